From an optimization exercise on the open Yosys and OpenROAD flow, aimed at small area; shortcuts taken in it are not production practice. Where RTL was checked, it was by simulation tests only, not by an equivalence proof against the original. Runs are listed by start time; runs that overlapped did not see each other's results, and the first one shown may already differ from the original design. The series may have gaps, and a smaller design here may also do less where the tests do not look. The RTL of runs 2 to 6 was laid out without a check of its function. The flow treats the clock pin as an ideal source, which a real chip does not have. Power figures rest on the tool's default switching activity, not on a simulated workload.

==> flow/design.v <==
`timescale 1ns / 1ps
module bin_to_seg(
    input [3:0] bin,  
    output reg [6:0] disp  
);
    always @(*) begin
        case(bin)
            4'b0000: begin disp = 7'b1000000; end  
            4'b0001: begin disp = 7'b1111001; end  
            4'b0010: begin disp = 7'b0100100; end  
            4'b0011: begin disp = 7'b0110000; end  
            4'b0100: begin disp = 7'b0011001; end  
				4'b0101: begin disp = 7'b0010010; end  
				4'b0110: begin disp = 7'b0000010; end  
				4'b0111: begin disp = 7'b1111000; end  
				4'b1000: begin disp = 7'b0000000; end  
				4'b1001: begin disp = 7'b0011000; end  
            default: begin disp = 7'b0000110; end  
        endcase
    end
endmodule
`timescale 1ns / 1ps
module vga_controller (clk,chip_rst,rst,pixel_en,HS,VS,hcounter,vcounter,blank);
	input clk, chip_rst;	 
	input rst, pixel_en;	 
	output reg HS, VS, blank;	 
	output reg [10:0] hcounter, vcounter;	 
	parameter HMAX = 800; 	 
	parameter VMAX = 525; 	 
	parameter HLINES = 640;	 
	parameter HFP = 648; 	 
	parameter HSP = 744; 	 
	parameter VLINES = 480;	 
	parameter VFP = 482; 	 
	parameter VSP = 484; 	 
	parameter SPP = 0;		 
	wire video_enable;	 
	always@(posedge clk)begin
		if(chip_rst) blank <= 0;
		else if(pixel_en) blank <= ~video_enable; 
	end
	always@(posedge clk)begin
		if(chip_rst == 1) hcounter <= 0;
		else if(!pixel_en) hcounter <= hcounter;
		else if(rst == 1) hcounter <= 0;
		else if (hcounter == HMAX) hcounter <= 0;
		else hcounter <= hcounter + 1'b1;
	end
	always@(posedge clk)begin
		if(chip_rst == 1) vcounter <= 0;
		else if(!pixel_en) vcounter <= vcounter;
		else if(rst == 1) vcounter <=0;
		else if(hcounter == HMAX) begin
			if(vcounter == VMAX) vcounter <= 0;
			else vcounter <= vcounter + 1'b1; 
		end
	end
	always@(posedge clk)begin
		if(chip_rst == 1) HS <= 0;
		else if(!pixel_en) HS <= HS;
		else if(hcounter >= HFP && hcounter < HSP) HS <= SPP;
		else HS <= ~SPP; 
	end
	always@(posedge clk)begin
		if(chip_rst == 1) VS <= 0;
		else if(!pixel_en) VS <= VS;
		else if(vcounter >= VFP && vcounter < VSP) VS <= SPP;
		else VS <= ~SPP; 
	end
	assign video_enable = (hcounter < HLINES && vcounter < VLINES) ? 1'b1 : 1'b0;
endmodule
`timescale 1ns / 1ps
module VGA_display(chip_rst, rst, clk, R, G, B, HS, VS, big_bin);
	input chip_rst;	 
	input rst;	 
	input clk;	 
	input [15:0] big_bin;
	output reg [2:0] R, G;
	output reg [1:0] B;
	output HS;
	output VS;
	wire [10:0] hcount, vcount;	 
	wire blank;	 
	wire [13:0] min_1, min_0, sec_1, sec_0;	 
	wire [1:0] dot; 
	wire [6:0] num_0, num_1, num_2, num_3;
	bin_to_seg bts0 (big_bin[3:0], num_0);
	bin_to_seg bts1 (big_bin[7:4], num_1);
	bin_to_seg bts2 (big_bin[11:8], num_2);
	bin_to_seg bts3 (big_bin[15:12], num_3);
	parameter N = 2;	 
	reg clk_25Mhz;
	reg clk_25Mhz_q;	 
	reg [N-1:0] count;
	always @ (posedge clk) begin
		if (chip_rst) begin
			count <= 0;
			clk_25Mhz <= 0;
			clk_25Mhz_q <= 0;
		end
		else begin
			count <= count + 1'b1;
			clk_25Mhz <= count[N-1];
			clk_25Mhz_q <= clk_25Mhz;
		end
	end
	wire pixel_en = clk_25Mhz & ~clk_25Mhz_q;	 
	vga_controller vc(
		.clk(clk),
		.chip_rst(chip_rst),
		.rst(rst), 
		.pixel_en(pixel_en), 
		.HS(HS), 
		.VS(VS), 
		.hcounter(hcount), 
		.vcounter(vcount), 
		.blank(blank));
	assign min_1[0] = ~blank & (hcount >= 200 & hcount <= 250 & vcount >= 100 & vcount <= 110);
	assign min_1[1] = ~blank & (hcount >= 240 & hcount <= 250 & vcount >= 115 & vcount <= 155);
	assign min_1[2] = ~blank & (hcount >= 240 & hcount <= 250 & vcount >= 160 & vcount <= 200);
	assign min_1[3] = ~blank & (hcount >= 200 & hcount <= 250 & vcount >= 205 & vcount <= 215);
	assign min_1[4] = ~blank & (hcount >= 200 & hcount <= 210 & vcount >= 160 & vcount <= 200);
	assign min_1[5] = ~blank & (hcount >= 200 & hcount <= 210 & vcount >= 115 & vcount <= 155);
	assign min_1[6] = ~blank & (hcount >= 215 & hcount <= 235 & vcount >= 153 & vcount <= 163);
	assign min_0[0] = ~blank & (hcount >= 260 & hcount <= 310 & vcount >= 100 & vcount <= 110);
	assign min_0[1] = ~blank & (hcount >= 300 & hcount <= 310 & vcount >= 115 & vcount <= 155);
	assign min_0[2] = ~blank & (hcount >= 300 & hcount <= 310 & vcount >= 160 & vcount <= 200);
	assign min_0[3] = ~blank & (hcount >= 260 & hcount <= 310 & vcount >= 205 & vcount <= 215);
	assign min_0[4] = ~blank & (hcount >= 260 & hcount <= 270 & vcount >= 160 & vcount <= 200);
	assign min_0[5] = ~blank & (hcount >= 260 & hcount <= 270 & vcount >= 115 & vcount <= 155);
	assign min_0[6] = ~blank & (hcount >= 275 & hcount <= 295 & vcount >= 153 & vcount <= 163);
	assign sec_1[0] = ~blank & (hcount >= 340 & hcount <= 390 & vcount >= 100 & vcount <= 110);
	assign sec_1[1] = ~blank & (hcount >= 380 & hcount <= 390 & vcount >= 115 & vcount <= 155);
	assign sec_1[2] = ~blank & (hcount >= 380 & hcount <= 390 & vcount >= 160 & vcount <= 200);
	assign sec_1[3] = ~blank & (hcount >= 340 & hcount <= 390 & vcount >= 205 & vcount <= 215);
	assign sec_1[4] = ~blank & (hcount >= 340 & hcount <= 350 & vcount >= 160 & vcount <= 200);
	assign sec_1[5] = ~blank & (hcount >= 340 & hcount <= 350 & vcount >= 115 & vcount <= 155);
	assign sec_1[6] = ~blank & (hcount >= 355 & hcount <= 375 & vcount >= 153 & vcount <= 163);
	assign sec_0[0] = ~blank & (hcount >= 400 & hcount <= 450 & vcount >= 100 & vcount <= 110);
	assign sec_0[1] = ~blank & (hcount >= 440 & hcount <= 450 & vcount >= 115 & vcount <= 155);
	assign sec_0[2] = ~blank & (hcount >= 440 & hcount <= 450 & vcount >= 160 & vcount <= 200);
	assign sec_0[3] = ~blank & (hcount >= 400 & hcount <= 450 & vcount >= 205 & vcount <= 215);
	assign sec_0[4] = ~blank & (hcount >= 400 & hcount <= 410 & vcount >= 160 & vcount <= 200);
	assign sec_0[5] = ~blank & (hcount >= 400 & hcount <= 410 & vcount >= 115 & vcount <= 155);
	assign sec_0[6] = ~blank & (hcount >= 415 & hcount <= 435 & vcount >= 153 & vcount <= 163);
	assign dot[0] = ~blank & (hcount >= 320 & hcount <= 330 & vcount >= 125 & vcount <= 145);
	assign dot[1] = ~blank & (hcount >= 320 & hcount <= 330 & vcount >= 170 & vcount <= 190);
	always @ (posedge clk) begin
		if (chip_rst) begin
			R <= 0;
			G <= 0;
			B <= 0;
		end
		else if ( (min_1[0] && !num_3[0]) || (min_1[1] && !num_3[1]) || (min_1[2] && !num_3[2]) || (min_1[3] && !num_3[3]) || (min_1[4] && !num_3[4]) || (min_1[5] && !num_3[5]) || (min_1[6] && !num_3[6]) ||
			  (min_0[0] && !num_2[0]) || (min_0[1] && !num_2[1]) || (min_0[2] && !num_2[2]) || (min_0[3] && !num_2[3]) || (min_0[4] && !num_2[4]) || (min_0[5] && !num_2[5]) || (min_0[6] && !num_2[6]) ||
			  (sec_1[0] && !num_1[0]) || (sec_1[1] && !num_1[1]) || (sec_1[2] && !num_1[2]) || (sec_1[3] && !num_1[3]) || (sec_1[4] && !num_1[4]) || (sec_1[5] && !num_1[5]) || (sec_1[6] && !num_1[6]) ||
			  (sec_0[0] && !num_0[0]) || (sec_0[1] && !num_0[1]) || (sec_0[2] && !num_0[2]) || (sec_0[3] && !num_0[3]) || (sec_0[4] && !num_0[4]) || (sec_0[5] && !num_0[5]) || (sec_0[6] && !num_0[6]) ||
			  (|dot)
			 ) begin	 
			R <= 1;
			G <= 0;
			B <= 0;
		end
		else begin
			R <= 0;
			G <= 0;
			B <= 0;
		end
	end
endmodule
`timescale 1ns / 1ps
module k_clock_delay(
    input clk, rst,
    output reg k_clk
);
reg [6:0] count;
always @(posedge clk) begin
	if (rst) begin
		count <= 0;
		k_clk <= 0;
	end
	else begin
    count <= count + 1;
    if (count == 100) begin
        k_clk <= ~k_clk;
        count <= 1;
    end 
	end
end
endmodule
`timescale 1ns / 1ps
module fakecounter(
	input clk, rst,  
	input clock,  
	input [3:0] min_1, min_0, sec_1, sec_0,  
	output reg [15:0] big_bin  
    );
reg clock_q;  
always @(posedge clk) begin
	if (rst) begin
		clock_q <= 0;
		big_bin <= 0;
	end
	else begin
		clock_q <= clock;
		if (clock && !clock_q)
			big_bin <= {min_1, min_0, sec_1, sec_0};
	end
end
endmodule
`timescale 1ns / 1ps
module debugger(
	input clk, rst, clock, up, reset, pause, start, get_min, get_sec,  
	input [5:0] num,  
	output reg led,  
	output reg [3:0] min_1, min_0, sec_1, sec_0  
);
reg move, strt, tick;
reg [5:0] min, sec;
always @(posedge clk) begin
	if (rst) begin  
		min_1 <= 0;
		min_0 <= 0;
		sec_1 <= 0;
		sec_0 <= 0;
		move <= 1;
		led <= 0;
		tick <= 1;
		strt <= 0;
		min <= 0;
		sec <= 0;
	end
	else begin
	if (reset) begin  
		min <= 0;
		sec <= 0;
		move <= 1;
		strt <= 0;
		led <= 0;
	end
	else if (start) begin  
		strt <= 1;
	end
	else if (pause) begin  
		move <= ~move;
	end
	else if (clock && up && tick && move && strt) begin  
		tick <= 0;
		led <= 0;
		if (sec < 59) begin
			sec <= sec + 1;
		end
		else if (sec == 59 && min < 59) begin
			sec <= 0;
			min <= min + 1;
		end
		else if (sec == 59 && min == 59) begin
			sec <= 0;
			min <= 0;
		end
	end
	else if (clock && !up && tick && move && strt) begin  
		tick <= 0;
		led <= 0;
		if (sec > 0) begin
			sec <= sec - 1;
		end
		else if (sec == 0 && min > 0) begin
			sec <= 59;
			min <= min - 1;
		end
		else if (min == 0 && sec == 0) begin
			led <= 1;
		end
	end
	else if (get_min && !strt) begin  
		if (num <= 59) begin
			min <= num;
		end
		else begin
			min <= 59;
		end
	end
	else if (get_sec && !strt) begin  
		if (num <= 59) begin
			sec <= num;
		end
		else begin
			sec <= 59;
		end
	end
	sec_0 <= sec%10;
	sec_1 <= sec/10;
	min_0 <= min%10;
	min_1 <= min/10;
	if (!clock) begin
		tick <= 1;
	end
	end
end
endmodule
`timescale 1ns / 1ps
module debouncer(
    input clk,
    input rst,
    input PB,   
    output PB_up
);
reg PB_state;   
reg PB_sync_0;  always @(posedge clk) if (rst) PB_sync_0 <= 0; else PB_sync_0 <= ~PB;   
reg PB_sync_1;  always @(posedge clk) if (rst) PB_sync_1 <= 0; else PB_sync_1 <= PB_sync_0;
reg [7:0] PB_cnt;
wire PB_idle = (PB_state==PB_sync_1);
wire PB_cnt_max = &PB_cnt;   
always @(posedge clk)
if (rst) begin
    PB_state <= 0;
    PB_cnt <= 0;
end
else if(PB_idle)
    PB_cnt <= 0;   
else
begin
    PB_cnt <= PB_cnt + 1;   
    if(PB_cnt_max) PB_state <= ~PB_state;   
end
assign PB_up = ~PB_idle & PB_cnt_max & PB_state;
endmodule
`timescale 1ns / 1ps
module clock_delay(
    input clk, rst, fast,  
    output reg clock  
);
reg [9:0] count;
always @(posedge clk) begin
	if (rst) begin
		count <= 0;
		clock <= 0;
	end
	else if(fast) begin
		count <= count +1;
		if(count == 200)begin
			clock <= ~clock;
			count <= 1;
		end
	end
	else begin
    count <= count + 1;
    if (count == 1000) begin
        clock <= ~clock;
        count <= 1;
    end 
	end
end
endmodule
`timescale 1ns / 1ps
module alternate(
    input clk, rst,  
    input k_clk,  
    input [15:0] big_bin,  
    output reg[3:0] small_bin, AN  
);
    reg [1:0] count;
    reg k_clk_q;  
    always @(posedge clk) begin
        if (rst) begin
            count <= 0;
            AN <= 0;
            small_bin <= 0;
            k_clk_q <= 0;
        end
        else begin
            k_clk_q <= k_clk;
            if (k_clk && !k_clk_q) begin
            count <= count + 1;
            case(count)
                2'b00: begin
                    AN <= 4'b1110;
                    small_bin <= big_bin[3:0];
                end
                2'b01: begin
                    AN <= 4'b1101;
                    small_bin <= big_bin[7:4];
                end
                2'b10: begin
                    AN <= 4'b1011;
                    small_bin <= big_bin[11:8];
                end
                2'b11: begin
                    AN <= 4'b0111;
                    small_bin <= big_bin[15:12];
                    count <= 0;
                end
            endcase
            end
        end
    end
endmodule
`timescale 1ns / 1ps
module Kitchen_Timer(
	input [5:0] num,  
	input un_start, un_pause, un_reset, un_get_min, un_get_sec,  
	input fast, up, clk,  
	input rst,  
	output led,  
	output [3:0] AN,  
	output [6:0] disp,  
	output HS, VS,
	output [2:0] R, G,
	output [1:0] B
);
wire clock, k_clk; 
wire reset, start, pause, get_min, get_sec;  
wire [3:0] small_bin, min_1, min_0, sec_1, sec_0;  
wire [15:0] big_bin;  
clock_delay cd0 (clk, rst, fast, clock);  
k_clock_delay cd1 (clk, rst, k_clk);  
debouncer s (clk, rst, un_start, start); 
debouncer p (clk, rst, un_pause, pause); 
debouncer r (clk, rst, un_reset, reset); 
debouncer gm (clk, rst, un_get_min, get_min); 
debouncer gs (clk, rst, un_get_sec, get_sec); 
debugger d (clk, rst, clock, up, reset, pause, start, get_min, get_sec, num, led, min_1, min_0, sec_1, sec_0); 
fakecounter fc (clk, rst, clock, min_1, min_0, sec_1, sec_0, big_bin); 
alternate alt (clk, rst, k_clk, big_bin, small_bin, AN); 
bin_to_seg bts (small_bin, disp); 
VGA_display vdisplay (rst, reset, clk, R, G, B, HS, VS, big_bin);
endmodule
==> flow/run.sh <==
#!/bin/bash
# synth_recipe.tcl (not shown) runs the flow's synth.tcl, then flattens the netlist and writes it again
# the make line also repeats each setting of config.mk as NAME=value (left out here)
make -C /OpenROAD-flow-scripts/flow DESIGN_CONFIG=/design/flow/config.mk WORK_HOME=/design/flow/orfs CLKGATE_MAP_FILE= SYNTH_SCRIPT=/design/flow/synth_recipe.tcl finish
==> flow/config.mk <==
export PLATFORM = sky130hd
export DESIGN_NAME = Kitchen_Timer
export DESIGN_NICKNAME = Kitchen_Timer
export VERILOG_FILES = /design/flow/design.v
export SDC_FILE = /design/flow/constraint.sdc
export NUM_CORES = 4
export LEC_CHECK = 0
export CAP_MARGIN = 20
export CORE_MARGIN = 2
export CORE_UTILIZATION = 40
export PLACE_DENSITY = 0.6
export SLEW_MARGIN = 20
==> flow/constraint.sdc <==
create_clock -name core_clock -period 10.0 [get_ports {clk}]
set_input_delay 2.0000 -clock core_clock [delete_from_list [all_inputs] [get_ports {clk}]]
set_output_delay 2.0000 -clock core_clock [all_outputs]
set_load 0.01 [all_outputs]
==> impl_metrics.csv, run 1 <==
group,metric,value,unit
power_and_ir_drop,cellLeakagePower,4.12,nW
cts,cts_hold_buffers,0,
detailed_routing,vias_per_cell,5.31,
sta,hold_viol,0,
cells_and_area,final_layout_size_suffix_gt1_share,6.70,%
yosys,syn_inst,1208,
die,placementRows,58,
yosys,synth_top_family_by_area,"simple AND/OR/NAND/NOR gates",
cts,clock_sinks,195,
die,io_pins,37,
yosys,synth_top_area_share,38.4,%
die,die_h,163,um
sta,slew_viol_final,0,
yosys,ys_ff_latch,195,
detailed_routing,wirelength,22500,um
power_and_ir_drop,powerDensity,138,mW/mm^2
setup_path,crit_start,"up",
sta,fin_crit_sh,39.3,%
setup_path,cp_data_required_time,10.32,ns
setup_path,reg2reg_setup_slack,6.55,ns
setup_path,path_class,"in -> reg",
die,die_area,0.0267,sq mm
setup_path,worstSetupEndpointType,"register",
setup_path,start_kind,"input pin",
power_and_ir_drop,vdd_drop_max,119,uV
power_and_ir_drop,pwr-share-clk,46.3,%
yosys,async_reset_ff_share,0,%
die,die_x,163,um
setup_path,cp.arrival,4.25,ns
yosys,synth.cell_area,0.0102,sq mm
detailed_routing,num_vias,8165,
setup_path,reg2reg_from,"d.sec[4]",
cells_and_area,multi_input_area,0.00573,sq mm
setup_path,reg2reg_to,"d.sec_0[2]",
die,start_util,40.6,%
hold_path,holdPathEnd,"vdisplay.count[0]",
place,portBuffers,29,
cts,clk_pin_slew,0.08,ns
yosys,ys_warn_count,9,
yosys,synth_edf_count,0,
flow_run,drv_cap,0,
place,globalplace.congestion,0.848,
yosys,synth_top_cells_by_area,"dfxtp_1 38%, ha_1 7.3%, nor2_1 6.5%",
sta,setup_violations,0,
setup_path,max_stage_delay,0.81,ns
place,dp_hpwl,15800,um
detailed_routing,drc,0,
power_and_ir_drop,p_int,0.00117,W
power_and_ir_drop,seqPwrFrac,51.1,%
cts,clock-root-buffer,"clkbuf_16",
grt,grt_usage,17.3,%
cts,clk_latency,0.43,ns
yosys,synth_top_area_cell,"dfxtp_1",
setup_path,cpMostUsedCell,"nor2_1",
yosys,synth_adder_area_share,7.38,%
yosys,synth-seq-area-share,38.4,%
cells_and_area,fin_nets,1270,
grt,grt-ovfl-total,0,
cts,cts_tree,"built",
yosys,synth_mux_area_share,3.15,%
setup_path,crit_chain,"clkdlybuf4s50_1, nor2_1, nand2b_1, nor2_1, nor4_4, o21ai_0, a22oi_1, nor2_1",
sta,skew,0.0188,ns
yosys,synth-xor-area-share,6.55,%
power_and_ir_drop,power_switching,0.000369,W
cells_and_area,fillers,2486,
yosys,avgSynthCellArea,8.41,sq um
sta,worst_slew_pin_slew,0.934,ns
cells_and_area,seqCellArea,0.00390,sq mm
grt,antenna_found_initial,0,
sta,relSlewSlack,37.6,%
detailed_routing,drt_iter0_drc,610,
detailed_routing,post_drt_wl_per_cell,14.6,um
yosys,synth-compound-area-share,14.8,%
detailed_routing,ant_nets,0,
cells_and_area,syn_to_final_growth,9.87,%
yosys,synth-simple-area-share,24.2,%
yosys,synth_ff_type,"dfxtp_1",
hold_path,hp-class,"reg -> reg",
yosys,synth_cell_types,90,
power_and_ir_drop,p_sw_share,23.9,%
power_and_ir_drop,fin_total_pwr,0.00154,W
cts,cts_buffers,17,
sta,fin_setup_tns,0,ns
cts,cts_buffer_depth,2,
setup_path,slowest_stage,"clkdlybuf4s50_1",
grt,grt_max_degree,81,
hold_path,hold_start,"vdisplay.count[0]",
detailed_routing,firstDrtPassIters,9,
die,core_area,0.0250,sq mm
sta,fmax,254,MHz
cts,cts_resized,0,
sta,period_needed,3.93,ns
cts,cts_setup_buffers,0,
hold_path,whs_path_depth,1,
sta,grt_setup_unrepaired,"no",
cts,htree_num_levels,4,
grt,grt_pass1_vias,7622,
run_status,outcome,"timing/DRC/antenna clean",
setup_path,reg2regPathDepth,12,
cells_and_area,insertedDiodeCount,0,
setup_path,path_max_fanout,17,
power_and_ir_drop,combPwrFrac,2.6,%
grt,grt_pass1_wl,38000,um
## power by group through the flow
stage / registers (W) / logic [W] / clock network (W)
after global routing: 0.000790 / 0.0000462 / 0.000766
after global placement: 0.000807 / 0.0000406 / 0
after detailed placement: 0.000807 / 0.0000411 / 0
after CTS: 0.000789 / 0.0000413 / 0.000732
after floorplan: 0.000805 / 0.0000299 / 0
final: 0.000789 / 0.0000404 / 0.000714
## layer usage
layer | share of wire [%] | up-vias | global-route usage (%)
li1 | - | 4165 | -
met1 | 51 | 3818 | 25.1
met2 | 44 | 164 | 26.4
met3 | 4.1 | 18 | 3.02
met4 | 1.3 | 0 | 4.83
met5 | 0 | - | 0
## kinds of logic (layout without fill, tap and decap cells)
kind of cell             Yosys count  in the layout
AND/OR/NAND/NOR                  498            498
AO/OA/AOI/OAI                    230            230
flip-flops                       195            195
buffers and inverters            117            112
XOR/XNOR                          76             76
adder cells (fa/ha/maj)           60             60
multiplexers                      31             31
other                              1              7
## layout by cell type, fill, tap and decap left out, types with 5 or more instances in the layout
cell type        count
o31ai_1              5
nor3_1              23
a21oi_1             59
nand4_1             14
or2_2               13
nand2_1             97
mux2_2               8
mux2i_1             23
clkbuf_16           17
a211oi_1            13
and2_1               8
a22oi_1              6
o211ai_1            11
ha_1                59
xnor2_1             40
nand3_1             58
nand2b_1            10
conb_1               7
nand4b_1             6
and3_1              15
nor2_1             175
a31oi_1             15
inv_1               46
o21a_1               7
nor2b_1             21
o21ai_0             61
xor2_1              36
dfxtp_1            195
nor3b_1              6
nor4_1              11
o21bai_1             5
or3_1               12
clkdlybuf4s50_1     28
## how the worst max path moves through the flow
stage | end | slack (ns)
after global placement | d.sec[3] | 5.64
after CTS | d.sec[3] | 6.13
after floorplan | d.sec[2] | 6.53
after detailed placement | d.sec[2] | 5.67
final | d.sec[3] | 6.07
after global routing | d.sec[2] | 5.88
## sequential cells by signal, indices dropped and copies added (netlist names), 6 cells and up
name,cells
vdisplay.num_0,7
cd0.count,10
gs.PB_cnt,8
r.PB_cnt,8
vdisplay.num_2,7
fc.big_bin,14
cd1.count,7
vdisplay.vc.hcounter,11
vdisplay.num_3,7
gm.PB_cnt,8
vdisplay.vc.vcounter,11
vdisplay.num_1,7
s.PB_cnt,8
d.min,6
d.sec,6
p.PB_cnt,8
disp,7
## cells in the mapped netlist, drive strengths merged, types with 14 or more instances
| cell | number |
|---|---|
| a31oi | 15 |
| dfxtp | 195 |
| xnor2 | 40 |
| or2 | 14 |
| nand2 | 97 |
| o21ai | 62 |
| a21oi | 61 |
| nor3 | 25 |
| nand4 | 14 |
| clkbuf | 37 |
| buf | 32 |
| nor2b | 21 |
| inv | 48 |
| and3 | 16 |
| xor2 | 36 |
| mux2i | 23 |
| ha | 59 |
| nor2 | 175 |
| nand3 | 59 |
## stage by stage
stage / cell area (sq um) / instances / util [%] / hold WS (ns) / worst slack (ns)
floorplan: 10200 / 1214 / - / 0.413 / 6.53
global route: 11200 / 1539 / 44.6 / 0.462 / 5.88
finish: 11200 / 1539 / 44.6 / 0.436 / 6.07
CTS: 11200 / 1539 / 44.6 / 0.440 / 6.13
global placement: 10500 / 1507 / 42.1 / 0.417 / 5.64
detailed placement: 10500 / 1507 / 42.1 / 0.422 / 5.67
## critical path: cells and delay by family
kind	cells	cell delay (ns)
compound gates	2	0.40
buf+inv	1	0.81
simple gates	5	1.03
## final cells by class
cell class	count	area share [%]
Tap cell	330	3.70
Clock inverter	13	1.54
Timing Repair Buffer	32	2.76
Sequential cell	195	35.0
Inverter	48	1.61
Clock buffer	19	4.06
Multi-Input combinational cell	902	51.4
==> run 2: changes to the inputs <==
==> flow/design.v (replaced) <==
`timescale 1ns / 1ps
module bin_to_seg(
    input [3:0] bin,
    output [6:0] disp
);
    wire x3 = bin[3], x2 = bin[2], x1 = bin[1], x0 = bin[0];
    assign disp[0] = (~x3 & ~x2 & ~x1 & x0) | (x2 & ~x1 & ~x0);
    assign disp[1] = x2 & (x1 ^ x0);
    assign disp[2] = ~x2 & x1 & ~x0;
    assign disp[3] = (~x2 & ~x1 & x0) | (x2 & ~(x1 ^ x0));
    assign disp[4] = x0 | (x2 & ~x1);
    assign disp[5] = (x1 & x0) | (~x2 & x1) | (~x3 & ~x2 & x0);
    assign disp[6] = (~x3 & ~x2 & ~x1) | (x2 & x1 & x0);
endmodule
`timescale 1ns / 1ps
module vga_controller (clk, chip_rst, rst, pixel_en, HS, VS, hcounter, vcounter);
	input clk, chip_rst;
	input rst, pixel_en;
	output reg HS, VS;
	output reg [9:0] hcounter, vcounter;
	wire hmax = hcounter[9] & hcounter[8] & hcounter[5];                
	wire vmax = vcounter[9] & vcounter[3] & vcounter[2] & vcounter[0];  
	always @(posedge clk) begin
		if (chip_rst) begin
			hcounter <= 0;
			vcounter <= 0;
			HS <= 0;
			VS <= 0;
		end else if (pixel_en) begin
			if (rst || hmax) hcounter <= 0;
			else hcounter <= hcounter + 1'b1;
			if (rst) vcounter <= 0;
			else if (hmax) vcounter <= vmax ? 10'd0 : vcounter + 1'b1;
			HS <= ~(hcounter >= 648 && hcounter < 744);
			VS <= ~(vcounter >= 482 && vcounter < 484);
		end
	end
endmodule
`timescale 1ns / 1ps
module VGA_display(chip_rst, rst, clk, ph, R, HS, VS, big_bin);
	input chip_rst, rst, clk;
	input [1:0] ph;
	input [13:0] big_bin;
	output reg R;
	output HS, VS;
	wire [9:0] h, v;
	vga_controller vc(.clk(clk), .chip_rst(chip_rst), .rst(rst), .pixel_en(ph == 2'b11),
		.HS(HS), .VS(VS), .hcounter(h), .vcounter(v));
	wire c3 = h >= 200 && h <= 250;
	wire c2 = h >= 260 && h <= 310;
	wire c1 = h >= 340 && h <= 390;
	wire c0 = h >= 400 && h <= 450;
	wire colL = (h >= 200 && h <= 210) || (h >= 260 && h <= 270) || (h >= 340 && h <= 350) || (h >= 400 && h <= 410);
	wire colM = (h >= 215 && h <= 235) || (h >= 275 && h <= 295) || (h >= 355 && h <= 375) || (h >= 415 && h <= 435);
	wire colR = (h >= 240 && h <= 250) || (h >= 300 && h <= 310) || (h >= 380 && h <= 390) || (h >= 440 && h <= 450);
	wire rA  = v >= 100 && v <= 110;
	wire rBF = v >= 115 && v <= 155;
	wire rCE = v >= 160 && v <= 200;
	wire rD  = v >= 205 && v <= 215;
	wire rG  = v >= 153 && v <= 163;
	wire dot = h >= 320 && h <= 330 && ((v >= 125 && v <= 145) || (v >= 170 && v <= 190));
	wire [3:0] dg = ({4{c0}} & big_bin[3:0]) | ({4{c1}} & {1'b0, big_bin[6:4]}) |
	                ({4{c2}} & big_bin[10:7]) | ({4{c3}} & {1'b0, big_bin[13:11]});
	wire [6:0] seg;
	bin_to_seg bts (dg, seg);
	wire lit = (rA & ~seg[0] | rD & ~seg[3]) |
	           colR & (rBF & ~seg[1] | rCE & ~seg[2]) |
	           colL & (rBF & ~seg[5] | rCE & ~seg[4]) |
	           colM & rG & ~seg[6];
	wire any = c0 | c1 | c2 | c3;
	always @(posedge clk) begin
		if (chip_rst) R <= 0;
		else R <= (any & lit) | dot;
	end
endmodule
`timescale 1ns / 1ps
module k_clock_delay(
    input clk, rst,
    output reg [7:0] tb
);
always @(posedge clk) begin
	if (rst || tb == 8'd199) tb <= 0;
	else tb <= tb + 1'b1;
end
endmodule
`timescale 1ns / 1ps
module debugger(
	input clk, rst, clock, clock_rise, up, reset, pause, start, get_min, get_sec,
	input [5:0] num,
	output reg led,
	output reg [13:0] big_bin
);
reg move, strt, tick;
reg [2:0] m1, s1;
reg [3:0] m0, s0;
reg [13:0] prev;  
wire [5:0] nc = (num > 6'd59) ? 6'd59 : num;
wire [2:0] n1 = nc / 10;
wire [3:0] n0 = nc % 10;
wire s0_z = (s0 == 0), s1_z = (s1 == 0), m0_z = (m0 == 0), m1_z = (m1 == 0);
wire s0_9 = (s0 == 9), s1_5 = (s1 == 5), m0_9 = (m0 == 9), m1_5 = (m1 == 5);
wire zero = s0_z & s1_z & m0_z & m1_z;
wire count = clock & tick & move & strt;
always @(posedge clk) begin
	if (rst) begin
		m1 <= 0; m0 <= 0; s1 <= 0; s0 <= 0;
		move <= 1; led <= 0; tick <= 1; strt <= 0;
		prev <= 0; big_bin <= 0;
	end else begin
		prev <= {m1, m0, s1, s0};
		if (clock_rise) big_bin <= prev;
		if (reset) begin
			m1 <= 0; m0 <= 0; s1 <= 0; s0 <= 0;
			move <= 1; strt <= 0; led <= 0;
		end else if (start) strt <= 1;
		else if (pause) move <= ~move;
		else if (count) begin
			tick <= 0;
			if (up) begin
				led <= 0;
				s0 <= s0_9 ? 4'd0 : s0 + 1'b1;
				if (s0_9) begin
					s1 <= s1_5 ? 3'd0 : s1 + 1'b1;
					if (s1_5) begin
						m0 <= m0_9 ? 4'd0 : m0 + 1'b1;
						if (m0_9) m1 <= m1_5 ? 3'd0 : m1 + 1'b1;
					end
				end
			end else if (zero) led <= 1;
			else begin
				led <= 0;
				s0 <= s0_z ? 4'd9 : s0 - 1'b1;
				if (s0_z) begin
					s1 <= s1_z ? 3'd5 : s1 - 1'b1;
					if (s1_z) begin
						m0 <= m0_z ? 4'd9 : m0 - 1'b1;
						if (m0_z) m1 <= m1 - 1'b1;
					end
				end
			end
		end else if (get_min && !strt) begin
			m1 <= n1; m0 <= n0;
		end else if (get_sec && !strt) begin
			s1 <= n1; s0 <= n0;
		end
		if (!clock) tick <= 1;
	end
end
endmodule
`timescale 1ns / 1ps
module debouncer(
    input clk,
    input rst,
    input PB,
    output PB_up
);
reg PB_state, PB_sync_0, PB_sync_1;
reg [7:0] PB_cnt;
wire PB_idle = (PB_state == PB_sync_1);
wire PB_cnt_max = &PB_cnt;
always @(posedge clk) begin
	if (rst) begin
		PB_sync_0 <= 0;
		PB_sync_1 <= 0;
		PB_state <= 0;
		PB_cnt <= 0;
	end else begin
		PB_sync_0 <= ~PB;
		PB_sync_1 <= PB_sync_0;
		if (PB_idle) PB_cnt <= 0;
		else begin
			PB_cnt <= PB_cnt + 1'b1;
			if (PB_cnt_max) PB_state <= ~PB_state;
		end
	end
end
assign PB_up = ~PB_idle & PB_cnt_max & PB_state;
endmodule
`timescale 1ns / 1ps
module clock_delay(
    input clk, rst, fast,
    output reg clock,
    output clock_rise
);
reg [9:0] count;
reg clock_q;
wire hit = fast ? (count == 10'd200) : (count == 10'd1000);
always @(posedge clk) begin
	if (rst) begin
		count <= 0;
		clock <= 0;
		clock_q <= 0;
	end else begin
		clock_q <= clock;
		if (hit) begin
			clock <= ~clock;
			count <= 1;
		end else
			count <= count + 1'b1;
	end
end
assign clock_rise = clock & ~clock_q;
endmodule
`timescale 1ns / 1ps
module alternate(
    input clk, rst,
    input [7:0] tb,
    input [13:0] big_bin,
    output reg [3:0] small_bin,
    output [3:0] AN
);
reg [1:0] cnt;
reg on;
always @(posedge clk) begin
	if (rst) begin
		cnt <= 0;
		on <= 0;
		small_bin <= 0;
	end else if (tb == 8'd101) begin
		cnt <= cnt + 1'b1;
		on <= 1;
		case (cnt)
			2'd0: small_bin <= big_bin[3:0];
			2'd1: small_bin <= {1'b0, big_bin[6:4]};
			2'd2: small_bin <= big_bin[10:7];
			2'd3: small_bin <= {1'b0, big_bin[13:11]};
		endcase
	end
end
assign AN[0] = on & ~(cnt == 2'd1);
assign AN[1] = on & ~(cnt == 2'd2);
assign AN[2] = on & ~(cnt == 2'd3);
assign AN[3] = on & ~(cnt == 2'd0);
endmodule
`timescale 1ns / 1ps
module Kitchen_Timer(
	input [5:0] num,
	input un_start, un_pause, un_reset, un_get_min, un_get_sec,
	input fast, up, clk,
	input rst,
	output led,
	output [3:0] AN,
	output [6:0] disp,
	output HS, VS,
	output [2:0] R, G,
	output [1:0] B
);
wire clock, clock_rise;
wire [7:0] tb;    
wire reset, start, pause, get_min, get_sec;
wire [13:0] big_bin;  
wire [3:0] small_bin;
clock_delay cd0 (clk, rst, fast, clock, clock_rise);
k_clock_delay cd1 (clk, rst, tb);
debouncer s  (clk, rst, un_start, start);
debouncer p  (clk, rst, un_pause, pause);
debouncer r  (clk, rst, un_reset, reset);
debouncer gm (clk, rst, un_get_min, get_min);
debouncer gs (clk, rst, un_get_sec, get_sec);
debugger d (clk, rst, clock, clock_rise, up, reset, pause, start, get_min, get_sec, num, led, big_bin);
alternate alt (clk, rst, tb, big_bin, small_bin, AN);
bin_to_seg bts (small_bin, disp);
VGA_display vdisplay (rst, reset, clk, tb[1:0], R[0], HS, VS, big_bin);
assign R[2:1] = 2'b00;
assign G = 3'b000;
assign B = 2'b00;
endmodule
==> run 2 against run 1 <==
Still clean. Area after synthesis decreased by 17%. First-iteration DRC count decreased by 35%. Synthesized cell count decreased by 13%. Cell area decreased by 16%. Routed wire length decreased by 22%. Clock skew decreased by 0.0087 ns. Register-to-register slack got worse by 0.08 ns. Sequential power decreased by 23%. Setup slack got worse by 1.2 ns. Flip-flop and latch count decreased by 44. Maximum frequency decreased by 24%.
==> impl_metrics.csv, run 2 <==
group,metric,value,unit
setup_path,reg2reg_to,"vdisplay.R",
grt,grt-ovfl-total,0,
sta,worst_slack,4.85,ns
die,die_h,149,um
yosys,avgSynthCellArea,7.99,sq um
setup_path,slowest_stage,"clkdlybuf4s50_1",
setup_path,cpMostUsedCell,"ha_1",
cts,clk_pin_slew,0.06,ns
setup_path,reg2reg_from,"vdisplay.vc.hcounter[3]",
yosys,ys_warn_count,7,
detailed_routing,num_vias,6993,
setup_path,crit_chain,"clkdlybuf4s50_1, inv_1, ha_1, or2_2, ha_1, nor2b_1, o2111ai_1, o21ai_0, or2_2, xnor2_1, ha_1, a21oi_1, nor3_1, o41ai_1",
detailed_routing,wirelength,17400,um
yosys,ys_ff_latch,151,
yosys,synth_ff_type,"dfxtp_1",
die,die_x,149,um
power_and_ir_drop,powerDensity,143,mW/mm^2
cells_and_area,final_layout_size_suffix_gt1_share,7.20,%
cts,cts_tree,"built",
cells_and_area,fin_nets,1093,
sta,fin_setup_tns,0,ns
cts,htree_num_levels,4,
detailed_routing,ant_nets,0,
cts,cts_setup_buffers,0,
die,io_pins,37,
sta,hold_viol,0,
yosys,synth-seq-area-share,35.9,%
run_status,outcome,"timing/DRC/antenna clean",
sta,skew,0.0100,ns
cells_and_area,final_common_cell,"nor2_1",
place,dp_hpwl,12100,um
setup_path,path_buf_inv,2,
cells_and_area,fillers,2125,
detailed_routing,post_drt_wl_per_cell,13.1,um
place,globalplace.congestion,0.806,
yosys,synth_edf_count,0,
cts,clk_latency,0.42,ns
grt,antenna_found_initial,0,
sta,grt_setup_unrepaired,"no",
cts,cts_hold_buffers,0,
yosys,synth_common_cells,"162 x nor2_1, 151 x dfxtp_1, 110 x nand2_1",
power_and_ir_drop,vdd_drop_max,102,uV
die,placementRows,53,
place,portBuffers,29,
setup_path,cp.arrival,5.47,ns
sta,fin_crit_sh,51.5,%
yosys,synth.cell_area,0.00841,sq mm
cells_and_area,syn_to_final_growth,11.3,%
detailed_routing,firstDrtPassIters,5,
setup_path,reg2regPathDepth,8,
cts,cts_buffers,17,
hold_path,holdPathEnd,"d.big_bin[1]",
setup_path,path_class,"in -> reg",
setup_path,reg2reg_setup_slack,6.47,ns
detailed_routing,drt_iter0_drc,399,
setup_path,cp_data_required_time,10.32,ns
setup_path,cp_top_family,"compound AO/OA/AOI/OAI gates",
place,pre_cts_slack,4.44,ns
grt,grt_pass1_vias,6303,
sta,relSlewSlack,32.9,%
cts,cts_resized,0,
grt,grt_pass1_wl,30200,um
flow_run,drv_cap,0,
cells_and_area,insertedDiodeCount,0,
hold_path,whs_path_depth,2,
cells_and_area,mostFrequentLayoutCells,"162 x nor2_1, 151 x dfxtp_1, 110 x nand2_1",
cts,clock_sinks,151,
power_and_ir_drop,cellLeakagePower,3.31,nW
yosys,async_reset_ff_share,0,%
die,die_area,0.0222,sq mm
hold_path,hp-class,"reg -> reg",
sta,setup_violations,0,
yosys,synth_top_area_share,35.9,%
detailed_routing,vias_per_cell,5.25,
yosys,yosysMostFrequentCell,"nor2_1",
sta,fmax,194,MHz
yosys,syn_inst,1053,
setup_path,max_stage_delay,0.63,ns
setup_path,path_max_fanout,11,
setup_path,start_kind,"input pin",
die,core_area,0.0208,sq mm
die,start_util,40.4,%
yosys,synth_top_area_cell,"dfxtp_1",
yosys,synth_top_cells_by_area,"dfxtp_1 36%, nor2_1 7.2%, ha_1 5.1%",
cts,cts_buffer_depth,2,
cts,clock-root-buffer,"clkbuf_16",
detailed_routing,drc,0,
sta,worst_slew_pin_slew,1.01,ns
yosys,synth_cell_types,89,
cells_and_area,reg_top3,"d.big_bin: 14 flops, d.prev: 14 flops",
sta,period_needed,5.15,ns
sta,slew_viol_final,0,
setup_path,worstSetupEndpointType,"register",
cells_and_area,final_util,45.0,%
hold_path,hold_start,"d.prev[1]",
grt,grt_usage,16.4,%
grt,grt_max_degree,61,
-- run 2: worst max-delay path by stage --
stage	start	endpoint	slack [ns]	depth (start not counted)
floorplan	num[4]	d.m0[2]	5.21	14
global placement	num[4]	d.m0[2]	4.55	14
detailed placement	num[4]	d.m0[2]	4.44	14
CTS	num[4]	d.m0[2]	4.89	14
global route	num[4]	d.m0[2]	4.53	14
finish	num[4]	d.m0[2]	4.85	14
-- run 2: final cells by class --
type / instances / area [sq um] / share of cell area [%]
Tap cell: 275 / 344 / 3.67
Timing Repair Buffer: 35 / 330 / 3.53
Inverter: 35 / 145 / 1.55
Sequential cell: 151 / 3020 / 32.3
Clock inverter: 13 / 166 / 1.78
Multi-Input combinational cell: 804 / 4920 / 52.5
Clock buffer: 18 / 439 / 4.69
-- run 2: stage by stage --
stage / total power [W] / instance area, sq um / cells / hold WS [ns]
after CTS: 0.00136 / 9360 / 1331 / 0.431
after global placement: 0.000690 / 8760 / 1300 / 0.422
after detailed placement: 0.000691 / 8760 / 1300 / 0.424
after floorplan: 0.000674 / 8430 / 1059 / 0.413
after global routing: 0.00139 / 9360 / 1331 / 0.445
final: 0.00134 / 9360 / 1331 / 0.433
-- run 2: cells by family after synthesis --
group / Yosys count / share of synthesized area [%]
AND/OR/NAND/NOR: 473 / 27.2
multiplexers: 16 / 1.95
adder cells (fa/ha/maj): 34 / 5.06
AO/OA/AOI/OAI: 207 / 17.0
flip-flops: 151 / 35.9
other: 1 / 0.0446
buffers and inverters: 104 / 5.88
XOR/XNOR: 67 / 6.98
-- run 2: report_power, final --
group | switching (W) | internal, W | leakage [nW]
sequential | 0.00000453 | 0.000607 | 1.22
combinational | 0.0000386 | 0.0000267 | 1.80
clock | 0.000260 | 0.000401 | 0.295
-- run 2: metal layers --
metal	routed length [um]	global-route usage, %	part of all wire (%)
met1	8690	22.3	50
met2	8000	26.4	46
met3	556	3.52	3.2
met4	180	4.33	1.0
met5	0	0	0
-- run 2: worst min-delay path: stages, from the launching register on --
cell and delay [ns]:
dfxtp_1 0.29, nand2_1 0.05, a21oi_1 0.05
==> run 3: changes to the inputs <==
--- a/flow/design.v
+++ b/flow/design.v
@@ -157,7 +157,9 @@
 reg PB_state, PB_sync_0, PB_sync_1;
 reg [7:0] PB_cnt;
 wire PB_idle = (PB_state == PB_sync_1);
-wire PB_cnt_max = &PB_cnt;
+wire low0 = ~|PB_cnt[6:0];
+wire PB_cnt_max = PB_cnt[7] & low0;
+wire fb = PB_cnt[7] ^ PB_cnt[5] ^ PB_cnt[4] ^ PB_cnt[3] ^ low0;
 always @(posedge clk) begin
 	if (rst) begin
 		PB_sync_0 <= 0;
@@ -169,8 +171,8 @@
 		PB_sync_1 <= PB_sync_0;
 		if (PB_idle) PB_cnt <= 0;
 		else begin
-			PB_cnt <= PB_cnt + 1'b1;
-			if (PB_cnt_max) PB_state <= ~PB_state;
+			PB_cnt <= {PB_cnt[6:0], fb};
+			if (PB_cnt_max) PB_state <= PB_sync_1;
 		end
 	end
 end
--- a/flow/config.mk
+++ b/flow/config.mk
@@ -8,5 +8,6 @@
 export CAP_MARGIN = 20
 export CORE_MARGIN = 2
 export CORE_UTILIZATION = 40
+export CTS_BUF_LIST = sky130_fd_sc_hd__clkbuf_8
 export PLACE_DENSITY = 0.6
 export SLEW_MARGIN = 20
==> run 3 against run 2 <==
First-iteration DRC count grew 57%. Largest cell class unchanged. Worst hold slack better by 0.0021 ns. Die area decreased by 2.5%. Flip-flop and latch count unchanged. Clock skew increased by 0.0025 ns. Clock-buffer cell count is 1 lower. Area after synthesis down 2.5%. Critical path depth stayed put.
==> impl_metrics.csv, run 3 <==
group,metric,value,unit
sta,slew_viol_final,0,
sta,fin_setup_tns,0,ns
place,globalplace.congestion,0.853,
cts,htree_num_levels,4,
yosys,async_reset_ff_share,0,%
detailed_routing,wirelength,17500,um
die,core_area,0.0202,sq mm
die,io_pins,37,
cts,clock_sinks,151,
yosys,ys_ff_latch,151,
setup_path,worstSetupEndpointType,"register",
yosys,ys_warn_count,7,
cts,cts_buffer_depth,2,
place,portBuffers,29,
detailed_routing,firstDrtPassIters,6,
cts,cts_hold_buffers,0,
grt,grt_pass1_vias,6195,
cells_and_area,reg_top3,"d.big_bin: 14 flops, d.prev: 14 flops",
yosys,synth_edf_count,0,
cts,cts_tree,"built",
grt,grt_max_degree,53,
sta,fmax,187,MHz
setup_path,reg2reg_from,"vdisplay.vc.hcounter[5]",
grt,antenna_found_initial,0,
setup_path,max_stage_delay,0.67,ns
setup_path,crit_start,"num[4]",
setup_path,cp.arrival,5.68,ns
sta,hold_viol,0,
cells_and_area,final_layout_size_suffix_gt1_share,5.98,%
setup_path,reg2reg_to,"vdisplay.R",
die,die_area,0.0217,sq mm
cells_and_area,final_util,44.0,%
yosys,synth_top_area_cell,"dfxtp_1",
power_and_ir_drop,cellLeakagePower,3.22,nW
yosys,syn_inst,1004,
yosys,synth_cell_types,81,
detailed_routing,ant_nets,0,
place,dpl-instance-area,0.00848,sq mm
yosys,synth_common_cells,"151 x dfxtp_1, 114 x nor2_1, 81 x nand2_1",
setup_path,worst_setup_path_endpoint,"d.s0[1]",
sta,grt_setup_unrepaired,"no",
grt,grt_pass1_wl,30200,um
yosys,avgSynthCellArea,8.16,sq um
setup_path,path_class,"in -> reg",
sta,skew,0.0126,ns
setup_path,slowest_stage,"clkdlybuf4s50_1",
yosys,synth.cell_area,0.00820,sq mm
yosys,synth_top_cells_by_area,"dfxtp_1 37%, nor2_1 5.2%, ha_1 4.3%",
setup_path,reg2regPathDepth,12,
sta,worst_slack,4.66,ns
cells_and_area,insertedDiodeCount,0,
grt,grt-ovfl-total,0,
detailed_routing,vias_per_cell,5.32,
yosys,synth_top_area_share,36.9,%
flow_run,drv_cap,0,
die,die_x,147,um
yosys,yosysMostFrequentCell,"dfxtp_1",
sta,period_needed,5.34,ns
power_and_ir_drop,powerDensity,129,mW/mm^2
cts,cts_buffers,17,
detailed_routing,post_drt_wl_per_cell,13.7,um
hold_path,hp-class,"reg -> reg",
yosys,synth_ff_type,"dfxtp_1",
cells_and_area,fin_nets,1033,
setup_path,crit_chain,"clkdlybuf4s50_1, inv_1, ha_1, or2_2, ha_1, nand2b_1, a21oi_1, a311oi_1, o211a_1, a211oi_1, a21oi_1, a31o_2, o21ai_0, a21oi_1",
die,die_h,147,um
sta,setup_violations,0,
setup_path,cpMostUsedCell,"a21oi_1",
run_status,outcome,"timing/DRC/antenna clean",
detailed_routing,drc,0,
cts,clock-root-buffer,"clkbuf_8",
cells_and_area,mostFrequentLayoutCells,"151 x dfxtp_1, 114 x nor2_1, 81 x nand2_1",
cts,clk_pin_slew,0.09,ns
setup_path,cp_data_required_time,10.33,ns
cells_and_area,final_area,0.00888,sq mm
die,placementRows,52,
cells_and_area,syn_to_final_growth,8.33,%
setup_path,path_max_fanout,12,
power_and_ir_drop,vdd_drop_max,75.8,uV
cts,clk_latency,0.45,ns
grt,grt_usage,16.6,%
place,dp_hpwl,12000,um
yosys,synth-seq-area-share,36.9,%
place,pre_cts_slack,4.26,ns
setup_path,start_kind,"input pin",
cells_and_area,fillers,2054,
sta,fin_crit_sh,53.4,%
setup_path,reg2reg_setup_slack,6.02,ns
sta,worst_slew_pin_slew,0.831,ns
sta,relSlewSlack,44.5,%
detailed_routing,num_vias,6774,
hold_path,hold_start,"d.prev[5]",
cts,cts_resized,0,
die,start_util,40.6,%
cts,cts_setup_buffers,0,
detailed_routing,drt_iter0_drc,625,
cells_and_area,final_common_cell,"dfxtp_1",
run 3: cell types whose count changed in the layout (fill, tap and decap cells not counted), sizes merged, moves of 7 or more:
cell,delta
nand2,-29
o21ai,-7
nor3,+17
a21oi,+14
nor2,-47
nor4,+9
nand3,-30
xor2,-9
and2,+34
run 3: stage by stage:
stage | instances | hold WS [ns] | total power, W
final | 1273 | 0.435 | 0.00115
after global routing | 1273 | 0.454 | 0.00120
after CTS | 1273 | 0.438 | 0.00116
after detailed placement | 1241 | 0.424 | 0.000693
after global placement | 1241 | 0.419 | 0.000692
after floorplan | 1010 | 0.414 | 0.000676
run 3: power breakdown:
part / internal, W / switching [W] / total [W] / leakage, nW
registers: 0.000606 / 0.00000455 / 0.000611 / 1.22
logic: 0.0000277 / 0.0000412 / 0.0000689 / 1.81
clock network: 0.000208 / 0.000259 / 0.000468 / 0.194
run 3: worst min-delay path by stage:
stage / cells after the start / end / slack, ns
finish: 2 / d.big_bin[5] / 0.44
CTS: 2 / d.big_bin[5] / 0.44
global route: 1 / r.PB_sync_1 / 0.45
detailed placement: 1 / r.PB_sync_1 / 0.42
floorplan: 1 / gm.PB_sync_1 / 0.41
global placement: 1 / s.PB_sync_1 / 0.42
run 3: cells by family (layout without fill, tap and decap cells):
group / after synthesis / in the layout / synth area share [%]
AO/OA/AOI/OAI: 213 / 213 / 17.2
XOR/XNOR: 56 / 56 / 5.98
adder cells (fa/ha/maj): 28 / 28 / 4.27
buffers and inverters: 103 / 96 / 6.12
flip-flops: 151 / 151 / 36.9
multiplexers: 12 / 12 / 1.48
other: 1 / 7 / 0.0458
AND/OR/NAND/NOR: 440 / 440 / 28.0
run 3: layer usage:
| metal | up-vias | GRT usage (%) | wire (um) |
|---|---|---|---|
| met5 | - | 0 | 0 |
| met4 | 0 | 4.57 | 182 |
| met3 | 16 | 3.91 | 760 |
| met2 | 151 | 26.8 | 8140 |
| met1 | 3128 | 22.4 | 8420 |
| li1 | 3479 | - | - |
run 3: layout make-up:
cell class                      instances  area, sq um  area share [%]
Sequential cell                       151         3020            34.0
Inverter                               32          120            1.35
Tap cell                              270          338            3.80
Clock inverter                         15          163            1.83
Clock buffer                           17          234            2.63
Timing Repair Buffer                   32          308            3.47
Multi-Input combinational cell        756         4690            52.9
run 3: worst max-delay path: cells and delay by family:
| family | cells | cell delay [ns] |
|---|---|---|
| buf+inv | 2 | 0.78 |
| fa+ha+maj | 2 | 0.57 |
| simple gates | 2 | 0.47 |
| compound gates | 8 | 1.85 |
==> run 4: changes to the inputs <==
--- a/flow/design.v
+++ b/flow/design.v
@@ -46,19 +46,32 @@
 	wire [9:0] h, v;
 	vga_controller vc(.clk(clk), .chip_rst(chip_rst), .rst(rst), .pixel_en(ph == 2'b11),
 		.HS(HS), .VS(VS), .hcounter(h), .vcounter(v));
-	wire c3 = h >= 200 && h <= 250;
-	wire c2 = h >= 260 && h <= 310;
-	wire c1 = h >= 340 && h <= 390;
-	wire c0 = h >= 400 && h <= 450;
-	wire colL = (h >= 200 && h <= 210) || (h >= 260 && h <= 270) || (h >= 340 && h <= 350) || (h >= 400 && h <= 410);
-	wire colM = (h >= 215 && h <= 235) || (h >= 275 && h <= 295) || (h >= 355 && h <= 375) || (h >= 415 && h <= 435);
-	wire colR = (h >= 240 && h <= 250) || (h >= 300 && h <= 310) || (h >= 380 && h <= 390) || (h >= 440 && h <= 450);
-	wire rA  = v >= 100 && v <= 110;
-	wire rBF = v >= 115 && v <= 155;
-	wire rCE = v >= 160 && v <= 200;
-	wire rD  = v >= 205 && v <= 215;
-	wire rG  = v >= 153 && v <= 163;
-	wire dot = h >= 320 && h <= 330 && ((v >= 125 && v <= 145) || (v >= 170 && v <= 190));
+	function ge(input [9:0] x, input [9:0] c);
+		integer i;
+		reg r;
+		begin
+			r = 1'b1;
+			for (i = 0; i < 10; i = i + 1)
+				r = c[i] ? (x[i] & r) : (x[i] | r);
+			ge = r;
+		end
+	endfunction
+	function in(input [9:0] x, input [9:0] c1, input [9:0] c2);
+		in = ge(x, c1) & ~ge(x, c2 + 10'd1);
+	endfunction
+	wire c3 = in(h, 200, 250);
+	wire c2 = in(h, 260, 310);
+	wire c1 = in(h, 340, 390);
+	wire c0 = in(h, 400, 450);
+	wire colL = in(h, 200, 210) | in(h, 260, 270) | in(h, 340, 350) | in(h, 400, 410);
+	wire colM = in(h, 215, 235) | in(h, 275, 295) | in(h, 355, 375) | in(h, 415, 435);
+	wire colR = in(h, 240, 250) | in(h, 300, 310) | in(h, 380, 390) | in(h, 440, 450);
+	wire rA  = in(v, 100, 110);
+	wire rBF = in(v, 115, 155);
+	wire rCE = in(v, 160, 200);
+	wire rD  = in(v, 205, 215);
+	wire rG  = in(v, 153, 163);
+	wire dot = in(h, 320, 330) & (in(v, 125, 145) | in(v, 170, 190));
 	wire [3:0] dg = ({4{c0}} & big_bin[3:0]) | ({4{c1}} & {1'b0, big_bin[6:4]}) |
 	                ({4{c2}} & big_bin[10:7]) | ({4{c3}} & {1'b0, big_bin[13:11]});
 	wire [6:0] seg;
@@ -94,56 +107,72 @@
 reg [2:0] m1, s1;
 reg [3:0] m0, s0;
 reg [13:0] prev;  
-wire [5:0] nc = (num > 6'd59) ? 6'd59 : num;
-wire [2:0] n1 = nc / 10;
-wire [3:0] n0 = nc % 10;
-wire s0_z = (s0 == 0), s1_z = (s1 == 0), m0_z = (m0 == 0), m1_z = (m1 == 0);
-wire s0_9 = (s0 == 9), s1_5 = (s1 == 5), m0_9 = (m0 == 9), m1_5 = (m1 == 5);
-wire zero = s0_z & s1_z & m0_z & m1_z;
-wire count = clock & tick & move & strt;
-always @(posedge clk) begin
+wire [2:0] n1;
+wire [3:0] n0;
+assign n1[0] = (num[5] & num[4] & num[2]) | (num[5] & ~num[4] & ~num[3]) | (num[5] & num[4] & num[1]) | (~num[5] & num[4] & ~num[3] & ~num[2]) | (~num[5] & ~num[4] & num[3] & num[2]) | (num[5] & num[4] & num[3]) | (num[4] & num[3] & num[2] & num[1]) | (~num[5] & ~num[4] & num[3] & num[1]);
+assign n1[1] = (num[5] & ~num[4] & ~num[3]) | (~num[5] & num[4] & num[2]) | (~num[5] & num[4] & num[3]);
+assign n1[2] = (num[5] & num[3]) | (num[5] & num[4]);
+assign n0[1] = (~num[5] & ~num[3] & num[2] & num[1]) | (num[5] & ~num[4] & num[3] & num[1]) | (num[5] & ~num[4] & ~num[3] & ~num[1]) | (~num[5] & ~num[4] & ~num[3] & num[1]) | (num[5] & ~num[3] & num[2] & ~num[1]) | (num[5] & num[4] & num[3] & ~num[2] & ~num[1]) | (~num[5] & num[4] & num[3] & ~num[2] & num[1]) | (~num[5] & num[4] & ~num[3] & ~num[2] & ~num[1]) | (~num[5] & ~num[4] & num[3] & num[2] & ~num[1]);
+assign n0[2] = (num[5] & ~num[4] & num[2] & ~num[1]) | (~num[5] & num[4] & num[3] & ~num[2]) | (~num[5] & ~num[4] & num[2] & num[1]) | (~num[5] & num[4] & ~num[2] & ~num[1]) | (~num[5] & ~num[4] & ~num[3] & num[2]) | (num[5] & ~num[4] & num[3] & num[2]) | (num[4] & num[3] & ~num[2] & ~num[1]) | (num[5] & ~num[4] & ~num[3] & ~num[2] & num[1]) | (num[5] & num[4] & ~num[3] & num[2] & num[1]);
+assign n0[3] = (num[5] & num[4] & num[3] & num[2]) | (num[5] & num[4] & num[3] & num[1]) | (num[4] & num[3] & num[2] & ~num[1]) | (~num[5] & num[4] & ~num[3] & ~num[2] & num[1]) | (~num[5] & ~num[4] & num[3] & ~num[2] & ~num[1]) | (num[5] & num[4] & ~num[3] & ~num[2] & ~num[1]) | (num[5] & ~num[4] & ~num[3] & num[2] & num[1]);
+assign n0[0] = num[0] | (num[5] & num[4] & num[3] & num[2]);
+function [3:0] step9(input [3:0] d, input up);
+	begin
+		step9[0] = ~d[0];
+		step9[1] = (up & d[1] & ~d[0]) | (~up & d[1] & d[0]) | (up & ~d[3] & ~d[1] & d[0]) | (~up & d[3] & ~d[0]) | (~up & d[2] & ~d[1] & ~d[0]);
+		step9[2] = (d[2] & ~d[1] & d[0]) | (d[2] & d[1] & ~d[0]) | (up & d[2] & ~d[0]) | (~up & d[2] & d[0]) | (~up & d[3] & ~d[0]) | (up & ~d[2] & d[1] & d[0]);
+		step9[3] = (~up & d[3] & d[0]) | (up & d[3] & ~d[0]) | (up & d[2] & d[1] & d[0]) | (~up & ~d[3] & ~d[2] & ~d[1] & ~d[0]);
+	end
+endfunction
+function [2:0] step5(input [2:0] d, input up);
+	begin
+		step5[0] = ~d[0];
+		step5[1] = (~up & d[1] & d[0]) | (up & d[1] & ~d[0]) | (~up & d[2] & ~d[0]) | (up & ~d[2] & ~d[1] & d[0]);
+		step5[2] = (up & d[2] & ~d[0]) | (up & d[1] & d[0]) | (~up & d[2] & d[0]) | (~up & ~d[2] & ~d[1] & ~d[0]);
+	end
+endfunction
+wire s0_w = up ? (s0[3] & s0[0]) : (s0 == 4'd0);
+wire s1_w = up ? (s1[2] & s1[0]) : (s1 == 3'd0);
+wire m0_w = up ? (m0[3] & m0[0]) : (m0 == 4'd0);
+wire zero = (s0 == 4'd0) & (s1 == 3'd0) & (m0 == 4'd0) & (m1 == 3'd0);
+wire clr = reset;
+wire busy = reset | start | pause;
+wire count = clock & tick & move & strt & ~busy;
+wire e0 = count & (up | ~zero);
+wire e1 = e0 & s0_w;
+wire e2 = e1 & s1_w;
+wire e3 = e2 & m0_w;
+wire ld_m = get_min & ~strt & ~busy;
+wire ld_s = get_sec & ~get_min & ~strt & ~busy;
+always @(posedge clk) begin
+	prev <= {m1, m0, s1, s0};
 	if (rst) begin
 		m1 <= 0; m0 <= 0; s1 <= 0; s0 <= 0;
 		move <= 1; led <= 0; tick <= 1; strt <= 0;
-		prev <= 0; big_bin <= 0;
+		big_bin <= 0;
 	end else begin
-		prev <= {m1, m0, s1, s0};
 		if (clock_rise) big_bin <= prev;
+		if (clr) begin
+			m1 <= 0; m0 <= 0; s1 <= 0; s0 <= 0;
+		end else begin
+			if (ld_s) begin s1 <= n1; s0 <= n0; end
+			else begin
+				if (e0) s0 <= step9(s0, up);
+				if (e1) s1 <= step5(s1, up);
+			end
+			if (ld_m) begin m1 <= n1; m0 <= n0; end
+			else begin
+				if (e2) m0 <= step9(m0, up);
+				if (e3) m1 <= step5(m1, up);
+			end
+		end
 		if (reset) begin
-			m1 <= 0; m0 <= 0; s1 <= 0; s0 <= 0;
 			move <= 1; strt <= 0; led <= 0;
 		end else if (start) strt <= 1;
 		else if (pause) move <= ~move;
-		else if (count) begin
-			tick <= 0;
-			if (up) begin
-				led <= 0;
-				s0 <= s0_9 ? 4'd0 : s0 + 1'b1;
-				if (s0_9) begin
-					s1 <= s1_5 ? 3'd0 : s1 + 1'b1;
-					if (s1_5) begin
-						m0 <= m0_9 ? 4'd0 : m0 + 1'b1;
-						if (m0_9) m1 <= m1_5 ? 3'd0 : m1 + 1'b1;
-					end
-				end
-			end else if (zero) led <= 1;
-			else begin
-				led <= 0;
-				s0 <= s0_z ? 4'd9 : s0 - 1'b1;
-				if (s0_z) begin
-					s1 <= s1_z ? 3'd5 : s1 - 1'b1;
-					if (s1_z) begin
-						m0 <= m0_z ? 4'd9 : m0 - 1'b1;
-						if (m0_z) m1 <= m1 - 1'b1;
-					end
-				end
-			end
-		end else if (get_min && !strt) begin
-			m1 <= n1; m0 <= n0;
-		end else if (get_sec && !strt) begin
-			s1 <= n1; s0 <= n0;
-		end
+		else if (count) led <= ~up & zero;
 		if (!clock) tick <= 1;
+		else if (count) tick <= 0;
 	end
 end
 endmodule
@@ -186,7 +215,9 @@
 );
 reg [9:0] count;
 reg clock_q;
-wire hit = fast ? (count == 10'd200) : (count == 10'd1000);
+wire low = ~|count[8:0];
+wire fb = count[9] ^ count[6] ^ low;
+wire hit = fast ? (count == 10'b1000001001) : (count == 10'b1111010110);
 always @(posedge clk) begin
 	if (rst) begin
 		count <= 0;
@@ -196,9 +227,9 @@
 		clock_q <= clock;
 		if (hit) begin
 			clock <= ~clock;
-			count <= 1;
+			count <= 10'd1;
 		end else
-			count <= count + 1'b1;
+			count <= {count[8:0], fb};
 	end
 end
 assign clock_rise = clock & ~clock_q;
==> flow/flow/run.sh (new file) <==
#!/bin/bash
# Standard layout (standard.sh: the ORFS flow with the standard synthesis), with
# smaller port buffers and a clock tree without dummy loads.
set -euo pipefail
bash standard.sh \
  BUFFER_PORTS_ARGS="-buffer_cell sky130_fd_sc_hd__buf_1" \
  CTS_ARGS="-sink_clustering_enable -repair_clock_nets -dont_use_dummy_load -buf_list \"sky130_fd_sc_hd__clkbuf_4 sky130_fd_sc_hd__clkbuf_8\" -sink_clustering_size 30 -sink_clustering_max_diameter 100" \
  finish > flow.log 2>&1
==> flow/standard.sh (new file) <==
#!/bin/bash
# synth_recipe.tcl (not shown) runs the flow's synth.tcl, then flattens the netlist and writes it again
# the make line also repeats each setting of config.mk as NAME=value (left out here)
make -C /OpenROAD-flow-scripts/flow DESIGN_CONFIG=/design/flow/config.mk WORK_HOME=/design/flow/orfs CLKGATE_MAP_FILE= SYNTH_SCRIPT=/design/flow/synth_recipe.tcl "${@:-finish}"
--- a/flow/config.mk
+++ b/flow/config.mk
@@ -7,7 +7,6 @@
 export LEC_CHECK = 0
 export CAP_MARGIN = 20
 export CORE_MARGIN = 2
-export CORE_UTILIZATION = 40
-export CTS_BUF_LIST = sky130_fd_sc_hd__clkbuf_8
-export PLACE_DENSITY = 0.6
+export CORE_UTILIZATION = 60
+export PLACE_DENSITY = 0.75
 export SLEW_MARGIN = 20
removed: flow/run.sh
==> run 4 against run 3 <==
The run now fails in clock tree synthesis (4_1_cts). Synthesized cell count is 13% lower. Area after synthesis decreased by 10%.
==> impl_metrics.csv, run 4 <==
group,metric,value,unit
place,globalplace.congestion,0.945,
place,dp_hpwl,10300,um
yosys,synth-seq-area-share,41.1,%
yosys,avgSynthCellArea,8.43,sq um
yosys,syn_inst,873,
yosys,async_reset_ff_share,0,%
die,io_pins,37,
die,start_util,61.3,%
yosys,synth_ff_type,"dfxtp_1",
yosys,synth_cell_types,79,
die,placementRows,40,
yosys,synth.cell_area,0.00736,sq mm
yosys,ys_warn_count,7,
yosys,synth_top_area_cell,"dfxtp_1",
die,die_x,115,um
place,portBuffers,29,
yosys,synth_top_cells_by_area,"dfxtp_1 41%, nor2_1 5.4%, xnor2_1 4.5%",
run_status,error_message,"[ERROR STA-0564] clock_tree_synthesis positional arguments not supported.",
run_status,outcome,"aborted with a tool error",
yosys,yosysMostFrequentCell,"dfxtp_1",
place,placed_cells,1005,
die,die_h,115,um
yosys,synth_top_area_share,41.1,%
yosys,ys_ff_latch,151,
yosys,synth_common_cells,"151 x dfxtp_1, 106 x nor2_1, 83 x nand2_1",
run_status,stop_stage,"clock tree synthesis (4_1_cts)",
yosys,synth_edf_count,0,
run 4: changes by cell type after synthesis, sizes merged, moves of 11 or more:
cell	before	now
xor2	25	14
clkbuf	52	26
ha	28	17
nand3	28	16
a21oi	70	52
run 4: through the flow:
step / hold slack [ns] / setup WS [ns] / total power [W] / instance area, sq um
detailed placement: 0.389 / 5.56 / 0.000667 / 7440
global placement: 0.383 / 5.66 / 0.000665 / 7440
floorplan: 0.329 / 6.01 / 0.000658 / 7380
run 4: cells by family after synthesis:
group                      Yosys count  share of synthesized area, %
xor gates and xnor gates            53                          6.41
AOI/OAI and AO/OA                  166                          15.4
DFF                                151                          41.1
other                                1                        0.0509
buffers and inverters               80                          4.84
and+or+nand+nor                    392                          27.6
adders and majority gates           17                          2.89
muxes                               13                          1.77
run 4: power groups by stage:
stage                     clock network, W  logic [W]  registers, W
after floorplan                          0  0.0000341      0.000624
after global placement                   0  0.0000403      0.000625
after detailed placement                 0  0.0000417      0.000625
run 4: how the worst max path moves through the flow:
stage,startpoint,end,slack (ns),cells past startpoint
3_5_place_dp,up,d.m1[1],5.56,10
3_3_place_gp,up,d.m0[2],5.66,10
2_1_floorplan,up,d.m1[1],6.01,10
==> run 5: changes to the inputs <==
==> flow/flow/run.sh (replaced) <==
#!/bin/bash
# Standard layout (standard.sh: the ORFS flow with the standard synthesis), with
# smaller port buffers and a clock tree without dummy loads.
set -euo pipefail
bash standard.sh \
  BUFFER_PORTS_ARGS="-buffer_cell sky130_fd_sc_hd__buf_1" \
  CTS_ARGS="-sink_clustering_enable -repair_clock_nets -dont_use_dummy_load -buf_list sky130_fd_sc_hd__clkbuf_8" \
  finish > flow.log 2>&1
--- a/flow/config.mk
+++ b/flow/config.mk
@@ -7,6 +7,6 @@
 export LEC_CHECK = 0
 export CAP_MARGIN = 20
 export CORE_MARGIN = 2
-export CORE_UTILIZATION = 60
-export PLACE_DENSITY = 0.75
+export CORE_UTILIZATION = 40
+export PLACE_DENSITY = 0.6
 export SLEW_MARGIN = 20
==> run 5 against run 4 <==
Area after synthesis stayed put. Synthesized cell count stayed put. Now clean on timing, DRC and antenna.
==> impl_metrics.csv, run 5 <==
group,metric,value,unit
power_and_ir_drop,power_switching,0.000219,W
hold_path,holdPathEnd,"d.prev[2]",
detailed_routing,vias_per_cell,5.28,
cts,clk_latency,0.46,ns
power_and_ir_drop,vdd_drop_max,94.5,uV
yosys,avgSynthCellArea,8.43,sq um
cells_and_area,insertedDiodeCount,0,
cts,clk_pin_slew,0.06,ns
cts,cts_resized,0,
sta,worst_slew_pin_slew,0.969,ns
die,die_x,140,um
yosys,syn_inst,873,
sta,relSlewSlack,35.2,%
setup_path,cp.arrival,4.35,ns
sta,setup_violations,0,
cts,cts_tree,"built",
die,placementRows,49,
power_and_ir_drop,powerDensity,127,mW/mm^2
yosys,synth_top_area_share,41.1,%
die,core_area,0.0180,sq mm
hold_path,whs_path_depth,0,
cells_and_area,multi_input_area,0.00401,sq mm
power_and_ir_drop,cellLeakagePower,2.80,nW
yosys,synth-seq-area-share,41.1,%
detailed_routing,drc,0,
setup_path,start_kind,"input pin",
sta,hold_viol,0,
sta,fin_crit_sh,40.8,%
sta,fmax,245,MHz
cells_and_area,syn_to_final_growth,5.76,%
cells_and_area,fin_nets,910,
yosys,yosysMostFrequentCell,"dfxtp_1",
place,dp_hpwl,10400,um
yosys,synth_edf_count,0,
detailed_routing,wirelength,14900,um
sta,period_needed,4.08,ns
die,io_pins,37,
grt,grt_pass1_wl,25600,um
cts,cts_hold_buffers,0,
sta,grt_setup_unrepaired,"no",
setup_path,path_class,"in -> reg",
power_and_ir_drop,pwr-share-clk,34.0,%
yosys,synth_common_cells,"151 x dfxtp_1, 106 x nor2_1, 83 x nand2_1",
grt,grt_usage,15.7,%
grt,grt_pass1_vias,5269,
sta,slew_viol_final,0,
die,die_h,140,um
cts,cts_buffer_depth,2,
power_and_ir_drop,seqPwrFrac,61.7,%
place,dpl-instance-area,0.00755,sq mm
detailed_routing,post_drt_wl_per_cell,13.5,um
cells_and_area,fillers,1822,
hold_path,hold_start,"d.s0[2]",
cells_and_area,final_layout_size_suffix_gt1_share,5.48,%
yosys,synth_ff_type,"dfxtp_1",
setup_path,reg2reg_to,"vdisplay.R",
cells_and_area,mostFrequentLayoutCells,"151 x dfxtp_1, 106 x nor2_1, 83 x nand2_1",
yosys,ys_warn_count,7,
power_and_ir_drop,p_int,0.000771,W
cts,cts_buffers,17,
grt,grt-ovfl-total,0,
power_and_ir_drop,combPwrFrac,4.3,%
sta,skew,0.0365,ns
yosys,async_reset_ff_share,0,%
yosys,synth_top_cells_by_area,"dfxtp_1 41%, nor2_1 5.4%, xnor2_1 4.5%",
setup_path,path_max_fanout,25,
yosys,synth.cell_area,0.00736,sq mm
place,globalplace.congestion,0.848,
setup_path,cp_data_required_time,10.27,ns
run_status,outcome,"timing/DRC/antenna clean",
flow_run,drv_cap,0,
grt,antenna_found_initial,0,
setup_path,reg2reg_from,"vdisplay.vc.hcounter[5]",
setup_path,worstSetupEndpointType,"register",
setup_path,reg2regPathDepth,10,
cts,htree_num_levels,4,
cells_and_area,final_common_cell,"dfxtp_1",
grt,grt_max_degree,42,
yosys,ys_ff_latch,151,
detailed_routing,num_vias,5836,
cts,clock_sinks,151,
detailed_routing,firstDrtPassIters,5,
yosys,synth_cell_types,79,
die,die_area,0.0195,sq mm
sta,fin_setup_tns,0,ns
die,start_util,40.8,%
setup_path,reg2reg_setup_slack,6.65,ns
cells_and_area,seqCellArea,0.00302,sq mm
cts,clock-root-buffer,"clkbuf_8",
hold_path,hp-class,"reg -> reg",
power_and_ir_drop,fin_total_pwr,0.000991,W
cts,cts_setup_buffers,0,
power_and_ir_drop,p_sw_share,22.1,%
detailed_routing,ant_nets,0,
cells_and_area,reg_top3,"d.big_bin: 14 flops, d.prev: 14 flops",
cells_and_area,final_area,0.00779,sq mm
detailed_routing,drt_iter0_drc,392,
yosys,synth_top_area_cell,"dfxtp_1",
place,portBuffers,29,
run 5: cell counts after synthesis:
Identical to the previous run, type by type.
run 5: how the worst max path moves through the flow:
stage | startpoint | end | slack, ns | cells after the start
2_1_floorplan | up | d.m1[1] | 6.01 | 10
3_3_place_gp | up | d.m1[1] | 5.61 | 10
3_5_place_dp | up | d.m0[2] | 5.53 | 10
4_1_cts | up | d.m0[2] | 5.99 | 10
5_1_grt | up | d.m1[1] | 5.79 | 10
6_report | up | d.m0[2] | 5.92 | 10
run 5: final cells by class:
type | count | area share [%]
tap | 229 | 3.68
clock buffer | 17 | 3.00
multi-input combinational | 648 | 51.4
inverter | 28 | 1.35
sequential | 151 | 38.8
timing repair buffer | 32 | 1.70
run 5: per-stage QoR:
step           cells  worst slack, ns  utilization [%]  hold WS (ns)
2_1_floorplan    879             6.01                -         0.329
3_3_place_gp    1088             5.61             41.9         0.411
3_5_place_dp    1088             5.53             41.9         0.414
4_1_cts         1105             5.99             43.2         0.415
5_1_grt         1105             5.79             43.2         0.433
6_report        1105             5.92             43.2         0.418
run 5: cells by family (layout without fill, tap and decap cells):
kind of cell / Yosys count / count (layout) / synth area share [%]
adders and majority gates: 17 / 17 / 2.89
AOI/OAI and AO/OA: 166 / 166 / 15.4
other: 1 / 7 / 0.0509
buffers and inverters: 80 / 77 / 4.84
and+or+nand+nor: 392 / 392 / 27.6
muxes: 13 / 13 / 1.77
DFF: 151 / 151 / 41.1
xor gates and xnor gates: 53 / 53 / 6.41
run 5: metal layers:
| layer | wire length (um) | global-route usage, % | up-vias | share of wire, % |
|---|---|---|---|---|
| li1 | - | - | 3026 | - |
| met1 | 7590 | 22.3 | 2684 | 51 |
| met2 | 6480 | 23.4 | 116 | 44 |
| met3 | 648 | 4.20 | 10 | 4.4 |
| met4 | 148 | 4.63 | 0 | 1.0 |
| met5 | 0 | 0 | - | 0 |
run 5: power by group through the flow:
| stage | registers, W | logic [W] | clock network (W) |
|---|---|---|---|
| after floorplan | 0.000624 | 0.0000341 | 0 |
| after global placement | 0.000625 | 0.0000424 | 0 |
| after detailed placement | 0.000625 | 0.0000428 | 0 |
| after CTS | 0.000611 | 0.0000429 | 0.000350 |
| after global routing | 0.000612 | 0.0000487 | 0.000373 |
| final | 0.000611 | 0.0000429 | 0.000337 |
run 5: critical path, cell delays in order:
cell	delay, ns
buf_1	0.07
buf_4	0.27
nor4_1	0.13
nand4_1	0.17
o2111ai_1	0.12
or4_1	0.63
nor2_2	0.27
o21ai_0	0.11
a2111oi_0	0.43
a221oi_1	0.13
==> run 6: changes to the inputs <==
==> flow/flow/run.sh (replaced) <==
#!/bin/bash
# Standard layout (standard.sh: the ORFS flow with the standard synthesis), with
# smaller port buffers and a clock tree without dummy loads.
set -euo pipefail
bash standard.sh \
  BUFFER_PORTS_ARGS="-buffer_cell sky130_fd_sc_hd__buf_1" \
  CTS_ARGS="-sink_clustering_enable -repair_clock_nets -dont_use_dummy_load -buf_list {sky130_fd_sc_hd__clkbuf_4 sky130_fd_sc_hd__clkbuf_8} -sink_clustering_size 30 -sink_clustering_max_diameter 100" \
  finish > flow.log 2>&1
--- a/flow/config.mk
+++ b/flow/config.mk
@@ -7,6 +7,6 @@
 export LEC_CHECK = 0
 export CAP_MARGIN = 20
 export CORE_MARGIN = 2
-export CORE_UTILIZATION = 40
-export PLACE_DENSITY = 0.6
+export CORE_UTILIZATION = 60
+export PLACE_DENSITY = 0.75
 export SLEW_MARGIN = 20
==> run 6 against run 5 <==
Sequential share of layout area rose by 0.56 points. Register-to-register slack about the same. Flip-flop and latch count unchanged. Clock-buffer cell count unchanged. Sequential power about the same. Still clean. Clock skew is 0.0031 ns lower. Non-clock buffer count fell by 1. Die area is 32% lower. Maximum frequency increased by 0.82%.
==> impl_metrics.csv, run 6 <==
group,metric,value,unit
power_and_ir_drop,fin_total_pwr,0.000986,W
cells_and_area,insertedDiodeCount,0,
detailed_routing,drt_iter0_drc,640,
sta,slew_viol_final,0,
cells_and_area,final_common_cell,"dfxtp_1",
sta,relSlewSlack,44.4,%
sta,grt_setup_unrepaired,"no",
yosys,synth_mux_area_share,1.77,%
yosys,synth_top_area_share,41.1,%
power_and_ir_drop,p_sw_share,21.8,%
yosys,synth-xor-area-share,6.41,%
power_and_ir_drop,seqPwrFrac,62.0,%
setup_path,crit_chain,"buf_1, buf_4, nor4_1, nand4_1, o2111ai_1, or4_1, nor3_2, nand2_1, a221oi_1, a221oi_1",
power_and_ir_drop,combPwrFrac,4.2,%
yosys,syn_inst,873,
yosys,synth_adder_area_share,2.89,%
power_and_ir_drop,vdd_drop_max,136,uV
cts,clock-root-buffer,"clkbuf_8",
detailed_routing,num_vias,5985,
cells_and_area,fin_nets,909,
detailed_routing,drc,0,
yosys,synth.cell_area,0.00736,sq mm
grt,grt_max_degree,57,
cells_and_area,syn_to_final_growth,4.27,%
cts,cts_buffer_depth,2,
die,die_x,115,um
die,placementRows,40,
sta,worst_slew_pin_slew,0.832,ns
yosys,synth-seq-area-share,41.1,%
cells_and_area,reg_top3,"d.big_bin: 14 flops, d.prev: 14 flops",
setup_path,cp_top_family,"simple AND/OR/NAND/NOR gates",
cts,cts_resized,0,
flow_run,drv_cap,0,
detailed_routing,wirelength,14400,um
hold_path,hp-class,"reg -> reg",
power_and_ir_drop,p_int,0.000771,W
yosys,yosysMostFrequentCell,"dfxtp_1",
die,start_util,61.3,%
sta,setup_violations,0,
cts,cts_hold_buffers,0,
setup_path,path_class,"in -> reg",
place,portBuffers,29,
detailed_routing,ant_nets,0,
setup_path,worstSetupEndpointType,"register",
cts,clock_sinks,151,
yosys,avgSynthCellArea,8.43,sq um
grt,grt-ovfl-total,0,
detailed_routing,post_drt_wl_per_cell,14.1,um
yosys,synth_ff_type,"dfxtp_1",
setup_path,path_max_fanout,25,
cells_and_area,fillers,1016,
detailed_routing,vias_per_cell,5.86,
yosys,ys_warn_count,7,
yosys,synth_edf_count,0,
yosys,synth_cell_types,79,
setup_path,slowest_stage,"or4_1",
cts,htree_num_levels,4,
yosys,synth-compound-area-share,15.4,%
sta,skew,0.0334,ns
power_and_ir_drop,pwr-share-clk,33.8,%
grt,grt_pass1_vias,5487,
setup_path,cp_data_required_time,10.27,ns
cts,clk_pin_slew,0.07,ns
sta,fin_setup_tns,0,ns
yosys,synth-simple-area-share,27.6,%
yosys,ys_ff_latch,151,
cells_and_area,mostFrequentLayoutCells,"151 x dfxtp_1, 106 x nor2_1, 83 x nand2_1",
power_and_ir_drop,powerDensity,128,mW/mm^2
die,die_h,115,um
setup_path,path_buf_inv,2,
die,die_area,0.0132,sq mm
cts,clk_latency,0.44,ns
sta,hold_viol,0,
place,placed_cells,1005,
sta,fin_crit_sh,40.5,%
cells_and_area,final_layout_size_suffix_gt1_share,5.37,%
yosys,synth_top_family_by_area,"simple AND/OR/NAND/NOR gates",
setup_path,cp.arrival,4.32,ns
place,globalplace.congestion,0.945,
cells_and_area,layoutNonFillerInstCount,1022,
yosys,synth_common_cells,"151 x dfxtp_1, 106 x nor2_1, 83 x nand2_1",
power_and_ir_drop,cellLeakagePower,2.79,nW
yosys,synth_top_area_cell,"dfxtp_1",
cts,cts_tree,"built",
run_status,outcome,"timing/DRC/antenna clean",
power_and_ir_drop,power_switching,0.000215,W
cts,cts_buffers,17,
cts,cts_setup_buffers,0,
yosys,async_reset_ff_share,0,%
die,core_area,0.0120,sq mm
sta,period_needed,4.05,ns
yosys,synth_top_cells_by_area,"dfxtp_1 41%, nor2_1 5.4%, xnor2_1 4.5%",
grt,antenna_found_initial,0,
setup_path,cpMostUsedCell,"a221oi_1",
grt,grt_pass1_wl,24900,um
detailed_routing,firstDrtPassIters,5,
grt,grt_usage,23.1,%
setup_path,start_kind,"input pin",
setup_path,max_stage_delay,0.63,ns
sta,fmax,247,MHz
die,io_pins,37,
place,dp_hpwl,10300,um
[run 6: cell count changes in the layout (fill, tap and decap cells not counted)]
| cell | delta |
|---|---|
| buf_4 | -1 |
[run 6: logic make-up (layout without fill, tap and decap cells)]
family | count (synthesis) | after routing
XOR/XNOR | 53 | 53
AO/OA/AOI/OAI | 166 | 166
adder cells (fa/ha/maj) | 17 | 17
flip-flops | 151 | 151
other | 1 | 7
AND/OR/NAND/NOR | 392 | 392
buffers and inverters | 80 | 76
multiplexers | 13 | 13
[run 6: layer usage]
layer / vias to the layer above / global-route usage [%] / wire length (um) / part of all wire, %
li1: 3036 / - / - / -
met1: 2744 / 29.3 / 6630 / 46
met2: 188 / 38.7 / 6790 / 47
met3: 17 / 6.38 / 756 / 5.3
met4: 0 / 6.67 / 191 / 1.3
met5: - / 0 / 0 / 0
[run 6: final cells by class]
class / instances / area (sq um) / share of cell area (%)
Tap cell: 147 / 184 / 2.40
Sequential cell: 151 / 3020 / 39.4
Inverter: 28 / 105 / 1.37
Clock buffer: 17 / 234 / 3.05
Timing Repair Buffer: 31 / 125 / 1.63
Multi-Input combinational cell: 648 / 4010 / 52.2
[run 6: worst paths after layout]
kind | startpoint | endpoint | slack, ns | depth (start not counted)
worst max register to register | vdisplay.vc.hcounter[0] | vdisplay.R | 6.66 | 11
worst min-delay path | d.m1[2] | d.prev[13] | 0.40 | 0
worst max-delay path | up | d.m1[1] | 5.95 | 10
worst min register to register | d.m1[2] | d.prev[13] | 0.40 | 0
[run 6: metrics by stage]
step           util [%]  worst slack, ns  hold WS [ns]  instance area [sq um]
3_5_place_dp       62.0             5.56         0.389                   7440
6_report           63.9             5.95         0.397                   7680
3_3_place_gp       62.0             5.66         0.383                   7440
5_1_grt            63.9             5.78         0.410                   7680
2_1_floorplan         -             6.01         0.329                   7380
4_1_cts            63.9             6.03         0.399                   7680
[run 6: power by group through the flow]
stage / clock [W] / combinational (W) / sequential (W)
finish: 0.000333 / 0.0000419 / 0.000611
global route: 0.000366 / 0.0000475 / 0.000612
CTS: 0.000343 / 0.0000418 / 0.000611
detailed placement: 0 / 0.0000417 / 0.000625
global placement: 0 / 0.0000403 / 0.000625
floorplan: 0 / 0.0000341 / 0.000624
==> run 7: changes to the inputs <==
--- a/flow/design.v
+++ b/flow/design.v
@@ -13,39 +13,53 @@
     assign disp[6] = (~x3 & ~x2 & ~x1) | (x2 & x1 & x0);
 endmodule
 `timescale 1ns / 1ps
-module vga_controller (clk, chip_rst, rst, pixel_en, HS, VS, hcounter, vcounter);
+module vga_controller (clk, chip_rst, rst, pixel_en, HS, VS, hq, hr, vcounter);
 	input clk, chip_rst;
 	input rst, pixel_en;
 	output reg HS, VS;
-	output reg [9:0] hcounter, vcounter;
-	wire hmax = hcounter[9] & hcounter[8] & hcounter[5];                
+	output reg [5:0] hq;
+	output reg [4:0] hr;
+	output reg [9:0] vcounter;
+	wire r19  = hr[4] & hr[1] & hr[0];                                  
+	wire hmax = hq[5] & hq[3] & ~|hr;                                   
 	wire vmax = vcounter[9] & vcounter[3] & vcounter[2] & vcounter[0];  
+	wire hsync = (hq == 6'd32 & (hr[4] | hr[3])) | (hq >= 6'd33 & hq <= 6'd36) |
+	             (hq == 6'd37 & ~hr[4] & ~hr[3] & ~hr[2]);
 	always @(posedge clk) begin
 		if (chip_rst) begin
-			hcounter <= 0;
+			hq <= 0;
+			hr <= 0;
 			vcounter <= 0;
 			HS <= 0;
 			VS <= 0;
 		end else if (pixel_en) begin
-			if (rst || hmax) hcounter <= 0;
-			else hcounter <= hcounter + 1'b1;
+			if (rst || hmax) begin
+				hq <= 0;
+				hr <= 0;
+			end else if (r19) begin
+				hq <= hq + 1'b1;
+				hr <= 0;
+			end else
+				hr <= hr + 1'b1;
 			if (rst) vcounter <= 0;
 			else if (hmax) vcounter <= vmax ? 10'd0 : vcounter + 1'b1;
-			HS <= ~(hcounter >= 648 && hcounter < 744);
+			HS <= ~hsync;
 			VS <= ~(vcounter >= 482 && vcounter < 484);
 		end
 	end
 endmodule
 `timescale 1ns / 1ps
-module VGA_display(chip_rst, rst, clk, ph, R, HS, VS, big_bin);
+module VGA_display(chip_rst, rst, clk, pixel_en, R, HS, VS, big_bin);
 	input chip_rst, rst, clk;
-	input [1:0] ph;
+	input pixel_en;
 	input [13:0] big_bin;
 	output reg R;
 	output HS, VS;
-	wire [9:0] h, v;
-	vga_controller vc(.clk(clk), .chip_rst(chip_rst), .rst(rst), .pixel_en(ph == 2'b11),
-		.HS(HS), .VS(VS), .hcounter(h), .vcounter(v));
+	wire [5:0] hq;
+	wire [4:0] hr;
+	wire [9:0] v;
+	vga_controller vc(.clk(clk), .chip_rst(chip_rst), .rst(rst), .pixel_en(pixel_en),
+		.HS(HS), .VS(VS), .hq(hq), .hr(hr), .vcounter(v));
 	function ge(input [9:0] x, input [9:0] c);
 		integer i;
 		reg r;
@@ -59,19 +73,26 @@
 	function in(input [9:0] x, input [9:0] c1, input [9:0] c2);
 		in = ge(x, c1) & ~ge(x, c2 + 10'd1);
 	endfunction
-	wire c3 = in(h, 200, 250);
-	wire c2 = in(h, 260, 310);
-	wire c1 = in(h, 340, 390);
-	wire c0 = in(h, 400, 450);
-	wire colL = in(h, 200, 210) | in(h, 260, 270) | in(h, 340, 350) | in(h, 400, 410);
-	wire colM = in(h, 215, 235) | in(h, 275, 295) | in(h, 355, 375) | in(h, 415, 435);
-	wire colR = in(h, 240, 250) | in(h, 300, 310) | in(h, 380, 390) | in(h, 440, 450);
+	wire [4:0] q = hq[4:0];
+	wire rl = ~hr[4] & (~hr[3] | (~hr[2] & ~(hr[1] & hr[0])));  
+	wire rm = hr[4] | (hr[3] & hr[2] & hr[1] & hr[0]);          
+	wire ru = ~hr[4];                                           
+	wire qa = q == 5'd10 | q == 5'd13 | q == 5'd17 | q == 5'd20;  
+	wire qb = q == 5'd11 | q == 5'd14 | q == 5'd18 | q == 5'd21;  
+	wire qc = q == 5'd12 | q == 5'd15 | q == 5'd19 | q == 5'd22;  
+	wire c3 = (q == 5'd10 | q == 5'd11) | (q == 5'd12 & rl);
+	wire c2 = (q == 5'd13 | q == 5'd14) | (q == 5'd15 & rl);
+	wire c1 = (q == 5'd17 | q == 5'd18) | (q == 5'd19 & rl);
+	wire c0 = (q == 5'd20 | q == 5'd21) | (q == 5'd22 & rl);
+	wire colL = qa & rl;
+	wire colM = (qa & rm) | (qb & ru);
+	wire colR = qc & rl;
 	wire rA  = in(v, 100, 110);
 	wire rBF = in(v, 115, 155);
 	wire rCE = in(v, 160, 200);
 	wire rD  = in(v, 205, 215);
 	wire rG  = in(v, 153, 163);
-	wire dot = in(h, 320, 330) & (in(v, 125, 145) | in(v, 170, 190));
+	wire dot = q == 5'd16 & rl & (in(v, 125, 145) | in(v, 170, 190));
 	wire [3:0] dg = ({4{c0}} & big_bin[3:0]) | ({4{c1}} & {1'b0, big_bin[6:4]}) |
 	                ({4{c2}} & big_bin[10:7]) | ({4{c3}} & {1'b0, big_bin[13:11]});
 	wire [6:0] seg;
@@ -89,10 +110,13 @@
 `timescale 1ns / 1ps
 module k_clock_delay(
     input clk, rst,
-    output reg [7:0] tb
+    output reg [7:0] tb,
+    output wrap
 );
+assign wrap = tb[7] & tb[6] & tb[2] & tb[1] & tb[0];  
 always @(posedge clk) begin
-	if (rst || tb == 8'd199) tb <= 0;
+	if (rst) tb <= 8'd98;
+	else if (wrap) tb <= 0;
 	else tb <= tb + 1'b1;
 end
 endmodule
@@ -237,33 +261,30 @@
 `timescale 1ns / 1ps
 module alternate(
     input clk, rst,
-    input [7:0] tb,
+    input step,
     input [13:0] big_bin,
     output reg [3:0] small_bin,
     output [3:0] AN
 );
 reg [1:0] cnt;
 reg on;
+wire d0 = cnt == 2'd0, d1 = cnt == 2'd1, d2 = cnt == 2'd2, d3 = cnt == 2'd3;
 always @(posedge clk) begin
 	if (rst) begin
 		cnt <= 0;
 		on <= 0;
 		small_bin <= 0;
-	end else if (tb == 8'd101) begin
+	end else if (step) begin
 		cnt <= cnt + 1'b1;
 		on <= 1;
-		case (cnt)
-			2'd0: small_bin <= big_bin[3:0];
-			2'd1: small_bin <= {1'b0, big_bin[6:4]};
-			2'd2: small_bin <= big_bin[10:7];
-			2'd3: small_bin <= {1'b0, big_bin[13:11]};
-		endcase
+		small_bin <= ({4{d0}} & big_bin[3:0]) | ({4{d1}} & {1'b0, big_bin[6:4]}) |
+		             ({4{d2}} & big_bin[10:7]) | ({4{d3}} & {1'b0, big_bin[13:11]});
 	end
 end
-assign AN[0] = on & ~(cnt == 2'd1);
-assign AN[1] = on & ~(cnt == 2'd2);
-assign AN[2] = on & ~(cnt == 2'd3);
-assign AN[3] = on & ~(cnt == 2'd0);
+assign AN[0] = on & ~d1;
+assign AN[1] = on & ~d2;
+assign AN[2] = on & ~d3;
+assign AN[3] = on & ~d0;
 endmodule
 `timescale 1ns / 1ps
 module Kitchen_Timer(
@@ -280,20 +301,21 @@
 );
 wire clock, clock_rise;
 wire [7:0] tb;    
+wire tb_wrap;
 wire reset, start, pause, get_min, get_sec;
 wire [13:0] big_bin;  
 wire [3:0] small_bin;
 clock_delay cd0 (clk, rst, fast, clock, clock_rise);
-k_clock_delay cd1 (clk, rst, tb);
+k_clock_delay cd1 (clk, rst, tb, tb_wrap);
 debouncer s  (clk, rst, un_start, start);
 debouncer p  (clk, rst, un_pause, pause);
 debouncer r  (clk, rst, un_reset, reset);
 debouncer gm (clk, rst, un_get_min, get_min);
 debouncer gs (clk, rst, un_get_sec, get_sec);
 debugger d (clk, rst, clock, clock_rise, up, reset, pause, start, get_min, get_sec, num, led, big_bin);
-alternate alt (clk, rst, tb, big_bin, small_bin, AN);
+alternate alt (clk, rst, tb_wrap, big_bin, small_bin, AN);
 bin_to_seg bts (small_bin, disp);
-VGA_display vdisplay (rst, reset, clk, tb[1:0], R[0], HS, VS, big_bin);
+VGA_display vdisplay (rst, reset, clk, tb[1:0] == 2'b01, R[0], HS, VS, big_bin);
 assign R[2:1] = 2'b00;
 assign G = 3'b000;
 assign B = 2'b00;
==> flow/flow/run.sh (replaced) <==
#!/bin/bash
# Standard layout (standard.sh: the ORFS flow with the standard synthesis), with
# smaller port buffers and a clock tree without dummy loads.
set -euo pipefail
bash standard.sh \
  BUFFER_PORTS_ARGS="-buffer_cell sky130_fd_sc_hd__buf_1" \
  CTS_ARGS="-sink_clustering_enable -repair_clock_nets -dont_use_dummy_load -buf_list sky130_fd_sc_hd__clkbuf_8" \
  finish > flow.log 2>&1
--- a/flow/config.mk
+++ b/flow/config.mk
@@ -7,6 +7,6 @@
 export LEC_CHECK = 0
 export CAP_MARGIN = 20
 export CORE_MARGIN = 2
-export CORE_UTILIZATION = 60
-export PLACE_DENSITY = 0.75
+export CORE_UTILIZATION = 40
+export PLACE_DENSITY = 0.6
 export SLEW_MARGIN = 20
==> run 7 against run 6 <==
Final cell count is 5.9% higher. Register-to-register slack worse by 0.03 ns. Worst hold slack better by 0.026 ns. Clock skew is 0.010 ns higher. Critical path type unchanged. Critical endpoint is now d.m0[1]. Highest routed layer unchanged.
==> impl_metrics.csv, run 7 <==
group,metric,value,unit
run_status,outcome,"timing/DRC/antenna clean",
power_and_ir_drop,powerDensity,129,mW/mm^2
sta,fmax,256,MHz
detailed_routing,ant_nets,0,
power_and_ir_drop,cellLeakagePower,2.83,nW
yosys,async_reset_ff_share,0,%
die,io_pins,37,
cells_and_area,multi_input_area,0.00392,sq mm
cells_and_area,fin_nets,892,
yosys,ys_warn_count,7,
cells_and_area,insertedDiodeCount,0,
yosys,synth_top_area_cell,"dfxtp_1",
setup_path,path_max_fanout,26,
cts,clk_latency,0.45,ns
sta,relSlewSlack,44.0,%
hold_path,whs_path_depth,0,
grt,grt_pass1_vias,5125,
yosys,synth_top_area_share,41.7,%
setup_path,crit_chain,"buf_1, buf_4, or2_2, nor4_1, and3_1, a211o_1, nor4_1, a211oi_1, a21oi_1, o21a_1",
sta,skew,0.0436,ns
yosys,synth_cell_types,71,
cts,cts_tree,"built",
place,globalplace.congestion,0.804,
setup_path,cp_data_required_time,10.33,ns
hold_path,holdPathEnd,"d.prev[5]",
yosys,synth_top_cells_by_area,"dfxtp_1 42%, a21oi_1 4.0%, and2_1 4.0%",
flow_run,drv_cap,0,
yosys,synth_common_cells,"152 x dfxtp_1, 75 x nor2_1, 67 x nand2_1",
die,die_h,139,um
setup_path,cpMostUsedCell,"nor4_1",
sta,worst_slew_pin_slew,0.838,ns
sta,hold_viol,0,
cts,cts_setup_buffers,0,
sta,fin_crit_sh,39.1,%
die,core_area,0.0179,sq mm
setup_path,slowest_stage,"a211o_1",
place,dpl-instance-area,0.00749,sq mm
yosys,syn_inst,852,
cts,htree_num_levels,4,
yosys,avgSynthCellArea,8.56,sq um
setup_path,reg2reg_from,"vdisplay.vc.hr[0]",
sta,period_needed,3.91,ns
sta,grt_setup_unrepaired,"no",
grt,grt_pass1_wl,24400,um
cts,cts_hold_buffers,0,
yosys,ys_ff_latch,152,
cts,clock-root-buffer,"clkbuf_8",
detailed_routing,firstDrtPassIters,7,
cells_and_area,reg_top3,"d.big_bin: 14 flops, d.prev: 14 flops",
setup_path,max_stage_delay,0.42,ns
place,portBuffers,29,
cells_and_area,final_layout_size_suffix_gt1_share,4.45,%
cells_and_area,fillers,1819,
yosys,synth-seq-area-share,41.7,%
cts,cts_buffers,17,
detailed_routing,vias_per_cell,5.32,
detailed_routing,num_vias,5758,
setup_path,cp.arrival,4.23,ns
cts,cts_buffer_depth,2,
setup_path,worstSetupEndpointType,"register",
grt,antenna_found_initial,0,
die,die_x,139,um
grt,grt-ovfl-total,0,
sta,whs,0.423,ns
die,placementRows,49,
sta,slew_viol_final,0,
yosys,yosysMostFrequentCell,"dfxtp_1",
setup_path,reg2reg_to,"vdisplay.R",
cells_and_area,mostFrequentLayoutCells,"152 x dfxtp_1, 75 x nor2_1, 67 x nand2_1",
sta,fin_setup_tns,0,ns
hold_path,hp-class,"reg -> reg",
cells_and_area,final_util,43.2,%
place,pre_cts_slack,5.68,ns
sta,setup_violations,0,
setup_path,reg2regPathDepth,14,
setup_path,start_kind,"input pin",
cts,clk_pin_slew,0.07,ns
setup_path,reg2reg_setup_slack,6.63,ns
die,die_area,0.0193,sq mm
cells_and_area,seqCellArea,0.00304,sq mm
cts,cts_resized,0,
detailed_routing,post_drt_wl_per_cell,13.3,um
detailed_routing,drt_iter0_drc,334,
sta,worst_slack,6.09,ns
power_and_ir_drop,vdd_drop_max,103,uV
hold_path,hold_start,"d.s1[1]",
cells_and_area,syn_to_final_growth,5.90,%
yosys,synth.cell_area,0.00730,sq mm
place,dp_hpwl,10100,um
detailed_routing,drc,0,
yosys,synth_edf_count,0,
grt,grt_max_degree,74,
die,start_util,40.8,%
cts,clock_sinks,152,
yosys,synth_ff_type,"dfxtp_1",
cells_and_area,final_area,0.00773,sq mm
detailed_routing,wirelength,14400,um
grt,grt_usage,15.0,%
cells_and_area,final_common_cell,"dfxtp_1",
setup_path,path_class,"in -> reg",
==> run 7: worst max path at each step <==
stage                     start  endpoint  slack [ns]
final                        up   d.m0[1]        6.09
after global routing         up   d.m0[1]        5.98
after CTS                    up   d.m0[3]        6.16
after detailed placement     up   d.m0[3]        5.68
after global placement       up   d.m0[1]        5.74
after floorplan              up   d.m0[1]        6.14
==> run 7: layout make-up <==
type,count,area share [%]
well taps,229,3.71
flip-flops and latches,152,39.4
multi-input cells,623,50.8
inverters,29,1.41
clock buffers,17,3.03
repair buffers,32,1.72
==> run 7: stage by stage <==
stage,total power [W],instances
floorplan,0.000665,858
global placement,0.000674,1065
detailed placement,0.000674,1065
CTS,0.00101,1082
global route,0.00104,1082
finish,0.000998,1082
==> run 7: cells by family after synthesis <==
logic type | Yosys count | share of synthesized area [%]
simple gates | 359 | 26.0
mux | 14 | 1.96
compound gates | 177 | 16.4
fa+ha+maj | 22 | 3.77
buf+inv | 83 | 4.85
flops | 152 | 41.7
xor+xnor | 44 | 5.28
other cells | 1 | 0.0514
==> run 7: worst max-delay path: cells and delay by family <==
family,cells,cell delay [ns]
buffers and inverters,2,0.27
and+or+nand+nor,4,1.04
AOI/OAI and AO/OA,4,0.91
==> run 7: report_power, final <==
part / switching [W] / internal, W
sequential: 0.00000446 / 0.000611
combinational: 0.0000285 / 0.0000159
clock: 0.000188 / 0.000150
total: 0.000221 / 0.000777
==> run 7: per-layer routing <==
layer | share of wire (%) | vias to the layer above | GRT usage [%]
met5 | 0 | - | 0
met4 | 1.3 | 0 | 4.41
met3 | 4.2 | 18 | 4.11
met2 | 43 | 127 | 22.6
met1 | 52 | 2641 | 21.0
li1 | - | 2972 | -
==> run 8: changes to the inputs <==
==> flow/flow/run.sh (replaced) <==
#!/bin/bash
# Standard layout (standard.sh: the ORFS flow with the standard synthesis), with
# smaller port buffers, combinational cells at their smallest size after floorplan,
# and a clock tree of clkbuf_8 without dummy loads.
set -euo pipefail
here=$(pwd)
bash standard.sh \
  POST_FLOORPLAN_TCL="$here/flow/downsize.tcl" \
  BUFFER_PORTS_ARGS="-buffer_cell sky130_fd_sc_hd__buf_1" \
  CTS_ARGS="-sink_clustering_enable -repair_clock_nets -dont_use_dummy_load -buf_list sky130_fd_sc_hd__clkbuf_8" \
  finish > flow.log 2>&1
==> flow/flow/downsize.tcl (new file) <==
# Swap every combinational cell that synthesis sized up for the smallest cell of the
# same family (same function and pins); timing has ample slack at this clock period,
# and the later repair steps fix any slew or capacitance limit this breaks.
set n_swapped 0
foreach inst [[ord::get_db_block] getInsts] {
  set name [[$inst getMaster] getName]
  if {![regexp {^(sky130_fd_sc_hd__[a-z0-9]+)_([0-9]+)$} $name -> base size]} { continue }
  if {[regexp {__(df|edf|sdf|dl|tap|fill|decap|conb|diode)} $base]} { continue }
  set best $name
  set best_area [get_property [get_lib_cells $name] area]
  foreach lc [get_lib_cells ${base}_*] {
    set ln [get_name $lc]
    if {![regexp "^${base}_\[0-9\]+\$" $ln]} { continue }
    set a [get_property $lc area]
    if {$a < $best_area} { set best $ln; set best_area $a }
  }
  if {$best ne $name} {
    replace_cell $inst [get_lib_cells $best]
    incr n_swapped
  }
}
puts "downsize: swapped $n_swapped cells to their smallest size"
==> run 8 against run 7 <==
The run now fails in floorplan (2_1_floorplan). Synthesized cell count stayed put. Area after synthesis stayed put.
==> impl_metrics.csv, run 8 <==
group,metric,value,unit
yosys,yosysMostFrequentCell,"dfxtp_1",
die,die_x,139,um
run_status,stop_stage,"floorplan (2_1_floorplan)",
run_status,outcome,"aborted with a tool error",
yosys,ys_ff_latch,152,
yosys,async_reset_ff_share,0,%
yosys,synth_cell_types,71,
yosys,synth_top_cells_by_area,"dfxtp_1 42%, a21oi_1 4.0%, and2_1 4.0%",
yosys,avgSynthCellArea,8.56,sq um
yosys,synth-seq-area-share,41.7,%
yosys,synth_top_area_share,41.7,%
die,placementRows,49,
yosys,synth_ff_type,"dfxtp_1",
die,die_h,139,um
yosys,synth_top_area_cell,"dfxtp_1",
yosys,syn_inst,852,
yosys,synth.cell_area,0.00730,sq mm
run_status,error_message,"[ERROR STA-0124] instance type 'odb__dbInst' is not an instance.",
yosys,ys_warn_count,7,
die,start_util,40.8,%
yosys,synth_common_cells,"152 x dfxtp_1, 75 x nor2_1, 67 x nand2_1",
yosys,synth_edf_count,0,
## run 8: cell counts after synthesis
Identical to the previous run, type by type.
## run 8: cells by family after synthesis
group | after synthesis | synth area share, %
buf+inv | 83 | 4.85
fa+ha+maj | 22 | 3.77
compound gates | 177 | 16.4
other cells | 1 | 0.0514
mux | 14 | 1.96
xor+xnor | 44 | 5.28
flops | 152 | 41.7
simple gates | 359 | 26.0
==> run 9: changes to the inputs <==
--- a/flow/flow/downsize.tcl
+++ b/flow/flow/downsize.tcl
@@ -15,7 +15,7 @@
     if {$a < $best_area} { set best $ln; set best_area $a }
   }
   if {$best ne $name} {
-    replace_cell $inst [get_lib_cells $best]
+    $inst swapMaster [[ord::get_db] findMaster $best]
     incr n_swapped
   }
 }
==> run 9 against run 8 <==
Now clean on timing, DRC and antenna. Synthesized cell count stayed put. Area after synthesis stayed put.
==> impl_metrics.csv, run 9 <==
group,metric,value,unit
cells_and_area,final_common_cell,"dfxtp_1",
detailed_routing,firstDrtPassIters,5,
place,dpl-instance-area,0.00744,sq mm
yosys,synth_top_cells_by_area,"dfxtp_1 42%, a21oi_1 4.0%, and2_1 4.0%",
sta,grt_setup_unrepaired,"no",
setup_path,worstSetupEndpointType,"register",
yosys,syn_inst,852,
yosys,avgSynthCellArea,8.56,sq um
sta,hold_viol,0,
sta,relSlewSlack,36.1,%
setup_path,cp.arrival,4.21,ns
grt,grt_max_degree,52,
grt,grt_usage,15.3,%
yosys,synth-seq-area-share,41.7,%
die,io_pins,37,
die,core_area,0.0179,sq mm
sta,setup_violations,0,
setup_path,cp_top_family,"simple AND/OR/NAND/NOR gates",
setup_path,crit_start,"up",
place,dp_hpwl,10200,um
place,globalplace.congestion,0.805,
die,placementRows,49,
cells_and_area,mostFrequentLayoutCells,"152 x dfxtp_1, 76 x nor2_1, 68 x nand2_1",
yosys,synth.cell_area,0.00730,sq mm
cts,htree_num_levels,4,
yosys,synth_ff_type,"dfxtp_1",
die,start_util,40.8,%
cts,clock_sinks,152,
grt,antenna_found_initial,0,
setup_path,path_max_fanout,26,
setup_path,path_buf_inv,2,
die,die_x,139,um
sta,slew_viol_final,0,
sta,fin_crit_sh,39.0,%
flow_run,drv_cap,0,
cells_and_area,fillers,1823,
cts,cts_buffer_depth,2,
cts,cts_buffers,17,
detailed_routing,wirelength,14400,um
die,die_h,139,um
cells_and_area,final_layout_size_suffix_gt1_share,3.28,%
run_status,outcome,"timing/DRC/antenna clean",
yosys,yosysMostFrequentCell,"dfxtp_1",
cts,clk_latency,0.45,ns
yosys,synth_top_area_share,41.7,%
yosys,ys_ff_latch,152,
hold_path,hp-class,"reg -> reg",
setup_path,crit_chain,"buf_1, buf_4, or2_2, nor4_1, and3_1, a211o_1, nor2_1, a221oi_1, a221oi_1",
cts,cts_tree,"built",
grt,grt_pass1_vias,5288,
sta,fin_setup_tns,0,ns
power_and_ir_drop,vdd_drop_max,106,uV
yosys,synth_edf_count,0,
sta,period_needed,3.90,ns
detailed_routing,drt_iter0_drc,398,
detailed_routing,post_drt_wl_per_cell,13.3,um
setup_path,start_kind,"input pin",
setup_path,cpMostUsedCell,"a221oi_1",
yosys,synth_top_area_cell,"dfxtp_1",
detailed_routing,vias_per_cell,5.34,
detailed_routing,ant_nets,0,
power_and_ir_drop,powerDensity,130,mW/mm^2
sta,skew,0.0332,ns
grt,grt-ovfl-total,0,
yosys,ys_warn_count,7,
cells_and_area,syn_to_final_growth,5.13,%
sta,worst_slew_pin_slew,0.953,ns
cts,clk_pin_slew,0.08,ns
hold_path,hold_start,"r.PB_sync_0",
setup_path,path_class,"in -> reg",
cts,cts_resized,0,
place,placed_cells,1066,
grt,grt_pass1_wl,24600,um
cells_and_area,reg_top3,"d.big_bin: 14 flops, d.prev: 14 flops",
yosys,synth_cell_types,71,
setup_path,max_stage_delay,0.37,ns
place,portBuffers,29,
cells_and_area,insertedDiodeCount,0,
cells_and_area,layoutNonFillerInstCount,1083,
power_and_ir_drop,fin_total_pwr,0.000997,W
sta,fmax,256,MHz
cts,cts_setup_buffers,0,
yosys,synth_common_cells,"152 x dfxtp_1, 75 x nor2_1, 67 x nand2_1",
die,die_area,0.0193,sq mm
cts,clock-root-buffer,"clkbuf_8",
power_and_ir_drop,cellLeakagePower,2.83,nW
detailed_routing,drc,0,
setup_path,reg2reg_from,"vdisplay.vc.hr[0]",
detailed_routing,num_vias,5787,
cts,cts_hold_buffers,0,
yosys,async_reset_ff_share,0,%
cells_and_area,fin_nets,893,
cells_and_area,final_area,0.00767,sq mm
setup_path,slowest_stage,"nor4_1",
sta,whs,0.418,ns
setup_path,cp_data_required_time,10.31,ns
## run 9: worst paths after layout
path / end / slack [ns] / depth (start not counted)
worst max register to register: vdisplay.R / 6.31 / 14
worst min-delay path: r.PB_sync_1 / 0.42 / 1
worst max-delay path: d.m0[3] / 6.10 / 9
worst min register to register: r.PB_sync_1 / 0.42 / 1
## run 9: where the power goes
| part | internal (W) | switching, W | total (W) | leakage, nW |
|---|---|---|---|---|
| registers | 0.000611 | 0.00000430 | 0.000616 | 1.23 |
| logic | 0.0000161 | 0.0000286 | 0.0000447 | 1.48 |
| clock network | 0.000149 | 0.000188 | 0.000337 | 0.122 |
## run 9: worst reg2reg max path, stage by stage (launching register included)
cell,delay (ns)
dfxtp_1,0.44
ha_1,0.20
inv_1,0.04
ha_1,0.18
and2b_1,0.32
o21ai_0,0.25
a32o_1,0.31
a211oi_1,0.65
inv_1,0.19
ha_1,0.23
nor3_1,0.18
nand2_1,0.09
a211o_1,0.28
o211ai_1,0.10
o31a_1,0.16
## run 9: area by class of cell
cell class,instances,area (sq um),area share [%]
multi-input combinational,623,3860,50.3
clock buffer,17,234,3.05
sequential,152,3040,39.7
timing repair buffer,33,140,1.83
inverter,29,109,1.42
tap,229,287,3.74
## run 9: cells by family (layout without fill, tap and decap cells)
family | count (synthesis) | after routing | share of synthesized area [%]
simple gates | 359 | 359 | 26.0
compound gates | 177 | 177 | 16.4
flops | 152 | 152 | 41.7
buf+inv | 83 | 79 | 4.85
xor+xnor | 44 | 44 | 5.28
fa+ha+maj | 22 | 22 | 3.77
mux | 14 | 14 | 1.96
other cells | 1 | 7 | 0.0514
## run 9: through the flow
| stage | worst slack (ns) | utilization (%) |
|---|---|---|
| 2_1_floorplan | 6.14 | - |
| 3_3_place_gp | 5.70 | 41.5 |
| 3_5_place_dp | 5.67 | 41.5 |
| 4_1_cts | 6.14 | 42.8 |
| 5_1_grt | 5.90 | 42.8 |
| 6_report | 6.10 | 42.8 |
## run 9: metal layers
metal  up-vias  GRT usage [%]  part of all wire [%]  wire [um]
li1       2975              -                     -          -
met1      2663           20.5                    50       7150
met2       128           23.4                    44       6330
met3        21           3.97                   4.5        649
met4         0           6.49                   2.0        284
met5         -              0                     0          0
==> run 10: changes to the inputs <==
==> flow/flow/run.sh (replaced) <==
#!/bin/bash
# The standard layout (standard.sh) with these changes:
#  - synthesis: synth_recipe.tcl unchanged except that its abc call uses flow/area.abc,
#    an area-oriented script (deepsyn, then area-recovering mapping), instead of ORFS's
#    speed script; the flip-flops and their names come from the same earlier passes;
#  - after floorplan, combinational cells go to their smallest size (flow/downsize.tcl);
#  - port buffers are buf_1;
#  - the clock tree uses clkbuf_8 and no dummy loads.
set -euo pipefail
here=$(pwd)
sed "1a proc abc {args} { set i [lsearch \$args -script]; if {\$i >= 0} { lset args [expr {\$i + 1}] $here/flow/area.abc }; yosys abc {*}\$args }" \
  synth_recipe.tcl > area_synth.tcl
bash standard.sh \
  SYNTH_SCRIPT="$here/area_synth.tcl" \
  POST_FLOORPLAN_TCL="$here/flow/downsize.tcl" \
  BUFFER_PORTS_ARGS="-buffer_cell sky130_fd_sc_hd__buf_1" \
  CTS_ARGS="-sink_clustering_enable -repair_clock_nets -dont_use_dummy_load -buf_list sky130_fd_sc_hd__clkbuf_8" \
  finish > flow.log 2>&1
==> flow/flow/area.abc (new file) <==
strash
&get -n
&st
&deepsyn -T 120
&st
&dch
&nf -a -R 1000
&st
&dch
&nf -a -R 1000
&put
==> run 10 against run 9 <==
Clock power is essentially flat. Maximum frequency shrank 23%. Routed wire length shrank 5.6%. Utilization grew 2.0 points. Cell area shrank 6.7%. Largest cell class unchanged. Area after synthesis shrank 10%. Non-clock buffer count shrank 1.
==> impl_metrics.csv, run 10 <==
group,metric,value,unit
sta,period_needed,5.04,ns
place,dpl-instance-area,0.00692,sq mm
place,portBuffers,29,
cells_and_area,final_common_cell,"dfxtp_1",
sta,worst_slew_pin_slew,0.841,ns
die,core_area,0.0159,sq mm
yosys,synth_top_area_share,46.4,%
sta,whs,0.401,ns
cts,cts_setup_buffers,0,
cells_and_area,reg_top3,"d.big_bin: 14 flops, d.prev: 14 flops",
cells_and_area,final_layout_size_suffix_gt1_share,2.65,%
cells_and_area,mostFrequentLayoutCells,"152 x dfxtp_1, 101 x nor2_1, 67 x nand2_1",
run_status,outcome,"timing/DRC/antenna clean",
power_and_ir_drop,pwr-share-clk,33.8,%
setup_path,cp_data_required_time,10.31,ns
sta,relSlewSlack,43.7,%
detailed_routing,ant_nets,0,
power_and_ir_drop,vdd_drop_max,103,uV
cts,cts_tree,"built",
grt,antenna_found_initial,0,
yosys,synth_ff_type,"dfxtp_1",
setup_path,start_kind,"input pin",
grt,grt-ovfl-total,0,
yosys,syn_inst,745,
yosys,synth_top_area_cell,"dfxtp_1",
cts,htree_num_levels,4,
cells_and_area,final_area,0.00715,sq mm
power_and_ir_drop,cellLeakagePower,2.66,nW
setup_path,path_max_fanout,12,
setup_path,max_stage_delay,0.45,ns
setup_path,cp.arrival,5.35,ns
die,die_h,132,um
place,placed_cells,991,
detailed_routing,vias_per_cell,5.27,
setup_path,slowest_stage,"o41a_1",
detailed_routing,wirelength,13600,um
setup_path,cpMostUsedCell,"o21ai_0",
sta,skew,0.0341,ns
cts,cts_hold_buffers,0,
detailed_routing,drc,0,
cells_and_area,final_util,44.9,%
sta,grt_setup_unrepaired,"no",
detailed_routing,firstDrtPassIters,6,
grt,grt_max_degree,42,
grt,grt_pass1_vias,4991,
cells_and_area,fin_nets,831,
cells_and_area,layoutNonFillerInstCount,1008,
grt,grt_usage,16.1,%
cells_and_area,syn_to_final_growth,9.14,%
yosys,synth_common_cells,"152 x dfxtp_1, 101 x nor2_1, 67 x nand2_1",
power_and_ir_drop,power_switching,0.000217,W
setup_path,worstSetupEndpointType,"register",
yosys,ys_ff_latch,152,
yosys,ys_warn_count,7,
yosys,synth_edf_count,0,
die,die_area,0.0174,sq mm
yosys,synth_cell_types,56,
power_and_ir_drop,seqPwrFrac,62.1,%
sta,slew_viol_final,0,
die,start_util,41.1,%
sta,fin_setup_tns,0,ns
power_and_ir_drop,p_int,0.000775,W
die,io_pins,37,
cts,clock_sinks,152,
sta,fmax,198,MHz
yosys,synth-seq-area-share,46.4,%
sta,setup_violations,0,
cts,cts_buffer_depth,2,
sta,fin_crit_sh,50.4,%
detailed_routing,drt_iter0_drc,354,
hold_path,hp-class,"reg -> reg",
power_and_ir_drop,powerDensity,139,mW/mm^2
detailed_routing,post_drt_wl_per_cell,13.5,um
yosys,async_reset_ff_share,0,%
sta,hold_viol,0,
detailed_routing,num_vias,5316,
cts,clk_pin_slew,0.08,ns
setup_path,crit_chain,"buf_1, or2_0, nor2_1, o22ai_1, nand2b_1, nor3_1, nand3_1, o41a_1, o21a_1, and3_1, a22o_1, nand2_1, a21o_1, o21ai_0, a21boi_0, o31a_1, o21ai_0, a31oi_1",
yosys,synth.cell_area,0.00655,sq mm
yosys,avgSynthCellArea,8.80,sq um
die,die_x,132,um
place,globalplace.congestion,0.861,
cts,clock-root-buffer,"clkbuf_8",
flow_run,drv_cap,0,
cts,clk_latency,0.45,ns
cells_and_area,insertedDiodeCount,0,
cts,cts_resized,0,
yosys,synth_top_cells_by_area,"dfxtp_1 46%, nor2_1 5.8%, and2_0 4.8%",
cts,cts_buffers,17,
place,dp_hpwl,9860,um
setup_path,cp_top_family,"compound AO/OA/AOI/OAI gates",
yosys,yosysMostFrequentCell,"dfxtp_1",
setup_path,path_class,"in -> reg",
power_and_ir_drop,p_sw_share,21.9,%
die,placementRows,46,
setup_path,path_buf_inv,1,
power_and_ir_drop,combPwrFrac,4.0,%
grt,grt_pass1_wl,23300,um
run 10: cell count changes after synthesis, sizes merged, moves of 18 or more:
| cell | change |
|---|---|
| clkbuf | -38 |
| a21oi | -18 |
| nor2 | +25 |
| inv | -29 |
| a22o | +19 |
| clkinv | +25 |
run 10: cell type report:
type,instances,area [sq um]
clock buffers,17,234
flip-flops and latches,152,3040
well taps,216,270
inverters,25,93.8
multi-input cells,566,3380
fillers,1581,8790
repair buffers,32,133
run 10: routing by layer:
layer	track usage, %	wire [um]
met5	0	0
met4	5.25	190
met3	4.15	553
met2	26.2	6290
met1	20.9	6580
run 10: power by group through the flow:
stage	Sequential [W]	Clock [W]	Combinational, W
global placement	0.000630	0	0.0000392
finish	0.000616	0.000336	0.0000402
global route	0.000617	0.000376	0.0000460
detailed placement	0.000630	0	0.0000402
CTS	0.000616	0.000349	0.0000404
floorplan	0.000629	0	0.0000276
run 10: logic make-up after synthesis:
| kind of cell | count (synthesis) | synth area share, % |
|---|---|---|
| muxes | 4 | 0.630 |
| other | 1 | 0.0572 |
| and+or+nand+nor | 335 | 25.2 |
| adders and majority gates | 22 | 4.20 |
| DFF | 152 | 46.4 |
| buffers and inverters | 33 | 2.35 |
| xor gates and xnor gates | 26 | 3.47 |
| AOI/OAI and AO/OA | 172 | 17.6 |
run 10: path summary, 6_finish.rpt:
kind / start / slack (ns) / endpoint / cells past startpoint
worst min-delay path: d.m1[1] / 0.40 / d.prev[12] / 0
worst max register to register: r.PB_cnt[5] / 6.20 / d.m1[2] / 16
worst min register to register: d.m1[1] / 0.40 / d.prev[12] / 0
worst max-delay path: up / 4.96 / d.m1[2] / 18
run 10: per-stage QoR:
step	power [W]	setup slack, ns
global route	0.00104	4.69
CTS	0.00101	5.08
floorplan	0.000656	5.40
finish	0.000992	4.96
global placement	0.000669	4.72
detailed placement	0.000670	4.61
==> run 11: changes to the inputs <==
--- a/flow/design.v
+++ b/flow/design.v
@@ -172,7 +172,7 @@
 	prev <= {m1, m0, s1, s0};
 	if (rst) begin
 		m1 <= 0; m0 <= 0; s1 <= 0; s0 <= 0;
-		move <= 1; led <= 0; tick <= 1; strt <= 0;
+		move <= 1; led <= 0; strt <= 0;
 		big_bin <= 0;
 	end else begin
 		if (clock_rise) big_bin <= prev;
@@ -195,9 +195,9 @@
 		end else if (start) strt <= 1;
 		else if (pause) move <= ~move;
 		else if (count) led <= ~up & zero;
-		if (!clock) tick <= 1;
-		else if (count) tick <= 0;
 	end
+	if (!clock) tick <= 1;
+	else if (count) tick <= 0;
 end
 endmodule
 `timescale 1ns / 1ps
@@ -243,12 +243,11 @@
 wire fb = count[9] ^ count[6] ^ low;
 wire hit = fast ? (count == 10'b1000001001) : (count == 10'b1111010110);
 always @(posedge clk) begin
+	clock_q <= clock;  
 	if (rst) begin
 		count <= 0;
 		clock <= 0;
-		clock_q <= 0;
 	end else begin
-		clock_q <= clock;
 		if (hit) begin
 			clock <= ~clock;
 			count <= 10'd1;
==> flow/flow/area.abc (replaced) <==
strash
&get -n
&st
&deepsyn -T 180
&st
&dch
&nf -a -R 1000
&st
&dch
&nf -a -R 1000
&put
==> run 11 against run 10 <==
Largest cell class unchanged. Critical endpoint is now d.m1[1]. Register-to-register slack worse by 0.09 ns. First-iteration DRC count down 15%. Highest routed layer unchanged. Clock-buffer cell count unchanged. Non-clock buffer count down 1. Sequential power about the same. Synthesized cell count down 1.1%. Area after synthesis down 1.1%. Routed wire length about the same. Cell area down 1.1%. Flip-flop and latch count unchanged. Largest power group unchanged.
==> impl_metrics.csv, run 11 <==
group,metric,value,unit
setup_path,path_max_fanout,9,
cells_and_area,mostFrequentLayoutCells,"152 x dfxtp_1, 94 x nor2_1, 75 x nand2_1",
yosys,synth_top_area_cell,"dfxtp_1",
place,dp_hpwl,9950,um
grt,antenna_found_initial,0,
cells_and_area,final_util,44.5,%
place,portBuffers,29,
cts,htree_num_levels,4,
cells_and_area,final_common_cell,"dfxtp_1",
die,die_x,131,um
cts,clk_pin_slew,0.06,ns
yosys,ys_warn_count,7,
sta,hold_viol,0,
detailed_routing,wl_met3,685,um
hold_path,hp-class,"reg -> reg",
cts,clk_latency,0.43,ns
yosys,synth_top_area_share,47.0,%
cells_and_area,insertedDiodeCount,0,
detailed_routing,firstDrtPassIters,5,
yosys,synth-xor-area-share,2.57,%
flow_run,drv_cap,0,
power_and_ir_drop,vdd_drop_max,86.1,uV
setup_path,path_class,"in -> reg",
sta,period_needed,4.52,ns
sta,fmax,221,MHz
yosys,synth_ff_type,"dfxtp_1",
place,globalplace.congestion,0.837,
yosys,avgSynthCellArea,8.79,sq um
yosys,async_reset_ff_share,0,%
cts,clock-root-buffer,"clkbuf_8",
run_status,outcome,"timing/DRC/antenna clean",
detailed_routing,top_layer,"met4",
die,placementRows,46,
sta,setup_violations,0,
detailed_routing,drc,0,
yosys,yosysMostFrequentCell,"dfxtp_1",
cts,cts_resized,0,
cts,cts_buffer_depth,2,
yosys,ys_ff_latch,152,
detailed_routing,ant_nets,0,
die,die_area,0.0172,sq mm
power_and_ir_drop,cellLeakagePower,2.68,nW
detailed_routing,post_drt_wl_per_cell,13.6,um
sta,fin_crit_sh,45.2,%
sta,slew_viol_final,0,
cts,cts_buffers,17,
yosys,synth_top_cells_by_area,"dfxtp_1 47%, nor2_1 5.4%, and2_0 4.6%",
detailed_routing,vias_per_cell,5.37,
cells_and_area,final_layout_size_suffix_gt1_share,2.55,%
detailed_routing,wl_met2,6450,um
die,core_area,0.0159,sq mm
setup_path,cp.arrival,4.83,ns
die,io_pins,37,
grt,grt-ovfl-total,0,
yosys,synth_cell_types,53,
grt,grt_max_degree,42,
detailed_routing,drt_iter0_drc,302,
detailed_routing,wirelength,13600,um
yosys,synth_mux_area_share,1.10,%
yosys,synth-compound-area-share,17.6,%
yosys,synth_adder_area_share,4.25,%
yosys,synth_top_family_by_area,"simple AND/OR/NAND/NOR gates",
cells_and_area,syn_to_final_growth,9.13,%
yosys,synth_common_cells,"152 x dfxtp_1, 94 x nor2_1, 75 x nand2_1",
yosys,synth.cell_area,0.00648,sq mm
yosys,synth-simple-area-share,24.9,%
sta,grt_setup_unrepaired,"no",
setup_path,cp_data_required_time,10.30,ns
die,die_h,131,um
cts,cts_tree,"built",
cts,cts_setup_buffers,0,
yosys,synth-seq-area-share,47.0,%
grt,grt_pass1_vias,5079,
grt,grt_pass1_wl,23200,um
cells_and_area,fillers,1574,
cts,cts_hold_buffers,0,
setup_path,start_kind,"input pin",
yosys,synth_edf_count,0,
sta,fin_setup_tns,0,ns
sta,worst_slew_pin_slew,1.00,ns
cells_and_area,reg_top3,"d.big_bin: 14 flops, d.prev: 14 flops",
setup_path,worstSetupEndpointType,"register",
cells_and_area,fin_nets,822,
sta,relSlewSlack,33.1,%
yosys,syn_inst,737,
detailed_routing,wl_met1,6290,um
sta,skew,0.0310,ns
grt,grt_usage,16.1,%
power_and_ir_drop,powerDensity,140,mW/mm^2
cts,clock_sinks,152,
die,start_util,40.8,%
detailed_routing,num_vias,5360,
==> run 11: metal layers <==
metal  up-vias  GRT usage [%]
met5         -              0
met4         0           5.98
met3        15           4.01
met2       144           27.2
met1      2485           19.9
li1       2716              -
==> run 11: cell families after synthesis <==
logic type      Yosys count
simple gates            330
other cells               1
mux                       7
buf+inv                  36
compound gates          170
xor+xnor                 19
fa+ha+maj                22
flops                   152
==> run 11: power by group <==
group | internal [W] | switching (W)
Sequential | 0.000612 | 0.00000493
Clock | 0.000150 | 0.000184
Combinational | 0.0000134 | 0.0000267
==> run 11: layout make-up <==
| type | count | area (sq um) | area share [%] |
|---|---|---|---|
| Clock buffer | 17 | 234 | 3.31 |
| Inverter | 28 | 105 | 1.49 |
| Multi-Input combinational cell | 555 | 3290 | 46.6 |
| Sequential cell | 152 | 3040 | 43.0 |
| Tap cell | 216 | 270 | 3.82 |
| Timing Repair Buffer | 31 | 125 | 1.77 |
==> run 11: stage by stage <==
stage               instance area, sq um  cells  hold WS, ns  power, W  worst slack (ns)
floorplan                           6500    743        0.359  0.000657              5.73
detailed placement                  6840    982        0.382  0.000670              5.12
CTS                                 7070    999        0.393   0.00101              5.57
global route                        7070    999        0.402   0.00104              5.20
global placement                    6840    982        0.384  0.000668              5.33
finish                              7070    999        0.397  0.000990              5.48
==> run 11: critical path, cell delays in order <==
cell and delay [ns]:
buf_1 0.32, or2_0 0.28, or4_1 0.18, o21ai_0 0.23, a21oi_1 0.35, nand2_1 0.15, nor2_1 0.16, nand2_1 0.12
or2_0 0.26, nor2_1 0.17, nand2_1 0.11, o21a_1 0.21, a32oi_1 0.18, o21ai_0 0.10
==> run 11: worst paths after layout <==
kind                                   from          to  slack, ns  depth (start not counted)
worst max register to register  s.PB_cnt[5]     d.m1[1]       6.11                         17
worst min-delay path                d.m1[2]  d.prev[13]       0.40                          0
worst max-delay path                     up     d.m1[1]       5.48                         14
worst min register to register      d.m1[2]  d.prev[13]       0.40                          0
==> run 12: changes to the inputs <==
--- a/flow/flow/run.sh
+++ b/flow/flow/run.sh
@@ -5,7 +5,8 @@
 #    speed script; the flip-flops and their names come from the same earlier passes;
 #  - after floorplan, combinational cells go to their smallest size (flow/downsize.tcl);
 #  - port buffers are buf_1;
-#  - the clock tree uses clkbuf_8 and no dummy loads.
+#  - the clock tree uses clkbuf_4 and no dummy loads; after CTS, leaf buffers whose
+#    flip-flops would see a clock slew near the limit become clkbuf_8 (flow/clk_upsize.tcl).
 set -euo pipefail
 here=$(pwd)
 sed "1a proc abc {args} { set i [lsearch \$args -script]; if {\$i >= 0} { lset args [expr {\$i + 1}] $here/flow/area.abc }; yosys abc {*}\$args }" \
@@ -14,5 +15,6 @@
   SYNTH_SCRIPT="$here/area_synth.tcl" \
   POST_FLOORPLAN_TCL="$here/flow/downsize.tcl" \
   BUFFER_PORTS_ARGS="-buffer_cell sky130_fd_sc_hd__buf_1" \
-  CTS_ARGS="-sink_clustering_enable -repair_clock_nets -dont_use_dummy_load -buf_list sky130_fd_sc_hd__clkbuf_8" \
+  CTS_ARGS="-sink_clustering_enable -repair_clock_nets -dont_use_dummy_load -buf_list sky130_fd_sc_hd__clkbuf_4" \
+  POST_CTS_TCL="$here/flow/clk_upsize.tcl" \
   finish > flow.log 2>&1
==> flow/flow/area.abc (replaced) <==
strash
&get -n
&st
&deepsyn -T 60
&st
&dch
&nf -a -R 1000
&st
&dch
&nf -a -R 1000
&put
==> flow/flow/clk_upsize.tcl (new file) <==
set limit 0.105
estimate_parasitics -placement
set changed 0
foreach inst [[ord::get_db_block] getInsts] {
  if {[[$inst getMaster] getName] ne "sky130_fd_sc_hd__clkbuf_4"} { continue }
  set worst 0
  foreach iterm [$inst getITerms] {
    if {![$iterm isOutputSignal]} { continue }
    set net [$iterm getNet]
    if {$net eq "NULL"} { continue }
    foreach load [$net getITerms] {
      if {[$load isOutputSignal]} { continue }
      set pin [get_pins -quiet "[[$load getInst] getName]/[[$load getMTerm] getName]"]
      if {$pin eq ""} { continue }
      set s [get_property $pin slew_max]
      if {$s > $worst} { set worst $s }
    }
  }
  if {$worst > $limit} {
    $inst swapMaster [[ord::get_db] findMaster sky130_fd_sc_hd__clkbuf_8]
    incr changed
  }
}
puts "clk_upsize: $changed clock buffers now clkbuf_8"
if {$changed > 0} {
  detailed_placement
  check_placement -verbose
  estimate_parasitics -placement
}
--- a/flow/config.mk
+++ b/flow/config.mk
@@ -7,6 +7,6 @@
 export LEC_CHECK = 0
 export CAP_MARGIN = 20
 export CORE_MARGIN = 2
-export CORE_UTILIZATION = 40
-export PLACE_DENSITY = 0.6
+export CORE_UTILIZATION = 70
+export PLACE_DENSITY = 0.85
 export SLEW_MARGIN = 20
==> run 12 against run 11 <==
Still clean. Sequential share of layout area up 1.2 points. Clock-buffer cell count unchanged. Synthesized cell count down 1.5%. Global-route usage up 11 points. Critical path depth down 2. Maximum frequency up 7.8%. Via count up 2.2%. First-iteration DRC count up 5.3%. Critical path type unchanged. Largest cell class unchanged. Largest power group unchanged.
==> impl_metrics.csv, run 12 <==
group,metric,value,unit
place,portBuffers,29,
yosys,synth_common_cells,"152 x dfxtp_1, 87 x nor2_1, 54 x nand2_1",
sta,relSlewSlack,36.1,%
setup_path,slowest_stage,"o311ai_0",
place,globalplace.congestion,0.911,
grt,antenna_found_initial,0,
yosys,syn_inst,726,
grt,met1_usage,33.5,%
setup_path,cp_data_required_time,10.28,ns
setup_path,cp.arrival,4.48,ns
run_status,outcome,"timing/DRC/antenna clean",
sta,fmax,238,MHz
die,die_x,100,um
flow_run,drv_cap,0,
detailed_routing,ant_nets,0,
sta,period_needed,4.20,ns
yosys,ys_warn_count,7,
power_and_ir_drop,fin_total_pwr,0.000931,W
cells_and_area,insertedDiodeCount,0,
power_and_ir_drop,powerDensity,135,mW/mm^2
cells_and_area,mostFrequentLayoutCells,"152 x dfxtp_1, 87 x nor2_1, 54 x nand2_1",
yosys,ys_ff_latch,152,
sta,fin_crit_sh,42.0,%
sta,hold_viol,0,
grt,grt_usage,27.2,%
power_and_ir_drop,cellLeakagePower,2.58,nW
detailed_routing,drc,0,
sta,worst_slew_pin_slew,0.959,ns
sta,grt_setup_unrepaired,"no",
detailed_routing,wirelength,13200,um
die,die_area,0.0101,sq mm
detailed_routing,drt_iter0_drc,318,
sta,setup_violations,0,
cts,clock_sinks,152,
power_and_ir_drop,vdd_drop_max,84.6,uV
setup_path,path_max_fanout,7,
yosys,synth_ff_type,"dfxtp_1",
grt,grt_pass1_wl,22300,um
cts,clk_latency,0.41,ns
cells_and_area,final_common_cell,"dfxtp_1",
hold_path,hp-class,"reg -> reg",
die,core_area,0.00911,sq mm
cts,cts_tree,"built",
setup_path,cpMostUsedCell,"nor2_1",
setup_path,path_class,"in -> reg",
cells_and_area,reg_top3,"d.big_bin: 14 flops, d.prev: 14 flops",
sta,slew_viol_final,0,
yosys,synth.cell_area,0.00650,sq mm
yosys,async_reset_ff_share,0,%
grt,grt-ovfl-total,0,
cells_and_area,syn_to_final_growth,5.93,%
yosys,synth-seq-area-share,46.8,%
place,dp_hpwl,9620,um
detailed_routing,num_vias,5480,
detailed_routing,vias_per_cell,6.21,
grt,grt.busiest_layer,"met2",
setup_path,max_stage_delay,0.78,ns
detailed_routing,post_drt_wl_per_cell,15.0,um
grt,grt_util_met2,46.7,%
cells_and_area,final_layout_size_suffix_gt1_share,2.59,%
sta,skew,0.0303,ns
die,start_util,71.3,%
sta,fin_setup_tns,0,ns
yosys,yosysMostFrequentCell,"dfxtp_1",
yosys,synth_top_area_cell,"dfxtp_1",
grt,grt_max_degree,41,
yosys,synth_edf_count,0,
yosys,synth_top_cells_by_area,"dfxtp_1 47%, nor2_1 5.0%, and2_0 4.6%",
die,die_h,100,um
grt,grt_pass1_vias,5082,
yosys,synth_top_area_share,46.8,%
setup_path,crit_chain,"buf_1, nor2_1, o21ai_0, nor2_1, a21oi_1, or2_0, nor2_1, o311ai_0, a21o_1, o41ai_1, a22oi_1, o211ai_1",
die,io_pins,37,
yosys,avgSynthCellArea,8.95,sq um
cts,clk_pin_slew,0.09,ns
yosys,synth_cell_types,54,
grt,use_met3,5.78,%
die,placementRows,35,
detailed_routing,firstDrtPassIters,6,
cells_and_area,fin_nets,811,
setup_path,start_kind,"input pin",
setup_path,worstSetupEndpointType,"register",
-- run 12: cell count changes in the layout (fill, tap and decap cells not counted), sizes merged, moves of 3 or more --
| cell | delta |
|---|---|
| nand2 | -21 |
| nand3 | +12 |
| nor3 | +12 |
| o21ai | -9 |
| nor2 | -7 |
| and3 | -5 |
| clkinv | -5 |
| a41oi | +4 |
| nand3b | +4 |
| o211ai | +4 |
| a22o | -3 |
| o31ai | -3 |
| xor2 | +3 |
-- run 12: through the flow --
| step | util [%] | area, sq um | setup slack (ns) | instances | hold WS, ns |
|---|---|---|---|---|---|
| after floorplan | - | 6520 | 6.29 | 732 | 0.369 |
| after global placement | 73.8 | 6720 | 5.69 | 866 | 0.381 |
| after detailed placement | 73.8 | 6720 | 5.54 | 866 | 0.384 |
| after global routing | 75.6 | 6880 | 5.62 | 883 | 0.410 |
| final | 75.6 | 6880 | 5.80 | 883 | 0.395 |
-- run 12: worst paths after layout --
check / startpoint / to / slack (ns) / cells past startpoint
max: num[3] / d.m0[2] / 5.80 / 12
min: d.m1[2] / d.prev[13] / 0.39 / 0
max reg2reg: vdisplay.vc.hr[0] / vdisplay.R / 6.08 / 18
min reg2reg: d.m1[2] / d.prev[13] / 0.39 / 0
-- run 12: area by class of cell --
type,count,area (sq um)
multi-input combinational,549,3330
sequential,152,3040
fill,679,2230
clock buffer,17,159
tap,111,139
timing repair buffer,31,125
inverter,23,86.3
-- run 12: per-layer routing --
metal,up-vias,wire length [um]
met5,-,0
met4,0,296
met3,38,754
met2,215,6440
met1,2527,5760
li1,2700,-
-- run 12: cell families after synthesis --
family / synth area share (%)
DFF: 46.8
other: 0.0577
adders and majority gates: 4.24
AOI/OAI and AO/OA: 17.1
xor gates and xnor gates: 3.10
and+or+nand+nor: 25.2
muxes: 1.29
buffers and inverters: 2.25
-- run 12: worst max-delay path: cells and delay by family --
kind,cells,cell delay [ns]
AND/OR/NAND/NOR,4,0.49
AO/OA/AOI/OAI,7,1.75
buffers and inverters,1,0.23
-- run 12: power breakdown --
group,total [W],internal [W],switching [W]
sequential,0.000616,0.000611,0.00000525
combinational,0.0000409,0.0000138,0.0000272
clock,0.000273,0.000101,0.000173
total,0.000931,0.000726,0.000205
==> run 13: changes to the inputs <==
--- a/flow/design.v
+++ b/flow/design.v
@@ -267,18 +267,14 @@
 );
 reg [1:0] cnt;
 reg on;
-wire d0 = cnt == 2'd0, d1 = cnt == 2'd1, d2 = cnt == 2'd2, d3 = cnt == 2'd3;
+wire d0 = ~cnt[1] & ~cnt[0], d1 = ~cnt[1] & cnt[0], d2 = cnt[1] & ~cnt[0], d3 = cnt[1] & cnt[0];
+wire [3:0] dig = ({4{d0}} & big_bin[3:0]) | ({4{d1}} & {1'b0, big_bin[6:4]}) |
+                 ({4{d2}} & big_bin[10:7]) | ({4{d3}} & {1'b0, big_bin[13:11]});
 always @(posedge clk) begin
-	if (rst) begin
-		cnt <= 0;
-		on <= 0;
-		small_bin <= 0;
-	end else if (step) begin
-		cnt <= cnt + 1'b1;
-		on <= 1;
-		small_bin <= ({4{d0}} & big_bin[3:0]) | ({4{d1}} & {1'b0, big_bin[6:4]}) |
-		             ({4{d2}} & big_bin[10:7]) | ({4{d3}} & {1'b0, big_bin[13:11]});
-	end
+	cnt[0] <= ~rst & (cnt[0] ^ step);
+	cnt[1] <= ~rst & (cnt[1] ^ (cnt[0] & step));
+	on <= ~rst & (on | step);
+	small_bin <= {4{~rst}} & (step ? dig : small_bin);
 end
 assign AN[0] = on & ~d1;
 assign AN[1] = on & ~d2;
==> flow/flow/area.abc (replaced) <==
strash
&get -n
&st
&deepsyn -T 180
&st
&dch
&nf -a -R 1000
&st
&dch
&nf -a -R 1000
&put
==> run 13 against run 12 <==
Still clean. Combinational power grew 1%. Critical path depth is 1 lower. Die area is 0.30% lower. Final cell count increased by 0.11%. Setup slack got worse by 0.70 ns. Utilization decreased by 0.069 points. Sequential share of layout area hardly changed. Non-clock buffer count rose by 1. Routed wire length decreased by 0.94%. Largest cell class unchanged. Highest routed layer unchanged.
==> impl_metrics.csv, run 13 <==
group,metric,value,unit
run_status,outcome,"timing/DRC/antenna clean",
detailed_routing,firstDrtPassIters,5,
setup_path,path_buf_inv,1,
flow_run,drv_cap,0,
cells_and_area,final_area,0.00688,sq mm
yosys,synth.cell_area,0.00648,sq mm
yosys,synth_top_area_cell,"dfxtp_1",
sta,hold_viol,0,
sta,fmax,204,MHz
hold_path,hp-class,"reg -> reg",
sta,worst_slew_pin_slew,1.00,ns
cts,clock_sinks,152,
power_and_ir_drop,powerDensity,137,mW/mm^2
sta,period_needed,4.90,ns
die,placementRows,35,
cells_and_area,seqCellArea,0.00304,sq mm
power_and_ir_drop,cellLeakagePower,2.65,nW
yosys,syn_inst,726,
sta,whs,0.389,ns
yosys,synth_top_area_share,47.0,%
cells_and_area,final_util,75.5,%
detailed_routing,vias_per_cell,6.14,
grt,grt_max_degree,36,
detailed_routing,drc,0,
cells_and_area,multi_input_area,0.00329,sq mm
sta,fin_setup_tns,0,ns
yosys,synth-seq-area-share,47.0,%
place,portBuffers,29,
detailed_routing,drt_iter0_drc,333,
detailed_routing,ant_nets,0,
grt,grt-ovfl-total,0,
die,die_x,100,um
cells_and_area,fillers,689,
cells_and_area,syn_to_final_growth,6.16,%
setup_path,path_max_fanout,18,
place,globalplace.congestion,0.864,
yosys,yosysMostFrequentCell,"dfxtp_1",
setup_path,slowest_stage,"buf_1",
yosys,synth_common_cells,"152 x dfxtp_1, 86 x nor2_1, 59 x nand2_1",
yosys,synth_ff_type,"dfxtp_1",
sta,skew,0.0305,ns
yosys,async_reset_ff_share,0,%
grt,grt_pass1_vias,4968,
grt,grt_usage,27.1,%
die,start_util,71.1,%
setup_path,cp_top_family,"compound AO/OA/AOI/OAI gates",
sta,relSlewSlack,33.2,%
cells_and_area,final_layout_size_suffix_gt1_share,3.10,%
detailed_routing,wirelength,13100,um
setup_path,max_stage_delay,0.52,ns
setup_path,cp_data_required_time,10.30,ns
grt,antenna_found_initial,0,
yosys,synth_top_cells_by_area,"dfxtp_1 47%, nor2_1 5.0%, and2_0 4.7%",
setup_path,cp.arrival,5.20,ns
sta,slew_viol_final,0,
yosys,synth_cell_types,54,
cts,clk_latency,0.42,ns
sta,fin_crit_sh,49.0,%
power_and_ir_drop,vdd_drop_max,112,uV
setup_path,path_class,"in -> reg",
yosys,avgSynthCellArea,8.92,sq um
yosys,ys_ff_latch,152,
place,dpl-instance-area,0.00671,sq mm
setup_path,crit_chain,"buf_1, nor4_1, nand2b_1, mux2i_1, a41oi_1, o21ai_0, a21oi_1, nor2b_1, and2_0, nor2_1, o32ai_1",
setup_path,start_kind,"input pin",
cells_and_area,mostFrequentLayoutCells,"152 x dfxtp_1, 86 x nor2_1, 59 x nand2_1",
yosys,ys_warn_count,7,
cells_and_area,reg_top3,"d.big_bin: 14 flops, d.prev: 14 flops",
die,die_h,100,um
place,dp_hpwl,9640,um
sta,setup_violations,0,
detailed_routing,num_vias,5425,
grt,grt_pass1_wl,22200,um
die,die_area,0.0100,sq mm
die,core_area,0.00911,sq mm
yosys,synth_edf_count,0,
die,io_pins,37,
detailed_routing,post_drt_wl_per_cell,14.8,um
cells_and_area,insertedDiodeCount,0,
sta,grt_setup_unrepaired,"no",
setup_path,worstSetupEndpointType,"register",
cells_and_area,fin_nets,809,
cts,clk_pin_slew,0.09,ns
cts,cts_tree,"built",
cells_and_area,final_common_cell,"dfxtp_1",
==> run 13: cell types whose count changed in the layout (fill, tap and decap cells not counted), moves of 5 or more <==
cell and change:
nor2b_1 -5, o21ai_0 +8, a31oi_1 +7, clkinv_1 +6
o22ai_1 +5, nor3_1 -12, nand2_1 +5
==> run 13: metrics by stage <==
| step | total power (W) | setup slack, ns | std cells |
|---|---|---|---|
| 3_5_place_dp | 0.000672 | 4.77 | 867 |
| 2_1_floorplan | 0.000658 | 5.96 | 732 |
| 3_3_place_gp | 0.000669 | 5.08 | 867 |
| 6_report | 0.000942 | 5.10 | 884 |
| 5_1_grt | 0.000982 | 4.83 | 884 |
==> run 13: worst paths after layout <==
path,end,startpoint,slack [ns],cells after the start
max reg2reg,d.m0[3],p.PB_cnt[4],6.08,15
max,d.m0[3],up,5.10,11
min,d.prev[12],d.m1[1],0.39,0
min reg2reg,d.prev[12],d.m1[1],0.39,0
==> run 13: area by class of cell <==
class                           instances  area share (%)
Inverter                               29            1.58
Multi-Input combinational cell        543            47.8
Clock buffer                           17            2.40
Timing Repair Buffer                   32            1.93
Sequential cell                       152            44.3
Tap cell                              111            2.02
==> run 13: kinds of logic (layout without fill, tap and decap cells) <==
kind of cell | after synthesis | after routing | share of synthesized area [%]
compound gates | 172 | 172 | 17.3
xor+xnor | 23 | 23 | 3.11
fa+ha+maj | 19 | 19 | 3.67
buf+inv | 37 | 78 | 2.61
flops | 152 | 152 | 47.0
mux | 9 | 9 | 2.01
other cells | 1 | 7 | 0.0579
simple gates | 313 | 313 | 24.3
==> run 13: report_power, final <==
part	total (W)	switching (W)	internal (W)
Combinational	0.0000414	0.0000274	0.0000140
Clock	0.000284	0.000179	0.000105
Sequential	0.000617	0.00000531	0.000611
==> run 13: per-layer routing <==
| layer | global-route usage (%) | wire [um] |
|---|---|---|
| met1 | 32.8 | 5740 |
| met2 | 47.1 | 6550 |
| met3 | 6.41 | 583 |
| met4 | 9.69 | 248 |
| met5 | 0 | 0 |
==> run 14: changes to the inputs <==
==> flow/flow/area.abc (replaced) <==
strash
&get -n
&st
&deepsyn -T 60
&st
&dch
&nf -a -R 1000
&st
&dch
&nf -a -R 1000
&put
--- a/flow/config.mk
+++ b/flow/config.mk
@@ -7,6 +7,6 @@
 export LEC_CHECK = 0
 export CAP_MARGIN = 20
 export CORE_MARGIN = 2
-export CORE_UTILIZATION = 70
-export PLACE_DENSITY = 0.85
+export CORE_UTILIZATION = 80
+export PLACE_DENSITY = 0.92
 export SLEW_MARGIN = 20
==> run 14 against run 13 <==
Still clean on timing, DRC and antenna. Synthesized cell count decreased by 0.55%. First-iteration DRC count increased by 50%. Routed wire length increased by 8.5%. Sequential share of layout area decreased by 0.072 points. Final cell count decreased by 1.6%. Global-route usage increased by 7.0 points. Critical path depth increased by 1. Area after synthesis increased by 0.37%. Via count increased by 2.3%. Setup slack got worse by 0.086 ns. Critical path type unchanged. Largest cell class unchanged.
==> impl_metrics.csv, run 14 <==
group,metric,value,unit
run_status,outcome,"timing/DRC/antenna clean",
setup_path,cp_top_family,"compound AO/OA/AOI/OAI gates",
setup_path,reg2regPathDepth,16,
setup_path,path_class,"in -> reg",
grt,antenna_found_initial,0,
power_and_ir_drop,powerDensity,139,mW/mm^2
setup_path,reg2reg_from,"p.PB_cnt[4]",
die,die_x,94.1,um
cells_and_area,final_area,0.00689,sq mm
cells_and_area,syn_to_final_growth,5.95,%
place,dp_hpwl,10200,um
sta,relSlewSlack,34.8,%
yosys,synth-simple-area-share,24.5,%
yosys,synth_edf_count,0,
grt,grt_pass1_vias,5309,
detailed_routing,drt_iter0_drc,499,
place,dpl-instance-area,0.00672,sq mm
setup_path,start_kind,"input pin",
cts,clock_sinks,152,
sta,fin_setup_tns,0,ns
die,io_pins,37,
flow_run,drv_cap,0,
cells_and_area,reg_top3,"d.big_bin: 14 flops, d.prev: 14 flops",
yosys,ys_warn_count,7,
yosys,synth_top_cells_by_area,"dfxtp_1 47%, nor2_1 4.8%, and2_0 4.7%",
detailed_routing,num_vias,5549,
power_and_ir_drop,cellLeakagePower,2.60,nW
setup_path,crit_chain,"buf_1, nor3_1, a31oi_1, nor3_1, a41oi_1, o21a_1, a21boi_0, nor2b_1, a21boi_0, a31oi_1, o21ai_0, o21ai_0",
yosys,synth-compound-area-share,17.5,%
setup_path,path_buf_inv,1,
hold_path,holdPathEnd,"d.prev[2]",
yosys,synth_top_area_share,46.8,%
hold_path,hp-class,"reg -> reg",
yosys,synth_common_cells,"152 x dfxtp_1, 83 x nor2_1, 55 x nand2_1",
detailed_routing,firstDrtPassIters,5,
die,placementRows,32,
yosys,synth_ff_type,"dfxtp_1",
setup_path,cp_data_required_time,10.29,ns
yosys,synth_adder_area_share,3.66,%
detailed_routing,post_drt_wl_per_cell,16.4,um
place,globalplace.congestion,0.916,
sta,grt_setup_unrepaired,"no",
sta,fin_crit_sh,49.9,%
detailed_routing,drc,0,
detailed_routing,wirelength,14200,um
cts,cts_tree,"built",
die,die_h,94.1,um
sta,hold_viol,0,
yosys,synth-xor-area-share,3.23,%
cts,clk_latency,0.43,ns
hold_path,whs_path_depth,0,
grt,grt_usage,34.1,%
setup_path,reg2reg_setup_slack,6.14,ns
yosys,synth_top_area_cell,"dfxtp_1",
yosys,synth_top_family_by_area,"simple AND/OR/NAND/NOR gates",
cells_and_area,final_layout_size_suffix_gt1_share,2.99,%
sta,period_needed,4.99,ns
detailed_routing,ant_nets,0,
yosys,avgSynthCellArea,9.00,sq um
yosys,synth_cell_types,50,
cells_and_area,mostFrequentLayoutCells,"152 x dfxtp_1, 83 x nor2_1, 55 x nand2_1",
sta,setup_violations,0,
detailed_routing,vias_per_cell,6.38,
setup_path,worstSetupEndpointType,"register",
grt,grt-ovfl-total,0,
cts,clk_pin_slew,0.08,ns
grt,grt_pass1_wl,23800,um
power_and_ir_drop,vdd_drop_max,137,uV
setup_path,reg2reg_to,"d.m0[1]",
die,core_area,0.00781,sq mm
sta,worst_slew_pin_slew,0.978,ns
sta,fmax,201,MHz
die,die_area,0.00886,sq mm
yosys,syn_inst,722,
yosys,synth.cell_area,0.00650,sq mm
setup_path,path_max_fanout,21,
yosys,synth_mux_area_share,1.81,%
cells_and_area,fin_nets,804,
sta,skew,0.0389,ns
yosys,yosysMostFrequentCell,"dfxtp_1",
setup_path,cp.arrival,5.28,ns
die,start_util,83.3,%
yosys,synth-seq-area-share,46.8,%
yosys,ys_ff_latch,152,
hold_path,hold_start,"d.s0[2]",
grt,grt_max_degree,44,
setup_path,max_stage_delay,0.56,ns
cells_and_area,final_common_cell,"dfxtp_1",
sta,slew_viol_final,0,
place,portBuffers,29,
setup_path,slowest_stage,"buf_1",
cells_and_area,insertedDiodeCount,0,
yosys,async_reset_ff_share,0,%
## run 14: kinds of logic after synthesis
group,after synthesis
multiplexers,8
XOR/XNOR,24
adder cells (fa/ha/maj),19
other,1
AO/OA/AOI/OAI,169
AND/OR/NAND/NOR,315
flip-flops,152
buffers and inverters,34
## run 14: worst reg2reg max path, stage by stage, from the launching register on
cell      delay [ns]
dfxtp_1         0.38
or4_1           0.15
nor3_1          0.07
nand2_1         0.10
nor3_1          0.08
nand2_1         0.16
nand2_1         0.07
nor3_1          0.37
clkinv_1        0.12
a41oi_1         0.39
o21a_1          0.26
a21boi_0        0.35
nor2b_1         0.48
a21boi_0        0.42
a31oi_1         0.12
o21ai_0         0.09
o21ai_0         0.11
## run 14: metrics by stage
step | setup WS, ns | power (W) | instances | hold WS, ns | util (%)
detailed placement | 4.61 | 0.000676 | 853 | 0.398 | 86.0
global route | 4.50 | 0.000984 | 870 | 0.414 | 88.2
finish | 5.01 | 0.000954 | 870 | 0.416 | 88.2
global placement | 4.92 | 0.000672 | 853 | 0.399 | 86.0
floorplan | 5.82 | 0.000661 | 728 | 0.373 | -
## run 14: report_power, final
part	internal (W)	switching, W
Combinational	0.0000159	0.0000304
Sequential	0.000612	0.00000579
Clock	0.000109	0.000182
Total	0.000736	0.000218
## run 14: cell type report
| cell class | count | area [sq um] |
|---|---|---|
| Clock buffer | 17 | 171 |
| Inverter | 26 | 97.6 |
| Multi-Input combinational cell | 542 | 3320 |
| Tap cell | 102 | 128 |
| Sequential cell | 152 | 3040 |
| Timing Repair Buffer | 31 | 125 |
| Fill cell | 382 | 920 |
## run 14: worst max path at each step
stage | startpoint | to | depth (start not counted)
after floorplan | up | d.m0[1] | 11
after global placement | up | d.m0[1] | 12
after detailed placement | up | d.m0[3] | 12
after global routing | up | d.m0[1] | 12
final | up | d.m0[1] | 12
## run 14: routing by layer
layer	vias up	wire (um)	track usage (%)
li1	2657	-	-
met1	2578	5830	39.8
met2	253	7070	59.3
met3	61	797	7.62
met4	0	539	15.9
met5	-	0	0
==> run 15: changes to the inputs <==
--- a/flow/design.v
+++ b/flow/design.v
@@ -240,20 +240,18 @@
 reg [9:0] count;
 reg clock_q;
 wire low = ~|count[8:0];
-wire fb = count[9] ^ count[6] ^ low;
-wire hit = fast ? (count == 10'b1000001001) : (count == 10'b1111010110);
+wire fb = count[9] ^ count[2] ^ low;
+wire hit = (count[9:4] == 6'b011010) & (count[2:0] == 3'b000) & (count[3] == fast);
 always @(posedge clk) begin
 	clock_q <= clock;  
 	if (rst) begin
-		count <= 0;
+		count <= 10'b0000100110;
 		clock <= 0;
-	end else begin
-		if (hit) begin
-			clock <= ~clock;
-			count <= 10'd1;
-		end else
-			count <= {count[8:0], fb};
-	end
+	end else if (hit) begin
+		clock <= ~clock;
+		count <= 10'b0001001101;
+	end else
+		count <= {count[8:0], fb};
 end
 assign clock_rise = clock & ~clock_q;
 endmodule
@@ -267,14 +265,18 @@
 );
 reg [1:0] cnt;
 reg on;
-wire d0 = ~cnt[1] & ~cnt[0], d1 = ~cnt[1] & cnt[0], d2 = cnt[1] & ~cnt[0], d3 = cnt[1] & cnt[0];
-wire [3:0] dig = ({4{d0}} & big_bin[3:0]) | ({4{d1}} & {1'b0, big_bin[6:4]}) |
-                 ({4{d2}} & big_bin[10:7]) | ({4{d3}} & {1'b0, big_bin[13:11]});
+wire d0 = cnt == 2'd0, d1 = cnt == 2'd1, d2 = cnt == 2'd2, d3 = cnt == 2'd3;
 always @(posedge clk) begin
-	cnt[0] <= ~rst & (cnt[0] ^ step);
-	cnt[1] <= ~rst & (cnt[1] ^ (cnt[0] & step));
-	on <= ~rst & (on | step);
-	small_bin <= {4{~rst}} & (step ? dig : small_bin);
+	if (rst) begin
+		cnt <= 0;
+		on <= 0;
+		small_bin <= 0;
+	end else if (step) begin
+		cnt <= cnt + 1'b1;
+		on <= 1;
+		small_bin <= ({4{d0}} & big_bin[3:0]) | ({4{d1}} & {1'b0, big_bin[6:4]}) |
+		             ({4{d2}} & big_bin[10:7]) | ({4{d3}} & {1'b0, big_bin[13:11]});
+	end
 end
 assign AN[0] = on & ~d1;
 assign AN[1] = on & ~d2;
==> flow/flow/area.abc (replaced) <==
strash
&get -n
&st
&deepsyn -T 180
&st
&dch
&nf -a -R 1000
&st
&dch
&nf -a -R 1000
&put
--- a/flow/config.mk
+++ b/flow/config.mk
@@ -7,6 +7,6 @@
 export LEC_CHECK = 0
 export CAP_MARGIN = 20
 export CORE_MARGIN = 2
-export CORE_UTILIZATION = 80
-export PLACE_DENSITY = 0.92
+export CORE_UTILIZATION = 70
+export PLACE_DENSITY = 0.85
 export SLEW_MARGIN = 20
==> run 15 against run 14 <==
Still clean on timing, DRC and antenna. Setup slack improved by 0.92 ns. Synthesized cell count rose by 0.83%. Global-route usage is 7.4 points lower. Critical path type unchanged.
==> impl_metrics.csv, run 15 <==
group,metric,value,unit
run_status,outcome,"timing/DRC/antenna clean",
yosys,synth_ff_type,"dfxtp_1",
cells_and_area,syn_to_final_growth,6.15,%
yosys,synth_common_cells,"152 x dfxtp_1, 86 x nor2_1, 64 x nand2_1",
die,placementRows,35,
yosys,synth-seq-area-share,47.0,%
grt,grt_usage,26.7,%
setup_path,start_kind,"input pin",
die,die_h,100,um
sta,period_needed,4.07,ns
power_and_ir_drop,cellLeakagePower,2.58,nW
power_and_ir_drop,seqPwrFrac,65.9,%
power_and_ir_drop,p_int,0.000734,W
hold_path,hp-class,"reg -> reg",
yosys,syn_inst,728,
cts,cts_tree,"built",
grt,antenna_found_initial,0,
die,io_pins,37,
cells_and_area,seqCellArea,0.00304,sq mm
yosys,ys_warn_count,7,
power_and_ir_drop,p_sw_share,21.7,%
power_and_ir_drop,fin_total_pwr,0.000937,W
cts,clock_sinks,152,
yosys,ys_ff_latch,152,
place,globalplace.congestion,0.909,
yosys,synth.cell_area,0.00647,sq mm
detailed_routing,drc,0,
yosys,synth_cell_types,56,
cells_and_area,final_area,0.00687,sq mm
cts,clk_pin_slew,0.10,ns
yosys,synth_top_area_cell,"dfxtp_1",
sta,slew_viol_final,0,
cells_and_area,multi_input_area,0.00329,sq mm
place,dp_hpwl,9240,um
detailed_routing,drt_iter0_drc,228,
sta,whs,0.393,ns
cells_and_area,insertedDiodeCount,0,
setup_path,path_max_fanout,6,
yosys,synth_top_area_share,47.0,%
setup_path,cp_data_required_time,10.31,ns
setup_path,worstSetupEndpointType,"register",
cells_and_area,reg_top3,"d.big_bin: 14 flops, d.prev: 14 flops",
cells_and_area,final_util,75.4,%
grt,grt-ovfl-total,0,
place,dpl-instance-area,0.00669,sq mm
cts,clk_latency,0.42,ns
sta,hold_viol,0,
sta,setup_violations,0,
grt,grt_max_degree,47,
sta,skew,0.0322,ns
sta,grt_setup_unrepaired,"no",
grt,grt_pass1_vias,5102,
yosys,yosysMostFrequentCell,"dfxtp_1",
power_and_ir_drop,vdd_drop_max,128,uV
die,die_x,100,um
setup_path,reg2reg_from,"vdisplay.vc.hr[0]",
detailed_routing,num_vias,5368,
power_and_ir_drop,powerDensity,136,mW/mm^2
detailed_routing,firstDrtPassIters,5,
yosys,synth_top_cells_by_area,"dfxtp_1 47%, nor2_1 5.0%, and2_0 4.3%",
hold_path,hold_start,"d.s1[1]",
detailed_routing,post_drt_wl_per_cell,14.2,um
die,start_util,71.0,%
cells_and_area,mostFrequentLayoutCells,"152 x dfxtp_1, 86 x nor2_1, 64 x nand2_1",
cells_and_area,final_common_cell,"dfxtp_1",
yosys,async_reset_ff_share,0,%
flow_run,drv_cap,0,
power_and_ir_drop,power_switching,0.000203,W
die,die_area,0.0100,sq mm
setup_path,path_class,"in -> reg",
place,portBuffers,29,
yosys,synth_edf_count,0,
die,core_area,0.00911,sq mm
yosys,avgSynthCellArea,8.88,sq um
sta,worst_slew_pin_slew,0.941,ns
sta,fmax,246,MHz
grt,grt_pass1_wl,21900,um
sta,relSlewSlack,37.3,%
power_and_ir_drop,combPwrFrac,4.1,%
sta,fin_crit_sh,40.7,%
cells_and_area,final_layout_size_suffix_gt1_share,2.58,%
setup_path,cp.arrival,4.38,ns
cells_and_area,fillers,664,
sta,fin_setup_tns,0,ns
detailed_routing,ant_nets,0,
setup_path,crit_start,"up",
power_and_ir_drop,pwr-share-clk,30.0,%
detailed_routing,wirelength,12600,um
cells_and_area,fin_nets,813,
detailed_routing,vias_per_cell,6.07,
[run 15: changes by cell type after synthesis, sizes merged, moves of 5 or more]
cell    previous run  this run
nor3              38        31
nand3             11        17
or2                9         4
nand2b             6        13
o21a               8         3
a31oi             14         9
nor2b             23        18
a21oi             32        42
and2              49        44
nand2             55        64
[run 15: cell type report]
type	count	share of cell area, %
multi-input cells	548	47.9
flip-flops and latches	152	44.3
clock buffers	17	2.50
well taps	111	2.02
repair buffers	31	1.82
inverters	26	1.42
[run 15: worst max-delay path, cell delays in order]
cell and delay, ns:
buf_1 0.19, nor4_1 0.07, nand4_1 0.10, nor4_1 0.06, nor4_1 0.32, and2_0 0.23, nor2b_1 0.27, nand2_1 0.15
nor2_1 0.14, and3_1 0.21, nor2_1 0.06, a21oi_1 0.24, o211ai_1 0.14, o211ai_1 0.10, o21ai_0 0.10
[run 15: final timing paths]
| check | to | slack (ns) | depth (start not counted) |
|---|---|---|---|
| max | d.m1[1] | 5.93 | 15 |
| min | d.prev[5] | 0.39 | 0 |
| max reg2reg | vdisplay.R | 6.28 | 16 |
| min reg2reg | d.prev[5] | 0.39 | 0 |
[run 15: per-layer routing]
layer	track usage, %	share of wire, %
met1	32.1	43
met2	45.6	49
met3	5.92	5.6
met4	12.0	2.0
met5	0	0
[run 15: logic make-up after synthesis]
family	Yosys count	share of synthesized area, %
and+or+nand+nor	331	25.8
AOI/OAI and AO/OA	162	16.8
DFF	152	47.0
buffers and inverters	34	2.44
xor gates and xnor gates	24	3.25
adders and majority gates	22	4.26
muxes	2	0.310
other	1	0.0580
[run 15: metrics by stage]
stage,setup WS (ns),cells
global route,5.56,885
detailed placement,5.54,868
floorplan,6.05,734
finish,5.93,885
global placement,5.67,868
[run 15: power groups by stage]
stage	clock (W)	sequential [W]	combinational [W]
floorplan	0	0.000630	0.0000264
global placement	0	0.000631	0.0000362
detailed placement	0	0.000631	0.0000380
global route	0.000313	0.000618	0.0000434
finish	0.000281	0.000617	0.0000386
==> run 16: changes to the inputs <==
--- a/flow/flow/run.sh
+++ b/flow/flow/run.sh
@@ -2,7 +2,9 @@
 # The standard layout (standard.sh) with these changes:
 #  - synthesis: synth_recipe.tcl unchanged except that its abc call uses flow/area.abc,
 #    an area-oriented script (deepsyn, then area-recovering mapping), instead of ORFS's
-#    speed script; the flip-flops and their names come from the same earlier passes;
+#    speed script, and that adders are left to abc (ADDER_MAP_FILE empty) instead of
+#    being mapped to half/full-adder cells; the flip-flops and their names come from
+#    the same earlier passes;
 #  - after floorplan, combinational cells go to their smallest size (flow/downsize.tcl);
 #  - port buffers are buf_1;
 #  - the clock tree uses clkbuf_4 and no dummy loads; after CTS, leaf buffers whose
@@ -13,6 +15,7 @@
   synth_recipe.tcl > area_synth.tcl
 bash standard.sh \
   SYNTH_SCRIPT="$here/area_synth.tcl" \
+  ADDER_MAP_FILE= \
   POST_FLOORPLAN_TCL="$here/flow/downsize.tcl" \
   BUFFER_PORTS_ARGS="-buffer_cell sky130_fd_sc_hd__buf_1" \
   CTS_ARGS="-sink_clustering_enable -repair_clock_nets -dont_use_dummy_load -buf_list sky130_fd_sc_hd__clkbuf_4" \
--- a/flow/flow/clk_upsize.tcl
+++ b/flow/flow/clk_upsize.tcl
@@ -1,4 +1,4 @@
-set limit 0.105
+set limit 0.112
 estimate_parasitics -placement
 set changed 0
 foreach inst [[ord::get_db_block] getInsts] {
==> run 16 against run 15 <==
Still clean. Total power fell by 1.7%. Via count is 2.3% lower. Sequential power about the same. Global-route usage increased by 1.1 points. Sequential share of layout area rose by 2.4 points. Area after synthesis decreased by 5.3%. First-iteration DRC count increased by 50%. Clock power fell by 5%. Register-to-register slack worse by 0.17 ns. Cell area is 5.2% lower. Critical path type unchanged. Largest power group unchanged. Highest routed layer unchanged.
==> impl_metrics.csv, run 16 <==
group,metric,value,unit
detailed_routing,drc,0,
flow_run,drv_cap,0,
grt,grt-ovfl-total,0,
detailed_routing,wirelength,12700,um
sta,relSlewSlack,35.6,%
yosys,synth_mux_area_share,1.45,%
setup_path,start_kind,"input pin",
place,globalplace.congestion,0.943,
die,start_util,71.3,%
power_and_ir_drop,p_int,0.000719,W
cells_and_area,layoutNonFillerInstCount,851,
sta,worst_slew_pin_slew,0.966,ns
cells_and_area,final_area,0.00651,sq mm
yosys,synth_adder_area_share,0,%
setup_path,reg2reg_setup_slack,6.11,ns
yosys,synth-simple-area-share,26.3,%
cells_and_area,final_common_cell,"dfxtp_1",
place,dp_hpwl,9270,um
yosys,synth-xor-area-share,3.15,%
sta,grt_setup_unrepaired,"no",
power_and_ir_drop,pwr-share-clk,29.1,%
sta,setup_violations,0,
cells_and_area,mostFrequentLayoutCells,"152 x dfxtp_1, 88 x nor2_1, 54 x nand2_1",
cells_and_area,insertedDiodeCount,0,
setup_path,reg2regPathDepth,18,
yosys,ys_warn_count,7,
setup_path,crit_start,"up",
run_status,outcome,"timing/DRC/antenna clean",
yosys,synth_edf_count,0,
detailed_routing,ant_nets,0,
setup_path,reg2reg_to,"d.m1[1]",
die,io_pins,37,
power_and_ir_drop,p_sw_share,21.9,%
hold_path,hp-class,"reg -> reg",
detailed_routing,vias_per_cell,6.16,
setup_path,cp.arrival,4.44,ns
grt,antenna_found_initial,0,
yosys,synth.cell_area,0.00612,sq mm
sta,whs,0.416,ns
die,placementRows,34,
sta,fmax,242,MHz
setup_path,reg2reg_from,"s.PB_cnt[1]",
yosys,yosysMostFrequentCell,"dfxtp_1",
setup_path,path_class,"in -> reg",
yosys,syn_inst,696,
cells_and_area,fin_nets,760,
yosys,synth_top_family_by_area,"simple AND/OR/NAND/NOR gates",
grt,grt_pass1_wl,22100,um
detailed_routing,drt_iter0_drc,343,
hold_path,hold_start,"d.s0[2]",
power_and_ir_drop,cellLeakagePower,2.38,nW
grt,grt_pass1_vias,4970,
sta,period_needed,4.13,ns
setup_path,path_max_fanout,11,
setup_path,worst_setup_path_endpoint,"d.m1[1]",
die,die_area,0.00951,sq mm
cts,cts_tree,"built",
power_and_ir_drop,powerDensity,141,mW/mm^2
die,die_x,97.5,um
grt,grt_max_degree,50,
die,core_area,0.00859,sq mm
cells_and_area,reg_top3,"d.big_bin: 14 flops, d.prev: 14 flops",
place,dpl-instance-area,0.00635,sq mm
detailed_routing,post_drt_wl_per_cell,14.9,um
sta,slew_viol_final,0,
power_and_ir_drop,power_switching,0.000201,W
cts,clock_sinks,152,
detailed_routing,num_vias,5243,
yosys,synth-compound-area-share,17.6,%
power_and_ir_drop,seqPwrFrac,66.9,%
sta,skew,0.0309,ns
die,die_h,97.5,um
yosys,synth_ff_type,"dfxtp_1",
place,portBuffers,29,
yosys,synth_top_area_share,49.7,%
yosys,synth_common_cells,"152 x dfxtp_1, 88 x nor2_1, 54 x nand2_1",
setup_path,worstSetupEndpointType,"register",
yosys,synth_top_cells_by_area,"dfxtp_1 50%, nor2_1 5.4%, a21oi_1 4.2%",
place,placed_cells,834,
cells_and_area,syn_to_final_growth,6.25,%
sta,fin_crit_sh,41.3,%
yosys,async_reset_ff_share,0,%
power_and_ir_drop,vdd_drop_max,133,uV
sta,fin_setup_tns,0,ns
grt,grt_usage,27.8,%
yosys,synth_cell_types,47,
cts,clk_pin_slew,0.11,ns
yosys,synth_top_area_cell,"dfxtp_1",
cells_and_area,final_layout_size_suffix_gt1_share,3.23,%
yosys,synth-seq-area-share,49.7,%
yosys,avgSynthCellArea,8.80,sq um
setup_path,cp_data_required_time,10.31,ns
yosys,ys_ff_latch,152,
cells_and_area,final_util,75.7,%
cts,clk_latency,0.42,ns
detailed_routing,firstDrtPassIters,5,
power_and_ir_drop,combPwrFrac,4.0,%
sta,hold_viol,0,
[run 16: cell types whose count changed in the layout (fill, tap and decap cells not counted), moves of 6 or more]
cell / delta
nand2_1: -10
nor3_1: +9
o21ai_0: +8
o22ai_1: +8
clkinv_1: -12
ha_1: -22
a21oi_1: +9
a222oi_1: -6
[run 16: stage by stage]
| stage | setup WS [ns] | total power (W) |
|---|---|---|
| global placement | 5.66 | 0.000664 |
| finish | 5.87 | 0.000921 |
| floorplan | 6.18 | 0.000653 |
| global route | 5.55 | 0.000956 |
| detailed placement | 5.55 | 0.000666 |
[run 16: critical path: stages]
cell	delay, ns
buf_1	0.36
or4_1	0.25
nor3_1	0.09
nand4_1	0.11
nand2_1	0.09
a21oi_1	0.33
o21a_1	0.24
o211ai_1	0.15
nor2_1	0.16
nor2_1	0.05
a21oi_1	0.27
nand3b_1	0.13
o211ai_1	0.11
o21ai_0	0.10
[run 16: cell families after synthesis]
kind of cell	Yosys count
flops	152
buf+inv	22
simple gates	323
compound gates	171
mux	5
other cells	1
xor+xnor	22
[run 16: routing by layer]
layer  global-route usage [%]  part of all wire [%]  vias up
met5                        0                     0        -
met1                     34.0                    42     2447
met4                     9.19                   1.9        0
met3                     8.06                   6.9       25
li1                         -                     -     2573
met2                     47.2                    49      198
[run 16: how the worst min path moves through the flow]
stage | endpoint | slack [ns] | cells after the start
floorplan | d.prev[9] | 0.36 | 0
global placement | d.prev[13] | 0.38 | 0
detailed placement | d.prev[9] | 0.39 | 0
global route | d.prev[9] | 0.42 | 0
finish | d.prev[2] | 0.42 | 0
[run 16: power groups by stage]
| stage | logic (W) | clock network, W | registers, W |
|---|---|---|---|
| 2_1_floorplan | 0.0000240 | 0 | 0.000629 |
| 3_3_place_gp | 0.0000344 | 0 | 0.000629 |
| 3_5_place_dp | 0.0000358 | 0 | 0.000630 |
| 5_1_grt | 0.0000411 | 0.000297 | 0.000617 |
| 6_report | 0.0000366 | 0.000268 | 0.000616 |
[run 16: cell type report]
class / instances / area (sq um)
Sequential cell: 152 / 3040
Multi-Input combinational cell: 528 / 2990
Fill cell: 643 / 2090
Clock buffer: 17 / 153
Tap cell: 108 / 135
Timing Repair Buffer: 32 / 133
Inverter: 14 / 52.6
==> run 17: changes to the inputs <==
--- a/flow/design.v
+++ b/flow/design.v
@@ -209,22 +209,23 @@
 );
 reg PB_state, PB_sync_0, PB_sync_1;
 reg [7:0] PB_cnt;
+wire [7:0] c = PB_cnt ^ 8'h55;
 wire PB_idle = (PB_state == PB_sync_1);
-wire low0 = ~|PB_cnt[6:0];
-wire PB_cnt_max = PB_cnt[7] & low0;
-wire fb = PB_cnt[7] ^ PB_cnt[5] ^ PB_cnt[4] ^ PB_cnt[3] ^ low0;
+wire low0 = ~|c[6:0];
+wire PB_cnt_max = c[7] & low0;
+wire fb = c[7] ^ c[5] ^ c[4] ^ c[3] ^ low0;
 always @(posedge clk) begin
 	if (rst) begin
 		PB_sync_0 <= 0;
 		PB_sync_1 <= 0;
 		PB_state <= 0;
-		PB_cnt <= 0;
+		PB_cnt <= 8'h55;
 	end else begin
 		PB_sync_0 <= ~PB;
 		PB_sync_1 <= PB_sync_0;
-		if (PB_idle) PB_cnt <= 0;
+		if (PB_idle) PB_cnt <= 8'h55;
 		else begin
-			PB_cnt <= {PB_cnt[6:0], fb};
+			PB_cnt <= {c[6:0], fb} ^ 8'h55;
 			if (PB_cnt_max) PB_state <= PB_sync_1;
 		end
 	end
@@ -237,21 +238,22 @@
     output reg clock,
     output clock_rise
 );
-reg [9:0] count;
+reg [9:0] cnt_q;    
 reg clock_q;
+wire [9:0] count = cnt_q ^ 10'h155;
 wire low = ~|count[8:0];
 wire fb = count[9] ^ count[2] ^ low;
 wire hit = (count[9:4] == 6'b011010) & (count[2:0] == 3'b000) & (count[3] == fast);
 always @(posedge clk) begin
 	clock_q <= clock;  
 	if (rst) begin
-		count <= 10'b0000100110;
+		cnt_q <= 10'b0000100110 ^ 10'h155;
 		clock <= 0;
 	end else if (hit) begin
 		clock <= ~clock;
-		count <= 10'b0001001101;
+		cnt_q <= 10'b0001001101 ^ 10'h155;
 	end else
-		count <= {count[8:0], fb};
+		cnt_q <= {count[8:0], fb} ^ 10'h155;
 end
 assign clock_rise = clock & ~clock_q;
 endmodule
==> flow/flow/area.abc (replaced) <==
strash
&get -n
&st
&deepsyn -T 300
&st
&dch
&nf -a -R 1000
&st
&dch
&nf -a -R 1000
&put
==> run 17 against run 16 <==
Worst hold slack lost 0.031 ns. Via count down 3.6%. Clock-buffer cell count unchanged. Flip-flop and latch count did not move. Sequential power hardly changed. Synthesized cell count down 1.1%. Still clean. Utilization fell by 0.38 points. Cell area down 0.50%. Global-route usage is 1.4 points lower. Die area decreased by 0.55%.
==> impl_metrics.csv, run 17 <==
group,metric,value,unit
yosys,synth.cell_area,0.00609,sq mm
power_and_ir_drop,vdd_drop_max,141,uV
yosys,synth-seq-area-share,50.0,%
power_and_ir_drop,p_sw_share,21.9,%
sta,fin_crit_sh,43.7,%
die,die_h,97.3,um
cells_and_area,syn_to_final_growth,6.33,%
die,placementRows,34,
place,dpl-instance-area,0.00631,sq mm
grt,grt_pass1_vias,4833,
cts,cts_tree,"built",
sta,fin_setup_tns,0,ns
cells_and_area,final_layout_size_suffix_gt1_share,3.27,%
power_and_ir_drop,pwr-share-clk,29.6,%
die,core_area,0.00859,sq mm
cts,clk_pin_slew,0.11,ns
power_and_ir_drop,power_switching,0.000203,W
cells_and_area,final_common_cell,"dfxtp_1",
setup_path,worstSetupEndpointType,"register",
die,die_area,0.00946,sq mm
yosys,avgSynthCellArea,8.85,sq um
yosys,synth_mux_area_share,1.60,%
setup_path,cp.arrival,4.62,ns
yosys,synth-compound-area-share,16.5,%
power_and_ir_drop,cellLeakagePower,2.40,nW
sta,hold_viol,0,
grt,antenna_found_initial,0,
sta,worst_slew_pin_slew,1.02,ns
detailed_routing,post_drt_wl_per_cell,14.2,um
cells_and_area,insertedDiodeCount,0,
flow_run,drv_cap,0,
detailed_routing,drc,0,
yosys,async_reset_ff_share,0,%
die,die_x,97.3,um
power_and_ir_drop,seqPwrFrac,66.5,%
yosys,synth_top_family_by_area,"simple AND/OR/NAND/NOR gates",
place,globalplace.congestion,0.925,
detailed_routing,wirelength,12000,um
yosys,ys_ff_latch,152,
power_and_ir_drop,p_int,0.000725,W
grt,grt_max_degree,53,
detailed_routing,firstDrtPassIters,5,
run_status,outcome,"timing/DRC/antenna clean",
hold_path,hp-class,"reg -> reg",
yosys,syn_inst,688,
yosys,yosysMostFrequentCell,"dfxtp_1",
yosys,synth_top_cells_by_area,"dfxtp_1 50%, nor2_1 6.5%, o21ai_0 3.8%",
sta,relSlewSlack,31.5,%
cts,clock_sinks,152,
sta,skew,0.0376,ns
sta,period_needed,4.37,ns
place,portBuffers,29,
detailed_routing,ant_nets,0,
yosys,synth-simple-area-share,25.4,%
setup_path,start_kind,"input pin",
yosys,synth-xor-area-share,4.31,%
place,dp_hpwl,8750,um
power_and_ir_drop,combPwrFrac,3.9,%
grt,grt_pass1_wl,20700,um
grt,grt_usage,26.3,%
detailed_routing,vias_per_cell,6.00,
sta,fmax,229,MHz
detailed_routing,drt_iter0_drc,270,
yosys,synth_top_area_cell,"dfxtp_1",
yosys,synth_cell_types,52,
yosys,synth_ff_type,"dfxtp_1",
yosys,synth_common_cells,"152 x dfxtp_1, 105 x nor2_1, 61 x nand2_1",
setup_path,cp_data_required_time,10.25,ns
power_and_ir_drop,powerDensity,143,mW/mm^2
yosys,ys_warn_count,7,
die,start_util,70.9,%
sta,setup_violations,0,
detailed_routing,num_vias,5056,
cells_and_area,mostFrequentLayoutCells,"152 x dfxtp_1, 105 x nor2_1, 61 x nand2_1",
cells_and_area,fin_nets,751,
cells_and_area,reg_top3,"d.big_bin: 14 flops, d.prev: 14 flops",
cells_and_area,final_area,0.00647,sq mm
yosys,synth_edf_count,0,
setup_path,path_class,"in -> reg",
sta,slew_viol_final,0,
cts,clk_latency,0.42,ns
yosys,synth_adder_area_share,0,%
die,io_pins,37,
yosys,synth_top_area_share,50.0,%
sta,grt_setup_unrepaired,"no",
grt,grt-ovfl-total,0,
setup_path,path_max_fanout,52,
## run 17: changes by cell type after synthesis, moves of 6 or more
cell      change
nand2_1       +7
nor2_1       +17
nor3_1       -17
o22ai_1       -6
xor2_1        +6
a21oi_1      -13
nand2b_1      +8
nand4b_1      +7
and2_0       -32
## run 17: per-stage QoR
step	hold slack [ns]	total power, W	instances	setup slack [ns]	util (%)
floorplan	0.355	0.000655	694	5.74	-
global placement	0.366	0.000665	825	5.33	73.5
detailed placement	0.372	0.000667	825	5.19	73.5
global route	0.403	0.000967	842	5.34	75.3
finish	0.386	0.000928	842	5.63	75.3
## run 17: power by group through the flow
stage,registers [W],logic (W),clock network [W]
floorplan,0.000630,0.0000248,0
detailed placement,0.000631,0.0000359,0
global placement,0.000631,0.0000341,0
finish,0.000618,0.0000364,0.000274
global route,0.000619,0.0000410,0.000307
## run 17: area by class of cell
cell class / instances / area, sq um
well taps: 108 / 135
fillers: 658 / 2120
flip-flops and latches: 152 / 3040
multi-input cells: 516 / 2950
repair buffers: 31 / 125
clock buffers: 17 / 159
inverters: 18 / 67.6
## run 17: critical path: stages
cell	delay (ns)
clkbuf_2	0.08
buf_4	0.42
nor2_1	0.31
o21ai_0	0.79
a21boi_0	0.89
nor2_1	0.10
## run 17: cells by family after synthesis
family,after synthesis
buf+inv,26
xor+xnor,30
flops,152
compound gates,157
mux,6
simple gates,316
other cells,1
## run 17: path summary, 6_finish.rpt
| check | start | endpoint | slack, ns | cells after the start |
|---|---|---|---|---|
| max | rst | vdisplay.vc.vcounter[1] | 5.63 | 6 |
| min | d.s0[2] | d.prev[2] | 0.39 | 0 |
| max reg2reg | r.PB_cnt[5] | d.m1[2] | 6.32 | 16 |
| min reg2reg | d.s0[2] | d.prev[2] | 0.39 | 0 |
## run 17: routing by layer
metal	track usage, %	share of wire, %
met2	45.6	49
met3	6.83	5.3
met5	0	0
met4	11.0	2.3
met1	31.1	43

[separate check: timing with driven ports]
How much do the figures lean on ideal ports? The routed layouts below were timed once more, with nothing changed but the port constraints.
Step 1 assumes that a clkbuf_16 drives the clock port and a buf_2 every other input.
Step 2 adds t to the input delays and takes it off the output delays; t is the mean of the earliest and latest rising clock arrival at the registers after step 1. Input paths then give back, and output paths get back, about the clock's delay inside the block.
Three values: no drivers, after step 1, after step 2; two values: the first two.
run	t, ns	slack for setup (ns)	worst setup path after step 2	slew at the worst register clock pin (ns)	cell pins on the clock port's net
run 1	0.470	6.070 / 6.089 / 5.619	input to register	0.08 / 0.08	1
run 2	0.462	4.853 / 4.875 / 4.413	input to register	0.07 / 0.07	1
run 3	0.485	4.657 / 4.676 / 4.190	input to register	0.10 / 0.10	1
run 5	0.473	5.917 / 5.923 / 5.450	input to register	0.10 / 0.10	1
run 6	0.461	5.950 / 5.957 / 5.497	input to register	0.08 / 0.08	1
run 7	0.468	6.095 / 6.112 / 5.644	input to register	0.09 / 0.09	1
run 9	0.473	6.098 / 6.116 / 5.643	input to register	0.08 / 0.08	1
run 10	0.464	4.958 / 4.970 / 4.506	input to register	0.09 / 0.09	1
run 11	0.451	5.475 / 5.484 / 5.034	input to register	0.08 / 0.08	1
run 12	0.426	5.801 / 5.813 / 5.386	input to register	0.11 / 0.11	1
run 13	0.438	5.100 / 5.104 / 4.666	input to register	0.10 / 0.10	1
run 14	0.454	5.013 / 5.023 / 4.569	input to register	0.10 / 0.10	1
run 15	0.441	5.929 / 5.932 / 5.491	input to register	0.10 / 0.10	1
run 16	0.429	5.868 / 5.872 / 5.443	input to register	0.11 / 0.11	1
run 17	0.439	5.631 / 5.644 / 5.205	input to register	0.11 / 0.11	1
After both steps every run listed still meets setup and hold.
